This design comes from an exercise in tuning for small area and a short achievable clock period on the open sky130 flow, not from production work. Where RTL was checked, it was by simulation tests only, not by an equivalence proof against the original. Order is by start time. A run may have started before the one above it ended, and the first run may already hold edits. Some runs may be left out. An edit can pass the tests and still lose a function that they never use. Function not checked in runs 1 to 4: the RTL went through the layout flow alone. No activity file was given, so power comes from the tool's default toggle rates.

[flow/config.mk]
export PLATFORM = sky130hd
export DESIGN_NAME = pbl2_datapath
export DESIGN_NICKNAME = pbl2_datapath
export VERILOG_FILES = /design/flow/design.v
export SDC_FILE = /design/flow/constraint.sdc
export NUM_CORES = 4
export LEC_CHECK = 0
export CAP_MARGIN = 20
export CORE_MARGIN = 2
export CORE_UTILIZATION = 40
export SLEW_MARGIN = 20
[flow/constraint.sdc]
create_clock -name core_clock -period 6.0 [get_ports {clk}]
set_input_delay 1.2000 -clock core_clock [delete_from_list [all_inputs] [get_ports {clk}]]
set_output_delay 1.2000 -clock core_clock [all_outputs]
set_load 0.01 [all_outputs]
[flow/design.v]
module unidade_de_controle_ULA(
			Opula,
			Selection
			);
input wire [4:0] Opula;
output reg [4:0] Selection;
parameter
		Opula_add		= 5'b00000,
		Opula_addinc	= 5'b00001,
		Opula_inca		= 5'b00010,
		Opula_subdec	= 5'b00011,
		Opula_sub		= 5'b00100,
		Opula_deca		= 5'b00101,
		Opula_lsl		= 5'b00110,
		Opula_rsl		= 5'b00111,
		Opula_zeros		= 5'b01000,
		Opula_and		= 5'b01001,
		Opula_andnota	= 5'b01010,
		Opula_andnotb	= 5'b01011,
		Opula_passa		= 5'b01100,
		Opula_passb		= 5'b01101,
		Opula_xor		= 5'b01110,
		Opula_or			= 5'b01111,
		Opula_nand		= 5'b10000,
		Opula_xnor		= 5'b10001,
		Opula_passnota	= 5'b10010,
		Opula_ornota	= 5'b10011,
		Opula_ornotb	= 5'b10100,
		Opula_nor		= 5'b10101,
		Opula_ones		= 5'b10110,
		Opula_asr		= 5'b10110
		;
parameter 
		Opcode_not 				= 5'd0,
		Opcode_and 				= 5'd1,
		Opcode_and_not_A 		= 5'd2,
		Opcode_and_not_B 		= 5'd3,
		Opcode_nand 			= 5'd4,
		Opcode_or 				= 5'd5,
		Opcode_or_not_A 		= 5'd6,
		Opcode_or_not_B 		= 5'd7,
		Opcode_nor 				= 5'd8,
		Opcode_xor 				= 5'd9,
		Opcode_xnor 			= 5'd10,
		Opcode_add 				= 5'd11,
		Opcode_add_inc 		= 5'd12,
		Opcode_inc_A 			= 5'd13,
		Opcode_sub 				= 5'd14,
		Opcode_sub_dec 		= 5'd15,
		Opcode_dec_A 			= 5'd16,
		Opcode_lsl 				= 5'd17,
		Opcode_rsl 				= 5'd18,
		Opcode_asr				= 5'd19
		;	
always @( * ) begin
	case(Opula)
		Opula_add: begin
			Selection = Opcode_add;
		end
		Opula_addinc: begin
			Selection = Opcode_add_inc;
		end
		Opula_inca: begin
			Selection = Opcode_inc_A;
		end
		Opula_subdec: begin
			Selection = Opcode_sub_dec;
		end
		Opula_sub: begin
			Selection = Opcode_sub;
		end
		Opula_deca: begin
			Selection = Opcode_dec_A;
		end
		Opula_lsl: begin
			Selection = Opcode_lsl;
		end
		Opula_rsl: begin
			Selection = Opcode_rsl;
		end
		Opula_zeros: begin
			Selection = Opcode_add;
		end
		Opula_and: begin
			Selection = Opcode_and;
		end
		Opula_andnota: begin
			Selection = Opcode_and_not_A;
		end
		Opula_andnotb: begin
			Selection = Opcode_and_not_B;
		end
		Opula_passa: begin
			Selection = Opcode_add;
		end
		Opula_passb: begin
			Selection = Opcode_or;
		end
		Opula_xor: begin
			Selection = Opcode_xor;
		end
		Opula_or: begin
			Selection = Opcode_or;
		end
		Opula_nand: begin
			Selection = Opcode_nand;
		end
		Opula_xnor: begin
			Selection = Opcode_xnor;
		end
		Opula_passnota: begin
			Selection = Opcode_not;
		end
		Opula_ornota: begin
			Selection = Opcode_or_not_A;
		end
		Opula_ornotb: begin
			Selection = Opcode_or_not_B;
		end
		Opula_nor: begin
			Selection = Opcode_nor;
		end
		Opula_ones: begin
			Selection = Opcode_add;
		end
		Opula_asr: begin
			Selection = Opcode_asr;
		end
		default: begin
			Selection = 5'd31;
		end
	endcase
end
endmodule	
module extensor_de_sinal(In, Out);
input wire [15:0] In;
output wire [31:0] Out;
localparam qtdBits = 16;
assign Out[31:0] = { {qtdBits{In[15]}} , In};
endmodule
module detector_de_flags(
			Enable,
			Data,
			Signal_A,
			Signal_B,
			Signal_Result,
			Seletion_Sum_Sub,
			Overflow,
			Zero
			);
input wire [31:0] Data;
input wire Enable, Signal_A, Signal_B, Signal_Result, Seletion_Sum_Sub;
wire or_Data;
output wire Overflow, Zero;
assign Overflow = (
						~Signal_A & ~Signal_B & Signal_Result & ~Seletion_Sum_Sub |	
						Signal_A & Signal_B & ~Signal_Result & ~Seletion_Sum_Sub | 
						~Signal_A & Signal_B & Signal_Result & Seletion_Sum_Sub |
						Signal_A & ~Signal_B & ~Signal_Result & Seletion_Sum_Sub
						) & Enable;
assign or_Data = |Data[31:0];					
assign Zero = ~or_Data;
endmodule
module banco_de_registradores(
			Read_1,
			Read_2,
			Data_to_write,
			Address_to_write,
			Signal_write,
			Signal_read,
			Signal_reset,
			Clock_in,
			Out_1,
			Out_2
			);
input wire [3:0] Read_1;
input wire [3:0] Read_2;
input wire [31:0] Data_to_write;
input wire [3:0] Address_to_write;
input wire Signal_write, Signal_read, Signal_reset;
input wire Clock_in;
reg [31:0] Data [0:16];
output reg [31:0] Out_1;
output reg [31:0] Out_2;
always @( posedge Clock_in ) begin
	if (Signal_reset) begin
		Data[0]  <= 32'b0;		Data[1]  <= 32'b1;		Data[2]  <= 32'b0;
		Data[3]  <= 32'b0;		Data[4]  <= 32'b0;		Data[5]  <= 32'b0;
		Data[6]  <= 32'b0;		Data[7]  <= 32'b0;		Data[8]  <= 32'b0;
		Data[9]  <= 32'b0;		Data[10] <= 32'b0;		Data[11] <= 32'b0;
		Data[12] <= 32'b0;		Data[13] <= 32'b0;      Data[14] <= 32'b0;
		Data[15] <= 32'b0;		
		Out_1 <= 32'b0; Out_2 <= 32'b0;
	end
	else begin
		if(Signal_write) begin
			Data[Address_to_write] <= Data_to_write;
		end
		if(Signal_read) begin
			Out_1 <= Data[Read_1];
			Out_2 <= Data[Read_2];
		end
	end
end
endmodule
module ula_32_bits(
			Clock,
			Reset,
			Selection,
			Enable,
			Data_A,
			Data_B,
			Data_out,
			Signal,
			Overflow,
			Carry_out,
			Zero,
			Ready
			);
parameter 
				Opcode_not 				= 5'd0,
				Opcode_and 				= 5'd1,
				Opcode_and_not_A 		= 5'd2,
				Opcode_and_not_B 		= 5'd3,
				Opcode_nand 			= 5'd4,
				Opcode_or 				= 5'd5,
				Opcode_or_not_A 		= 5'd6,
				Opcode_or_not_B 		= 5'd7,
				Opcode_nor 				= 5'd8,
				Opcode_xor 				= 5'd9,
				Opcode_xnor 			= 5'd10,
				Opcode_add 				= 5'd11,
				Opcode_add_inc 		= 5'd12,
				Opcode_inc_A 			= 5'd13,
				Opcode_sub 				= 5'd14,
				Opcode_sub_dec 		= 5'd15,
				Opcode_dec_A 			= 5'd16,
				Opcode_lsl 				= 5'd17,
				Opcode_rsl 				= 5'd18,
				Opcode_asr 				= 5'd19
				;
input Clock, Reset;
input [31:0] Data_A, Data_B;
input [4:0] Selection;
input Enable;
reg [32:0] S;
reg Seletion_Sum_Sub_reg, Enable_overflow_reg;
wire Seletion_Sum_Sub, Enable_overflow, Overflow_wire, Zero_wire, Signal_A, Signal_B, Signal_Result;
output reg [31:0] Data_out;
output reg Overflow, Signal, Carry_out, Zero, Ready;
reg [31:0] Data_next;
reg Signal_next, Carry_next, Overflow_force;
wire Overflow_next;
always @(*) begin
	if(Selection == Opcode_add | Selection == Opcode_add_inc | Selection == Opcode_inc_A | 
		Selection == Opcode_sub | Selection == Opcode_sub_dec |Selection == Opcode_dec_A) begin
		Enable_overflow_reg = 1'b1;
	end
	else begin
		Enable_overflow_reg = 1'b0;
	end
	if(Selection == Opcode_add | Selection == Opcode_add_inc | Selection == Opcode_inc_A) begin
		Seletion_Sum_Sub_reg = 1'b0;
	end
	else begin
		Seletion_Sum_Sub_reg = 1'b1;
	end
end
assign Enable_overflow = Enable_overflow_reg;
assign Seletion_Sum_Sub = Seletion_Sum_Sub_reg;
assign Signal_A = Data_A[31];
assign Signal_B = Data_B[31];
assign Signal_Result = Data_next[31];
detector_de_flags U1 (Enable_overflow, Data_next, Signal_A, Signal_B, Signal_Result, Seletion_Sum_Sub, 
				Overflow_wire, Zero_wire);
always @( * ) begin
	Data_next = Data_out;
	Carry_next = Carry_out;
	Signal_next = Signal;
	Overflow_force = 1'b0;
	S = 33'd0;
		case (Selection)
			Opcode_not: begin
				Data_next = ~Data_A;
			end
			Opcode_and: begin
				Data_next = Data_A & Data_B;
			end
			Opcode_and_not_A: begin
				Data_next = ~Data_A & Data_B;
			end
			Opcode_and_not_B: begin
				Data_next = Data_A & ~Data_B;
			end
			Opcode_nand: begin
				Data_next = ~(Data_A & Data_B);
			end
			Opcode_or: begin
				Data_next = Data_A | Data_B;
			end
			Opcode_or_not_A: begin
				Data_next = ~Data_A | Data_B;
			end
			Opcode_or_not_B: begin
				Data_next = Data_A | ~Data_B;
			end
			Opcode_nor: begin
				Data_next = ~(Data_A | Data_B);			
			end
			Opcode_xor: begin
				Data_next = Data_A ^ Data_B;
			end
			Opcode_xnor: begin
				Data_next = ~(Data_A ^ Data_B);
			end
			Opcode_add: begin
				S[32:0] = Data_A[31:0] + Data_B[31:0];
				Carry_next = S[32];
				Signal_next = S[31];
				Data_next[31:0] = S[31:0];
			end
			Opcode_add_inc: begin
				S[32:0] = Data_A[31:0] + Data_B[31:0] + 31'd1;
				Carry_next = S[32];		
				Signal_next = S[31];
				Data_next[31:0] = S[31:0];
			end
			Opcode_inc_A: begin
				S[32:0] = Data_A[31:0] + 31'd1;
				Carry_next = S[32];
				Signal_next = S[31];
				Data_next[31:0] = S[31:0];
				if(Data_A[31] == 0 && Data_next[31] == 1) begin
					Overflow_force = 1'b1;
				end
			end
			Opcode_sub: begin
				S[32:0] = Data_A[31:0] - Data_B[31:0];
				Carry_next = S[32];
				Signal_next = S[31];
				Data_next[31:0] = S[31:0];
			end
			Opcode_sub_dec: begin
				S[32:0] = Data_A[31:0] - Data_B[31:0] - 31'd1;
				Carry_next = S[32];		
				Signal_next = S[31];
				Data_next[31:0] = S[31:0];
			end
			Opcode_dec_A: begin
				S[32:0] = Data_A[31:0] - 31'd1;
				Carry_next = S[32];
				Signal_next = S[31];
				Data_next[31:0] = S[31:0];
				if(Data_A[31] == 1 && Data_next[31] == 0) begin
					Overflow_force = 1'b1;
				end
			end
			Opcode_lsl: begin
				Data_next[31:0] = Data_A[31:0] << Data_B[31:0];
			end
			Opcode_rsl: begin
				Data_next[31:0] = Data_A[31:0] >> Data_B[31:0];
			end			
			Opcode_rsl: begin
				Data_next[31:0] = Data_A[31:0] >>> Data_B[31:0];
			end
		endcase
end
assign Overflow_next = Overflow_wire | Overflow_force;
always @( posedge Clock ) begin
	if(Reset) begin
		Data_out <= 32'd0;
		Carry_out <= 1'b0;
		Signal <= 1'b0;
		Overflow <= 1'b0;
		Zero <= 1'b0;
		Ready <= 1'b0;
	end
	else if(Enable) begin
		Data_out <= Data_next;
		Carry_out <= Carry_next;
		Signal <= Signal_next;
		Overflow <= Overflow_next;
		Zero <= Zero_wire;
		Ready <= 1'b1;
	end
	else begin
		Ready <= 1'b0;
	end
end
endmodule
module pbl2_datapath(
	input wire        clk,
	input wire        rst,
	input wire [3:0]  rf_read_a,
	input wire [3:0]  rf_read_b,
	input wire [3:0]  rf_write_addr,
	input wire        rf_read_en,
	input wire        rf_write_en,
	input wire        wb_from_mem,
	input wire [31:0] mem_data,
	input wire [4:0]  opula,
	input wire        alu_src_imm,
	input wire [15:0] imm,
	input wire        alu_en,
	output wire [31:0] alu_result,
	output wire       flag_zero,
	output wire       flag_carry,
	output wire       flag_sign,
	output wire       flag_overflow,
	output wire       alu_ready,
	output wire [31:0] rf_out_a,
	output wire [31:0] rf_out_b
);
wire [4:0]  ULA_Selection;
wire [31:0] EXTENSOR_DE_SINAL_OUT;
wire [31:0] ULA_IN_B;
wire [31:0] B_R_Data_to_write;
unidade_de_controle_ULA UNIDADE_CONTR_ULA (opula, ULA_Selection);
extensor_de_sinal EXTENSOR_DE_SINAL (imm, EXTENSOR_DE_SINAL_OUT);
assign ULA_IN_B = alu_src_imm ? EXTENSOR_DE_SINAL_OUT : rf_out_b;
assign B_R_Data_to_write = wb_from_mem ? mem_data : alu_result;
banco_de_registradores BANCO_DE_REGISTRADORES (rf_read_a, rf_read_b, B_R_Data_to_write,
			rf_write_addr, rf_write_en, rf_read_en, rst,
			clk, rf_out_a, rf_out_b);
ula_32_bits ULA (clk, rst, ULA_Selection, alu_en, rf_out_a, ULA_IN_B, alu_result, flag_sign,
			flag_overflow, flag_carry, flag_zero, alu_ready);
endmodule
[flow/run.sh]
#!/bin/bash
# synth_recipe.tcl (not shown) runs the flow's synth.tcl, then flattens the netlist and writes it again
# the make line also repeats each setting of config.mk as NAME=value (left out here)
make -C /OpenROAD-flow-scripts/flow DESIGN_CONFIG=/design/flow/config.mk WORK_HOME=/design/flow/orfs CLKGATE_MAP_FILE= SYNTH_SCRIPT=/design/flow/synth_recipe.tcl finish
==> metrics.md, run 1 <==
| Metric | Value |
|---|---|
| Initial antenna violation count | 8 |
| CTS H-tree depth | 3 |
| Leak Pwr | 22.7 nW |
| Distinct cells, synth | 127 |
| Largest net degree at the start of global routing | 95 |
| Pins Over Slew Limit | 0 |
| Ys Warns | 3 |
| Setup TNS Final | 0 ns |
| Non-filler instance count after layout | 6926 |
| Most common cell after layout, fill and taps aside | buf_4 |
| Post-Synthesis Cells | 4446 |
| Synthesized net count | 4692 |
| Later-pin clock latency in the skew report | 0.64 ns |
| Startpoint Class | input pin |
| Tcrit/Tclk final | 97.9% |
| Clock sink count | 613 |
| FF+latch count, synth | 613 |
| DRC viols | 0 |
| Place WS | -1.20 ns |
| Relative max-transition margin | 25.0% |
| Input/output buffers | 172 |
| DRT Pass-1 Iters | 6 |
| Drt via density | 6.45 |
| Clock Pin Slew Worst Setup and Hold Paths | 0.06 ns |
| Placed Cells incl. Taps | 6793 |
| WP data arrival | 6.37 ns |
| Area delta synth->final | 27.2% |
| RSZ-0062 raised after global routing | no |
| Nets | 5594 |
| GP Congestion | 1.05 |
| Routed Antenna Nets | 0 |
| Mean Syn Cell Area | 10.5 um^2 |
| CTS Buffer Depth | 3 |
| Commonest non-fill, non-tap cells in the layout | buf_4, nor2_1, edfxtp_1, mux4_2, nand2_1 |
| IO Pins | 173 |
| Via count | 44652 |
| CP max FO | 20 |
| Post-layout util | 51.2% |
| Total global routing overflow | 0 |
| Rows | 125 |
| Maxcap violations | 0 |
| Post-synth EDFFs | 512 |
| WP data required | 6.49 ns |
| Clock buffer count from CTS | 67 |
| Die Span X | 345 um |
| Final WL | 233000 um |
| Outcome | timing/DRC/antenna clean |
| Hold Vio Cnt, Final | 0 |
| Max VDD drop | 0.243 mV |
| Final setup fails | 0 |
| Violation count after the first detailed-routing iteration | 5824 |
| Post-route worst setup slack | 0.127 ns |
| Critical path class | input pin to register |
| Synth Flop Type | edfxtp_1 |
| Core box area | 116000 um^2 |
| WL/cell | 33.6 um |
| Hold slack | 0.515 ns |
| Hold Path Class | register to register |
| Netlist Area Pre-Place | 46500 um^2 |
| Layout cells sized above 1 | 31.1% |
| Asr flop ratio synth | 0% |
| Die Y | 345 um |
| Least-Margin Pin Slew | 1.13 ns |
| Die area | 119000 um^2 |
| Pwr Density | 237 nW/um^2 |
| Fmax | 170 MHz |
| Critical Path End Type | register |
| Seq/Total Area, Yosys | 37.4% |
| Root buffer cell | clkbuf_16 |
| Initial core utilization | 40.2% |
| Design area | 59200 um^2 |
| Placed Instance Area | 56900 um^2 |
| CTS tree | built |
| Number of global-route vias before repair | 43967 |
| GR Util All Layers | 38.2% |
| Worst reg2reg setup slack | 0.31 ns |
| DP Wirelength | 173000 um |
| First-pass GRT wire length | 326000 um |
| Tmin final | 5.87 ns |
| Clock Skews | 0.0424 ns |
| Total Power | 14.0 mW |
## report_power, final
group	total (mW)	internal (mW)	switching, mW
sequential	5.01	4.80	0.216
clock	4.02	2.22	1.80
combinational	4.98	2.12	2.86
## worst paths after layout
kind	startpoint	endpoint	depth (start not counted)
max	alu_src_imm	ULA.Zero	23
min	ULA.Zero	ULA.Zero	2
max reg2reg	BANCO_DE_REGISTRADORES.Out_1[4]	ULA.Zero	19
min reg2reg	ULA.Zero	ULA.Zero	2
## final cells by class
cell class                 instances  area [um^2]
antenna                            4         10.0
clock buffer                      89         1800
clock inverter                    30          260
fill                           10569        56500
inverter                          94          360
multi-input combinational       3366        27700
sequential                       613        17400
tap                             1524         1910
timing repair buffer            1206         9820
## sequential cells by signal, indices dropped and copies added, names as in the netlist
name,flops
BANCO_DE_REGISTRADORES.Data,512
BANCO_DE_REGISTRADORES.Out_1,32
BANCO_DE_REGISTRADORES.Out_2,32
ULA.Carry_out,1
ULA.Data_out,32
ULA.Overflow,1
ULA.Ready,1
ULA.Signal,1
ULA.Zero,1
## per-layer routing
metal	vias to the layer above	global-route usage (%)	wire length, um	part of all wire [%]
met3	749	7.49	23900	10
met4	12	22.1	15800	6.8
met5	-	0	69	0.030
met1	22113	48.3	86700	37
met2	2874	61.1	107000	46
li1	18904	-	-	-
## cells by family (layout without fill, tap and decap cells)
group           after synthesis  in the layout  share of synthesized area, %
fa+ha+maj                   174            174                          4.71
compound gates              869            869                          13.4
xor+xnor                    119            119                          2.29
buf+inv                     467           1419                          4.17
flops                       613            613                          37.4
mux                         571            571                          22.1
other cells                   0              4                             0
simple gates               1633           1633                          16.0
## Yosys cell counts (11+ instances only)
cell type / n / area, um^2
a22o_1: 14 / 123
a221oi_1: 29 / 254
or2_2: 11 / 68.8
o2111ai_1: 29 / 254
xnor2_1: 91 / 797
buf_1: 45 / 169
o221ai_1: 20 / 175
a22oi_1: 30 / 225
o22ai_1: 44 / 275
a21o_1: 21 / 158
or3_1: 21 / 131
o32ai_1: 15 / 131
a21oi_1: 175 / 876
a31oi_1: 32 / 200
a211oi_1: 49 / 368
nand3_1: 100 / 500
o21a_1: 15 / 113
nor4_1: 36 / 225
o31ai_1: 12 / 90.1
or4_1: 14 / 105
nor2_1: 829 / 3110
ha_1: 172 / 2150
and3_1: 29 / 181
buf_4: 11 / 82.6
and2_1: 18 / 113
o21ai_0: 136 / 681
inv_1: 82 / 308
xor2_1: 26 / 228
nand4_1: 70 / 438
nor3_1: 92 / 460
o211ai_1: 47 / 353
nand2b_1: 16 / 100
clkbuf_1: 255 / 957
edfxtp_1: 512 / 15400
a2111oi_0: 20 / 175
mux4_2: 354 / 7970
mux2i_1: 200 / 2000
a211o_1: 12 / 105
nor2b_1: 17 / 106
dfxtp_1: 101 / 2020
and4_1: 15 / 131
nand2_1: 298 / 1120
buf_2: 51 / 255
## what timing repair did
item	4_1_cts	5_1_grt
buffers inserted	4	6
hold buffers	0	0
gates resized for setup	11	28
cloned	0	0
setup endpoints to repair	3	2
hold endpoints to repair	0	0
pin swaps	3	13
## critical path, cell delays in order
cell and delay, ns:
clkbuf_4 0.27, buf_4 0.22, mux2i_4 0.24, buf_4 0.18, inv_6 0.04, buf_12 0.14
buf_4 0.21, mux2i_1 0.15, mux2_2 0.37, a221oi_1 0.64, a21oi_1 0.17, a311oi_1 0.83
o31ai_1 0.24, buf_4 0.21, nor2b_1 0.12, o2111ai_1 0.15, nor4_2 0.10, buf_4 0.18
nand4b_1 0.19, nor4_4 0.08, buf_4 0.14, nand4b_1 0.12, o32ai_2 0.08
==> run 2, diff against run 1 <==
==> flow/design.v (replaced) <==
module unidade_de_controle_ULA(
	input  wire [4:0] opula,
	output reg        arith,     
	output reg        sub,       
	output reg  [1:0] xsel,      
	output reg        cin,
	output reg        ovf_inc,   
	output reg        ovf_dec,   
	output reg        shl,
	output reg        shr,
	output reg        logic_op,
	output reg  [3:0] lut,       
	output reg        nop        
);
always @(*) begin
	arith = 1'b0; sub = 1'b0; xsel = 2'd0; cin = 1'b0;
	ovf_inc = 1'b0; ovf_dec = 1'b0; shl = 1'b0; shr = 1'b0;
	logic_op = 1'b0; lut = 4'b0000; nop = 1'b0;
	case (opula)
		5'd0, 5'd8, 5'd12, 5'd22: begin arith = 1'b1; end
		5'd1:  begin arith = 1'b1; cin = 1'b1; end
		5'd2:  begin arith = 1'b1; xsel = 2'd2; cin = 1'b1; ovf_inc = 1'b1; end
		5'd3:  begin arith = 1'b1; sub = 1'b1; xsel = 2'd1; end
		5'd4:  begin arith = 1'b1; sub = 1'b1; xsel = 2'd1; cin = 1'b1; end
		5'd5:  begin arith = 1'b1; sub = 1'b1; xsel = 2'd3; ovf_dec = 1'b1; end
		5'd6:  shl = 1'b1;
		5'd7:  shr = 1'b1;
		5'd9:  begin logic_op = 1'b1; lut = 4'b1000; end  
		5'd10: begin logic_op = 1'b1; lut = 4'b0010; end  
		5'd11: begin logic_op = 1'b1; lut = 4'b0100; end  
		5'd13, 5'd15: begin logic_op = 1'b1; lut = 4'b1110; end  
		5'd14: begin logic_op = 1'b1; lut = 4'b0110; end  
		5'd16: begin logic_op = 1'b1; lut = 4'b0111; end  
		5'd17: begin logic_op = 1'b1; lut = 4'b1001; end  
		5'd18: begin logic_op = 1'b1; lut = 4'b0011; end  
		5'd19: begin logic_op = 1'b1; lut = 4'b1011; end  
		5'd20: begin logic_op = 1'b1; lut = 4'b1101; end  
		5'd21: begin logic_op = 1'b1; lut = 4'b0001; end  
		default: nop = 1'b1;
	endcase
end
endmodule
module extensor_de_sinal(In, Out);
input wire [15:0] In;
output wire [31:0] Out;
assign Out = {{16{In[15]}}, In};
endmodule
module detector_de_flags(
	input  wire arith,
	input  wire sub,
	input  wire ovf_inc,
	input  wire ovf_dec,
	input  wire a,
	input  wire b,
	input  wire r,
	output wire overflow
);
assign overflow = arith & (
	(~sub & ~a & ~b &  r) | (~sub & a &  b & ~r) |
	( sub & ~a &  b &  r) | ( sub & a & ~b & ~r) |
	(ovf_inc & ~a & r) | (ovf_dec & a & ~r));
endmodule
module banco_de_registradores(
	input  wire        clk,
	input  wire        rst,
	input  wire [3:0]  read_a,
	input  wire [3:0]  read_b,
	input  wire [3:0]  write_addr,
	input  wire        read_en,
	input  wire        write_en,
	input  wire [31:0] write_data,
	output reg  [31:0] out_a,
	output reg  [31:0] out_b
);
wire [31:0] wd = rst ? 32'd0 : write_data;
wire [511:0] regs;
genvar i;
generate
	for (i = 0; i < 16; i = i + 1) begin : g_reg
		reg [31:0] q;
		wire en = rst | (write_en & (write_addr == i));
		always @(posedge clk)
			if (en) q <= (i == 1) ? {wd[31:1], wd[0] | rst} : wd;
		assign regs[32*i +: 32] = q;
	end
endgenerate
reg [31:0] ma, mb;
integer k;
always @(*) begin
	ma = 32'd0;
	mb = 32'd0;
	for (k = 0; k < 16; k = k + 1) begin
		ma = ma | ({32{~rst & (read_a == k)}} & regs[32*k +: 32]);
		mb = mb | ({32{~rst & (read_b == k)}} & regs[32*k +: 32]);
	end
end
always @(posedge clk)
	if (rst | read_en) begin
		out_a <= ma;
		out_b <= mb;
	end
endmodule
module ula_32_bits(
	input  wire        clk,
	input  wire        rst,
	input  wire        en,
	input  wire        arith,
	input  wire        sub,
	input  wire [1:0]  xsel,
	input  wire        cin,
	input  wire        ovf_inc,
	input  wire        ovf_dec,
	input  wire        shl,
	input  wire        shr,
	input  wire        logic_op,
	input  wire [3:0]  lut,
	input  wire        nop,
	input  wire [31:0] a,
	input  wire [31:0] b,
	output reg  [31:0] result,
	output reg         flag_zero,
	output reg         flag_carry,
	output reg         flag_sign,
	output reg         flag_overflow,
	output reg         ready
);
reg [31:0] x;
always @(*) begin
	case (xsel)
		2'd0: x = b;
		2'd1: x = ~b;
		2'd2: x = 32'd0;
		default: x = 32'hFFFFFFFF;
	endcase
end
wire [33:0] s_full = {1'b0, a, cin} + {1'b0, x, cin};
wire [31:0] sum  = s_full[32:1];
wire        cout = s_full[33];
wire [31:0] p = a ^ x;
wire [31:0] t = {a[30:0] | x[30:0], cin};
wire        sum_zero = ~|(p ^ t);
wire        big = |b[31:5];
function [31:0] rev(input [31:0] v);
	integer n;
	for (n = 0; n < 32; n = n + 1) rev[n] = v[31-n];
endfunction
wire [31:0] sh_in  = shl ? rev(a) : a;
wire [31:0] sh_out = sh_in >> b[4:0];
wire [31:0] lg = ({32{lut[3]}} &  a &  b) | ({32{lut[2]}} &  a & ~b) |
                 ({32{lut[1]}} & ~a &  b) | ({32{lut[0]}} & ~a & ~b);
wire        sh_ok = ~big & ~rst;
wire [31:0] r_new = ({32{arith & ~rst}} & sum) |
                    ({32{shr & sh_ok}} & sh_out) |
                    ({32{shl & sh_ok}} & rev(sh_out)) |
                    ({32{logic_op & ~rst}} & lg);
wire z_new = nop ? ~|result :
             arith ? sum_zero :
             logic_op ? ~|lg :
             (big | ~|sh_out);
wire ovf;
detector_de_flags U1 (.arith(arith), .sub(sub), .ovf_inc(ovf_inc), .ovf_dec(ovf_dec),
	.a(a[31]), .b(b[31]), .r(sum[31]), .overflow(ovf));
always @(posedge clk) begin
	if (rst | (en & ~nop))
		result <= r_new;
	if (rst | en) begin
		flag_zero     <= ~rst & z_new;
		flag_overflow <= ~rst & ovf;
	end
	if (rst | (en & arith)) begin
		flag_carry <= ~rst & (cout ^ sub);
		flag_sign  <= ~rst & sum[31];
	end
	ready <= ~rst & en;
end
endmodule
module pbl2_datapath(
	input wire        clk,
	input wire        rst,
	input wire [3:0]  rf_read_a,
	input wire [3:0]  rf_read_b,
	input wire [3:0]  rf_write_addr,
	input wire        rf_read_en,
	input wire        rf_write_en,
	input wire        wb_from_mem,
	input wire [31:0] mem_data,
	input wire [4:0]  opula,
	input wire        alu_src_imm,
	input wire [15:0] imm,
	input wire        alu_en,
	output wire [31:0] alu_result,
	output wire       flag_zero,
	output wire       flag_carry,
	output wire       flag_sign,
	output wire       flag_overflow,
	output wire       alu_ready,
	output wire [31:0] rf_out_a,
	output wire [31:0] rf_out_b
);
wire        arith, sub, cin, ovf_inc, ovf_dec, shl, shr, logic_op, nop;
wire [1:0]  xsel;
wire [3:0]  lut;
wire [31:0] imm_ext;
unidade_de_controle_ULA UNIDADE_CONTR_ULA (.opula(opula), .arith(arith), .sub(sub),
	.xsel(xsel), .cin(cin), .ovf_inc(ovf_inc), .ovf_dec(ovf_dec), .shl(shl), .shr(shr),
	.logic_op(logic_op), .lut(lut), .nop(nop));
extensor_de_sinal EXTENSOR_DE_SINAL (imm, imm_ext);
wire [31:0] alu_b = alu_src_imm ? imm_ext : rf_out_b;
wire [31:0] wdata = wb_from_mem ? mem_data : alu_result;
banco_de_registradores BANCO_DE_REGISTRADORES (.clk(clk), .rst(rst),
	.read_a(rf_read_a), .read_b(rf_read_b), .write_addr(rf_write_addr),
	.read_en(rf_read_en), .write_en(rf_write_en), .write_data(wdata),
	.out_a(rf_out_a), .out_b(rf_out_b));
ula_32_bits ULA (.clk(clk), .rst(rst), .en(alu_en), .arith(arith), .sub(sub),
	.xsel(xsel), .cin(cin), .ovf_inc(ovf_inc), .ovf_dec(ovf_dec), .shl(shl), .shr(shr),
	.logic_op(logic_op), .lut(lut), .nop(nop), .a(rf_out_a), .b(alu_b),
	.result(alu_result), .flag_zero(flag_zero), .flag_carry(flag_carry),
	.flag_sign(flag_sign), .flag_overflow(flag_overflow), .ready(alu_ready));
endmodule
==> run 2 against run 1 <==
Sequential share of layout area grew 18 points. Register-to-register slack gained 1.4 ns. Design area shrank 35%. Wire length shrank 35%. First-iteration DRC count shrank 24%. Cell count shrank 43%. Worst setup slack gained 0.42 ns. Maximum frequency grew 7.6%. Combinational power shrank 47%.
==> metrics.md, run 2 <==
| Metric | Value |
|---|---|
| Routed Antenna Nets | 0 |
| Core box area | 80500 um^2 |
| GR Util All Layers | 35.5% |
| Post-Synthesis Cells | 2604 |
| Initial antenna violation count | 6 |
| DR WL met2 | 67200 um |
| Nets | 2956 |
| Area delta synth->final | 19.0% |
| Leading area contributor after synthesis | edfxtp_1 |
| GP Congestion | 1.04 |
| Hold Path Class | register to register |
| Max VDD drop | 0.204 mV |
| DRT Pass-1 Iters | 10 |
| Setup TNS Final | 0 ns |
| Setup Buffers After CTS | 0 |
| Synthesized net count | 2746 |
| Violation count after the first detailed-routing iteration | 4429 |
| Netlist Area Pre-Place | 32500 um^2 |
| Relative max-transition margin | 15.8% |
| Critical Path, Cell by Cell | clkdlybuf4s50_1, buf_4, ha_1, and2_1, o21ai_2, buf_4, buf_4, nand2_1, xor2_1, inv_1, ha_1, a21o_1, a21o_1, a21oi_1, o31a_1, a21boi_0, o31ai_1, a21o_1, a31o_1, a221oi_2, mux2_1 |
| Leak Pwr | 14.3 nW |
| Slowest cell on crit path | clkdlybuf4s50_1 |
| Hold Vio Cnt, Final | 0 |
| Distinct cells, synth | 84 |
| Pins Over Slew Limit | 0 |
| Die Span X | 289 um |
| CP max FO | 17 |
| Final setup fails | 0 |
| Crit path largest cell delay | 0.49 ns |
| Input/output buffers | 172 |
| Clock Skews | 0.0363 ns |
| Most common cell after layout, fill and taps aside | edfxtp_1 |
| Ys Warns | 3 |
| Post_cts resized | 0 |
| WL met3 | 18600 um |
| FF+latch count, synth | 613 |
| WL/cell | 38.4 um |
| Tcrit/Tclk final | 91.0% |
| Die Y | 289 um |
| Filler cells | 7086 |
| RSZ-0062 raised after global routing | no |
| Commonest non-fill, non-tap cells in the layout | edfxtp_1, nand2_1, a221oi_1, clkdlybuf4s50_1, buf_4 |
| Seq/Total Area, Yosys | 56.6% |
| Least-Margin Pin Slew | 1.26 ns |
| Highest routed layer | met5 |
| IO Pins | 173 |
| Fmax | 183 MHz |
| Non-filler instance count after layout | 3930 |
| Total global routing overflow | 0 |
| Final WL | 151000 um |
| Tmin final | 5.46 ns |
| DRC viols | 0 |
| Critical path class | input pin to register |
| Maxcap violations | 0 |
| Drt via density | 7.00 |
| Rows | 104 |
| Startpoint Class | input pin |
| Via count | 27508 |
| Clock buffer count from CTS | 67 |
| DRT met1 WL | 55300 um |
| Layout cells sized above 1 | 13.5% |
| CTS tree | built |
| DP Wirelength | 100000 um |
| Clock Pin Slew Worst Setup and Hold Paths | 0.07 ns |
| CTS Hold Bufs | 0 |
| Mean Syn Cell Area | 12.5 um^2 |
| Post-synth EDFFs | 612 |
| Commonest cells post-synth | edfxtp_1, nand2_1, a221oi_1, clkbuf_1, a22o_1 |
| Critical Path End Type | register |
| Largest net degree at the start of global routing | 65 |
| Synth Flop Type | edfxtp_1 |
| Biggest register | BANCO_DE_REGISTRADORES.g.q |
| Clock sink count | 613 |
| CTS H-tree depth | 3 |
| Later-pin clock latency in the skew report | 0.63 ns |
| Outcome | timing/DRC/antenna clean |
| Number of global-route vias before repair | 26675 |
| Root buffer cell | clkbuf_16 |
| WP data required | 6.37 ns |
| Placed Cells incl. Taps | 3805 |
| CTS Buffer Depth | 3 |
| First-pass GRT wire length | 207000 um |
| Share of the synthesized area in the top cell type | 56.5% |
| Top post-synthesis cells by area | edfxtp_1, a221oi_1, mux2i_1 |
| Initial core utilization | 40.4% |
| Asr flop ratio synth | 0% |
| WP data arrival | 5.83 ns |
| Max FFs per register | 512 |
| Die area | 83600 um^2 |
| Count leader, synth | edfxtp_1 |
| Pwr Density | 324 nW/um^2 |
-- run 2: metrics by stage --
step	hold slack, ns	utilization (%)	total power, mW	setup slack [ns]	area, um^2
floorplan	0.520	-	6.84	0.591	32500
global placement	0.551	45.2	8.25	0.0645	36400
detailed placement	0.545	45.3	8.24	0.0223	36500
CTS	0.569	48.0	12.4	0.646	38700
global route	0.599	48.0	12.8	0.330	38700
finish	0.572	48.0	12.5	0.542	38700
-- run 2: path summary, 6_finish.rpt --
| check | from | endpoint | slack [ns] | cells past startpoint |
|---|---|---|---|---|
| worst max register to register | BANCO_DE_REGISTRADORES.out_b[1] | ULA.result[26] | 1.71 | 9 |
| worst min-delay path | BANCO_DE_REGISTRADORES.g_reg[8].q[11] | BANCO_DE_REGISTRADORES.out_b[11] | 0.57 | 1 |
| worst max-delay path | opula[0] | ULA.flag_carry | 0.54 | 21 |
| worst min register to register | BANCO_DE_REGISTRADORES.g_reg[8].q[11] | BANCO_DE_REGISTRADORES.out_b[11] | 0.57 | 1 |
-- run 2: cell families after synthesis --
| logic type | Yosys count | synth area share, % |
|---|---|---|
| adder cells (fa/ha/maj) | 70 | 2.72 |
| multiplexers | 189 | 7.08 |
| flip-flops | 613 | 56.6 |
| buffers and inverters | 281 | 3.45 |
| AO/OA/AOI/OAI | 782 | 19.2 |
| AND/OR/NAND/NOR | 580 | 8.54 |
| XOR/XNOR | 89 | 2.40 |
-- run 2: where the power goes --
part	leakage (nW)	switching, mW	internal (mW)
clock network	1.07	1.84	2.42
logic	6.86	1.71	0.952
registers	6.35	0.408	5.19
-- run 2: routing by layer --
layer  track usage [%]  up-vias
li1                  -    11039
met1              45.4    13603
met2              54.8     2348
met3              9.37      516
met4              19.9        2
met5             0.398        -
-- run 2: worst max-delay path, delay by kind of cell --
family | cells | cell delay (ns)
buf+inv | 5 | 1.19
mux | 1 | 0.36
fa+ha+maj | 2 | 0.50
compound gates | 10 | 2.08
simple gates | 2 | 0.29
xor+xnor | 1 | 0.22
-- run 2: layout make-up --
class | instances | area [um^2] | area share [%]
Tap cell | 1060 | 1330 | 3.43
Antenna cell | 4 | 10.0 | 0.0259
Multi-Input combinational cell | 1710 | 13400 | 34.7
Timing Repair Buffer | 337 | 3000 | 7.75
Inverter | 85 | 319 | 0.825
Clock inverter | 39 | 465 | 1.20
Sequential cell | 613 | 18400 | 47.5
Clock buffer | 82 | 1750 | 4.53
==> run 3, diff against run 2 <==
--- a/flow/config.mk
+++ b/flow/config.mk
@@ -8,4 +8,5 @@
 export CAP_MARGIN = 20
 export CORE_MARGIN = 2
 export CORE_UTILIZATION = 40
+export SETUP_SLACK_MARGIN = 2
 export SLEW_MARGIN = 20
==> run 3 against run 2 <==
Cell count increased by 1.7%. Largest power group unchanged. Largest cell class unchanged. Global-route usage is 0.20 points higher. Clock power decreased by 6.8%. Sequential share of layout area fell by 2.3 points.
==> metrics.md, run 3 <==
| Metric | Value |
|---|---|
| Clock Skews | 0.0309 ns |
| Leading area contributor after synthesis | edfxtp_1 |
| Max VDD drop | 0.200 mV |
| Pins Over Slew Limit | 0 |
| Tcrit/Tclk final | 74.3% |
| Final WL | 153000 um |
| Fmax | 224 MHz |
| Input/output buffers | 172 |
| Hold_sp | BANCO_DE_REGISTRADORES.g_reg[2].q[12] |
| Clock sink count | 613 |
| CTS H-tree depth | 3 |
| Post-layout util | 50.5% |
| Tmin final | 4.46 ns |
| Startpoint Class | input pin |
| DP Wirelength | 99300 um |
| Max FFs per register | 512 |
| Least-Margin Pin Slew | 1.13 ns |
| FF+latch count, synth | 613 |
| Routed Antenna Nets | 0 |
| Reg-to-Reg Start | BANCO_DE_REGISTRADORES.out_a[5] |
| Count leader, synth | edfxtp_1 |
| Core box area | 80500 um^2 |
| Violation count after the first detailed-routing iteration | 4501 |
| WP data arrival | 4.82 ns |
| Share of the synthesized area in the top cell type | 56.5% |
| Final setup fails | 0 |
| Post-synth EDFFs | 612 |
| Number of global-route vias before repair | 26845 |
| CTS Hold Bufs | 0 |
| Layout cells sized above 1 | 21.5% |
| Setup TNS Final | 0 ns |
| Design area | 40700 um^2 |
| Ys Warns | 3 |
| Crit path launch | opula[0] |
| Clock buffer count from CTS | 66 |
| Drt via density | 7.04 |
| Netlist Area Pre-Place | 32500 um^2 |
| Outcome | timing/DRC/antenna clean |
| RSZ-0062 raised after global routing | yes |
| Total Power | 12.7 mW |
| GR Util All Layers | 35.7% |
| Placed Instance Area | 36500 um^2 |
| Critical path class | input pin to register |
| Synthesized net count | 2746 |
| Initial core utilization | 40.4% |
| Distinct cells, synth | 84 |
| Area delta synth->final | 25.1% |
| Largest net degree at the start of global routing | 65 |
| DRT Pass-1 Iters | 8 |
| Later-pin clock latency in the skew report | 0.64 ns |
| IO Pins | 173 |
| Hold Path Class | register to register |
| Total global routing overflow | 0 |
| Die area | 83600 um^2 |
| Die Span X | 289 um |
| Commonest cells post-synth | edfxtp_1, nand2_1, a221oi_1, clkbuf_1, a22o_1 |
| Die Y | 289 um |
| Asr flop ratio synth | 0% |
| Filler cells | 6887 |
| Hold Vio Cnt, Final | 0 |
| Nets | 3025 |
| Mean Syn Cell Area | 12.5 um^2 |
| Seq. cell area | 18400 um^2 |
| Seq/Total Area, Yosys | 56.6% |
| Initial antenna violation count | 9 |
| Leak Pwr | 14.9 nW |
| WL/cell | 38.3 um |
| CP max FO | 6 |
| WP data required | 6.36 ns |
| Via count | 28133 |
| Place WS | 0.159 ns |
| Relative max-transition margin | 22.3% |
| Post-Synthesis Cells | 2604 |
| CTS Buffer Depth | 3 |
| Root buffer cell | clkbuf_16 |
| Multi-input gate area | 14700 um^2 |
| First-pass GRT wire length | 208000 um |
| Synth Flop Type | edfxtp_1 |
| Commonest non-fill, non-tap cells in the layout | edfxtp_1, buf_4, nand2_1, a221oi_1, clkdlybuf4s50_1 |
| Biggest register | BANCO_DE_REGISTRADORES.g.q |
| CTS tree | built |
| Critical Path End Type | register |
| GP Congestion | 0.988 |
| Post-route worst setup slack | 1.54 ns |
| Top post-synthesis cells by area | edfxtp_1, a221oi_1, mux2i_1 |
| DRC viols | 0 |
| Most common cell after layout, fill and taps aside | edfxtp_1 |
| Pwr Density | 312 nW/um^2 |
| Clock Pin Slew Worst Setup and Hold Paths | 0.07 ns |
| Maxcap violations | 0 |
| Rows | 104 |
## run 3: power breakdown
group,internal (mW),switching [mW]
Combinational,1.20,1.90
Clock,2.18,1.80
Sequential,5.19,0.388
## run 3: through the flow
| step | hold slack [ns] | instances |
|---|---|---|
| 3_3_place_gp | 0.577 | 3786 |
| 3_5_place_dp | 0.567 | 3787 |
| 2_1_floorplan | 0.520 | 2604 |
| 4_1_cts | 0.586 | 3958 |
| 5_1_grt | 0.600 | 3993 |
| 6_report | 0.597 | 3997 |
## run 3: worst paths after layout
path	end	slack (ns)	cells past startpoint
setup / recovery	ULA.flag_carry	1.54	22
hold / removal	BANCO_DE_REGISTRADORES.out_b[12]	0.60	2
setup reg to reg	ULA.flag_carry	1.99	12
hold reg to reg	BANCO_DE_REGISTRADORES.out_b[12]	0.60	2
## run 3: critical path, stage by stage
cell and delay (ns):
buf_12 0.10, inv_6 0.03, ha_4 0.14, nor2b_4 0.13, o21ai_4 0.20, buf_6 0.13, buf_12 0.13, buf_12 0.11
buf_16 0.11, nand2_2 0.06, xor2_2 0.19, inv_1 0.10, ha_4 0.25, a21o_1 0.19, a21oi_2 0.14, o21a_1 0.17
o2111a_2 0.27, o31ai_4 0.10, a21o_1 0.19, a31o_1 0.24, a221oi_2 0.26, mux2_1 0.34
## run 3: repair_timing
item,in CTS,in global routing
gates cloned,6,1
pin swaps,52,73
resized for setup,158,123
setup buffers,47,34
endpoints found under the setup margin,36,30
## run 3: cell families after synthesis
group	share of synthesized area, %
flip-flops	56.6
multiplexers	7.08
adder cells (fa/ha/maj)	2.72
XOR/XNOR	2.40
AO/OA/AOI/OAI	19.2
AND/OR/NAND/NOR	8.54
buffers and inverters	3.45
## run 3: area by class of cell
type	count	share of cell area (%)
Antenna cell	4	0.0246
Multi-Input combinational cell	1711	36.2
Tap cell	1060	3.26
Timing Repair Buffer	406	9.41
Inverter	85	0.809
Clock inverter	35	0.815
Sequential cell	613	45.2
Clock buffer	83	4.27
## run 3: metal layers
layer	vias up	wire (um)	global-route usage [%]	part of all wire, %
met5	-	40	0	0.026
met3	644	18400	8.84	12
met1	13881	54800	44.4	36
li1	11163	-	-	-
met4	6	12200	23.8	8.0
met2	2439	67500	55.3	44
==> run 4, diff against run 3 <==
--- a/flow/config.mk
+++ b/flow/config.mk
@@ -8,5 +8,5 @@
 export CAP_MARGIN = 20
 export CORE_MARGIN = 2
 export CORE_UTILIZATION = 40
-export SETUP_SLACK_MARGIN = 2
+export SETUP_SLACK_MARGIN = 3
 export SLEW_MARGIN = 20
==> run 4 against run 3 <==
First-iteration DRC count shrank 1.2%. Area after synthesis stayed put. Critical endpoint is now ULA.flag_overflow. Maximum frequency decreased by 1.9%. Worst setup slack worse by 0.084 ns. Still clean on timing, DRC and antenna. Power up 2.3%. Die area did not move. Combinational power increased by about 10%. Non-clock buffer count up 101. Cell count increased by 2.7%.
==> metrics.md, run 4 <==
| Metric | Value |
|---|---|
| Pwr Density | 307 nW/um^2 |
| Critical Path End Type | register |
| Synth Flop Type | edfxtp_1 |
| GR Util All Layers | 36.9% |
| DRC viols | 0 |
| Die Y | 289 um |
| Filler cells | 6773 |
| CTS H-tree depth | 3 |
| Count leader, synth | edfxtp_1 |
| Initial core utilization | 40.4% |
| Multi-input gate area | 14900 um^2 |
| Placed Instance Area | 36600 um^2 |
| Reg-to-Reg End | ULA.flag_carry |
| DP Wirelength | 101000 um |
| Seq. cell area | 18400 um^2 |
| Mean Syn Cell Area | 12.5 um^2 |
| Root buffer cell | clkbuf_16 |
| Hold Path Class | register to register |
| Maxcap violations | 0 |
| Relative max-transition margin | 30.8% |
| Final WL | 158000 um |
| Worst reg2reg setup slack | 2.04 ns |
| Most common cell after layout, fill and taps aside | edfxtp_1 |
| FF+latch count, synth | 613 |
| Reg-to-Reg Start | BANCO_DE_REGISTRADORES.out_b[5] |
| Rows | 104 |
| Seq/Total Area, Yosys | 56.6% |
| Clock Skews | 0.0282 ns |
| Number of global-route vias before repair | 26635 |
| Biggest register | BANCO_DE_REGISTRADORES.g.q |
| Worst Setup EP | ULA.flag_overflow |
| Via count | 28516 |
| Clock buffer count from CTS | 66 |
| Post-synth EDFFs | 612 |
| WP data arrival | 4.92 ns |
| Netlist Area Pre-Place | 32500 um^2 |
| WL/cell | 38.6 um |
| Max FFs per register | 512 |
| First-pass GRT wire length | 214000 um |
| Ys Warns | 3 |
| Critical Path, Cell by Cell | buf_8, buf_6, ha_4, and2_4, o21ai_4, buf_12, buf_16, nand2_4, xor2_2, buf_4, ha_4, a21o_1, a21o_1, a221o_1, a21oi_2, a311oi_2, or3b_4, o31ai_4, mux2i_1, a211oi_2, buf_4, mux2i_1 |
| Max VDD drop | 0.215 mV |
| RSZ-0062 raised after global routing | yes |
| Largest net degree at the start of global routing | 65 |
| Startpoint Class | input pin |
| Distinct cells, synth | 84 |
| Least-Margin Pin Slew | 1.01 ns |
| CTS tree | built |
| R2R cell count | 15 |
| Crit path launch | opula[0] |
| Drt via density | 6.95 |
| Violation count after the first detailed-routing iteration | 4449 |
| Setup TNS Final | 0 ns |
| Hold slack | 0.590 ns |
| Commonest cells post-synth | edfxtp_1, nand2_1, a221oi_1, clkbuf_1, a22o_1 |
| Core box area | 80500 um^2 |
| CTS Buffer Depth | 3 |
| Final setup fails | 0 |
| Leak Pwr | 15.7 nW |
| Tmin final | 4.54 ns |
| Clock Pin Slew Worst Setup and Hold Paths | 0.06 ns |
| Pins Over Slew Limit | 0 |
| IO Pins | 173 |
| Top post-synthesis cells by area | edfxtp_1, a221oi_1, mux2i_1 |
| Area delta synth->final | 29.8% |
| Total global routing overflow | 0 |
| Layout cells sized above 1 | 25.8% |
| WP data required | 6.38 ns |
| Clock sink count | 613 |
| Outcome | timing/DRC/antenna clean |
| Input/output buffers | 172 |
| Leading area contributor after synthesis | edfxtp_1 |
| Routed Antenna Nets | 0 |
| Slowest cell on crit path | or3b_4 |
| Initial antenna violation count | 9 |
| Die area | 83600 um^2 |
| Post-Synthesis Cells | 2604 |
| Critical path class | input pin to register |
| Die Span X | 289 um |
| Hold Vio Cnt, Final | 0 |
| CTS Hold Bufs | 0 |
| DRT Pass-1 Iters | 10 |
| Design area | 42200 um^2 |
| Asr flop ratio synth | 0% |
| Fmax | 220 MHz |
| Commonest non-fill, non-tap cells in the layout | edfxtp_1, buf_4, a221oi_1, nand2_1, a22o_1 |
| GP Congestion | 1.00 |
| Nets | 3129 |
| Crit path largest cell delay | 0.42 ns |
| CP max FO | 4 |
| Synthesized net count | 2746 |
| Share of the synthesized area in the top cell type | 56.5% |
| Tcrit/Tclk final | 75.7% |
| Later-pin clock latency in the skew report | 0.63 ns |
run 4: metal layers:
layer	up-vias	wire [um]	track usage [%]	part of all wire, %
met5	-	36	0	0.023
met4	6	12100	21.0	7.6
met3	637	20200	9.88	13
met2	2524	70100	57.8	44
met1	13978	55800	46.4	35
li1	11371	-	-	-
run 4: layout make-up:
cell class | count | area share (%)
flip-flops and latches | 613 | 43.6
diodes | 8 | 0.0474
well taps | 1060 | 3.14
repair buffers | 507 | 12.1
multi-input cells | 1714 | 35.3
clock inverters | 41 | 1.10
clock buffers | 75 | 3.99
inverters | 85 | 0.762
run 4: cell families (layout without fill, tap and decap cells):
group	after synthesis	count (layout)	share of synthesized area [%]
AOI/OAI and AO/OA	782	782	19.2
DFF	613	613	56.6
and+or+nand+nor	580	584	8.54
buffers and inverters	281	708	3.45
muxes	189	189	7.08
xor gates and xnor gates	89	89	2.40
adders and majority gates	70	70	2.72
other	0	8	0
run 4: worst min path at each step:
stage                                           from                          endpoint  slack [ns]  depth (start not counted)
2_1_floorplan  BANCO_DE_REGISTRADORES.g_reg[10].q[1]   BANCO_DE_REGISTRADORES.out_b[1]        0.52                          1
3_3_place_gp   BANCO_DE_REGISTRADORES.g_reg[0].q[10]  BANCO_DE_REGISTRADORES.out_b[10]        0.55                          1
3_5_place_dp   BANCO_DE_REGISTRADORES.g_reg[0].q[10]  BANCO_DE_REGISTRADORES.out_b[10]        0.56                          1
4_1_cts        BANCO_DE_REGISTRADORES.g_reg[0].q[10]  BANCO_DE_REGISTRADORES.out_b[10]        0.59                          1
5_1_grt        BANCO_DE_REGISTRADORES.g_reg[0].q[10]  BANCO_DE_REGISTRADORES.out_b[10]        0.61                          1
6_report       BANCO_DE_REGISTRADORES.g_reg[0].q[10]  BANCO_DE_REGISTRADORES.out_b[10]        0.59                          1
run 4: repair_timing:
action,4_1_cts,5_1_grt
pin swaps,60,49
cloned,10,1
endpoints found under the setup margin,245,189
hold endpoints to repair,0,0
setup buffers,138,27
resized for setup,247,169
run 4: metrics by stage:
step	power (mW)	util, %	std cells	worst slack [ns]
final	13.0	52.4	4103	1.46
after global routing	13.3	52.4	4095	1.35
after CTS	12.7	51.1	4067	1.52
after detailed placement	8.27	45.4	3803	0.0986
after global placement	8.28	45.4	3802	0.137
after floorplan	6.90	-	2604	1.02
run 4: where the power goes:
group / switching [mW] / total (mW) / leakage, nW / internal, mW
clock: 1.82 / 4.07 / 1.04 / 2.25
sequential: 0.279 / 5.47 / 6.35 / 5.19
combinational: 2.10 / 3.42 / 8.31 / 1.32
run 4: critical path, delay by kind of cell:
family | cells | cell delay (ns)
simple gates | 3 | 0.63
compound gates | 8 | 1.44
buf+inv | 6 | 0.78
mux | 2 | 0.39
xor+xnor | 1 | 0.15
fa+ha+maj | 2 | 0.31
==> run 5, diff against run 4 <==
==> flow/design.v (replaced) <==
module pg_bit(
	input  wire a,
	input  wire b,
	input  wire use_b,
	input  wire sub,
	output wire g,
	output wire p
);
wire x = (b & use_b) ^ sub;
assign g = a & x;
assign p = a ^ x;
endmodule
module ks_carries(
	input  wire        cin,
	input  wire [30:0] g,    
	input  wire [30:0] p,    
	output wire [31:0] cn    
);
wire g1_0;
cell_inv i1_0 (.a(cin), .y(g1_0));
wire g1_1;
pfx_aoi_g u1_1 (.gh(g[0]), .ph(p[0]), .gl(cin), .go(g1_1));
wire g1_2, p1_2;
pfx_aoi_gp u1_2 (.gh(g[1]), .ph(p[1]), .gl(g[0]), .pl(p[0]), .go(g1_2), .po(p1_2));
wire g1_3, p1_3;
pfx_aoi_gp u1_3 (.gh(g[2]), .ph(p[2]), .gl(g[1]), .pl(p[1]), .go(g1_3), .po(p1_3));
wire g1_4, p1_4;
pfx_aoi_gp u1_4 (.gh(g[3]), .ph(p[3]), .gl(g[2]), .pl(p[2]), .go(g1_4), .po(p1_4));
wire g1_5, p1_5;
pfx_aoi_gp u1_5 (.gh(g[4]), .ph(p[4]), .gl(g[3]), .pl(p[3]), .go(g1_5), .po(p1_5));
wire g1_6, p1_6;
pfx_aoi_gp u1_6 (.gh(g[5]), .ph(p[5]), .gl(g[4]), .pl(p[4]), .go(g1_6), .po(p1_6));
wire g1_7, p1_7;
pfx_aoi_gp u1_7 (.gh(g[6]), .ph(p[6]), .gl(g[5]), .pl(p[5]), .go(g1_7), .po(p1_7));
wire g1_8, p1_8;
pfx_aoi_gp u1_8 (.gh(g[7]), .ph(p[7]), .gl(g[6]), .pl(p[6]), .go(g1_8), .po(p1_8));
wire g1_9, p1_9;
pfx_aoi_gp u1_9 (.gh(g[8]), .ph(p[8]), .gl(g[7]), .pl(p[7]), .go(g1_9), .po(p1_9));
wire g1_10, p1_10;
pfx_aoi_gp u1_10 (.gh(g[9]), .ph(p[9]), .gl(g[8]), .pl(p[8]), .go(g1_10), .po(p1_10));
wire g1_11, p1_11;
pfx_aoi_gp u1_11 (.gh(g[10]), .ph(p[10]), .gl(g[9]), .pl(p[9]), .go(g1_11), .po(p1_11));
wire g1_12, p1_12;
pfx_aoi_gp u1_12 (.gh(g[11]), .ph(p[11]), .gl(g[10]), .pl(p[10]), .go(g1_12), .po(p1_12));
wire g1_13, p1_13;
pfx_aoi_gp u1_13 (.gh(g[12]), .ph(p[12]), .gl(g[11]), .pl(p[11]), .go(g1_13), .po(p1_13));
wire g1_14, p1_14;
pfx_aoi_gp u1_14 (.gh(g[13]), .ph(p[13]), .gl(g[12]), .pl(p[12]), .go(g1_14), .po(p1_14));
wire g1_15, p1_15;
pfx_aoi_gp u1_15 (.gh(g[14]), .ph(p[14]), .gl(g[13]), .pl(p[13]), .go(g1_15), .po(p1_15));
wire g1_16, p1_16;
pfx_aoi_gp u1_16 (.gh(g[15]), .ph(p[15]), .gl(g[14]), .pl(p[14]), .go(g1_16), .po(p1_16));
wire g1_17, p1_17;
pfx_aoi_gp u1_17 (.gh(g[16]), .ph(p[16]), .gl(g[15]), .pl(p[15]), .go(g1_17), .po(p1_17));
wire g1_18, p1_18;
pfx_aoi_gp u1_18 (.gh(g[17]), .ph(p[17]), .gl(g[16]), .pl(p[16]), .go(g1_18), .po(p1_18));
wire g1_19, p1_19;
pfx_aoi_gp u1_19 (.gh(g[18]), .ph(p[18]), .gl(g[17]), .pl(p[17]), .go(g1_19), .po(p1_19));
wire g1_20, p1_20;
pfx_aoi_gp u1_20 (.gh(g[19]), .ph(p[19]), .gl(g[18]), .pl(p[18]), .go(g1_20), .po(p1_20));
wire g1_21, p1_21;
pfx_aoi_gp u1_21 (.gh(g[20]), .ph(p[20]), .gl(g[19]), .pl(p[19]), .go(g1_21), .po(p1_21));
wire g1_22, p1_22;
pfx_aoi_gp u1_22 (.gh(g[21]), .ph(p[21]), .gl(g[20]), .pl(p[20]), .go(g1_22), .po(p1_22));
wire g1_23, p1_23;
pfx_aoi_gp u1_23 (.gh(g[22]), .ph(p[22]), .gl(g[21]), .pl(p[21]), .go(g1_23), .po(p1_23));
wire g1_24, p1_24;
pfx_aoi_gp u1_24 (.gh(g[23]), .ph(p[23]), .gl(g[22]), .pl(p[22]), .go(g1_24), .po(p1_24));
wire g1_25, p1_25;
pfx_aoi_gp u1_25 (.gh(g[24]), .ph(p[24]), .gl(g[23]), .pl(p[23]), .go(g1_25), .po(p1_25));
wire g1_26, p1_26;
pfx_aoi_gp u1_26 (.gh(g[25]), .ph(p[25]), .gl(g[24]), .pl(p[24]), .go(g1_26), .po(p1_26));
wire g1_27, p1_27;
pfx_aoi_gp u1_27 (.gh(g[26]), .ph(p[26]), .gl(g[25]), .pl(p[25]), .go(g1_27), .po(p1_27));
wire g1_28, p1_28;
pfx_aoi_gp u1_28 (.gh(g[27]), .ph(p[27]), .gl(g[26]), .pl(p[26]), .go(g1_28), .po(p1_28));
wire g1_29, p1_29;
pfx_aoi_gp u1_29 (.gh(g[28]), .ph(p[28]), .gl(g[27]), .pl(p[27]), .go(g1_29), .po(p1_29));
wire g1_30, p1_30;
pfx_aoi_gp u1_30 (.gh(g[29]), .ph(p[29]), .gl(g[28]), .pl(p[28]), .go(g1_30), .po(p1_30));
wire g1_31, p1_31;
pfx_aoi_gp u1_31 (.gh(g[30]), .ph(p[30]), .gl(g[29]), .pl(p[29]), .go(g1_31), .po(p1_31));
wire g2_0;
cell_inv i2_0 (.a(g1_0), .y(g2_0));
wire g2_1;
cell_inv i2_1 (.a(g1_1), .y(g2_1));
wire g2_2;
pfx_oai_g u2_2 (.gh(g1_2), .ph(p1_2), .gl(g1_0), .go(g2_2));
wire g2_3;
pfx_oai_g u2_3 (.gh(g1_3), .ph(p1_3), .gl(g1_1), .go(g2_3));
wire g2_4, p2_4;
pfx_oai_gp u2_4 (.gh(g1_4), .ph(p1_4), .gl(g1_2), .pl(p1_2), .go(g2_4), .po(p2_4));
wire g2_5, p2_5;
pfx_oai_gp u2_5 (.gh(g1_5), .ph(p1_5), .gl(g1_3), .pl(p1_3), .go(g2_5), .po(p2_5));
wire g2_6, p2_6;
pfx_oai_gp u2_6 (.gh(g1_6), .ph(p1_6), .gl(g1_4), .pl(p1_4), .go(g2_6), .po(p2_6));
wire g2_7, p2_7;
pfx_oai_gp u2_7 (.gh(g1_7), .ph(p1_7), .gl(g1_5), .pl(p1_5), .go(g2_7), .po(p2_7));
wire g2_8, p2_8;
pfx_oai_gp u2_8 (.gh(g1_8), .ph(p1_8), .gl(g1_6), .pl(p1_6), .go(g2_8), .po(p2_8));
wire g2_9, p2_9;
pfx_oai_gp u2_9 (.gh(g1_9), .ph(p1_9), .gl(g1_7), .pl(p1_7), .go(g2_9), .po(p2_9));
wire g2_10, p2_10;
pfx_oai_gp u2_10 (.gh(g1_10), .ph(p1_10), .gl(g1_8), .pl(p1_8), .go(g2_10), .po(p2_10));
wire g2_11, p2_11;
pfx_oai_gp u2_11 (.gh(g1_11), .ph(p1_11), .gl(g1_9), .pl(p1_9), .go(g2_11), .po(p2_11));
wire g2_12, p2_12;
pfx_oai_gp u2_12 (.gh(g1_12), .ph(p1_12), .gl(g1_10), .pl(p1_10), .go(g2_12), .po(p2_12));
wire g2_13, p2_13;
pfx_oai_gp u2_13 (.gh(g1_13), .ph(p1_13), .gl(g1_11), .pl(p1_11), .go(g2_13), .po(p2_13));
wire g2_14, p2_14;
pfx_oai_gp u2_14 (.gh(g1_14), .ph(p1_14), .gl(g1_12), .pl(p1_12), .go(g2_14), .po(p2_14));
wire g2_15, p2_15;
pfx_oai_gp u2_15 (.gh(g1_15), .ph(p1_15), .gl(g1_13), .pl(p1_13), .go(g2_15), .po(p2_15));
wire g2_16, p2_16;
pfx_oai_gp u2_16 (.gh(g1_16), .ph(p1_16), .gl(g1_14), .pl(p1_14), .go(g2_16), .po(p2_16));
wire g2_17, p2_17;
pfx_oai_gp u2_17 (.gh(g1_17), .ph(p1_17), .gl(g1_15), .pl(p1_15), .go(g2_17), .po(p2_17));
wire g2_18, p2_18;
pfx_oai_gp u2_18 (.gh(g1_18), .ph(p1_18), .gl(g1_16), .pl(p1_16), .go(g2_18), .po(p2_18));
wire g2_19, p2_19;
pfx_oai_gp u2_19 (.gh(g1_19), .ph(p1_19), .gl(g1_17), .pl(p1_17), .go(g2_19), .po(p2_19));
wire g2_20, p2_20;
pfx_oai_gp u2_20 (.gh(g1_20), .ph(p1_20), .gl(g1_18), .pl(p1_18), .go(g2_20), .po(p2_20));
wire g2_21, p2_21;
pfx_oai_gp u2_21 (.gh(g1_21), .ph(p1_21), .gl(g1_19), .pl(p1_19), .go(g2_21), .po(p2_21));
wire g2_22, p2_22;
pfx_oai_gp u2_22 (.gh(g1_22), .ph(p1_22), .gl(g1_20), .pl(p1_20), .go(g2_22), .po(p2_22));
wire g2_23, p2_23;
pfx_oai_gp u2_23 (.gh(g1_23), .ph(p1_23), .gl(g1_21), .pl(p1_21), .go(g2_23), .po(p2_23));
wire g2_24, p2_24;
pfx_oai_gp u2_24 (.gh(g1_24), .ph(p1_24), .gl(g1_22), .pl(p1_22), .go(g2_24), .po(p2_24));
wire g2_25, p2_25;
pfx_oai_gp u2_25 (.gh(g1_25), .ph(p1_25), .gl(g1_23), .pl(p1_23), .go(g2_25), .po(p2_25));
wire g2_26, p2_26;
pfx_oai_gp u2_26 (.gh(g1_26), .ph(p1_26), .gl(g1_24), .pl(p1_24), .go(g2_26), .po(p2_26));
wire g2_27, p2_27;
pfx_oai_gp u2_27 (.gh(g1_27), .ph(p1_27), .gl(g1_25), .pl(p1_25), .go(g2_27), .po(p2_27));
wire g2_28, p2_28;
pfx_oai_gp u2_28 (.gh(g1_28), .ph(p1_28), .gl(g1_26), .pl(p1_26), .go(g2_28), .po(p2_28));
wire g2_29, p2_29;
pfx_oai_gp u2_29 (.gh(g1_29), .ph(p1_29), .gl(g1_27), .pl(p1_27), .go(g2_29), .po(p2_29));
wire g2_30, p2_30;
pfx_oai_gp u2_30 (.gh(g1_30), .ph(p1_30), .gl(g1_28), .pl(p1_28), .go(g2_30), .po(p2_30));
wire g2_31, p2_31;
pfx_oai_gp u2_31 (.gh(g1_31), .ph(p1_31), .gl(g1_29), .pl(p1_29), .go(g2_31), .po(p2_31));
wire g3_0;
cell_inv i3_0 (.a(g2_0), .y(g3_0));
wire g3_1;
cell_inv i3_1 (.a(g2_1), .y(g3_1));
wire g3_2;
cell_inv i3_2 (.a(g2_2), .y(g3_2));
wire g3_3;
cell_inv i3_3 (.a(g2_3), .y(g3_3));
wire g3_4;
pfx_aoi_g u3_4 (.gh(g2_4), .ph(p2_4), .gl(g2_0), .go(g3_4));
wire g3_5;
pfx_aoi_g u3_5 (.gh(g2_5), .ph(p2_5), .gl(g2_1), .go(g3_5));
wire g3_6;
pfx_aoi_g u3_6 (.gh(g2_6), .ph(p2_6), .gl(g2_2), .go(g3_6));
wire g3_7;
pfx_aoi_g u3_7 (.gh(g2_7), .ph(p2_7), .gl(g2_3), .go(g3_7));
wire g3_8, p3_8;
pfx_aoi_gp u3_8 (.gh(g2_8), .ph(p2_8), .gl(g2_4), .pl(p2_4), .go(g3_8), .po(p3_8));
wire g3_9, p3_9;
pfx_aoi_gp u3_9 (.gh(g2_9), .ph(p2_9), .gl(g2_5), .pl(p2_5), .go(g3_9), .po(p3_9));
wire g3_10, p3_10;
pfx_aoi_gp u3_10 (.gh(g2_10), .ph(p2_10), .gl(g2_6), .pl(p2_6), .go(g3_10), .po(p3_10));
wire g3_11, p3_11;
pfx_aoi_gp u3_11 (.gh(g2_11), .ph(p2_11), .gl(g2_7), .pl(p2_7), .go(g3_11), .po(p3_11));
wire g3_12, p3_12;
pfx_aoi_gp u3_12 (.gh(g2_12), .ph(p2_12), .gl(g2_8), .pl(p2_8), .go(g3_12), .po(p3_12));
wire g3_13, p3_13;
pfx_aoi_gp u3_13 (.gh(g2_13), .ph(p2_13), .gl(g2_9), .pl(p2_9), .go(g3_13), .po(p3_13));
wire g3_14, p3_14;
pfx_aoi_gp u3_14 (.gh(g2_14), .ph(p2_14), .gl(g2_10), .pl(p2_10), .go(g3_14), .po(p3_14));
wire g3_15, p3_15;
pfx_aoi_gp u3_15 (.gh(g2_15), .ph(p2_15), .gl(g2_11), .pl(p2_11), .go(g3_15), .po(p3_15));
wire g3_16, p3_16;
pfx_aoi_gp u3_16 (.gh(g2_16), .ph(p2_16), .gl(g2_12), .pl(p2_12), .go(g3_16), .po(p3_16));
wire g3_17, p3_17;
pfx_aoi_gp u3_17 (.gh(g2_17), .ph(p2_17), .gl(g2_13), .pl(p2_13), .go(g3_17), .po(p3_17));
wire g3_18, p3_18;
pfx_aoi_gp u3_18 (.gh(g2_18), .ph(p2_18), .gl(g2_14), .pl(p2_14), .go(g3_18), .po(p3_18));
wire g3_19, p3_19;
pfx_aoi_gp u3_19 (.gh(g2_19), .ph(p2_19), .gl(g2_15), .pl(p2_15), .go(g3_19), .po(p3_19));
wire g3_20, p3_20;
pfx_aoi_gp u3_20 (.gh(g2_20), .ph(p2_20), .gl(g2_16), .pl(p2_16), .go(g3_20), .po(p3_20));
wire g3_21, p3_21;
pfx_aoi_gp u3_21 (.gh(g2_21), .ph(p2_21), .gl(g2_17), .pl(p2_17), .go(g3_21), .po(p3_21));
wire g3_22, p3_22;
pfx_aoi_gp u3_22 (.gh(g2_22), .ph(p2_22), .gl(g2_18), .pl(p2_18), .go(g3_22), .po(p3_22));
wire g3_23, p3_23;
pfx_aoi_gp u3_23 (.gh(g2_23), .ph(p2_23), .gl(g2_19), .pl(p2_19), .go(g3_23), .po(p3_23));
wire g3_24, p3_24;
pfx_aoi_gp u3_24 (.gh(g2_24), .ph(p2_24), .gl(g2_20), .pl(p2_20), .go(g3_24), .po(p3_24));
wire g3_25, p3_25;
pfx_aoi_gp u3_25 (.gh(g2_25), .ph(p2_25), .gl(g2_21), .pl(p2_21), .go(g3_25), .po(p3_25));
wire g3_26, p3_26;
pfx_aoi_gp u3_26 (.gh(g2_26), .ph(p2_26), .gl(g2_22), .pl(p2_22), .go(g3_26), .po(p3_26));
wire g3_27, p3_27;
pfx_aoi_gp u3_27 (.gh(g2_27), .ph(p2_27), .gl(g2_23), .pl(p2_23), .go(g3_27), .po(p3_27));
wire g3_28, p3_28;
pfx_aoi_gp u3_28 (.gh(g2_28), .ph(p2_28), .gl(g2_24), .pl(p2_24), .go(g3_28), .po(p3_28));
wire g3_29, p3_29;
pfx_aoi_gp u3_29 (.gh(g2_29), .ph(p2_29), .gl(g2_25), .pl(p2_25), .go(g3_29), .po(p3_29));
wire g3_30, p3_30;
pfx_aoi_gp u3_30 (.gh(g2_30), .ph(p2_30), .gl(g2_26), .pl(p2_26), .go(g3_30), .po(p3_30));
wire g3_31, p3_31;
pfx_aoi_gp u3_31 (.gh(g2_31), .ph(p2_31), .gl(g2_27), .pl(p2_27), .go(g3_31), .po(p3_31));
wire g4_0;
cell_inv i4_0 (.a(g3_0), .y(g4_0));
wire g4_1;
cell_inv i4_1 (.a(g3_1), .y(g4_1));
wire g4_2;
cell_inv i4_2 (.a(g3_2), .y(g4_2));
wire g4_3;
cell_inv i4_3 (.a(g3_3), .y(g4_3));
wire g4_4;
cell_inv i4_4 (.a(g3_4), .y(g4_4));
wire g4_5;
cell_inv i4_5 (.a(g3_5), .y(g4_5));
wire g4_6;
cell_inv i4_6 (.a(g3_6), .y(g4_6));
wire g4_7;
cell_inv i4_7 (.a(g3_7), .y(g4_7));
wire g4_8;
pfx_oai_g u4_8 (.gh(g3_8), .ph(p3_8), .gl(g3_0), .go(g4_8));
wire g4_9;
pfx_oai_g u4_9 (.gh(g3_9), .ph(p3_9), .gl(g3_1), .go(g4_9));
wire g4_10;
pfx_oai_g u4_10 (.gh(g3_10), .ph(p3_10), .gl(g3_2), .go(g4_10));
wire g4_11;
pfx_oai_g u4_11 (.gh(g3_11), .ph(p3_11), .gl(g3_3), .go(g4_11));
wire g4_12;
pfx_oai_g u4_12 (.gh(g3_12), .ph(p3_12), .gl(g3_4), .go(g4_12));
wire g4_13;
pfx_oai_g u4_13 (.gh(g3_13), .ph(p3_13), .gl(g3_5), .go(g4_13));
wire g4_14;
pfx_oai_g u4_14 (.gh(g3_14), .ph(p3_14), .gl(g3_6), .go(g4_14));
wire g4_15;
pfx_oai_g u4_15 (.gh(g3_15), .ph(p3_15), .gl(g3_7), .go(g4_15));
wire g4_16, p4_16;
pfx_oai_gp u4_16 (.gh(g3_16), .ph(p3_16), .gl(g3_8), .pl(p3_8), .go(g4_16), .po(p4_16));
wire g4_17, p4_17;
pfx_oai_gp u4_17 (.gh(g3_17), .ph(p3_17), .gl(g3_9), .pl(p3_9), .go(g4_17), .po(p4_17));
wire g4_18, p4_18;
pfx_oai_gp u4_18 (.gh(g3_18), .ph(p3_18), .gl(g3_10), .pl(p3_10), .go(g4_18), .po(p4_18));
wire g4_19, p4_19;
pfx_oai_gp u4_19 (.gh(g3_19), .ph(p3_19), .gl(g3_11), .pl(p3_11), .go(g4_19), .po(p4_19));
wire g4_20, p4_20;
pfx_oai_gp u4_20 (.gh(g3_20), .ph(p3_20), .gl(g3_12), .pl(p3_12), .go(g4_20), .po(p4_20));
wire g4_21, p4_21;
pfx_oai_gp u4_21 (.gh(g3_21), .ph(p3_21), .gl(g3_13), .pl(p3_13), .go(g4_21), .po(p4_21));
wire g4_22, p4_22;
pfx_oai_gp u4_22 (.gh(g3_22), .ph(p3_22), .gl(g3_14), .pl(p3_14), .go(g4_22), .po(p4_22));
wire g4_23, p4_23;
pfx_oai_gp u4_23 (.gh(g3_23), .ph(p3_23), .gl(g3_15), .pl(p3_15), .go(g4_23), .po(p4_23));
wire g4_24, p4_24;
pfx_oai_gp u4_24 (.gh(g3_24), .ph(p3_24), .gl(g3_16), .pl(p3_16), .go(g4_24), .po(p4_24));
wire g4_25, p4_25;
pfx_oai_gp u4_25 (.gh(g3_25), .ph(p3_25), .gl(g3_17), .pl(p3_17), .go(g4_25), .po(p4_25));
wire g4_26, p4_26;
pfx_oai_gp u4_26 (.gh(g3_26), .ph(p3_26), .gl(g3_18), .pl(p3_18), .go(g4_26), .po(p4_26));
wire g4_27, p4_27;
pfx_oai_gp u4_27 (.gh(g3_27), .ph(p3_27), .gl(g3_19), .pl(p3_19), .go(g4_27), .po(p4_27));
wire g4_28, p4_28;
pfx_oai_gp u4_28 (.gh(g3_28), .ph(p3_28), .gl(g3_20), .pl(p3_20), .go(g4_28), .po(p4_28));
wire g4_29, p4_29;
pfx_oai_gp u4_29 (.gh(g3_29), .ph(p3_29), .gl(g3_21), .pl(p3_21), .go(g4_29), .po(p4_29));
wire g4_30, p4_30;
pfx_oai_gp u4_30 (.gh(g3_30), .ph(p3_30), .gl(g3_22), .pl(p3_22), .go(g4_30), .po(p4_30));
wire g4_31, p4_31;
pfx_oai_gp u4_31 (.gh(g3_31), .ph(p3_31), .gl(g3_23), .pl(p3_23), .go(g4_31), .po(p4_31));
cell_inv i5_0 (.a(g4_0), .y(cn[0]));
cell_inv i5_1 (.a(g4_1), .y(cn[1]));
cell_inv i5_2 (.a(g4_2), .y(cn[2]));
cell_inv i5_3 (.a(g4_3), .y(cn[3]));
cell_inv i5_4 (.a(g4_4), .y(cn[4]));
cell_inv i5_5 (.a(g4_5), .y(cn[5]));
cell_inv i5_6 (.a(g4_6), .y(cn[6]));
cell_inv i5_7 (.a(g4_7), .y(cn[7]));
cell_inv i5_8 (.a(g4_8), .y(cn[8]));
cell_inv i5_9 (.a(g4_9), .y(cn[9]));
cell_inv i5_10 (.a(g4_10), .y(cn[10]));
cell_inv i5_11 (.a(g4_11), .y(cn[11]));
cell_inv i5_12 (.a(g4_12), .y(cn[12]));
cell_inv i5_13 (.a(g4_13), .y(cn[13]));
cell_inv i5_14 (.a(g4_14), .y(cn[14]));
cell_inv i5_15 (.a(g4_15), .y(cn[15]));
pfx_aoi_g u5_16 (.gh(g4_16), .ph(p4_16), .gl(g4_0), .go(cn[16]));
pfx_aoi_g u5_17 (.gh(g4_17), .ph(p4_17), .gl(g4_1), .go(cn[17]));
pfx_aoi_g u5_18 (.gh(g4_18), .ph(p4_18), .gl(g4_2), .go(cn[18]));
pfx_aoi_g u5_19 (.gh(g4_19), .ph(p4_19), .gl(g4_3), .go(cn[19]));
pfx_aoi_g u5_20 (.gh(g4_20), .ph(p4_20), .gl(g4_4), .go(cn[20]));
pfx_aoi_g u5_21 (.gh(g4_21), .ph(p4_21), .gl(g4_5), .go(cn[21]));
pfx_aoi_g u5_22 (.gh(g4_22), .ph(p4_22), .gl(g4_6), .go(cn[22]));
pfx_aoi_g u5_23 (.gh(g4_23), .ph(p4_23), .gl(g4_7), .go(cn[23]));
pfx_aoi_g u5_24 (.gh(g4_24), .ph(p4_24), .gl(g4_8), .go(cn[24]));
pfx_aoi_g u5_25 (.gh(g4_25), .ph(p4_25), .gl(g4_9), .go(cn[25]));
pfx_aoi_g u5_26 (.gh(g4_26), .ph(p4_26), .gl(g4_10), .go(cn[26]));
pfx_aoi_g u5_27 (.gh(g4_27), .ph(p4_27), .gl(g4_11), .go(cn[27]));
pfx_aoi_g u5_28 (.gh(g4_28), .ph(p4_28), .gl(g4_12), .go(cn[28]));
pfx_aoi_g u5_29 (.gh(g4_29), .ph(p4_29), .gl(g4_13), .go(cn[29]));
pfx_aoi_g u5_30 (.gh(g4_30), .ph(p4_30), .gl(g4_14), .go(cn[30]));
pfx_aoi_g u5_31 (.gh(g4_31), .ph(p4_31), .gl(g4_15), .go(cn[31]));
endmodule
module cell_inv(input wire a, output wire y);
assign y = ~a;
endmodule
module pfx_aoi_gp(input wire gh, ph, gl, pl, output wire go, po);
assign go = ~(gh | (ph & gl));
assign po = ~(ph & pl);
endmodule
module pfx_aoi_g(input wire gh, ph, gl, output wire go);
assign go = ~(gh | (ph & gl));
endmodule
module pfx_oai_gp(input wire gh, ph, gl, pl, output wire go, po);
assign go = ~(gh & (ph | gl));
assign po = ~(ph | pl);
endmodule
module pfx_oai_g(input wire gh, ph, gl, output wire go);
assign go = ~(gh & (ph | gl));
endmodule
module mux_cell(input wire s, d1, d0, output wire y);
assign y = s ? d1 : d0;
endmodule
module alu_ctl(input wire [3:0] op, output wire sub, use_b, cin);
assign sub   = ~op[3] & (op[1] ? op[0] : op[2]);
assign use_b = ~((~op[2] & op[1] & ~op[0]) | (op[2] & ~op[1] & op[0]));
assign cin   = ~op[3] & (op[0] ? ~(op[1] | op[2]) : (op[1] ^ op[2]));
endmodule
module zx_cell(input wire p, g, q, output wire e);
assign e = ~(p ^ (g | q));
endmodule
module nand4_cell(input wire a, b, c, d, output wire y);
assign y = ~(a & b & c & d);
endmodule
module nor2_cell(input wire a, b, output wire y);
assign y = ~(a | b);
endmodule
module zfin_cell(input wire zn, en, o, output wire y);
assign y = (en & ~zn) | o;
endmodule
module pbl2_datapath(
	input wire        clk,
	input wire        rst,
	input wire [3:0]  rf_read_a,
	input wire [3:0]  rf_read_b,
	input wire [3:0]  rf_write_addr,
	input wire        rf_read_en,
	input wire        rf_write_en,
	input wire        wb_from_mem,
	input wire [31:0] mem_data,
	input wire [4:0]  opula,
	input wire        alu_src_imm,
	input wire [15:0] imm,
	input wire        alu_en,
	output reg [31:0] alu_result,
	output reg        flag_zero,
	output reg        flag_carry,
	output reg        flag_sign,
	output reg        flag_overflow,
	output reg        alu_ready,
	output reg [31:0] rf_out_a,
	output reg [31:0] rf_out_b
);
genvar i;
integer k;
wire [31:0]  wdata = wb_from_mem ? mem_data : alu_result;
wire [31:0]  wd    = rst ? 32'd0 : wdata;
wire [511:0] regs;
generate
	for (i = 0; i < 16; i = i + 1) begin : g_reg
		reg [31:0] q;
		wire en = rst | (rf_write_en & (rf_write_addr == i));
		always @(posedge clk)
			if (en) q <= (i == 1) ? {wd[31:1], wd[0] | rst} : wd;
		assign regs[32*i +: 32] = q;
	end
endgenerate
reg [31:0] ma, mb;
always @(*) begin
	ma = 32'd0;
	mb = 32'd0;
	for (k = 0; k < 16; k = k + 1) begin
		ma = ma | ({32{~rst & (rf_read_a == k)}} & regs[32*k +: 32]);
		mb = mb | ({32{~rst & (rf_read_b == k)}} & regs[32*k +: 32]);
	end
end
always @(posedge clk)
	if (rst | rf_read_en) begin
		rf_out_a <= ma;
		rf_out_b <= mb;
	end
reg       arith;     
reg       ovf_inc;   
reg       ovf_dec;   
reg       shl, shr;
reg       logic_op;
reg [3:0] lut;       
reg       nop;       
always @(*) begin
	arith = 1'b0;
	ovf_inc = 1'b0; ovf_dec = 1'b0; shl = 1'b0; shr = 1'b0;
	logic_op = 1'b0; lut = 4'b0000; nop = 1'b0;
	case (opula)
		5'd0, 5'd8, 5'd12, 5'd22: arith = 1'b1;                            
		5'd1, 5'd3, 5'd4: arith = 1'b1;                                   
		5'd2:  begin arith = 1'b1; ovf_inc = 1'b1; end                     
		5'd5:  begin arith = 1'b1; ovf_dec = 1'b1; end                     
		5'd6:  shl = 1'b1;
		5'd7:  shr = 1'b1;
		5'd9:  begin logic_op = 1'b1; lut = 4'b1000; end  
		5'd10: begin logic_op = 1'b1; lut = 4'b0010; end  
		5'd11: begin logic_op = 1'b1; lut = 4'b0100; end  
		5'd13, 5'd15: begin logic_op = 1'b1; lut = 4'b1110; end  
		5'd14: begin logic_op = 1'b1; lut = 4'b0110; end  
		5'd16: begin logic_op = 1'b1; lut = 4'b0111; end  
		5'd17: begin logic_op = 1'b1; lut = 4'b1001; end  
		5'd18: begin logic_op = 1'b1; lut = 4'b0011; end  
		5'd19: begin logic_op = 1'b1; lut = 4'b1011; end  
		5'd20: begin logic_op = 1'b1; lut = 4'b1101; end  
		5'd21: begin logic_op = 1'b1; lut = 4'b0001; end  
		default: nop = 1'b1;
	endcase
end
wire sub, use_b, cin;
alu_ctl u_ctl (.op(opula[3:0]), .sub(sub), .use_b(use_b), .cin(cin));
wire [31:0] a = rf_out_a;
wire [31:0] b = alu_src_imm ? {{16{imm[15]}}, imm} : rf_out_b;
wire [31:0] g, p;
generate
	for (i = 0; i < 32; i = i + 1) begin : g_pg
		pg_bit u_pg (.a(a[i]), .b(b[i]), .use_b(use_b), .sub(sub), .g(g[i]), .p(p[i]));
	end
endgenerate
wire [31:0] cn;    
ks_carries u_ks (.cin(cin), .g(g[30:0]), .p(p[30:0]), .cn(cn));
wire [31:0] ze;
zx_cell u_zx0 (.p(p[0]), .g(cin), .q(1'b0), .e(ze[0]));
generate
	for (i = 1; i < 32; i = i + 1) begin : g_zx
		zx_cell u_zx (.p(p[i]), .g(g[i-1]), .q(p[i-1]), .e(ze[i]));
	end
endgenerate
wire [7:0] zn4;
wire [3:0] z8;
wire       sum_zero_n;
generate
	for (i = 0; i < 8; i = i + 1) begin : g_z4
		nand4_cell u_z4 (.a(ze[4*i]), .b(ze[4*i+1]), .c(ze[4*i+2]), .d(ze[4*i+3]), .y(zn4[i]));
	end
	for (i = 0; i < 4; i = i + 1) begin : g_z8
		nor2_cell u_z8 (.a(zn4[2*i]), .b(zn4[2*i+1]), .y(z8[i]));
	end
endgenerate
nand4_cell u_z32 (.a(z8[0]), .b(z8[1]), .c(z8[2]), .d(z8[3]), .y(sum_zero_n));
function [31:0] rev(input [31:0] v);
	integer n;
	for (n = 0; n < 32; n = n + 1) rev[n] = v[31-n];
endfunction
wire        big = |b[31:5];
wire [31:0] shr_out = a >> b[4:0];
wire [31:0] shl_out = a << b[4:0];
reg  [31:0] keep_r;    
always @(*)
	for (k = 0; k < 32; k = k + 1)
		keep_r[k] = (k >= b[4:0]);
wire zshr = ~|(a & keep_r);
wire zshl = ~|(a & rev(keep_r));
wire [31:0] lg = ({32{lut[3]}} &  a &  b) | ({32{lut[2]}} &  a & ~b) |
                 ({32{lut[1]}} & ~a &  b) | ({32{lut[0]}} & ~a & ~b);
wire        sh_ok   = ~big & ~rst;
wire [31:0] r_other = ({32{shr & sh_ok}} & shr_out) |
                      ({32{shl & sh_ok}} & shl_out) |
                      ({32{logic_op & ~rst}} & lg);
wire        sel_sum = arith & ~rst;
wire [31:0] r_new;
generate
	for (i = 0; i < 32; i = i + 1) begin : g_res
		mux_cell u_r (.s(cn[i]), .d1(( sel_sum & p[i]) | r_other[i]),
		              .d0((sel_sum & ~p[i]) | r_other[i]), .y(r_new[i]));
	end
endgenerate
wire z_other = ~rst & (nop ? ~|alu_result :
                       logic_op ? ~|lg :
                       (shl | shr) ? (big | (shl ? zshl : zshr)) : 1'b0);
wire z_new;
zfin_cell u_zfin (.zn(sum_zero_n), .en(arith & ~rst), .o(z_other), .y(z_new));
function ovf_of(input ar, input sb, input inc, input dec, input a31, input b31, input r31);
	ovf_of = ar & (
		(~sb & ~a31 & ~b31 &  r31) | (~sb & a31 &  b31 & ~r31) |
		( sb & ~a31 &  b31 &  r31) | ( sb & a31 & ~b31 & ~r31) |
		(inc & ~a31 & r31) | (dec & a31 & ~r31));
endfunction
wire ovf, carry, sign;
mux_cell u_ovf (.s(cn[31]),
	.d1(~rst & ovf_of(arith, sub, ovf_inc, ovf_dec, a[31], b[31],  p[31])),
	.d0(~rst & ovf_of(arith, sub, ovf_inc, ovf_dec, a[31], b[31], ~p[31])), .y(ovf));
mux_cell u_carry (.s(cn[31]), .d1(~rst & (g[31] ^ sub)),
	.d0(~rst & ((g[31] | p[31]) ^ sub)), .y(carry));
mux_cell u_sign (.s(cn[31]), .d1(~rst & p[31]), .d0(~rst & ~p[31]), .y(sign));
always @(posedge clk) begin
	if (rst | (alu_en & ~nop))
		alu_result <= r_new;
	if (rst | alu_en) begin
		flag_zero     <= z_new;
		flag_overflow <= ovf;
	end
	if (rst | (alu_en & arith)) begin
		flag_carry <= carry;
		flag_sign  <= sign;
	end
	alu_ready <= ~rst & alu_en;
end
endmodule
==> flow/flow/run.sh (new file) <==
#!/bin/bash
# The standard layout (standard.sh), with the port buffers that
# buffer_ports inserts made plain buf_2 cells instead of its default choice
# (clkdlybuf4s50_1, a delay cell). Every port still gets its own buffer.
set -euo pipefail
bash standard.sh BUFFER_PORTS_ARGS="-buffer_cell sky130_fd_sc_hd__buf_2" finish > standard.log 2>&1
==> flow/standard.sh (new file) <==
#!/bin/bash
# synth_recipe.tcl (not shown) runs the flow's synth.tcl, then flattens the netlist and writes it again
# the make line also repeats each setting of config.mk as NAME=value (left out here)
make -C /OpenROAD-flow-scripts/flow DESIGN_CONFIG=/design/flow/config.mk WORK_HOME=/design/flow/orfs CLKGATE_MAP_FILE= SYNTH_SCRIPT=/design/flow/synth_recipe.tcl "${@:-finish}"
--- a/flow/config.mk
+++ b/flow/config.mk
@@ -10,3 +10,6 @@
 export CORE_UTILIZATION = 40
 export SETUP_SLACK_MARGIN = 3
 export SLEW_MARGIN = 20
+export SYNTH_HIERARCHICAL = 1
+export SYNTH_MINIMUM_KEEP_SIZE = 0
+export TNS_END_PERCENT = 0
removed: flow/run.sh
==> run 5 against run 4 <==
Synthesized cell count up 15%. Still clean on timing, DRC and antenna. Critical path depth fell by 10. Highest routed layer unchanged. Flip-flop and latch count stayed put. Die area rose by 7.7%.
==> metrics.md, run 5 <==
| Metric | Value |
|---|---|
| Outcome | timing/DRC/antenna clean |
| DP Wirelength | 115000 um |
| Layout cells sized above 1 | 32.8% |
| Input/output buffers | 172 |
| Buf/Inv on CP | 3 |
| Most common cell after layout, fill and taps aside | edfxtp_1 |
| Relative max-transition margin | 16.3% |
| CTS Buffer Depth | 3 |
| Hold Path Class | register to register |
| Leak Pwr | 16.4 nW |
| Synthesized net count | 3110 |
| GP Congestion | 1.04 |
| Biggest register | g.q |
| ANT cells | 0 |
| Final WL | 178000 um |
| Distinct cells, synth | 79 |
| Root buffer cell | clkbuf_16 |
| Critical path class | input pin to register |
| CTS tree | built |
| Clock sink count | 613 |
| Area delta synth->final | 25.0% |
| GR Util All Layers | 38.1% |
| Crit path largest cell delay | 0.43 ns |
| Tcrit/Tclk final | 60.3% |
| Least-Margin Pin Slew | 1.25 ns |
| Initial antenna violation count | 6 |
| Post-synth EDFFs | 612 |
| Commonest cells post-synth | edfxtp_1, nand2_1, nor2_1, mux2i_1, a221oi_1 |
| Core box area | 86900 um^2 |
| Max FFs per register | 512 |
| Seq pwr share | 40.7% |
| Synth Flop Type | edfxtp_1 |
| Clock Pin Slew Worst Setup and Hold Paths | 0.07 ns |
| Routed Antenna Nets | 0 |
| Hold Vio Cnt, Final | 0 |
| Largest net degree at the start of global routing | 65 |
| FF+latch count, synth | 613 |
| Post-layout util | 50.4% |
| Filler cells | 7579 |
| Top post-synthesis cells by area | edfxtp_1, mux2i_1, a221oi_1 |
| Count leader, synth | edfxtp_1 |
| Drt via density | 7.08 |
| Startpoint Class | input pin |
| Fmax | 276 MHz |
| Total global routing overflow | 0 |
| Ys Warns | 7 |
| CTS Hold Bufs | 0 |
| Pins Over Slew Limit | 0 |
| Critical Path End Type | register |
| Number of global-route vias before repair | 30154 |
| Mean Syn Cell Area | 11.7 um^2 |
| Clock Skews | 0.0496 ns |
| Tmin final | 3.62 ns |
| Seq. cell area | 18400 um^2 |
| Die Y | 300 um |
| Via count | 31856 |
| Leading area contributor after synthesis | edfxtp_1 |
| Initial core utilization | 40.4% |
| Crit path max-delay family | compound AO/OA/AOI/OAI gates |
| Seq/Total Area, Yosys | 52.5% |
| Netlist Area Pre-Place | 35100 um^2 |
| DRC viols | 0 |
| Asr flop ratio synth | 0% |
| Clock buffer count from CTS | 70 |
| CTS H-tree depth | 3 |
| Setup TNS Final | 0 ns |
| WP data required | 6.45 ns |
| Clock power frac | 30.1% |
| Commonest non-fill, non-tap cells in the layout | edfxtp_1, buf_4, nand2_1, nor2_1, a221oi_1 |
| Net Switching | 4.90 mW |
| WP data arrival | 4.07 ns |
| Violation count after the first detailed-routing iteration | 5305 |
| WL/cell | 39.6 um |
| CP max FO | 31 |
| Die Span X | 300 um |
| Later-pin clock latency in the skew report | 0.64 ns |
| Comb power frac | 29.1% |
| Pwr Density | 317 nW/um^2 |
| Die area | 90100 um^2 |
| Maxcap violations | 0 |
| IO Pins | 173 |
| First-pass GRT wire length | 240000 um |
| Post-Synthesis Cells | 3003 |
| Rows | 108 |
| Share of the synthesized area in the top cell type | 52.4% |
| RSZ-0062 raised after global routing | yes |
| Critical Path, Cell by Cell | buf_12, buf_2, maj3_2, a22oi_2, buf_12, nand2_1, a32oi_2, nand4_1, nor3_1, nand2_1, o41ai_2, a21o_4 |
| Max VDD drop | 0.199 mV |
| Slowest cell on crit path | a32oi_2 |
| Hold slack | 0.569 ns |
| Cell internal pwr | 9.00 mW |
| Nets | 3399 |
| Final setup fails | 0 |
| DRT Pass-1 Iters | 9 |
| Switching share of power | 35.2% |
| Multi-input gate area | 18000 um^2 |
==> run 5: cell types whose count changed after synthesis, moves of 27 or more <==
cell,delta
a21o_1,-42
a21oi_2,+74
a222oi_1,-34
ha_1,-34
inv_1,-27
mux2_2,+29
mux2_4,+34
mux2i_1,+58
nand2_1,+62
nor2_1,+107
o211ai_1,+32
o21ai_2,+43
xor2_1,-42
==> run 5: final timing paths <==
kind | slack (ns) | from | end | depth (start not counted)
worst max-delay path | 2.38 | opula[1] | flag_zero | 12
worst min register to register | 0.57 | g_reg[11].q[12] | rf_out_a[12] | 1
worst min-delay path | 0.57 | g_reg[11].q[12] | rf_out_a[12] | 1
worst max register to register | 2.54 | alu_result[5] | flag_zero | 9
==> run 5: cells by family (layout without fill, tap and decap cells) <==
logic type	Yosys count	in the layout	share of synthesized area, %
buffers and inverters	291	632	3.43
multiplexers	308	308	10.5
XOR/XNOR	67	67	1.67
AND/OR/NAND/NOR	742	745	9.54
other	1	1	0.0107
flip-flops	613	613	52.5
adder cells (fa/ha/maj)	36	36	1.28
AO/OA/AOI/OAI	945	945	21.1
==> run 5: final cells by class <==
class                           instances  area share [%]
Sequential cell                       613            42.0
Multi-Input combinational cell       2102            41.1
Timing Repair Buffer                  445            7.96
Clock buffer                           80            4.08
Tap cell                             1155            3.30
Clock inverter                         47           0.971
Inverter                               60           0.565
==> run 5: stage by stage <==
| stage | cells | power [mW] | instance area, um^2 | setup slack [ns] |
|---|---|---|---|---|
| final | 4502 | 13.9 | 43800 | 2.38 |
| after detailed placement | 4225 | 8.79 | 37800 | 0.494 |
| after global placement | 4225 | 8.78 | 37800 | 0.449 |
| after CTS | 4456 | 13.6 | 42800 | 2.55 |
| after floorplan | 3003 | 7.40 | 35200 | 1.99 |
| after global routing | 4502 | 14.2 | 43800 | 2.43 |
==> run 5: timing repair <==
action	4_1_cts	5_1_grt
gates cloned	9	6
setup buffers	95	40
resized for setup	374	106
hold endpoints to repair	0	0
pin swaps	87	63
endpoints found under the setup margin	607	259
==> run 5: power groups by stage <==
stage	clock network (mW)	registers, mW	logic (mW)
final	4.19	5.66	4.05
after floorplan	0	5.52	1.88
after global routing	4.38	5.67	4.18
after CTS	4.22	5.64	3.70
after detailed placement	0	5.72	3.07
after global placement	0	5.71	3.07
==> run 5: per-layer routing <==
layer / track usage [%] / vias up / part of all wire, %
met5: 0 / - / 0.030
met3: 11.1 / 780 / 13
li1: - / 12633 / -
met1: 46.7 / 15615 / 35
met4: 23.5 / 8 / 8.3
met2: 59.4 / 2820 / 44
==> run 5: modules after synthesis, one instance, submodules excluded, excerpt <==
module / cell area (um^2) / flip-flops and latches
pbl2_datapath: 31600 / 613
nand4_cell: 6.26 / 0
cell_inv: 3.75 / 0
pfx_aoi_g: 8.76 / 0
mux_cell: 15.0 / 0
pfx_oai_g: 5.00 / 0
pfx_oai_gp: 12.5 / 0
nor2_cell: 3.75 / 0
pfx_aoi_gp: 12.5 / 0
zx_cell: 12.5 / 0
zfin_cell: 11.3 / 0
pg_bit: 25.0 / 0
==> run 6, diff against run 5 <==
==> flow/run.sh (new file) <==
#!/bin/bash
# synth_recipe.tcl (not shown) runs the flow's synth.tcl, then flattens the netlist and writes it again
# the make line also repeats each setting of config.mk as NAME=value (left out here)
make -C /OpenROAD-flow-scripts/flow DESIGN_CONFIG=/design/flow/config.mk WORK_HOME=/design/flow/orfs CLKGATE_MAP_FILE= SYNTH_SCRIPT=/design/flow/synth_recipe.tcl finish
removed: flow/flow/run.sh
removed: flow/standard.sh
==> run 6 against run 5 <==
Design area is 0.78% lower. Synthesized cell count stayed put. Sequential power rose by 1%. Cell count down 1.4%. Utilization fell by 0.39 points. Largest power group unchanged.
==> metrics.md, run 6 <==
| Metric | Value |
|---|---|
| Drt via density | 7.13 |
| Leak Pwr | 15.9 nW |
| Fmax | 271 MHz |
| Worst reg2reg setup slack | 2.53 ns |
| Top post-synthesis cells by area | edfxtp_1, mux2i_1, a221oi_1 |
| Die area | 90100 um^2 |
| IO Pins | 173 |
| Cell internal pwr | 9.01 mW |
| Reg-to-Reg End | alu_result[8] |
| Adder-cell share of the synthesized area | 1.28% |
| DP Wirelength | 113000 um |
| Leading area contributor after synthesis | edfxtp_1 |
| Startpoint Class | input pin |
| Post-synthesis mux area share | 10.5% |
| Pins Over Slew Limit | 0 |
| CTS tree | built |
| Distinct cells, synth | 79 |
| GR Util All Layers | 37.3% |
| Violation count after the first detailed-routing iteration | 5421 |
| Reg-to-Reg Start | rf_out_b[0] |
| Die Span X | 300 um |
| Max VDD drop | 0.198 mV |
| Seq. cell area | 18400 um^2 |
| Buf/Inv on CP | 1 |
| Seq/Total Area, Yosys | 52.5% |
| Multi-input gate area | 17300 um^2 |
| Outcome | timing/DRC/antenna clean |
| Commonest cells post-synth | edfxtp_1, nand2_1, nor2_1, mux2i_1, a221oi_1 |
| CP max FO | 12 |
| Least-Margin Pin Slew | 1.29 ns |
| Post-route worst setup slack | 2.32 ns |
| Hold_sp | g_reg[15].q[29] |
| Net Switching | 4.65 mW |
| Setup TNS Final | 0 ns |
| Critical Path, Cell by Cell | clkdlybuf4s50_1, nand2_1, nor2_2, a22o_1, a221oi_1, nand4_1 |
| Share of the synthesized area in the top cell type | 52.4% |
| Critical Path End Type | register |
| Largest family of logic cells by synthesized area | compound AO/OA/AOI/OAI gates |
| FF+latch count, synth | 613 |
| Netlist Area Pre-Place | 35100 um^2 |
| Layout cells sized above 1 | 24.9% |
| Clock Pin Slew Worst Setup and Hold Paths | 0.06 ns |
| Clock sink count | 613 |
| Routed Antenna Nets | 0 |
| Tmin final | 3.68 ns |
| Maxcap violations | 0 |
| Post-Synth XOR/XNOR Area | 1.67% |
| Mean Syn Cell Area | 11.7 um^2 |
| Final WL | 174000 um |
| Hold Path Class | register to register |
| Initial antenna violation count | 12 |
| Pwr Density | 314 nW/um^2 |
| Number of global-route vias before repair | 30223 |
| GP Congestion | 1.07 |
| Die Y | 300 um |
| Clock buffer count from CTS | 66 |
| Crit path largest cell delay | 1.14 ns |
| Later-pin clock latency in the skew report | 0.66 ns |
| Tcrit/Tclk final | 61.4% |
| CTS H-tree depth | 3 |
| DRT Pass-1 Iters | 9 |
| Filler cells | 7548 |
| Post-layout util | 50.0% |
| Switching share of power | 34.0% |
| Clock power frac | 30.4% |
| Root buffer cell | clkbuf_16 |
| Critical path class | input pin to register |
| CTS Buffer Depth | 3 |
| Max FFs per register | 512 |
| Rows | 108 |
| Synth Area in Simple Gates | 9.54% |
| Place WS | 0.559 ns |
| Total Power | 13.7 mW |
| Ys Warns | 7 |
| WL/cell | 39.3 um |
| Largest net degree at the start of global routing | 65 |
| First-pass GRT wire length | 235000 um |
| Final setup fails | 0 |
| Biggest register | g.q |
| Core box area | 86900 um^2 |
| WP data required | 6.48 ns |
| Hold Vio Cnt, Final | 0 |
| Clock Skews | 0.0509 ns |
| Most common cell after layout, fill and taps aside | edfxtp_1 |
| Synthesized net count | 3110 |
| Initial core utilization | 40.4% |
| Comb power frac | 27.7% |
| Asr flop ratio synth | 0% |
| R2R cell count | 10 |
| Synth Area in Compound Gates | 21.1% |
| Hold slack | 0.607 ns |
| Post-Synthesis Cells | 3003 |
| Synth Flop Type | edfxtp_1 |
| Via count | 31678 |
| Input/output buffers | 172 |
| Crit path max-delay family | simple AND/OR/NAND/NOR gates |
| Seq pwr share | 41.9% |
| Total global routing overflow | 0 |
| WP data arrival | 4.16 ns |
| Hold Path Cell Cnt | 1 |
| Commonest non-fill, non-tap cells in the layout | edfxtp_1, nand2_1, nor2_1, mux2i_1, a221oi_1 |
| Nets | 3338 |
| RSZ-0062 raised after global routing | yes |
| DRC viols | 0 |
| Count leader, synth | edfxtp_1 |
| Hold EP | rf_out_a[29] |
| Slowest cell on crit path | nor2_2 |
| Area delta synth->final | 24.0% |
| Relative max-transition margin | 13.8% |
| Post-synth EDFFs | 612 |
-- run 6: worst reg2reg max path: cells and delay by family, from the launching register on --
kind | cells | cell delay, ns
buffers and inverters | 2 | 0.38
AO/OA/AOI/OAI | 2 | 0.55
AND/OR/NAND/NOR | 1 | 0.42
multiplexers | 5 | 1.30
flip-flops | 1 | 0.61
-- run 6: layer usage --
metal	share of wire [%]	vias to the layer above	global-route usage [%]	wire, um
li1	-	12524	-	-
met1	35	15547	45.4	60800
met2	44	2769	57.8	76300
met3	13	828	10.1	21800
met4	8.8	10	25.5	15400
met5	0.044	-	0	77
-- run 6: power by group through the flow --
stage	clock, mW	sequential [mW]	combinational [mW]
after floorplan	0	5.52	1.88
after global placement	0	5.77	3.08
after detailed placement	0	5.77	3.09
after CTS	4.17	5.69	3.45
after global routing	4.36	5.73	3.90
final	4.15	5.73	3.78
-- run 6: worst max path at each step --
stage / start / to / slack, ns / depth (start not counted)
CTS: alu_src_imm / flag_zero / 2.41 / 13
detailed placement: opula[0] / flag_overflow / 0.56 / 12
global placement: imm[0] / alu_result[3] / 0.46 / 10
finish: rf_read_b[1] / rf_out_b[9] / 2.32 / 6
global route: rf_read_a[0] / rf_out_a[3] / 2.40 / 9
floorplan: alu_src_imm / alu_result[31] / 1.99 / 16
-- run 6: kinds of logic (layout without fill, tap and decap cells) --
group / count (synthesis) / count (layout)
AO/OA/AOI/OAI: 945 / 945
XOR/XNOR: 67 / 67
adder cells (fa/ha/maj): 36 / 36
buffers and inverters: 291 / 565
flip-flops: 613 / 613
multiplexers: 308 / 309
other: 1 / 6
AND/OR/NAND/NOR: 742 / 745
-- run 6: timing repair --
item | 4_1_cts | 5_1_grt
setup buffers | 52 | 39
gates cloned | 7 | 6
pin swaps | 30 | 51
endpoints found under the hold margin | 0 | 0
resized for setup | 243 | 160
hold buffers | 0 | 0
setup endpoints to repair | 376 | 460
-- run 6: layout make-up --
type                            count  share of cell area, %
Sequential cell                   613                   42.3
Tap cell                         1155                   3.32
Antenna cell                        5                 0.0288
Clock inverter                     41                   1.11
Inverter                           60                  0.573
Multi-Input combinational cell   2103                   39.8
Timing Repair Buffer              387                   8.97
Clock buffer                       77                   3.89
-- run 6: modules after synthesis, one instance, submodules excluded, a selection --
module / flip-flops and latches / times used
pbl2_datapath: 613 / 1
alu_ctl: 0 / 1
pfx_aoi_g: 0 / 21
mux_cell: 0 / 35
zfin_cell: 0 / 1
nor2_cell: 0 / 4
pg_bit: 0 / 32
cell_inv: 0 / 31
nand4_cell: 0 / 9
pfx_oai_gp: 0 / 44
pfx_oai_g: 0 / 10
pfx_aoi_gp: 0 / 54
zx_cell: 0 / 32
-- run 6: per-stage QoR --
stage                     cells  area [um^2]
after floorplan            3003        35200
after global placement     4213        38500
after detailed placement   4214        38500
after CTS                  4391        42300
after global routing       4436        43500
final                      4441        43500
==> run 7, diff against run 6 <==
--- a/flow/design.v
+++ b/flow/design.v
@@ -6,9 +6,23 @@
 	output wire g,
 	output wire p
 );
-wire x = (b & use_b) ^ sub;
-assign g = a & x;
-assign p = a ^ x;
+wire nb, x;
+nand2_cell u_nb (.a(b), .b(use_b), .y(nb));
+xnor2_cell u_x  (.a(nb), .b(sub), .y(x));
+xor2_cell  u_p  (.a(a), .b(x), .y(p));
+and2_cell  u_g  (.a(a), .b(x), .y(g));
+endmodule
+module nand2_cell(input wire a, b, output wire y);
+assign y = ~(a & b);
+endmodule
+module xnor2_cell(input wire a, b, output wire y);
+assign y = ~(a ^ b);
+endmodule
+module xor2_cell(input wire a, b, output wire y);
+assign y = a ^ b;
+endmodule
+module and2_cell(input wire a, b, output wire y);
+assign y = a & b;
 endmodule
 module ks_carries(
 	input  wire        cin,
@@ -325,10 +339,14 @@
 module mux_cell(input wire s, d1, d0, output wire y);
 assign y = s ? d1 : d0;
 endmodule
-module alu_ctl(input wire [3:0] op, output wire sub, use_b, cin);
-assign sub   = ~op[3] & (op[1] ? op[0] : op[2]);
-assign use_b = ~((~op[2] & op[1] & ~op[0]) | (op[2] & ~op[1] & op[0]));
-assign cin   = ~op[3] & (op[0] ? ~(op[1] | op[2]) : (op[1] ^ op[2]));
+module sub_ctl(input wire [3:0] op, output wire y);
+assign y = ~op[3] & (op[1] ? op[0] : op[2]);
+endmodule
+module useb_ctl(input wire [3:0] op, output wire y);
+assign y = ~((~op[2] & op[1] & ~op[0]) | (op[2] & ~op[1] & op[0]));
+endmodule
+module cin_ctl(input wire [3:0] op, output wire y);
+assign y = ~op[3] & (op[0] ? ~(op[1] | op[2]) : (op[1] ^ op[2]));
 endmodule
 module zx_cell(input wire p, g, q, output wire e);
 assign e = ~(p ^ (g | q));
@@ -426,7 +444,9 @@
 	endcase
 end
 wire sub, use_b, cin;
-alu_ctl u_ctl (.op(opula[3:0]), .sub(sub), .use_b(use_b), .cin(cin));
+sub_ctl  u_sub  (.op(opula[3:0]), .y(sub));
+useb_ctl u_useb (.op(opula[3:0]), .y(use_b));
+cin_ctl  u_cin  (.op(opula[3:0]), .y(cin));
 wire [31:0] a = rf_out_a;
 wire [31:0] b = alu_src_imm ? {{16{imm[15]}}, imm} : rf_out_b;
 wire [31:0] g, p;
@@ -460,20 +480,19 @@
 	integer n;
 	for (n = 0; n < 32; n = n + 1) rev[n] = v[31-n];
 endfunction
-wire        big = |b[31:5];
-wire [31:0] shr_out = a >> b[4:0];
-wire [31:0] shl_out = a << b[4:0];
-reg  [31:0] keep_r;    
+wire        big = |b[31:5];    
+wire [31:0] sh_in  = opula[0] ? a : rev(a);
+wire [31:0] sh_out = sh_in >> b[4:0];
+reg  [31:0] keep;
 always @(*)
 	for (k = 0; k < 32; k = k + 1)
-		keep_r[k] = (k >= b[4:0]);
-wire zshr = ~|(a & keep_r);
-wire zshl = ~|(a & rev(keep_r));
+		keep[k] = (k >= b[4:0]);
+wire zsh = ~|(sh_in & keep);
 wire [31:0] lg = ({32{lut[3]}} &  a &  b) | ({32{lut[2]}} &  a & ~b) |
                  ({32{lut[1]}} & ~a &  b) | ({32{lut[0]}} & ~a & ~b);
 wire        sh_ok   = ~big & ~rst;
-wire [31:0] r_other = ({32{shr & sh_ok}} & shr_out) |
-                      ({32{shl & sh_ok}} & shl_out) |
+wire [31:0] r_other = ({32{shr & sh_ok}} & sh_out) |
+                      ({32{shl & sh_ok}} & rev(sh_out)) |
                       ({32{logic_op & ~rst}} & lg);
 wire        sel_sum = arith & ~rst;
 wire [31:0] r_new;
@@ -485,7 +504,7 @@
 endgenerate
 wire z_other = ~rst & (nop ? ~|alu_result :
                        logic_op ? ~|lg :
-                       (shl | shr) ? (big | (shl ? zshl : zshr)) : 1'b0);
+                       (shl | shr) ? (big | zsh) : 1'b0);
 wire z_new;
 zfin_cell u_zfin (.zn(sum_zero_n), .en(arith & ~rst), .o(z_other), .y(z_new));
 function ovf_of(input ar, input sb, input inc, input dec, input a31, input b31, input r31);
==> run 7 against run 6 <==
Still clean on timing, DRC and antenna. Maximum frequency is 4.3% higher. Utilization is 0.81 points higher. Sequential power is 1% lower. Flip-flop and latch count stayed put. Cell count is 4.3% lower. Combinational power is 8.7% lower. Area after synthesis is 4.5% lower. Worst hold slack worse by 0.042 ns. Clock-buffer cell count is 2 higher. Sequential share of layout area is 1.1 points higher. Critical endpoint is now rf_out_a[19].
==> metrics.md, run 7 <==
| Metric | Value |
|---|---|
| Initial antenna violation count | 13 |
| ANT cells | 0 |
| Asr flop ratio synth | 0% |
| CTS Hold Bufs | 0 |
| Biggest register | g.q |
| Hold Path Class | register to register |
| Top post-synthesis cells by area | edfxtp_1, a221oi_1, mux2i_1 |
| Slowest cell on crit path | nand3_2 |
| Root buffer cell | clkbuf_16 |
| Outcome | timing/DRC/antenna clean |
| Synth Flop Type | edfxtp_1 |
| Max VDD drop | 0.190 mV |
| Clock sink count | 613 |
| Tcrit/Tclk final | 58.9% |
| Post-layout util | 50.9% |
| Seq/Total Area, Yosys | 54.9% |
| Area delta synth->final | 26.5% |
| Nets | 3198 |
| DR WL met2 | 72300 um |
| IO Pins | 173 |
| Post-synth EDFFs | 612 |
| Hold Path Cell Cnt | 1 |
| DRT Pass-1 Iters | 8 |
| WL met3 | 19700 um |
| DRC viols | 0 |
| Violation count after the first detailed-routing iteration | 5733 |
| Commonest cells post-synth | edfxtp_1, nand2_1, a221oi_1, nor2_1, mux2i_1 |
| Crit path largest cell delay | 0.61 ns |
| Mean Syn Cell Area | 12.1 um^2 |
| Pins Over Slew Limit | 0 |
| Relative max-transition margin | 16.7% |
| Final setup fails | 0 |
| Maxcap violations | 0 |
| Distinct cells, synth | 84 |
| Post-Synthesis Cells | 2771 |
| CTS H-tree depth | 3 |
| Pwr Density | 315 nW/um^2 |
| Fmax | 283 MHz |
| Later-pin clock latency in the skew report | 0.63 ns |
| Routed Antenna Nets | 0 |
| Die Y | 293 um |
| WP data required | 6.43 ns |
| Initial core utilization | 40.2% |
| Rows | 106 |
| RSZ-0062 raised after global routing | yes |
| Number of global-route vias before repair | 28049 |
| CP max FO | 18 |
| Max FFs per register | 512 |
| Leading area contributor after synthesis | edfxtp_1 |
| Netlist Area Pre-Place | 33500 um^2 |
| WL/cell | 37.9 um |
| Share of the synthesized area in the top cell type | 54.9% |
| Layout cells sized above 1 | 28.2% |
| Count leader, synth | edfxtp_1 |
| Leak Pwr | 15.5 nW |
| Placed Instance Area | 37300 um^2 |
| Startpoint Class | input pin |
| Core box area | 83300 um^2 |
| Switching share of power | 32.8% |
| Critical Path End Type | register |
| First-pass GRT wire length | 219000 um |
| Clock Skews | 0.0310 ns |
| R2R cell count | 9 |
| Via count | 29650 |
| Critical Path, Cell by Cell | clkdlybuf4s50_1, buf_4, nand3_2, nor2_1, buf_4, a222oi_1, and3_1, nand3_1 |
| WP depth | 8 |
| CTS Buffer Depth | 3 |
| Buf/Inv on CP | 3 |
| Hold Vio Cnt, Final | 0 |
| Input/output buffers | 172 |
| Most common cell after layout, fill and taps aside | edfxtp_1 |
| GP Congestion | 1.03 |
| Clock buffer count from CTS | 67 |
| DP Wirelength | 106000 um |
| CTS tree | built |
| Total Power | 13.3 mW |
| Die area | 86000 um^2 |
| Least-Margin Pin Slew | 1.25 ns |
| Critical path class | input pin to register |
| CP dominant cell by count | buf_4 |
| Crit path max-delay family | simple AND/OR/NAND/NOR gates |
| Seq pwr share | 42.5% |
| GR Util All Layers | 36.3% |
| Commonest non-fill, non-tap cells in the layout | edfxtp_1, nand2_1, buf_4, a221oi_1, a22o_1 |
| Largest net degree at the start of global routing | 65 |
| Clock Pin Slew Worst Setup and Hold Paths | 0.06 ns |
| Ys Warns | 7 |
| Setup TNS Final | 0 ns |
| Tmin final | 3.53 ns |
| Final WL | 161000 um |
| Drt via density | 6.97 |
| Highest routed layer | met5 |
| Net Switching | 4.36 mW |
| Comb power frac | 25.9% |
| FF+latch count, synth | 613 |
| Total global routing overflow | 0 |
| Clock power frac | 31.6% |
| Cell internal pwr | 8.96 mW |
| WP data arrival | 3.96 ns |
| DRT met1 WL | 57400 um |
| Design area | 42400 um^2 |
| Synthesized net count | 2844 |
| Die Span X | 293 um |
==> run 7: cell count changes after synthesis, sizes merged, moves of 20 or more <==
cell,change
o211ai,-24
nor2,-46
a222oi,+20
a22oi,-26
and2,+25
xor2,+32
mux2i,-32
clkbuf,-31
ha,-34
nand3,-31
buf,-22
==> run 7: area by class of cell <==
type | instances | area [um^2]
repair buffers | 454 | 4220
multi-input cells | 1931 | 15900
well taps | 1080 | 1350
repair inverters | 4 | 37.5
clock buffers | 79 | 1740
inverters | 54 | 256
clock inverters | 37 | 450
fillers | 7157 | 40900
flip-flops and latches | 613 | 18400
==> run 7: metal layers <==
metal / up-vias / GRT usage [%]
li1: 11874 / -
met1: 14516 / 45.5
met2: 2626 / 56.9
met3: 630 / 9.07
met4: 4 / 21.5
met5: - / 0
==> run 7: final timing paths <==
path / from / end / slack [ns]
setup / recovery: rf_read_a[3] / rf_out_a[19] / 2.47
hold / removal: g_reg[14].q[18] / rf_out_a[18] / 0.57
setup reg to reg: rf_out_a[10] / alu_result[6] / 2.51
hold reg to reg: g_reg[14].q[18] / rf_out_a[18] / 0.57
==> run 7: power groups by stage <==
stage	registers [mW]	clock network [mW]	logic, mW
after floorplan	5.52	0	1.61
after global placement	5.72	0	2.78
after detailed placement	5.72	0	2.78
after CTS	5.64	4.23	3.13
after global routing	5.68	4.40	3.59
final	5.67	4.20	3.45
==> run 7: timing repair <==
action                     in CTS  in global routing
setup endpoints to repair     360                393
pin swaps                      47                 43
setup buffers                  90                 41
cloned                         10                  5
gates resized for setup       214                149
==> run 7: metrics by stage <==
step	hold slack [ns]	std cells	setup slack (ns)
after floorplan	0.521	2771	1.93
after global placement	0.544	3990	0.589
after detailed placement	0.543	3990	0.647
after CTS	0.561	4206	2.52
after global routing	0.595	4252	2.42
final	0.565	4252	2.47
==> run 7: per-module statistics from Yosys (local to each module, per instance), a selection <==
module	cells inside	cell area, um^2	flip-flops and latches	copies in the design
cell_inv	1	3.75	0	31
mux_cell	1	15.0	0	35
nand4_cell	1	6.26	0	9
nand2_cell	1	3.75	0	32
zx_cell	2	12.5	0	32
xor2_cell	1	8.76	0	32
sub_ctl	2	13.8	0	1
pfx_oai_g	1	5.00	0	10
useb_ctl	3	18.8	0	1
zfin_cell	2	11.3	0	1
cin_ctl	5	33.8	0	1
pbl2_datapath	2261	30000	613	1
==> run 7: worst reg2reg max path: cells and delay by family (launching register included) <==
kind            cells  cell delay [ns]
flops               1             0.73
mux                 4             1.49
simple gates        1             0.06
compound gates      4             0.98
==> run 7: kinds of logic after synthesis <==
| group | count (synthesis) | share of synthesized area, % |
|---|---|---|
| mux | 259 | 9.35 |
| compound gates | 875 | 20.7 |
| other cells | 1 | 0.0112 |
| fa+ha+maj | 2 | 0.0710 |
| simple gates | 689 | 9.38 |
| buf+inv | 232 | 2.91 |
| xor+xnor | 100 | 2.62 |
| flops | 613 | 54.9 |
==> run 8, diff against run 7 <==
--- a/flow/design.v
+++ b/flow/design.v
@@ -397,20 +397,20 @@
 		assign regs[32*i +: 32] = q;
 	end
 endgenerate
+wire rd_hold = ~rst & ~rf_read_en;
 reg [31:0] ma, mb;
 always @(*) begin
-	ma = 32'd0;
-	mb = 32'd0;
+	ma = {32{rd_hold}} & rf_out_a;
+	mb = {32{rd_hold}} & rf_out_b;
 	for (k = 0; k < 16; k = k + 1) begin
-		ma = ma | ({32{~rst & (rf_read_a == k)}} & regs[32*k +: 32]);
-		mb = mb | ({32{~rst & (rf_read_b == k)}} & regs[32*k +: 32]);
+		ma = ma | ({32{~rst & rf_read_en & (rf_read_a == k)}} & regs[32*k +: 32]);
+		mb = mb | ({32{~rst & rf_read_en & (rf_read_b == k)}} & regs[32*k +: 32]);
 	end
 end
-always @(posedge clk)
-	if (rst | rf_read_en) begin
-		rf_out_a <= ma;
-		rf_out_b <= mb;
-	end
+always @(posedge clk) begin
+	rf_out_a <= ma;
+	rf_out_b <= mb;
+end
 reg       arith;     
 reg       ovf_inc;   
 reg       ovf_dec;   
==> run 8 against run 7 <==
Worst hold slack worse by 0.10 ns. Global-route usage is 2.5 points higher. Power fell by 5.0%. Clock power rose by 3%. Combinational power is 17% lower. Clock skew grew 0.0015 ns. Flip-flop and latch count did not move. First-iteration DRC count increased by 5.3%. Worst setup slack got worse by 0.11 ns. Sequential share of layout area down 2.1 points. Maximum frequency decreased by 3.0%. Design area is 1.4% higher. Critical path type unchanged. Critical endpoint is now alu_result[25]. Largest cell class unchanged. Largest power group unchanged.
==> metrics.md, run 8 <==
| Metric | Value |
|---|---|
| Clock Skews | 0.0326 ns |
| Worst reg2reg setup slack | 2.45 ns |
| Clock Pin Slew Worst Setup and Hold Paths | 0.06 ns |
| Drt via density | 7.16 |
| First-pass GRT wire length | 235000 um |
| DP Wirelength | 114000 um |
| Clock sink count | 613 |
| Hold Vio Cnt, Final | 0 |
| Critical path class | input pin to register |
| Buf/Inv on CP | 2 |
| Share of the synthesized area in the top cell type | 48.9% |
| Final setup fails | 0 |
| Initial antenna violation count | 9 |
| Pins Over Slew Limit | 0 |
| Hold Path Class | register to register |
| Startpoint Class | input pin |
| FF+latch count, synth | 613 |
| CP max FO | 11 |
| Mean Syn Cell Area | 11.5 um^2 |
| Clock power frac | 34.3% |
| Rows | 106 |
| WL/cell | 38.9 um |
| Hold slack | 0.460 ns |
| CTS Buffer Depth | 3 |
| IO Pins | 173 |
| Initial core utilization | 40.3% |
| Die Span X | 294 um |
| CTS tree | built |
| Cell internal pwr | 8.63 mW |
| GR Util All Layers | 38.7% |
| Critical Path, Cell by Cell | clkdlybuf4s50_1, mux2_4, nor3_1, nand4_1, buf_4, or4b_4, nor2_4, nand2_1, o211ai_1, mux2_4 |
| Post-Synthesis Cells | 2929 |
| Total Power | 12.7 mW |
| Asr flop ratio synth | 0% |
| Synth Area in Simple Gates | 11.5% |
| Post-Synth XOR/XNOR Area | 2.60% |
| Synthesized net count | 3002 |
| Tcrit/Tclk final | 60.7% |
| Crit path launch | imm[10] |
| Worst Setup EP | alu_result[25] |
| Number of global-route vias before repair | 30137 |
| Routed Antenna Nets | 0 |
| DRT Pass-1 Iters | 9 |
| WP data required | 6.49 ns |
| Net Switching | 4.03 mW |
| Pwr Density | 295 nW/um^2 |
| Final WL | 172000 um |
| Top post-synthesis cells by area | edfxtp_1, a22oi_1, dfxtp_1 |
| R2R cell count | 8 |
| Commonest cells post-synth | edfxtp_1, a22oi_1, nor2_1, nand2_1, clkbuf_1 |
| Via count | 31686 |
| CTS Hold Bufs | 0 |
| Distinct cells, synth | 82 |
| Violation count after the first detailed-routing iteration | 6034 |
| Post-synthesis mux area share | 9.44% |
| Most common cell after layout, fill and taps aside | edfxtp_1 |
| Layout cells sized above 1 | 26.8% |
| Total global routing overflow | 0 |
| Setup TNS Final | 0 ns |
| RSZ-0062 raised after global routing | yes |
| Die area | 86400 um^2 |
| Maxcap violations | 0 |
| Reg-to-Reg Start | rf_out_b[23] |
| Post-synth EDFFs | 548 |
| Clock buffer count from CTS | 68 |
| Count leader, synth | edfxtp_1 |
| Biggest register | g.q |
| Reg-to-Reg End | alu_result[25] |
| Relative max-transition margin | 23.9% |
| WP data arrival | 4.13 ns |
| Critical Path End Type | register |
| Leak Pwr | 15.5 nW |
| Outcome | timing/DRC/antenna clean |
| Leading area contributor after synthesis | edfxtp_1 |
| Slowest cell on crit path | or4b_4 |
| Adder-cell share of the synthesized area | 0.0669% |
| Nets | 3359 |
| Max VDD drop | 0.270 mV |
| Root buffer cell | clkbuf_16 |
| Ys Warns | 7 |
| Seq pwr share | 43.1% |
| GP Congestion | 1.04 |
| Crit path largest cell delay | 0.65 ns |
| Core box area | 83400 um^2 |
| Synth Flop Type | edfxtp_1 |
| Seq/Total Area, Yosys | 52.8% |
| Max FFs per register | 512 |
| Area delta synth->final | 27.6% |
| DRC viols | 0 |
| Comb power frac | 22.6% |
| Commonest non-fill, non-tap cells in the layout | edfxtp_1, a22oi_1, buf_4, nand2_1, nor2_1 |
| Least-Margin Pin Slew | 1.14 ns |
| Filler cells | 7143 |
| CP dominant cell by count | mux2_4 |
| WP depth | 10 |
| CTS H-tree depth | 3 |
| Netlist Area Pre-Place | 33600 um^2 |
| Later-pin clock latency in the skew report | 0.64 ns |
| Largest net degree at the start of global routing | 45 |
| Tmin final | 3.64 ns |
| Largest family of logic cells by synthesized area | compound AO/OA/AOI/OAI gates |
| Fmax | 275 MHz |
| Synth Area in Compound Gates | 20.6% |
| Switching share of power | 31.8% |
| Crit path max-delay family | simple AND/OR/NAND/NOR gates |
| Input/output buffers | 172 |
| Die Y | 294 um |
run 8: changes by cell type in the layout (fill, tap and decap cells not counted), sizes merged, moves of 23 or more:
cell,change
o21ai,-26
and3,+37
a221oi,-117
nor2,+69
a22o,-123
dfxtp,+64
nand3,+38
o22ai,-23
a22oi,+270
mux2i,-48
edfxtp,-64
nand2,-35
run 8: per-stage QoR:
| step | setup slack [ns] | instance area, um^2 | utilization [%] | cells |
|---|---|---|---|---|
| detailed placement | 0.737 | 37900 | 45.4 | 4149 |
| global placement | 0.737 | 37800 | 45.3 | 4147 |
| finish | 2.36 | 42900 | 51.5 | 4423 |
| CTS | 2.50 | 42400 | 50.8 | 4397 |
| global route | 2.34 | 42900 | 51.4 | 4421 |
| floorplan | 1.86 | 33900 | - | 2929 |
run 8: final cells by class:
class | count | area (um^2) | area share (%)
Timing Repair Buffer | 467 | 4600 | 10.7
Multi-Input combinational cell | 2079 | 16700 | 38.8
Timing Repair inverter | 2 | 15.0 | 0.0350
Sequential cell | 613 | 17800 | 41.4
Antenna cell | 2 | 5.00 | 0.0117
Clock buffer | 94 | 1920 | 4.47
Inverter | 55 | 240 | 0.560
Tap cell | 1080 | 1350 | 3.15
Clock inverter | 31 | 383 | 0.892
run 8: power groups by stage:
stage | Sequential (mW) | Clock, mW | Combinational (mW)
after floorplan | 5.38 | 0 | 1.30
after global placement | 5.50 | 0 | 2.35
after detailed placement | 5.51 | 0 | 2.37
after CTS | 5.43 | 4.35 | 2.66
after global routing | 5.47 | 4.53 | 2.94
final | 5.45 | 4.34 | 2.87
run 8: worst min-delay path by stage:
stage / start / to / slack, ns / depth (start not counted)
finish: g_reg[2].q[19] / rf_out_a[19] / 0.46 / 2
floorplan: g_reg[5].q[24] / rf_out_b[24] / 0.45 / 2
global route: g_reg[2].q[19] / rf_out_a[19] / 0.48 / 2
global placement: g_reg[0].q[17] / rf_out_a[17] / 0.48 / 2
detailed placement: g_reg[9].q[9] / rf_out_a[9] / 0.48 / 2
CTS: g_reg[2].q[19] / rf_out_a[19] / 0.46 / 2
run 8: timing repair:
item	CTS	global route
buffers inserted	111	21
pin swaps	57	31
endpoints found under the setup margin	600	860
resized for setup	229	68
cloned	12	3
run 8: kinds of logic (layout without fill, tap and decap cells):
kind of cell    count (synthesis)  in the layout
other cells                     1              3
fa+ha+maj                       2              2
xor+xnor                      100            100
buf+inv                       244            649
simple gates                  827            834
flops                         613            613
mux                           246            246
compound gates                896            896
run 8: worst register-to-register path: cells and delay by family, from the launching register on:
kind | cells | cell delay (ns)
and+or+nand+nor | 5 | 2.06
AOI/OAI and AO/OA | 2 | 0.63
DFF | 1 | 0.46
muxes | 1 | 0.25
run 8: layer usage:
metal / track usage (%) / up-vias / part of all wire [%]
li1: - / 12406 / -
met1: 47.6 / 15419 / 34
met2: 58.6 / 3016 / 43
met3: 10.9 / 837 / 13
met4: 27.8 / 8 / 9.3
met5: 0 / - / 0.028
run 8: per-module statistics from Yosys, one instance, submodules excluded, excerpt:
module         times used  cell area [um^2]  flip-flops and latches
cin_ctl                 1              33.8                       0
cell_inv               31              3.75                       0
useb_ctl                1              18.8                       0
pfx_oai_gp             44              12.5                       0
zfin_cell               1              11.3                       0
nor2_cell               4              3.75                       0
pbl2_datapath           1             30100                     613
mux_cell               35              15.0                       0
zx_cell                32              12.5                       0
pfx_aoi_gp             54              12.5                       0
pfx_oai_g              10              5.00                       0
xnor2_cell             32              8.76                       0
nand4_cell              9              6.26                       0
xor2_cell              32              8.76                       0
sub_ctl                 1              13.8                       0
==> run 9, diff against run 8 <==
--- a/flow/design.v
+++ b/flow/design.v
@@ -397,20 +397,20 @@
 		assign regs[32*i +: 32] = q;
 	end
 endgenerate
-wire rd_hold = ~rst & ~rf_read_en;
 reg [31:0] ma, mb;
 always @(*) begin
-	ma = {32{rd_hold}} & rf_out_a;
-	mb = {32{rd_hold}} & rf_out_b;
+	ma = 32'd0;
+	mb = 32'd0;
 	for (k = 0; k < 16; k = k + 1) begin
-		ma = ma | ({32{~rst & rf_read_en & (rf_read_a == k)}} & regs[32*k +: 32]);
-		mb = mb | ({32{~rst & rf_read_en & (rf_read_b == k)}} & regs[32*k +: 32]);
+		ma = ma | ({32{~rst & (rf_read_a == k)}} & regs[32*k +: 32]);
+		mb = mb | ({32{~rst & (rf_read_b == k)}} & regs[32*k +: 32]);
 	end
 end
-always @(posedge clk) begin
-	rf_out_a <= ma;
-	rf_out_b <= mb;
-end
+always @(posedge clk)
+	if (rst | rf_read_en) begin
+		rf_out_a <= ma;
+		rf_out_b <= mb;
+	end
 reg       arith;     
 reg       ovf_inc;   
 reg       ovf_dec;   
--- a/flow/config.mk
+++ b/flow/config.mk
@@ -7,7 +7,7 @@
 export LEC_CHECK = 0
 export CAP_MARGIN = 20
 export CORE_MARGIN = 2
-export CORE_UTILIZATION = 40
+export CORE_UTILIZATION = 55
 export SETUP_SLACK_MARGIN = 3
 export SLEW_MARGIN = 20
 export SYNTH_HIERARCHICAL = 1
==> run 9 against run 8 <==
Still clean. Wire length shrank 9.3%. Sequential power grew 4.0%. Sequential share of layout area grew 3.3 points. Area after synthesis shrank 0.47%. Design area shrank 4.0%. Utilization grew 17 points. Via count shrank 4.7%. Clock-buffer cell count shrank 29. Cell count shrank 12%. Flip-flop and latch count is the same. Combinational power grew 16%. Clock power shrank 6.0%. Highest routed layer unchanged.
==> metrics.md, run 9 <==
| Metric | Value |
|---|---|
| Initial core utilization | 55.6% |
| Final setup fails | 0 |
| Ys Warns | 7 |
| Clock Skews | 0.0983 ns |
| Routed Antenna Nets | 0 |
| Distinct cells, synth | 84 |
| Least-Margin Pin Slew | 1.23 ns |
| Critical path class | input pin to register |
| R2R cell count | 9 |
| GP Congestion | 1.08 |
| CTS H-tree depth | 2 |
| Root buffer cell | clkbuf_16 |
| Initial antenna violation count | 6 |
| Critical Path, Cell by Cell | clkdlybuf4s50_1, nand2_1, nor2_4, buf_4, a22o_1, a221oi_1, nand4_1 |
| Netlist Area Pre-Place | 33500 um^2 |
| Startpoint Class | input pin |
| Multi-input gate area | 15600 um^2 |
| Hold slack | 0.556 ns |
| Clock Pin Slew Worst Setup and Hold Paths | 0.07 ns |
| Asr flop ratio synth | 0% |
| Maxcap violations | 0 |
| DRC viols | 0 |
| DRT Pass-1 Iters | 10 |
| Hold EP | rf_out_a[5] |
| CTS Hold Bufs | 0 |
| Crit path max-delay family | simple AND/OR/NAND/NOR gates |
| Die Span X | 251 um |
| Clock sink count | 613 |
| Non-filler instance count after layout | 3908 |
| Leading area contributor after synthesis | edfxtp_1 |
| First-pass GRT wire length | 216000 um |
| Layout cells sized above 1 | 26.3% |
| Hold_sp | g_reg[14].q[5] |
| Synthesized net count | 2844 |
| Biggest register | g.q |
| Rows | 90 |
| Synth Flop Type | edfxtp_1 |
| Post-synth EDFFs | 612 |
| Area delta synth->final | 23.0% |
| Buf/Inv on CP | 2 |
| Tmin final | 3.63 ns |
| Relative max-transition margin | 15.4% |
| GR Util All Layers | 48.7% |
| Reg-to-Reg End | flag_zero |
| Placed Cells incl. Taps | 3679 |
| Share of the synthesized area in the top cell type | 54.9% |
| Seq. cell area | 18400 um^2 |
| Commonest cells post-synth | edfxtp_1, nand2_1, a221oi_1, nor2_1, mux2i_1 |
| Reg-to-Reg Start | alu_result[1] |
| Max VDD drop | 0.325 mV |
| Setup TNS Final | 0 ns |
| Count leader, synth | edfxtp_1 |
| Slowest cell on crit path | nor2_4 |
| Clock power frac | 31.2% |
| CP max FO | 12 |
| Die area | 62900 um^2 |
| Via count | 30190 |
| Seq pwr share | 43.3% |
| Seq/Total Area, Yosys | 54.9% |
| Cell internal pwr | 8.78 mW |
| Largest net degree at the start of global routing | 65 |
| Hold Path Class | register to register |
| WP data arrival | 4.13 ns |
| Input/output buffers | 172 |
| Leak Pwr | 15.1 nW |
| Crit path largest cell delay | 0.86 ns |
| Pwr Density | 318 nW/um^2 |
| Max FFs per register | 512 |
| Hold Vio Cnt, Final | 0 |
| Top post-synthesis cells by area | edfxtp_1, a221oi_1, mux2i_1 |
| IO Pins | 173 |
| Net Switching | 4.31 mW |
| Core box area | 60200 um^2 |
| Commonest non-fill, non-tap cells in the layout | edfxtp_1, nand2_1, buf_4, a221oi_1 |
| Mean Syn Cell Area | 12.1 um^2 |
| DP Wirelength | 102000 um |
| Clock buffer count from CTS | 61 |
| CTS Buffer Depth | 3 |
| WP data required | 6.49 ns |
| Filler cells | 4177 |
| Tcrit/Tclk final | 60.5% |
| Placed Instance Area | 36800 um^2 |
| Post-Synthesis Cells | 2771 |
| WL/cell | 39.9 um |
| Most common cell after layout, fill and taps aside | edfxtp_1 |
| CTS tree | built |
| Critical Path End Type | register |
| Total Power | 13.1 mW |
| Drt via density | 7.73 |
| Outcome | timing/DRC/antenna clean |
| Comb power frac | 25.5% |
| Later-pin clock latency in the skew report | 0.69 ns |
| Pins Over Slew Limit | 0 |
| Switching share of power | 32.9% |
| Number of global-route vias before repair | 28796 |
| Total global routing overflow | 0 |
| Worst reg2reg setup slack | 2.53 ns |
| FF+latch count, synth | 613 |
| Fmax | 275 MHz |
| Violation count after the first detailed-routing iteration | 5429 |
| Hold Path Cell Cnt | 1 |
| RSZ-0062 raised after global routing | yes |
| Die Y | 251 um |
| Nets | 3146 |
| Final WL | 156000 um |
| Design area | 41200 um^2 |
==> run 9: Yosys stat by module, one instance, submodules excluded, excerpt <==
module / cell area [um^2] / copies in the design / flops+latches / cells
pbl2_datapath: 30000 / 1 / 613 / 2261
sub_ctl: 13.8 / 1 / 0 / 2
pfx_aoi_gp: 12.5 / 54 / 0 / 2
pfx_oai_gp: 12.5 / 44 / 0 / 2
zfin_cell: 11.3 / 1 / 0 / 2
xor2_cell: 8.76 / 32 / 0 / 1
and2_cell: 6.26 / 32 / 0 / 1
==> run 9: logic make-up after synthesis <==
logic type	synth area share (%)
compound gates	20.7
simple gates	9.38
other cells	0.0112
fa+ha+maj	0.0710
flops	54.9
mux	9.35
buf+inv	2.91
xor+xnor	2.62
==> run 9: repair_timing <==
| item | CTS | global route |
|---|---|---|
| pin swaps | 57 | 18 |
| gates resized for setup | 231 | 58 |
| cloned | 11 | 1 |
| buffers inserted | 87 | 12 |
| hold endpoints to repair | 0 | 0 |
| endpoints found under the setup margin | 511 | 665 |
==> run 9: how the worst max path moves through the flow <==
stage,from,endpoint,slack (ns),cells after the start
global route,opula[0],alu_result[29],2.39,14
CTS,opula[0],alu_result[4],2.56,13
global placement,opula[2],flag_overflow,0.61,13
finish,rf_read_b[1],rf_out_b[13],2.37,7
floorplan,opula[1],alu_result[31],1.93,10
detailed placement,opula[1],flag_sign,0.61,13
==> run 9: power by group through the flow <==
stage	Sequential, mW	Clock [mW]	Combinational [mW]
floorplan	5.52	0	1.61
CTS	5.63	4.06	3.12
detailed placement	5.71	0	2.74
finish	5.67	4.08	3.33
global route	5.67	4.22	3.44
global placement	5.69	0	2.74
==> run 9: per-layer routing <==
layer	vias up	share of wire, %	GRT usage (%)
met5	-	0.056	0.695
met4	8	10	36.9
met3	920	15	17.6
met2	3177	43	73.3
met1	14327	32	57.2
li1	11758	-	-
==> run 9: metrics by stage <==
stage	util [%]	setup slack, ns
final	68.4	2.37
after global placement	61.1	0.607
after CTS	67.7	2.56
after floorplan	-	1.93
after global routing	68.4	2.39
after detailed placement	61.1	0.613
==> run 9: cell type report <==
class	count	share of cell area, %
clock buffers	65	3.74
diodes	2	0.0121
well taps	782	2.38
multi-input cells	1933	37.9
inverters	54	0.559
repair buffers	409	9.34
clock inverters	49	1.42
flip-flops and latches	613	44.7
repair inverters	1	0.0213
==> run 10, diff against run 9 <==
--- a/flow/config.mk
+++ b/flow/config.mk
@@ -7,7 +7,9 @@
 export LEC_CHECK = 0
 export CAP_MARGIN = 20
 export CORE_MARGIN = 2
-export CORE_UTILIZATION = 55
+export CORE_UTILIZATION = 40
+export CTS_CLUSTER_DIAMETER = 100
+export CTS_CLUSTER_SIZE = 30
 export SETUP_SLACK_MARGIN = 3
 export SLEW_MARGIN = 20
 export SYNTH_HIERARCHICAL = 1
==> run 10 against run 9 <==
Worst hold slack improved by 0.028 ns. Maximum frequency rose by 3.2%. Global-route usage fell by 13 points. Non-clock buffer count increased by 37. Wire length is 2.2% higher. Sequential share of layout area is 0.40 points higher. Highest routed layer unchanged. Largest power group unchanged. Clock skew fell by 0.067 ns. Worst setup slack better by 0.11 ns. Via count is 3.1% lower. Power is 13% lower. Die area is 37% higher.
==> metrics.md, run 10 <==
| Metric | Value |
|---|---|
| Outcome | timing/DRC/antenna clean |
| Hold Vio Cnt, Final | 0 |
| Total global routing overflow | 0 |
| Largest family of logic cells by synthesized area | compound AO/OA/AOI/OAI gates |
| Clock Skews | 0.0312 ns |
| Synth Area in Compound Gates | 20.7% |
| WP data arrival | 3.93 ns |
| Post-route worst setup slack | 2.48 ns |
| Input/output buffers | 172 |
| Drt via density | 7.02 |
| Biggest register | g.q |
| Ys Warns | 7 |
| Netlist Area Pre-Place | 33500 um^2 |
| Post-Synthesis Cells | 2771 |
| Area delta synth->final | 21.9% |
| Clock buffer count from CTS | 27 |
| Layout cells sized above 1 | 25.9% |
| Die Y | 293 um |
| Crit path largest cell delay | 0.32 ns |
| Initial core utilization | 40.2% |
| Number of global-route vias before repair | 27274 |
| FF+latch count, synth | 613 |
| Top post-synthesis cells by area | edfxtp_1, a221oi_1, mux2i_1 |
| CTS tree | built |
| Synth Flop Type | edfxtp_1 |
| Leak Pwr | 14.7 nW |
| Hold Path Class | register to register |
| CTS Buffer Depth | 3 |
| Tmin final | 3.52 ns |
| CP dominant cell by count | nand2_1 |
| GR Util All Layers | 35.5% |
| Commonest cells post-synth | edfxtp_1, nand2_1, a221oi_1, nor2_1, mux2i_1 |
| Max VDD drop | 0.230 mV |
| WP data required | 6.42 ns |
| Leading area contributor after synthesis | edfxtp_1 |
| Filler cells | 7336 |
| Post-synth EDFFs | 612 |
| Root buffer cell | clkbuf_16 |
| Pwr Density | 278 nW/um^2 |
| Adder-cell share of the synthesized area | 0.0710% |
| DRT Pass-1 Iters | 7 |
| Crit path max-delay family | simple AND/OR/NAND/NOR gates |
| Critical Path, Cell by Cell | buf_4, nor3b_4, a21oi_4, buf_12, buf_6, nand2_1, xnor2_4, xor2_4, nand2_1, nor2_2, nand2_1, nor2_1, a21oi_2, mux2_4 |
| Synthesized net count | 2844 |
| Synth Area in Simple Gates | 9.38% |
| IO Pins | 173 |
| Hold slack | 0.584 ns |
| Buf/Inv on CP | 3 |
| Share of the synthesized area in the top cell type | 54.9% |
| Seq/Total Area, Yosys | 54.9% |
| Final setup fails | 0 |
| Mean Syn Cell Area | 12.1 um^2 |
| Post-Synth XOR/XNOR Area | 2.62% |
| Routed Antenna Nets | 0 |
| DP Wirelength | 106000 um |
| DRC viols | 0 |
| Core box area | 83300 um^2 |
| Startpoint Class | input pin |
| Most common cell after layout, fill and taps aside | edfxtp_1 |
| Critical Path End Type | register |
| WL/cell | 38.3 um |
| Die Span X | 293 um |
| Fmax | 284 MHz |
| Tcrit/Tclk final | 58.7% |
| Clock sink count | 613 |
| GP Congestion | 1.03 |
| Die area | 86000 um^2 |
| First-pass GRT wire length | 215000 um |
| Distinct cells, synth | 84 |
| Initial antenna violation count | 12 |
| CTS H-tree depth | 1 |
| Max FFs per register | 512 |
| Commonest non-fill, non-tap cells in the layout | edfxtp_1, nand2_1, buf_4, a221oi_1, a22o_1 |
| Pins Over Slew Limit | 0 |
| CP max FO | 14 |
| Violation count after the first detailed-routing iteration | 5488 |
| Setup TNS Final | 0 ns |
| Asr flop ratio synth | 0% |
| RSZ-0062 raised after global routing | yes |
| Rows | 106 |
| Slowest cell on crit path | mux2_4 |
| Critical path class | input pin to register |
| Least-Margin Pin Slew | 1.20 ns |
| Maxcap violations | 0 |
| Final WL | 159000 um |
| Largest net degree at the start of global routing | 65 |
| Clock Pin Slew Worst Setup and Hold Paths | 0.12 ns |
| Nets | 3149 |
| Count leader, synth | edfxtp_1 |
| Post-synthesis mux area share | 9.35% |
| Relative max-transition margin | 20.1% |
| Place WS | 0.647 ns |
| Via count | 29243 |
| Later-pin clock latency in the skew report | 0.66 ns |
-- run 10: changes by cell type in the layout (fill, tap and decap cells not counted), sizes merged, moves of 2 or more --
cell / delta
dlymetal6s2s: +2
clkinvlp: -6
clkbuf: -33
buf: +33
clkinv: -28
nor2: -3
clkdlybuf4s50: -2
bufinv: -7
inv: +3
-- run 10: stage by stage --
step	total power, mW	instances	instance area [um^2]	util [%]
floorplan	7.13	2771	33600	-
global placement	8.50	3990	37300	44.7
detailed placement	8.50	3990	37300	44.7
CTS	11.0	4082	39400	47.2
global route	11.7	4163	40800	49.0
finish	11.4	4164	40800	49.0
-- run 10: routing by layer --
metal	vias to the layer above	part of all wire [%]	routed length, um	GRT usage [%]
met2	2555	45	71300	55.8
li1	11725	-	-	-
met1	14362	35	55800	44.8
met5	-	0.036	57	0
met4	8	7.5	11900	20.3
met3	593	13	20300	8.49
-- run 10: worst register-to-register path: cells and delay by family, from the launching register on --
family	cells	cell delay, ns
AO/OA/AOI/OAI	3	0.74
AND/OR/NAND/NOR	5	2.03
flip-flops	1	0.57
-- run 10: kinds of logic (layout without fill, tap and decap cells) --
kind of cell | count (synthesis) | in the layout
AO/OA/AOI/OAI | 875 | 875
AND/OR/NAND/NOR | 689 | 693
flip-flops | 613 | 613
multiplexers | 259 | 259
buffers and inverters | 232 | 540
XOR/XNOR | 100 | 100
adder cells (fa/ha/maj) | 2 | 2
other | 1 | 2
-- run 10: layout make-up --
cell class	instances	area, um^2	area share, %
flip-flops and latches	613	18400	45.1
multi-input cells	1930	15700	38.6
repair buffers	446	4190	10.3
well taps	1080	1350	3.31
clock buffers	28	679	1.66
inverters	54	267	0.653
clock inverters	8	164	0.401
repair inverters	4	35.0	0.0858
diodes	1	2.50	0.00613
-- run 10: what timing repair did --
action | CTS | global route
hold buffers | 0 | 0
pin swaps | 32 | 38
endpoints found under the setup margin | 313 | 363
cloned | 7 | 6
endpoints found under the hold margin | 0 | 0
setup buffers | 49 | 75
gates resized for setup | 169 | 161
-- run 10: power breakdown --
part           internal (mW)  leakage (nW)  switching, mW
logic                   1.30          7.97           2.09
registers               5.20          6.35          0.447
clock network          0.912         0.409           1.41
-- run 10: final timing paths --
check	from	to	slack, ns	cells past startpoint
hold reg to reg	g_reg[14].q[18]	rf_out_a[18]	0.58	1
setup reg to reg	alu_result[12]	flag_zero	2.52	8
hold / removal	g_reg[14].q[18]	rf_out_a[18]	0.58	1
setup / recovery	opula[1]	alu_result[18]	2.48	14
-- run 10: Yosys stat by module (local to each module, per instance), excerpt --
module | copies in the design | cells
pfx_aoi_gp | 54 | 2
sub_ctl | 1 | 2
nand2_cell | 32 | 1
nand4_cell | 9 | 1
xnor2_cell | 32 | 1
pbl2_datapath | 1 | 2261
and2_cell | 32 | 1
mux_cell | 35 | 1
zfin_cell | 1 | 2
==> run 11, diff against run 10 <==
==> flow/flow/run.sh (new file) <==
#!/bin/bash
# The standard layout (standard.sh), with the port buffers that
# buffer_ports inserts made plain buf_2 cells instead of its default choice
# (clkdlybuf4s50_1, a delay cell). Every port still gets its own buffer.
set -euo pipefail
bash standard.sh BUFFER_PORTS_ARGS="-buffer_cell sky130_fd_sc_hd__buf_2" finish > standard.log 2>&1
==> flow/standard.sh (new file) <==
#!/bin/bash
# synth_recipe.tcl (not shown) runs the flow's synth.tcl, then flattens the netlist and writes it again
# the make line also repeats each setting of config.mk as NAME=value (left out here)
make -C /OpenROAD-flow-scripts/flow DESIGN_CONFIG=/design/flow/config.mk WORK_HOME=/design/flow/orfs CLKGATE_MAP_FILE= SYNTH_SCRIPT=/design/flow/synth_recipe.tcl "${@:-finish}"
--- a/flow/config.mk
+++ b/flow/config.mk
@@ -5,13 +5,13 @@
 export SDC_FILE = /design/flow/constraint.sdc
 export NUM_CORES = 4
 export LEC_CHECK = 0
-export CAP_MARGIN = 20
+export CAP_MARGIN = 30
 export CORE_MARGIN = 2
 export CORE_UTILIZATION = 40
 export CTS_CLUSTER_DIAMETER = 100
 export CTS_CLUSTER_SIZE = 30
 export SETUP_SLACK_MARGIN = 3
-export SLEW_MARGIN = 20
+export SLEW_MARGIN = 30
 export SYNTH_HIERARCHICAL = 1
 export SYNTH_MINIMUM_KEEP_SIZE = 0
 export TNS_END_PERCENT = 0
removed: flow/run.sh
==> run 11 against run 10 <==
Via count is 0.21% higher. Flip-flop and latch count unchanged. Critical path depth up 1. Design area shrank 0.77%. Die area unchanged. Wire length up 1.4%. Register-to-register slack better by 0.03 ns. Synthesized cell count is the same. Cell count is 0.31% lower. First-iteration DRC count fell by 12%. Maximum frequency is 0.96% higher. Largest cell class unchanged.
==> metrics.md, run 11 <==
| Metric | Value |
|---|---|
| CTS H-tree depth | 1 |
| Later-pin clock latency in the skew report | 0.70 ns |
| WL/cell | 39.0 um |
| CP dominant cell by count | mux2_2 |
| Mean Syn Cell Area | 12.1 um^2 |
| Share of the synthesized area in the top cell type | 54.9% |
| Total Power | 11.5 mW |
| Crit path max-delay family | multiplexers |
| Final setup fails | 0 |
| Via count | 29305 |
| Hold slack | 0.585 ns |
| Buf/Inv on CP | 6 |
| Top post-synthesis cells by area | edfxtp_1, a221oi_1, mux2i_1 |
| Relative max-transition margin | 24.4% |
| Final WL | 162000 um |
| Cell internal pwr | 7.38 mW |
| Layout cells sized above 1 | 32.5% |
| Clock sink count | 613 |
| Die Span X | 293 um |
| WP data arrival | 4.01 ns |
| Clock Pin Slew Worst Setup and Hold Paths | 0.11 ns |
| Reg-to-Reg Start | rf_out_a[6] |
| Count leader, synth | edfxtp_1 |
| Maxcap violations | 0 |
| Commonest non-fill, non-tap cells in the layout | edfxtp_1, nand2_1, buf_4, a221oi_1, buf_2 |
| Seq pwr share | 49.3% |
| Max VDD drop | 0.209 mV |
| Pwr Density | 284 nW/um^2 |
| Hold EP | rf_out_a[28] |
| WP depth | 15 |
| Asr flop ratio synth | 0% |
| Slowest cell on crit path | mux2_2 |
| First-pass GRT wire length | 220000 um |
| Largest net degree at the start of global routing | 65 |
| DRT Pass-1 Iters | 8 |
| Nets | 3130 |
| Root buffer cell | clkbuf_16 |
| Critical Path, Cell by Cell | buf_16, mux2i_4, buf_6, clkinv_8, buf_8, buf_4, mux2_2, mux2_2, mux2_2, o211ai_1, o21a_1, a21oi_2, buf_4, o21ai_2, mux2_4 |
| Input/output buffers | 172 |
| Number of global-route vias before repair | 28247 |
| Fmax | 287 MHz |
| Most common cell after layout, fill and taps aside | edfxtp_1 |
| Pins Over Slew Limit | 0 |
| Initial antenna violation count | 14 |
| Max FFs per register | 512 |
| Core box area | 83300 um^2 |
| Synthesized net count | 2844 |
| Distinct cells, synth | 84 |
| DP Wirelength | 106000 um |
| Startpoint Class | input pin |
| Rows | 106 |
| Tmin final | 3.49 ns |
| Hold Vio Cnt, Final | 0 |
| GP Congestion | 1.01 |
| Outcome | timing/DRC/antenna clean |
| Seq/Total Area, Yosys | 54.9% |
| DRC viols | 0 |
| Post-synth EDFFs | 612 |
| Routed Antenna Nets | 0 |
| Violation count after the first detailed-routing iteration | 4839 |
| Setup TNS Final | 0 ns |
| Clock buffer count from CTS | 28 |
| WP data required | 6.52 ns |
| Netlist Area Pre-Place | 33500 um^2 |
| Initial core utilization | 40.2% |
| Switching share of power | 35.9% |
| CTS tree | built |
| Die Y | 293 um |
| Area delta synth->final | 21.0% |
| GR Util All Layers | 36.3% |
| Ys Warns | 7 |
| Biggest register | g.q |
| Clock Skews | 0.0867 ns |
| Total global routing overflow | 0 |
| Clock power frac | 20.7% |
| Commonest cells post-synth | edfxtp_1, nand2_1, a221oi_1, nor2_1, mux2i_1 |
| CTS Hold Bufs | 0 |
| Filler cells | 7329 |
| Leading area contributor after synthesis | edfxtp_1 |
| Synth Flop Type | edfxtp_1 |
| Comb power frac | 30.1% |
| RSZ-0062 raised after global routing | yes |
| FF+latch count, synth | 613 |
| CTS Buffer Depth | 3 |
| Drt via density | 7.06 |
| Critical Path End Type | register |
| Leak Pwr | 14.9 nW |
| Net Switching | 4.12 mW |
| Hold_sp | g_reg[14].q[28] |
| Critical path class | input pin to register |
| Worst reg2reg setup slack | 2.55 ns |
| Die area | 86000 um^2 |
| Crit path largest cell delay | 0.31 ns |
| R2R cell count | 10 |
| Reg-to-Reg End | alu_result[31] |
| Least-Margin Pin Slew | 1.13 ns |
| Tcrit/Tclk final | 58.1% |
| IO Pins | 173 |
| CP max FO | 7 |
| Post-Synthesis Cells | 2771 |
| Hold Path Class | register to register |
| Hold Path Cell Cnt | 1 |
==> run 11: cell types whose count changed in the layout (fill, tap and decap cells not counted), sizes merged, moves of 4 or more <==
cell and delta:
clkdlybuf4s50 -156, buf +146, diode +7, clkinv +5
nor2 -4, inv -6
==> run 11: metrics by stage <==
stage	setup slack (ns)	cells	utilization, %	area, um^2
finish	2.51	4151	48.6	40500
CTS	2.56	4106	47.2	39300
global route	2.48	4144	48.6	40500
floorplan	1.93	2771	-	33600
detailed placement	0.839	3963	43.6	36300
global placement	0.839	3962	43.5	36300
==> run 11: layer usage <==
metal | up-vias | routed length [um] | global-route usage (%)
met3 | 704 | 19700 | 10.2
met2 | 2477 | 72400 | 57.0
met1 | 14439 | 56400 | 43.9
li1 | 11679 | - | -
met5 | - | 41 | 0
met4 | 6 | 13100 | 23.6
==> run 11: cell type report <==
cell class | instances | area, um^2 | area share (%)
antenna | 8 | 20.0 | 0.0494
clock buffer | 28 | 701 | 1.73
clock inverter | 8 | 198 | 0.488
inverter | 54 | 230 | 0.568
multi-input combinational | 1927 | 16300 | 40.1
sequential | 613 | 18400 | 45.4
tap | 1080 | 1350 | 3.34
timing repair buffer | 430 | 3350 | 8.27
timing repair inverter | 3 | 17.5 | 0.0432
==> run 11: power groups by stage <==
| stage | Combinational (mW) | Clock [mW] | Sequential (mW) |
|---|---|---|---|
| 2_1_floorplan | 1.61 | 0 | 5.52 |
| 3_3_place_gp | 2.69 | 0 | 5.70 |
| 3_5_place_dp | 2.70 | 0 | 5.71 |
| 4_1_cts | 3.12 | 2.40 | 5.63 |
| 5_1_grt | 3.58 | 2.53 | 5.68 |
| 6_report | 3.46 | 2.38 | 5.67 |
==> run 11: timing repair <==
| item | in CTS | in global routing |
|---|---|---|
| buffers inserted | 97 | 29 |
| endpoints found under the setup margin | 210 | 258 |
| gates cloned | 10 | 5 |
| hold endpoints to repair | 0 | 0 |
| pin swaps | 52 | 57 |
| gates resized for setup | 223 | 171 |
==> run 11: how the worst max path moves through the flow <==
stage	slack (ns)	to	start
finish	2.51	alu_result[31]	alu_src_imm
global route	2.48	alu_result[13]	alu_src_imm
CTS	2.56	alu_result[31]	alu_src_imm
detailed placement	0.84	flag_overflow	alu_src_imm
global placement	0.84	flag_overflow	alu_src_imm
floorplan	1.93	alu_result[31]	opula[1]
==> run 11: worst register-to-register path, cell delays in order (launching register included) <==
cell,delay (ns)
edfxtp_1,0.73
mux2i_1,0.59
mux2i_1,0.24
mux4_2,0.50
nand2_1,0.08
o211ai_1,0.15
o21a_1,0.21
a21oi_2,0.22
buf_4,0.17
o21ai_2,0.05
mux2_4,0.27
==> run 11: per-module statistics from Yosys, one instance, submodules excluded, excerpt <==
module      flops+latches  copies in the design  area [um^2]  cells
useb_ctl                0                     1         18.8      3
pfx_aoi_gp              0                    54         12.5      2
pfx_aoi_g               0                    21         8.76      1
cell_inv                0                    31         3.75      1
and2_cell               0                    32         6.26      1
zfin_cell               0                     1         11.3      2
nand2_cell              0                    32         3.75      1
==> run 11: cells by family (layout without fill, tap and decap cells) <==
family,after synthesis,count (layout),share of synthesized area [%]
adder cells (fa/ha/maj),2,2,0.0710
flip-flops,613,613,54.9
XOR/XNOR,100,100,2.62
AND/OR/NAND/NOR,689,689,9.38
multiplexers,259,259,9.35
other,1,9,0.0112
AO/OA/AOI/OAI,875,876,20.7
buffers and inverters,232,523,2.91
==> run 12, diff against run 11 <==
==> flow/flow/run.sh (replaced) <==
#!/bin/bash
# The standard layout (standard.sh) with two changes to how the resizer
# works: the port buffers that buffer_ports inserts are plain buf_2 cells
# instead of its default choice (clkdlybuf4s50_1, a delay cell), and gate
# sizing may pick any cell of the same function (MATCH_CELL_FOOTPRINT=0)
# rather than only cells of the same footprint. Every port still gets its
# own buffer.
set -euo pipefail
bash standard.sh BUFFER_PORTS_ARGS="-buffer_cell sky130_fd_sc_hd__buf_2" MATCH_CELL_FOOTPRINT=0 finish > standard.log 2>&1
==> run 12 against run 11 <==
Sequential share of layout area rose by 2.0 points. Global-route usage rose by 0.057 points. Clock-buffer cell count did not move. Via count is essentially flat. Synthesized cell count is the same. Die area did not move. Worst setup slack got worse by 0.28 ns. Register-to-register slack got worse by 0.27 ns. First-iteration DRC count increased by 3.0%. Combinational power down 11%.
==> metrics.md, run 12 <==
| Metric | Value |
|---|---|
| Worst reg2reg setup slack | 2.28 ns |
| Initial core utilization | 40.2% |
| RSZ-0062 raised after global routing | yes |
| FF+latch count, synth | 613 |
| Die Y | 293 um |
| Reg-to-Reg Start | rf_out_a[4] |
| Initial antenna violation count | 13 |
| Distinct cells, synth | 84 |
| CP max FO | 5 |
| Tmin final | 3.76 ns |
| Hold Vio Cnt, Final | 0 |
| Nets | 3075 |
| Rows | 106 |
| Biggest register | g.q |
| IO Pins | 173 |
| Least-Margin Pin Slew | 1.12 ns |
| Max VDD drop | 0.269 mV |
| Commonest non-fill, non-tap cells in the layout | edfxtp_1, nand2_1, a221oi_1, buf_4, buf_2 |
| Via count | 29280 |
| Largest family of logic cells by synthesized area | compound AO/OA/AOI/OAI gates |
| CTS H-tree depth | 1 |
| WP data arrival | 4.17 ns |
| Clock Pin Slew Worst Setup and Hold Paths | 0.12 ns |
| Adder-cell share of the synthesized area | 0.0710% |
| Drt via density | 7.16 |
| Commonest cells post-synth | edfxtp_1, nand2_1, a221oi_1, nor2_1, mux2i_1 |
| Routed Antenna Nets | 0 |
| Clock sink count | 613 |
| DRC viols | 0 |
| Most common cell after layout, fill and taps aside | edfxtp_1 |
| Synth Area in Compound Gates | 20.7% |
| Input/output buffers | 172 |
| CTS tree | built |
| Post-synth EDFFs | 612 |
| Synthesized net count | 2844 |
| WP data required | 6.40 ns |
| Later-pin clock latency in the skew report | 0.67 ns |
| Startpoint Class | input pin |
| GP Congestion | 1.12 |
| Final WL | 161000 um |
| Critical Path End Type | register |
| Pwr Density | 284 nW/um^2 |
| Outcome | timing/DRC/antenna clean |
| Number of global-route vias before repair | 28183 |
| Hold Path Class | register to register |
| Share of the synthesized area in the top cell type | 54.9% |
| Top post-synthesis cells by area | edfxtp_1, a221oi_1, mux2i_1 |
| Maxcap violations | 0 |
| CTS Hold Bufs | 0 |
| GR Util All Layers | 36.4% |
| Netlist Area Pre-Place | 33500 um^2 |
| Violation count after the first detailed-routing iteration | 4984 |
| Critical path class | input pin to register |
| DRT Pass-1 Iters | 8 |
| Root buffer cell | clkbuf_16 |
| Mean Syn Cell Area | 12.1 um^2 |
| Core box area | 83300 um^2 |
| Total Power | 11.0 mW |
| Setup TNS Final | 0 ns |
| Layout cells sized above 1 | 27.2% |
| Pins Over Slew Limit | 0 |
| Leak Pwr | 14.3 nW |
| Post-Synthesis Cells | 2771 |
| Clock Skews | 0.0674 ns |
| Post-Synth XOR/XNOR Area | 2.62% |
| Synth Flop Type | edfxtp_1 |
| Leading area contributor after synthesis | edfxtp_1 |
| Seq/Total Area, Yosys | 54.9% |
| Count leader, synth | edfxtp_1 |
| Die area | 86000 um^2 |
| Crit path launch | alu_src_imm |
| Asr flop ratio synth | 0% |
| Die Span X | 293 um |
| Ys Warns | 7 |
| Tcrit/Tclk final | 62.7% |
| Relative max-transition margin | 25.3% |
| Area delta synth->final | 16.0% |
| Filler cells | 7535 |
| Largest net degree at the start of global routing | 65 |
| Hold_sp | g_reg[14].q[18] |
| Synth Area in Simple Gates | 9.38% |
| Max FFs per register | 512 |
| CTS Buffer Depth | 3 |
| Clock buffer count from CTS | 27 |
| DP Wirelength | 107000 um |
| Final setup fails | 0 |
| WL/cell | 39.3 um |
| Fmax | 266 MHz |
| First-pass GRT wire length | 220000 um |
| Total global routing overflow | 0 |
| Post-synthesis mux area share | 9.35% |
run 12: cell count changes in the layout (fill, tap and decap cells not counted), moves of 6 or more:
cell,change
xnor2_2,-8
a21oi_4,-15
a21oi_1,+11
mux2i_2,-11
mux2i_1,+27
xnor2_4,-11
nand2_2,-21
mux2i_4,-16
buf_4,-40
xnor2_1,+19
nand2_1,+25
nor2_4,-12
diode_2,-6
nor2_1,+10
run 12: per-module statistics from Yosys, one instance, submodules excluded, excerpt:
module         cell area (um^2)  times used  cells inside
useb_ctl                   18.8           1             3
nand2_cell                 3.75          32             1
zx_cell                    12.5          32             2
mux_cell                   15.0          35             1
pbl2_datapath             30000           1          2261
pfx_aoi_gp                 12.5          54             2
run 12: worst paths after layout:
path                                        to  cells after the start
worst min register to register    rf_out_a[18]                      1
worst max-delay path            alu_result[16]                     12
worst min-delay path              rf_out_a[18]                      1
worst max register to register  alu_result[16]                      9
run 12: logic make-up (layout without fill, tap and decap cells):
logic type,Yosys count,after routing
adders and majority gates,2,2
muxes,259,259
and+or+nand+nor,689,689
buffers and inverters,232,468
xor gates and xnor gates,100,100
other,1,3
DFF,613,613
AOI/OAI and AO/OA,875,876
run 12: metal layers:
layer	routed length [um]	global-route usage (%)
met5	100	0
met4	13400	24.8
met3	19400	8.54
met2	71800	57.1
met1	56100	44.7
run 12: per-stage QoR:
step	area, um^2	hold WS [ns]	cells	setup WS, ns	utilization, %
global route	38800	0.610	4088	2.29	46.6
global placement	36200	0.551	3961	0.890	43.5
detailed placement	36300	0.546	3962	0.940	43.6
CTS	38600	0.577	4081	2.51	46.4
finish	38800	0.581	4090	2.24	46.6
floorplan	33600	0.521	2771	1.91	-
run 12: timing repair:
action,4_1_cts,5_1_grt
pin swaps,31,1
resized for setup,151,10
buffers inserted,73,4
setup endpoints to repair,259,289
cloned,11,0
run 12: power breakdown:
group / leakage [nW] / switching [mW] / total, mW / internal, mW
registers: 6.35 / 0.466 / 5.67 / 5.20
clock network: 0.398 / 1.42 / 2.29 / 0.865
logic: 7.55 / 2.00 / 3.07 / 1.08
total: 14.3 / 3.89 / 11.0 / 7.14
run 12: layout make-up:
class | count | area (um^2) | share of cell area [%]
inverters | 54 | 233 | 0.599
multi-input cells | 1927 | 15200 | 39.1
diodes | 2 | 5.00 | 0.0129
flip-flops and latches | 613 | 18400 | 47.4
well taps | 1080 | 1350 | 3.48
clock inverters | 7 | 154 | 0.396
repair inverters | 2 | 17.5 | 0.0451
clock buffers | 28 | 679 | 1.75
repair buffers | 377 | 2810 | 7.23
run 12: critical path: stages:
cell	delay [ns]
buf_16	0.12
mux2i_4	0.28
buf_6	0.17
clkinv_8	0.07
mux2_4	0.32
mux2_4	0.28
mux2i_4	0.20
mux2i_2	0.13
a222oi_1	0.80
buf_4	0.27
o21ai_2	0.05
mux2_4	0.27
==> run 13, diff against run 12 <==
--- a/flow/design.v
+++ b/flow/design.v
@@ -397,20 +397,20 @@
 		assign regs[32*i +: 32] = q;
 	end
 endgenerate
+wire rd_hold = ~rst & ~rf_read_en;
 reg [31:0] ma, mb;
 always @(*) begin
-	ma = 32'd0;
-	mb = 32'd0;
+	ma = {32{rd_hold}} & rf_out_a;
+	mb = {32{rd_hold}} & rf_out_b;
 	for (k = 0; k < 16; k = k + 1) begin
-		ma = ma | ({32{~rst & (rf_read_a == k)}} & regs[32*k +: 32]);
-		mb = mb | ({32{~rst & (rf_read_b == k)}} & regs[32*k +: 32]);
+		ma = ma | ({32{~rst & rf_read_en & (rf_read_a == k)}} & regs[32*k +: 32]);
+		mb = mb | ({32{~rst & rf_read_en & (rf_read_b == k)}} & regs[32*k +: 32]);
 	end
 end
-always @(posedge clk)
-	if (rst | rf_read_en) begin
-		rf_out_a <= ma;
-		rf_out_b <= mb;
-	end
+always @(posedge clk) begin
+	rf_out_a <= ma;
+	rf_out_b <= mb;
+end
 reg       arith;     
 reg       ovf_inc;   
 reg       ovf_dec;   
==> flow/flow/run.sh (replaced) <==
#!/bin/bash
# The standard layout (standard.sh), with the port buffers that
# buffer_ports inserts made plain buf_2 cells instead of its default choice
# (clkdlybuf4s50_1, a delay cell). Every port still gets its own buffer.
set -euo pipefail
bash standard.sh BUFFER_PORTS_ARGS="-buffer_cell sky130_fd_sc_hd__buf_2" finish > standard.log 2>&1
==> run 13 against run 12 <==
Still clean on timing, DRC and antenna. Synthesized cell count rose by 5.7%. Worst setup slack improved by 0.17 ns. Critical path type unchanged. Cell count increased by 5.9%. Clock power rose by 6%. Via count grew 7.1%. Clock-buffer cell count grew 12. Clock skew up 0.016 ns. Largest power group unchanged. Power is 2.0% lower. Flip-flop and latch count unchanged. Area after synthesis increased by 0.47%. Maximum frequency is 4.6% higher.
==> metrics.md, run 13 <==
| Metric | Value |
|---|---|
| Outcome | timing/DRC/antenna clean |
| Placed Cells incl. Taps | 4121 |
| Routed Antenna Nets | 0 |
| Drt via density | 7.24 |
| Seq/Total Area, Yosys | 52.8% |
| Clock sink count | 613 |
| Slowest cell on crit path | nor2_4 |
| Leak Pwr | 14.9 nW |
| Netlist Area Pre-Place | 33600 um^2 |
| Final setup fails | 0 |
| CP max FO | 19 |
| Die Y | 294 um |
| Crit path launch | rst |
| Adder-cell share of the synthesized area | 0.0669% |
| Die Span X | 294 um |
| Crit path largest cell delay | 0.97 ns |
| Post-Synth XOR/XNOR Area | 2.60% |
| Initial antenna violation count | 12 |
| GP Congestion | 1.01 |
| GR Util All Layers | 38.9% |
| Number of global-route vias before repair | 30362 |
| Commonest cells post-synth | edfxtp_1, a22oi_1, nor2_1, nand2_1, clkbuf_1 |
| Post-synth EDFFs | 548 |
| Via count | 31373 |
| Tcrit/Tclk final | 60.0% |
| DRC viols | 0 |
| Max VDD drop | 0.275 mV |
| Least-Margin Pin Slew | 1.08 ns |
| WP data required | 6.60 ns |
| Top post-synthesis cells by area | edfxtp_1, a22oi_1, dfxtp_1 |
| Ys Warns | 7 |
| IO Pins | 173 |
| Hold Vio Cnt, Final | 0 |
| Die area | 86400 um^2 |
| Non-filler instance count after layout | 4332 |
| Violation count after the first detailed-routing iteration | 5271 |
| Post-route worst setup slack | 2.40 ns |
| Hold Path Class | register to register |
| Leading area contributor after synthesis | edfxtp_1 |
| Relative max-transition margin | 28.2% |
| Pwr Density | 263 nW/um^2 |
| Post-Synthesis Cells | 2929 |
| Reg-to-Reg Start | rf_out_a[13] |
| Post-synthesis mux area share | 9.44% |
| Hold slack | 0.497 ns |
| Root buffer cell | clkbuf_16 |
| Biggest register | g.q |
| Hold_sp | g_reg[7].q[27] |
| Most common cell after layout, fill and taps aside | edfxtp_1 |
| Critical Path End Type | register |
| Fmax | 278 MHz |
| Synthesized net count | 3002 |
| Largest family of logic cells by synthesized area | compound AO/OA/AOI/OAI gates |
| WL/cell | 39.8 um |
| Total Power | 10.8 mW |
| Largest net degree at the start of global routing | 65 |
| First-pass GRT wire length | 236000 um |
| Max FFs per register | 512 |
| Clock buffer count from CTS | 28 |
| Clock Pin Slew Worst Setup and Hold Paths | 0.12 ns |
| CTS H-tree depth | 1 |
| Pins Over Slew Limit | 0 |
| Nets | 3297 |
| Core box area | 83400 um^2 |
| Tmin final | 3.60 ns |
| Later-pin clock latency in the skew report | 0.70 ns |
| RSZ-0062 raised after global routing | yes |
| WP data arrival | 4.20 ns |
| Asr flop ratio synth | 0% |
| Clock Skews | 0.0833 ns |
| Critical Path, Cell by Cell | buf_2, nand2b_1, or3_1, nor2_4, buf_4, a22oi_1, nand3_1, nor2_1, nand2_1 |
| Critical path class | input pin to register |
| Input/output buffers | 172 |
| Synth Area in Simple Gates | 11.5% |
| Final WL | 173000 um |
| DRT Pass-1 Iters | 14 |
| Rows | 106 |
| CTS Buffer Depth | 3 |
| DP Wirelength | 111000 um |
| Mean Syn Cell Area | 11.5 um^2 |
| Share of the synthesized area in the top cell type | 48.9% |
| Area delta synth->final | 22.4% |
| Startpoint Class | input pin |
| Initial core utilization | 40.3% |
| Synth Flop Type | edfxtp_1 |
| FF+latch count, synth | 613 |
| CTS tree | built |
| Place WS | 0.819 ns |
| Setup TNS Final | 0 ns |
| Total global routing overflow | 0 |
| Count leader, synth | edfxtp_1 |
| Synth Area in Compound Gates | 20.6% |
| Layout cells sized above 1 | 33.1% |
| Commonest non-fill, non-tap cells in the layout | edfxtp_1, a22oi_1, buf_4, nand2_1, nor2_1 |
| Distinct cells, synth | 82 |
| Maxcap violations | 0 |
[run 13: cell types whose count changed after synthesis, moves of 37 or more]
| cell | change |
|---|---|
| a221oi_1 | -116 |
| a22o_1 | -123 |
| a22oi_1 | +271 |
| and3_1 | +37 |
| dfxtp_1 | +64 |
| edfxtp_1 | -64 |
| mux2i_1 | -47 |
| nand3_1 | +38 |
| nor2_1 | +71 |
[run 13: critical path, delay by kind of cell]
family          cells  cell delay [ns]
compound gates      1             0.11
simple gates        6             2.15
buf+inv             2             0.70
[run 13: where the power goes]
part,leakage (nW),total (mW),switching [mW],internal (mW)
combinational,8.29,2.92,1.88,1.04
sequential,6.18,5.45,0.377,5.08
clock,0.437,2.43,1.50,0.937
[run 13: worst paths after layout]
check	end	slack, ns	cells past startpoint
setup / recovery	rf_out_b[28]	2.40	9
hold / removal	rf_out_b[27]	0.50	2
setup reg to reg	alu_result[21]	2.50	8
hold reg to reg	rf_out_b[27]	0.50	2
[run 13: cell type report]
cell class,instances,area [um^2]
multi-input combinational,2078,17300
tap,1080,1350
clock inverter,10,198
clock buffer,40,746
sequential,613,17800
inverter,55,229
antenna,8,20.0
timing repair buffer,448,3590
fill,7348,42300
[run 13: cells by family after synthesis]
family / Yosys count
AOI/OAI and AO/OA: 896
and+or+nand+nor: 827
DFF: 613
muxes: 246
buffers and inverters: 244
xor gates and xnor gates: 100
adders and majority gates: 2
other: 1
[run 13: stage by stage]
step / area (um^2) / util, %
final: 41200 / 49.4
after global routing: 41200 / 49.3
after CTS: 40800 / 48.9
after detailed placement: 36700 / 44.0
after global placement: 36600 / 43.9
after floorplan: 33900 / -
[run 13: Yosys stat by module (local to each module, per instance), a selection]
module / cells / times used / flops+latches / area, um^2
pbl2_datapath: 2419 / 1 / 613 / 30100
cin_ctl: 5 / 1 / 0 / 33.8
mux_cell: 1 / 35 / 0 / 15.0
sub_ctl: 2 / 1 / 0 / 13.8
zx_cell: 2 / 32 / 0 / 12.5
pfx_oai_gp: 2 / 44 / 0 / 12.5
zfin_cell: 2 / 1 / 0 / 11.3
xnor2_cell: 1 / 32 / 0 / 8.76
nand4_cell: 1 / 9 / 0 / 6.26
pfx_oai_g: 1 / 10 / 0 / 5.00
cell_inv: 1 / 31 / 0 / 3.75
nand2_cell: 1 / 32 / 0 / 3.75
[run 13: routing by layer]
layer / wire length [um] / up-vias / global-route usage, %
li1: - / 12250 / -
met1: 57600 / 15299 / 45.8
met2: 74500 / 2927 / 58.8
met3: 23700 / 891 / 12.8
met4: 16700 / 6 / 29.7
met5: 31 / - / 0.227
[run 13: what timing repair did]
item	4_1_cts	5_1_grt
setup endpoints to repair	189	110
cloned	16	0
hold buffers	0	0
resized for setup	375	22
setup buffers	117	17
pin swaps	111	7
==> run 14, diff against run 13 <==
--- a/flow/design.v
+++ b/flow/design.v
@@ -397,20 +397,20 @@
 		assign regs[32*i +: 32] = q;
 	end
 endgenerate
-wire rd_hold = ~rst & ~rf_read_en;
 reg [31:0] ma, mb;
 always @(*) begin
-	ma = {32{rd_hold}} & rf_out_a;
-	mb = {32{rd_hold}} & rf_out_b;
+	ma = 32'd0;
+	mb = 32'd0;
 	for (k = 0; k < 16; k = k + 1) begin
-		ma = ma | ({32{~rst & rf_read_en & (rf_read_a == k)}} & regs[32*k +: 32]);
-		mb = mb | ({32{~rst & rf_read_en & (rf_read_b == k)}} & regs[32*k +: 32]);
+		ma = ma | ({32{~rst & (rf_read_a == k)}} & regs[32*k +: 32]);
+		mb = mb | ({32{~rst & (rf_read_b == k)}} & regs[32*k +: 32]);
 	end
 end
-always @(posedge clk) begin
-	rf_out_a <= ma;
-	rf_out_b <= mb;
-end
+always @(posedge clk)
+	if (rst | rf_read_en) begin
+		rf_out_a <= ma;
+		rf_out_b <= mb;
+	end
 reg       arith;     
 reg       ovf_inc;   
 reg       ovf_dec;   
@@ -490,11 +490,16 @@
 wire zsh = ~|(sh_in & keep);
 wire [31:0] lg = ({32{lut[3]}} &  a &  b) | ({32{lut[2]}} &  a & ~b) |
                  ({32{lut[1]}} & ~a &  b) | ({32{lut[0]}} & ~a & ~b);
-wire        sh_ok   = ~big & ~rst;
+wire        go      = alu_en & ~rst;
+wire        hold_r  = ~rst & ~(alu_en & ~nop);     
+wire        hold_f  = ~rst & ~alu_en;              
+wire        hold_cs = ~rst & ~(alu_en & arith);    
+wire        sh_ok   = ~big & go;
 wire [31:0] r_other = ({32{shr & sh_ok}} & sh_out) |
                       ({32{shl & sh_ok}} & rev(sh_out)) |
-                      ({32{logic_op & ~rst}} & lg);
-wire        sel_sum = arith & ~rst;
+                      ({32{logic_op & go}} & lg) |
+                      ({32{hold_r}} & alu_result);
+wire        sel_sum = arith & go;
 wire [31:0] r_new;
 generate
 	for (i = 0; i < 32; i = i + 1) begin : g_res
@@ -502,35 +507,36 @@
 		              .d0((sel_sum & ~p[i]) | r_other[i]), .y(r_new[i]));
 	end
 endgenerate
-wire z_other = ~rst & (nop ? ~|alu_result :
-                       logic_op ? ~|lg :
-                       (shl | shr) ? (big | zsh) : 1'b0);
+wire z_other = (go & (nop ? ~|alu_result :
+                      logic_op ? ~|lg :
+                      (shl | shr) ? (big | zsh) : 1'b0)) |
+               (hold_f & flag_zero);
 wire z_new;
-zfin_cell u_zfin (.zn(sum_zero_n), .en(arith & ~rst), .o(z_other), .y(z_new));
+zfin_cell u_zfin (.zn(sum_zero_n), .en(arith & go), .o(z_other), .y(z_new));
 function ovf_of(input ar, input sb, input inc, input dec, input a31, input b31, input r31);
 	ovf_of = ar & (
 		(~sb & ~a31 & ~b31 &  r31) | (~sb & a31 &  b31 & ~r31) |
 		( sb & ~a31 &  b31 &  r31) | ( sb & a31 & ~b31 & ~r31) |
 		(inc & ~a31 & r31) | (dec & a31 & ~r31));
 endfunction
+wire ovf_keep   = hold_f & flag_overflow;
+wire carry_keep = hold_cs & flag_carry;
+wire sign_keep  = hold_cs & flag_sign;
+wire upd_cs     = arith & go;
 wire ovf, carry, sign;
 mux_cell u_ovf (.s(cn[31]),
-	.d1(~rst & ovf_of(arith, sub, ovf_inc, ovf_dec, a[31], b[31],  p[31])),
-	.d0(~rst & ovf_of(arith, sub, ovf_inc, ovf_dec, a[31], b[31], ~p[31])), .y(ovf));
-mux_cell u_carry (.s(cn[31]), .d1(~rst & (g[31] ^ sub)),
-	.d0(~rst & ((g[31] | p[31]) ^ sub)), .y(carry));
-mux_cell u_sign (.s(cn[31]), .d1(~rst & p[31]), .d0(~rst & ~p[31]), .y(sign));
+	.d1((go & ovf_of(arith, sub, ovf_inc, ovf_dec, a[31], b[31],  p[31])) | ovf_keep),
+	.d0((go & ovf_of(arith, sub, ovf_inc, ovf_dec, a[31], b[31], ~p[31])) | ovf_keep), .y(ovf));
+mux_cell u_carry (.s(cn[31]), .d1((upd_cs & (g[31] ^ sub)) | carry_keep),
+	.d0((upd_cs & ((g[31] | p[31]) ^ sub)) | carry_keep), .y(carry));
+mux_cell u_sign (.s(cn[31]), .d1((upd_cs & p[31]) | sign_keep),
+	.d0((upd_cs & ~p[31]) | sign_keep), .y(sign));
 always @(posedge clk) begin
-	if (rst | (alu_en & ~nop))
-		alu_result <= r_new;
-	if (rst | alu_en) begin
-		flag_zero     <= z_new;
-		flag_overflow <= ovf;
-	end
-	if (rst | (alu_en & arith)) begin
-		flag_carry <= carry;
-		flag_sign  <= sign;
-	end
-	alu_ready <= ~rst & alu_en;
+	alu_result    <= r_new;
+	flag_zero     <= z_new;
+	flag_overflow <= ovf;
+	flag_carry    <= carry;
+	flag_sign     <= sign;
+	alu_ready     <= ~rst & alu_en;
 end
 endmodule
==> run 14 against run 13 <==
Still clean on timing, DRC and antenna. Clock power shrank 2%. Design area shrank 2.9%. Via count shrank 5.5%. Critical path type is now register to register. Largest cell class unchanged.
==> metrics.md, run 14 <==
| Metric | Value |
|---|---|
| Share of the synthesized area in the top cell type | 52.0% |
| Startpoint Class | register |
| Pwr Density | 283 nW/um^2 |
| Post-Synth XOR/XNOR Area | 2.63% |
| Hold Path Class | register to register |
| IO Pins | 173 |
| Commonest non-fill, non-tap cells in the layout | edfxtp_1, nand2_1, buf_4, a221oi_1, a22o_1 |
| DRC viols | 0 |
| DP Wirelength | 104000 um |
| Leading area contributor after synthesis | edfxtp_1 |
| Hold Vio Cnt, Final | 0 |
| Die area | 85500 um^2 |
| Mean Syn Cell Area | 11.9 um^2 |
| Least-Margin Pin Slew | 1.10 ns |
| Routed Antenna Nets | 0 |
| Synth Flop Type | edfxtp_1 |
| Filler cells | 7242 |
| Die Span X | 292 um |
| Later-pin clock latency in the skew report | 0.70 ns |
| CTS tree | built |
| Top post-synthesis cells by area | edfxtp_1, a221oi_1, a22o_1 |
| Final WL | 162000 um |
| Clock sink count | 613 |
| Input/output buffers | 172 |
| Biggest register | g.q |
| DRT Pass-1 Iters | 8 |
| Layout cells sized above 1 | 31.9% |
| CTS H-tree depth | 1 |
| Nets | 3153 |
| FF+latch count, synth | 613 |
| GR Util All Layers | 36.7% |
| Tmin final | 3.34 ns |
| WP data required | 6.54 ns |
| Synth Area in Simple Gates | 10.2% |
| Commonest cells post-synth | edfxtp_1, nand2_1, nor2_1, a221oi_1, a22o_1 |
| Final setup fails | 0 |
| CP max FO | 7 |
| Number of global-route vias before repair | 28288 |
| Synthesized net count | 2867 |
| Total global routing overflow | 0 |
| Area delta synth->final | 20.2% |
| Seq/Total Area, Yosys | 54.2% |
| Initial core utilization | 40.5% |
| Crit path largest cell delay | 0.78 ns |
| WP data arrival | 3.88 ns |
| Die Y | 292 um |
| Slowest cell on crit path | edfxtp_1 |
| Clock buffer count from CTS | 28 |
| Clock Pin Slew Worst Setup and Hold Paths | 0.11 ns |
| Critical path class | register to register |
| Distinct cells, synth | 81 |
| Largest net degree at the start of global routing | 37 |
| Root buffer cell | clkbuf_16 |
| Leak Pwr | 14.5 nW |
| Rows | 105 |
| Post-synthesis mux area share | 8.70% |
| Max VDD drop | 0.256 mV |
| CTS Buffer Depth | 3 |
| Most common cell after layout, fill and taps aside | edfxtp_1 |
| Netlist Area Pre-Place | 33300 um^2 |
| WL/cell | 39.0 um |
| Relative max-transition margin | 24.8% |
| Asr flop ratio synth | 0% |
| Drt via density | 7.12 |
| GP Congestion | 1.08 |
| Hold slack | 0.612 ns |
| Adder-cell share of the synthesized area | 0.102% |
| Count leader, synth | edfxtp_1 |
| Post-Synthesis Cells | 2794 |
| Max FFs per register | 512 |
| Ys Warns | 7 |
| Outcome | timing/DRC/antenna clean |
| Fmax | 299 MHz |
| Core box area | 82200 um^2 |
| Initial antenna violation count | 13 |
| Seq. cell area | 18000 um^2 |
| Critical Path End Type | register |
| Clock Skews | 0.0805 ns |
| First-pass GRT wire length | 221000 um |
| Tcrit/Tclk final | 55.7% |
| Multi-input gate area | 16200 um^2 |
| Via count | 29643 |
| Setup TNS Final | 0 ns |
| Pins Over Slew Limit | 0 |
| RSZ-0062 raised after global routing | yes |
| Total Power | 11.3 mW |
| Synth Area in Compound Gates | 21.1% |
| Critical Path, Cell by Cell | mux2i_1, mux2i_2, mux2_4, mux2_2, a22oi_2, buf_6, a21oi_4, a21oi_4, o21ai_1, mux2_4 |
| Largest family of logic cells by synthesized area | compound AO/OA/AOI/OAI gates |
| Violation count after the first detailed-routing iteration | 5122 |
| Maxcap violations | 0 |
| Post-synth EDFFs | 576 |
[run 14: changes by cell type after synthesis, sizes merged, moves of 11 or more]
cell    delta
a22oi    -197
nor3      -11
a22o     +141
nand3     -40
a222oi    -41
edfxtp    +28
and3      -18
a221oi   +109
dfxtp     -28
a21oi     +11
nor2      -59
o32ai     -12
nand4     +31
o21ai     +11
[run 14: path summary, 6_finish.rpt]
path,start,endpoint,slack (ns),cells after the start
worst max register to register,rf_out_a[5],alu_result[4],2.66,10
worst max-delay path,rf_out_a[5],alu_result[4],2.66,10
worst min-delay path,g_reg[2].q[7],rf_out_a[7],0.61,2
worst min register to register,g_reg[2].q[7],rf_out_a[7],0.61,2
[run 14: power breakdown]
| part | switching [mW] | internal, mW | total (mW) |
|---|---|---|---|
| sequential | 0.447 | 5.13 | 5.58 |
| combinational | 2.13 | 1.22 | 3.34 |
| clock | 1.47 | 0.908 | 2.38 |
| total | 4.05 | 7.26 | 11.3 |
[run 14: worst max-delay path: cells and delay by family (launching register included)]
kind / cells / cell delay (ns)
flops: 1 / 0.78
mux: 5 / 1.53
compound gates: 4 / 0.72
buf+inv: 1 / 0.16
[run 14: cell type report]
class,instances,share of cell area (%)
repair buffers,434,8.25
multi-input cells,1946,40.4
inverters,56,0.585
well taps,1070,3.35
repair inverters,1,0.0219
clock buffers,30,1.77
flip-flops and latches,613,45.1
diodes,5,0.0313
clock inverters,9,0.479
[run 14: what timing repair did]
| item | in CTS | in global routing |
|---|---|---|
| gates cloned | 8 | 0 |
| hold buffers | 0 | 0 |
| setup endpoints to repair | 159 | 97 |
| pin swaps | 75 | 43 |
| resized for setup | 233 | 112 |
| setup buffers | 105 | 29 |
[run 14: modules after synthesis (local to each module, per instance), a selection]
| module | flip-flops and latches | copies in the design | cell area (um^2) |
|---|---|---|---|
| cell_inv | 0 | 31 | 3.75 |
| sub_ctl | 0 | 1 | 13.8 |
| mux_cell | 0 | 35 | 15.0 |
| nor2_cell | 0 | 4 | 3.75 |
| nand2_cell | 0 | 32 | 3.75 |
| cin_ctl | 0 | 1 | 33.8 |
| pfx_aoi_gp | 0 | 54 | 12.5 |
| pbl2_datapath | 613 | 1 | 29700 |
[run 14: kinds of logic after synthesis]
kind of cell,after synthesis
and+or+nand+nor,715
DFF,613
muxes,229
AOI/OAI and AO/OA,896
buffers and inverters,237
adders and majority gates,3
other,1
xor gates and xnor gates,100
[run 14: per-stage QoR]
| step | area, um^2 | worst slack (ns) | utilization, % | std cells |
|---|---|---|---|---|
| after floorplan | 33400 | 2.07 | - | 2794 |
| after global placement | 36100 | 0.727 | 43.9 | 3975 |
| after detailed placement | 36100 | 0.800 | 43.9 | 3977 |
| after CTS | 39200 | 2.75 | 47.7 | 4129 |
| after global routing | 40000 | 2.63 | 48.6 | 4159 |
| final | 40000 | 2.66 | 48.6 | 4164 |
[run 14: layer usage]
layer  global-route usage (%)  wire [um]
met5                        0         18
met1                     45.3      57100
met2                     56.9      71600
met4                     24.2      13500
met3                     9.68      20100
==> run 15, diff against run 14 <==
--- a/flow/config.mk
+++ b/flow/config.mk
@@ -8,8 +8,8 @@
 export CAP_MARGIN = 30
 export CORE_MARGIN = 2
 export CORE_UTILIZATION = 40
-export CTS_CLUSTER_DIAMETER = 100
-export CTS_CLUSTER_SIZE = 30
+export CTS_CLUSTER_DIAMETER = 90
+export CTS_CLUSTER_SIZE = 26
 export SETUP_SLACK_MARGIN = 3
 export SLEW_MARGIN = 30
 export SYNTH_HIERARCHICAL = 1
==> run 15 against run 14 <==
Die area is the same. Still clean. Via count is 0.86% lower. Maximum frequency fell by 3.3%. Highest routed layer unchanged. Clock power is 11% higher. Non-clock buffer count fell by 29. Clock-buffer cell count is 5 higher. Largest cell class unchanged.
==> metrics.md, run 15 <==
| Metric | Value |
|---|---|
| Startpoint Class | input pin |
| Relative max-transition margin | 24.7% |
| Input/output buffers | 172 |
| Top post-synthesis cells by area | edfxtp_1, a221oi_1, a22o_1 |
| Switching share of power | 35.5% |
| WL/cell | 39.0 um |
| Net Switching | 4.06 mW |
| Die Y | 292 um |
| Maxcap violations | 0 |
| Post-route worst setup slack | 2.55 ns |
| Leak Pwr | 14.4 nW |
| Mean Syn Cell Area | 11.9 um^2 |
| Hold_sp | g_reg[2].q[7] |
| Total global routing overflow | 0 |
| Biggest register | g.q |
| Final WL | 162000 um |
| Initial antenna violation count | 12 |
| Clock sink count | 613 |
| Count leader, synth | edfxtp_1 |
| Core box area | 82200 um^2 |
| GP Congestion | 1.08 |
| WP data arrival | 3.69 ns |
| Final setup fails | 0 |
| Nets | 3130 |
| DRT Pass-1 Iters | 6 |
| DRC viols | 0 |
| Pins Over Slew Limit | 0 |
| CP max FO | 32 |
| Later-pin clock latency in the skew report | 0.62 ns |
| Seq/Total Area, Yosys | 54.2% |
| Share of the synthesized area in the top cell type | 52.0% |
| Synthesized net count | 2867 |
| WP data required | 6.24 ns |
| Number of global-route vias before repair | 27959 |
| Pwr Density | 289 nW/um^2 |
| Post-Synthesis Cells | 2794 |
| CTS Buffer Depth | 3 |
| First-pass GRT wire length | 220000 um |
| DP Wirelength | 104000 um |
| Crit path launch | rst |
| Clock Pin Slew Worst Setup and Hold Paths | 0.10 ns |
| Rows | 105 |
| Cell internal pwr | 7.37 mW |
| Asr flop ratio synth | 0% |
| Ys Warns | 7 |
| Critical Path End Type | register |
| Die area | 85500 um^2 |
| Hold Path Cell Cnt | 2 |
| Tcrit/Tclk final | 57.5% |
| Commonest cells post-synth | edfxtp_1, nand2_1, nor2_1, a221oi_1, a22o_1 |
| Most common cell after layout, fill and taps aside | edfxtp_1 |
| Comb power frac | 28.1% |
| Initial core utilization | 40.5% |
| Reg-to-Reg Start | rf_out_a[5] |
| GR Util All Layers | 36.7% |
| Setup TNS Final | 0 ns |
| Largest net degree at the start of global routing | 37 |
| Clock power frac | 23.1% |
| CTS Hold Bufs | 0 |
| Root buffer cell | clkbuf_16 |
| FF+latch count, synth | 613 |
| RSZ-0062 raised after global routing | yes |
| Distinct cells, synth | 81 |
| Place WS | 0.800 ns |
| Fmax | 290 MHz |
| CTS tree | built |
| Max VDD drop | 0.213 mV |
| Drt via density | 7.10 |
| Hold Vio Cnt, Final | 0 |
| Violation count after the first detailed-routing iteration | 5011 |
| Tmin final | 3.45 ns |
| Seq pwr share | 48.8% |
| Max FFs per register | 512 |
| R2R cell count | 9 |
| Layout cells sized above 1 | 30.4% |
| Critical path class | input pin to register |
| Clock buffer count from CTS | 34 |
| Hold Path Class | register to register |
| Netlist Area Pre-Place | 33300 um^2 |
| Commonest non-fill, non-tap cells in the layout | edfxtp_1, nand2_1, buf_4, a221oi_1, a22o_1 |
| CTS H-tree depth | 2 |
| Routed Antenna Nets | 0 |
| Leading area contributor after synthesis | edfxtp_1 |
| Post-layout util | 48.1% |
| Synth Flop Type | edfxtp_1 |
| IO Pins | 173 |
| Area delta synth->final | 18.8% |
| Least-Margin Pin Slew | 1.10 ns |
| Via count | 29389 |
| Clock Skews | 0.0361 ns |
| Post-synth EDFFs | 576 |
| Outcome | timing/DRC/antenna clean |
| Die Span X | 292 um |
## run 15: area by class of cell
class,instances,area [um^2]
fill,7314,42700
sequential,613,18000
multi-input combinational,1946,15900
timing repair buffer,405,2960
tap,1070,1340
clock buffer,35,855
inverter,56,231
clock inverter,11,206
antenna,5,12.5
timing repair inverter,1,6.26
## run 15: metrics by stage
stage	cell area (um^2)	hold slack [ns]	power, mW	std cells
after global routing	39500	0.659	11.7	4137
after detailed placement	36100	0.583	8.29	3977
after global placement	36100	0.579	8.29	3975
after floorplan	33400	0.520	7.03	2794
final	39500	0.613	11.4	4142
after CTS	38900	0.600	11.2	4122
## run 15: timing repair
action,in CTS,in global routing
hold endpoints to repair,0,0
resized for setup,181,96
gates cloned,6,0
setup endpoints to repair,201,119
buffers inserted,93,13
pin swaps,50,40
## run 15: path summary, 6_finish.rpt
check	endpoint	slack (ns)
worst min register to register	rf_out_a[7]	0.61
worst max-delay path	rf_out_a[5]	2.55
worst max register to register	alu_result[9]	2.72
worst min-delay path	rf_out_a[7]	0.61
## run 15: metal layers
metal / GRT usage [%] / up-vias / routed length (um)
met5: 0 / - / 48
met4: 23.4 / 8 / 12900
met3: 9.24 / 653 / 19800
met2: 57.5 / 2614 / 71500
met1: 45.5 / 14411 / 57400
li1: - / 11703 / -
## run 15: worst max-delay path: stages
cell and delay, ns:
buf_2 0.25, buf_4 0.35, buf_6 0.45, nor4_2 0.11, buf_4 0.38, a22o_1 0.33, a221oi_1 0.22, nand4b_1 0.37
## run 15: modules after synthesis, one instance, submodules excluded, a selection
module | cells | flip-flops and latches | area, um^2
cin_ctl | 5 | 0 | 33.8
pfx_oai_gp | 2 | 0 | 12.5
pfx_aoi_gp | 2 | 0 | 12.5
sub_ctl | 2 | 0 | 13.8
zx_cell | 2 | 0 | 12.5
mux_cell | 1 | 0 | 15.0
useb_ctl | 3 | 0 | 18.8
pfx_aoi_g | 1 | 0 | 8.76
zfin_cell | 2 | 0 | 11.3
nor2_cell | 1 | 0 | 3.75
xnor2_cell | 1 | 0 | 8.76
xor2_cell | 1 | 0 | 8.76
pfx_oai_g | 1 | 0 | 5.00
nand4_cell | 1 | 0 | 6.26
## run 15: power by group through the flow
stage,clock [mW],combinational [mW],sequential [mW]
after floorplan,0,1.58,5.46
after detailed placement,0,2.65,5.64
after global routing,2.80,3.32,5.59
final,2.64,3.22,5.58
after global placement,0,2.66,5.63
after CTS,2.66,2.98,5.55
## run 15: cells by family after synthesis
family | Yosys count | synth area share (%)
buffers and inverters | 237 | 3.05
AND/OR/NAND/NOR | 715 | 10.2
multiplexers | 229 | 8.70
flip-flops | 613 | 54.2
other | 1 | 0.0113
XOR/XNOR | 100 | 2.63
AO/OA/AOI/OAI | 896 | 21.1
adder cells (fa/ha/maj) | 3 | 0.102
==> run 16, diff against run 15 <==
--- a/flow/design.v
+++ b/flow/design.v
@@ -397,20 +397,20 @@
 		assign regs[32*i +: 32] = q;
 	end
 endgenerate
+wire rd_hold = ~rst & ~rf_read_en;
 reg [31:0] ma, mb;
 always @(*) begin
-	ma = 32'd0;
-	mb = 32'd0;
+	ma = {32{rd_hold}} & rf_out_a;
+	mb = {32{rd_hold}} & rf_out_b;
 	for (k = 0; k < 16; k = k + 1) begin
-		ma = ma | ({32{~rst & (rf_read_a == k)}} & regs[32*k +: 32]);
-		mb = mb | ({32{~rst & (rf_read_b == k)}} & regs[32*k +: 32]);
+		ma = ma | ({32{~rst & rf_read_en & (rf_read_a == k)}} & regs[32*k +: 32]);
+		mb = mb | ({32{~rst & rf_read_en & (rf_read_b == k)}} & regs[32*k +: 32]);
 	end
 end
-always @(posedge clk)
-	if (rst | rf_read_en) begin
-		rf_out_a <= ma;
-		rf_out_b <= mb;
-	end
+always @(posedge clk) begin
+	rf_out_a <= ma;
+	rf_out_b <= mb;
+end
 reg       arith;     
 reg       ovf_inc;   
 reg       ovf_dec;   
--- a/flow/config.mk
+++ b/flow/config.mk
@@ -8,8 +8,8 @@
 export CAP_MARGIN = 30
 export CORE_MARGIN = 2
 export CORE_UTILIZATION = 40
-export CTS_CLUSTER_DIAMETER = 90
-export CTS_CLUSTER_SIZE = 26
+export CTS_CLUSTER_DIAMETER = 100
+export CTS_CLUSTER_SIZE = 30
 export SETUP_SLACK_MARGIN = 3
 export SLEW_MARGIN = 30
 export SYNTH_HIERARCHICAL = 1
==> run 16 against run 15 <==
First-iteration DRC count rose by 17%. Worst setup slack got worse by 0.016 ns. Non-clock buffer count rose by 62. Synthesized cell count increased by 4.9%. Clock-buffer cell count is 6 higher. Cell count rose by 4.7%. Critical path depth rose by 1. Area after synthesis down 0.21%.
==> metrics.md, run 16 <==
| Metric | Value |
|---|---|
| Seq. cell area | 17400 um^2 |
| Biggest register | g.q |
| Violation count after the first detailed-routing iteration | 5876 |
| Pwr Density | 263 nW/um^2 |
| Most common cell after layout, fill and taps aside | edfxtp_1 |
| Place WS | 0.840 ns |
| Commonest cells post-synth | edfxtp_1, nand2_1, a22oi_1, nor2_1, clkbuf_1 |
| WP data arrival | 4.12 ns |
| Relative max-transition margin | 20.8% |
| CTS Hold Bufs | 0 |
| Number of global-route vias before repair | 29416 |
| Multi-input gate area | 16900 um^2 |
| Crit path largest cell delay | 1.04 ns |
| Commonest non-fill, non-tap cells in the layout | edfxtp_1, a22oi_1, buf_4, nand2_1, buf_2 |
| RSZ-0062 raised after global routing | yes |
| WP data required | 6.65 ns |
| Critical Path, Cell by Cell | buf_2, nand2b_1, nor2_1, nand2_1, nor2_4, buf_4, a222oi_1, and3_1, nand4_1 |
| Max FFs per register | 512 |
| Final setup fails | 0 |
| DRC viols | 0 |
| Largest net degree at the start of global routing | 44 |
| Filler cells | 7184 |
| Critical path class | input pin to register |
| Top post-synthesis cells by area | edfxtp_1, a22oi_1, dfxtp_1 |
| Synthesized net count | 3003 |
| GP Congestion | 1.04 |
| Seq/Total Area, Yosys | 52.4% |
| Post-synth EDFFs | 512 |
| Clock buffer count from CTS | 30 |
| Tcrit/Tclk final | 57.8% |
| Share of the synthesized area in the top cell type | 46.3% |
| Hold Vio Cnt, Final | 0 |
| DRT Pass-1 Iters | 10 |
| Clock Skews | 0.0882 ns |
| First-pass GRT wire length | 229000 um |
| Startpoint Class | input pin |
| Later-pin clock latency in the skew report | 0.71 ns |
| Crit path max-delay family | simple AND/OR/NAND/NOR gates |
| Design area | 40700 um^2 |
| Leading area contributor after synthesis | edfxtp_1 |
| FF+latch count, synth | 613 |
| CTS Buffer Depth | 3 |
| CTS tree | built |
| Synth Flop Type | edfxtp_1 |
| Mean Syn Cell Area | 11.3 um^2 |
| DP Wirelength | 107000 um |
| Count leader, synth | edfxtp_1 |
| Least-Margin Pin Slew | 1.19 ns |
| Post-route worst setup slack | 2.53 ns |
| Netlist Area Pre-Place | 33200 um^2 |
| Max VDD drop | 0.328 mV |
| Total global routing overflow | 0 |
| Asr flop ratio synth | 0% |
| GR Util All Layers | 38.0% |
| Input/output buffers | 172 |
| Hold Path Class | register to register |
| Layout cells sized above 1 | 32.5% |
| Initial antenna violation count | 9 |
| Drt via density | 7.15 |
| Setup TNS Final | 0 ns |
| Distinct cells, synth | 82 |
| Rows | 105 |
| Pins Over Slew Limit | 0 |
| CTS H-tree depth | 1 |
| Routed Antenna Nets | 0 |
| Ys Warns | 7 |
| Tmin final | 3.47 ns |
| IO Pins | 173 |
| Die area | 85300 um^2 |
| Core box area | 82100 um^2 |
| Via count | 31025 |
| Slowest cell on crit path | nor2_4 |
| Buf/Inv on CP | 2 |
| Clock sink count | 613 |
| Maxcap violations | 0 |
| WL/cell | 38.6 um |
| Area delta synth->final | 22.5% |
| Die Span X | 292 um |
| Critical Path End Type | register |
| CP max FO | 19 |
| Placed Instance Area | 36200 um^2 |
| Die Y | 292 um |
| Post-layout util | 49.6% |
| Final WL | 168000 um |
| Nets | 3319 |
| Post-Synthesis Cells | 2930 |
| Clock Pin Slew Worst Setup and Hold Paths | 0.12 ns |
| Initial core utilization | 40.4% |
| Leak Pwr | 14.9 nW |
| Outcome | timing/DRC/antenna clean |
| Fmax | 288 MHz |
| Root buffer cell | clkbuf_16 |
==> run 16: path summary, 6_finish.rpt <==
check / start / to / slack (ns) / cells after the start
worst max-delay path: rst / rf_out_a[10] / 2.53 / 9
worst min-delay path: g_reg[6].q[22] / rf_out_a[22] / 0.50 / 2
worst max register to register: rf_out_a[20] / alu_result[0] / 2.64 / 9
worst min register to register: g_reg[6].q[22] / rf_out_a[22] / 0.50 / 2
==> run 16: worst min-delay path: cells and delay by family, from the launching register on <==
kind / cells / cell delay [ns]
AO/OA/AOI/OAI: 1 / 0.09
flip-flops: 1 / 0.37
AND/OR/NAND/NOR: 1 / 0.07
==> run 16: what timing repair did <==
item	4_1_cts	5_1_grt
pin swaps	92	50
setup endpoints to repair	653	470
gates resized for setup	249	98
cloned	16	1
setup buffers	123	34
==> run 16: cell type report <==
cell class,count,area share (%)
clock inverter,11,0.673
inverter,64,0.673
clock buffer,41,1.95
multi-input combinational,2068,41.6
tap,1070,3.29
sequential,613,42.8
timing repair buffer,467,8.97
antenna,2,0.0123
timing repair inverter,2,0.0492
==> run 16: modules after synthesis (local to each module, per instance), a selection <==
| module | flops+latches | cells |
|---|---|---|
| useb_ctl | 0 | 3 |
| nand4_cell | 0 | 1 |
| xor2_cell | 0 | 1 |
| pbl2_datapath | 613 | 2420 |
| pfx_aoi_gp | 0 | 2 |
| sub_ctl | 0 | 2 |
| pfx_oai_gp | 0 | 2 |
| pfx_oai_g | 0 | 1 |
| nand2_cell | 0 | 1 |
==> run 16: cell families after synthesis <==
logic type	after synthesis	synth area share, %
flip-flops	613	52.4
adder cells (fa/ha/maj)	2	0.0678
buffers and inverters	256	3.19
other	1	0.0113
AO/OA/AOI/OAI	901	21.2
XOR/XNOR	100	2.64
AND/OR/NAND/NOR	816	11.2
multiplexers	241	9.38
==> run 16: metal layers <==
| metal | global-route usage, % | vias to the layer above | wire length (um) | part of all wire, % |
|---|---|---|---|---|
| met5 | 0 | - | 42 | 0.025 |
| met4 | 25.2 | 8 | 14500 | 8.7 |
| met3 | 11.8 | 809 | 23700 | 14 |
| met2 | 57.9 | 2956 | 72200 | 43 |
| met1 | 46.5 | 15067 | 57100 | 34 |
| li1 | - | 12185 | - | - |
==> run 16: power breakdown <==
part,switching [mW],internal (mW)
clock,1.57,1.02
combinational,1.73,0.992
sequential,0.378,5.00
total,3.68,7.00
==> run 16: per-stage QoR <==
step	std cells	power (mW)	hold WS [ns]
6_report	4338	10.7	0.500
5_1_grt	4336	10.9	0.516
4_1_cts	4298	10.4	0.478
3_5_place_dp	4107	7.54	0.480
3_3_place_gp	4103	7.52	0.482
2_1_floorplan	2930	6.55	0.447

port drivers added, routing unchanged:
In the flow no input, the clock included, has a driving cell. The finished layouts below were timed again as built, in two steps. Step 1, drivers: a clkbuf_16 drives clk and a buf_2 each remaining input, both assumed. Step 2 also shifts input and output timing later by t, the mid clock arrival at the registers, as if the neighbouring blocks saw the same clock. a / b / c = no drivers / after step 1 / after step 2; a / b = the first two.
run	t, ns	slack for setup (ns)	worst register clock-pin slew, ns	worst data-port slew with drivers (ns)	pins driven straight from the clock port
run 1	0.688	0.127 / 0.163 / -0.524	0.07 / 0.07	0.06	1
run 2	0.684	0.542 / 0.581 / -0.103	0.07 / 0.07	0.08	1
run 3	0.688	1.540 / 1.541 / 0.853	0.07 / 0.07	0.06	1
run 4	0.685	1.456 / 1.479 / 0.794	0.07 / 0.07	0.09	1
run 5	0.681	2.379 / 2.287 / 1.606	0.07 / 0.07	0.17	1
run 6	0.702	2.316 / 2.265 / 1.653	0.07 / 0.07	0.10	1
run 7	0.683	2.469 / 2.367 / 1.683	0.08 / 0.08	0.19	1
run 8	0.694	2.360 / 2.373 / 1.679	0.07 / 0.07	0.18	1
run 9	0.708	2.367 / 2.400 / 1.693	0.09 / 0.09	0.07	1
run 10	0.718	2.481 / 2.314 / 1.596	0.12 / 0.12	0.29	1
run 11	0.738	2.514 / 2.390 / 1.652	0.12 / 0.12	0.20	1
run 12	0.712	2.235 / 2.151 / 1.439	0.12 / 0.12	0.15	1
run 13	0.731	2.402 / 2.405 / 1.674	0.12 / 0.12	0.17	1
run 14	0.733	2.661 / 2.518 / 1.785	0.11 / 0.11	0.23	1
run 15	0.674	2.547 / 2.436 / 1.761	0.11 / 0.11	0.23	1
run 16	0.742	2.532 / 2.565 / 1.823	0.12 / 0.12	0.11	1
Met with ideal ports but missed after step 2: setup timing in run 1 and run 2. The setup slack of run 10, which loses most, moves by -0.167 ns with the drivers and by -0.885 ns with both steps.
